This is an optimization exercise on Yosys and OpenROAD, whose aim is small area, a short achievable clock period and few clock cycles per item, not a production implementation.
At most, simulation tests tie the RTL to the original design; equivalence was not proved.
The runs stand in the order in which they began. Some may have run side by side, so a run need not build on the results above it, and the first need not be the original design.
Not every run is shown, and edits may drop behaviour that the tests do not exercise.
For runs 2, 4 to 8, 11, 12, 15, 16, 19 and 27, only the layout was checked, not whether the RTL still works.
The flow treats the clock pin as an ideal source, which a real chip does not have.
Power and IR drop assume default switching activity.

### run.sh
#!/bin/bash
# synth_recipe.tcl (not shown) runs the flow's synth.tcl, then flattens the netlist and writes it again
# the make line also repeats each setting of config.mk as NAME=value (left out here)
make -C /OpenROAD-flow-scripts/flow DESIGN_CONFIG=/design/flow/config.mk WORK_HOME=/design/flow/orfs CLKGATE_MAP_FILE= SYNTH_SCRIPT=/design/flow/synth_recipe.tcl finish
### design.v
module lpc_encoder
(
	input wire ACLK,
	input wire ARESET_N,
	input wire[15:0] TDATA,
	input wire TVALID,
	input wire TLAST,
	input wire TUSER,
	output wire TREADY,
	output wire OUT_VALID,
	output wire OUT_LAST,
	output wire OUT_USER,
	output wire [79:0] OUT_DATA,
	input wire OUT_READY
);
	reg [63:0] data_reg;
	reg [7:0]  pv_reg;
	reg [7:0]  ph_reg;
	reg        user_reg, last_reg;
	reg [1:0]  cnt_reg;
	reg        valid_reg;
	wire       acc   = TVALID & TREADY;
	wire [1:0] slot  = TUSER ? 2'd0 : cnt_reg;
	wire       first = (slot == 2'd0);
	wire [7:0] hi    = TDATA[15:8];
	wire [7:0] lo    = TDATA[7:0];
	always @(posedge ACLK or negedge ARESET_N) begin
		if (~ARESET_N) begin
			cnt_reg   <= 2'd0;
			valid_reg <= 1'b0;
		end else begin
			if (acc)
				cnt_reg <= slot + 2'd1;
			valid_reg <= (acc & (slot == 2'd3)) | (valid_reg & ~OUT_READY);
		end
	end
	always @(posedge ACLK) begin
		if (acc) begin
			case (slot)
				2'd0: begin data_reg[15:0]  <= {lo, hi}; pv_reg[1:0] <= {^lo, ^hi}; end
				2'd1: begin data_reg[31:16] <= {lo, hi}; pv_reg[3:2] <= {^lo, ^hi}; end
				2'd2: begin data_reg[47:32] <= {lo, hi}; pv_reg[5:4] <= {^lo, ^hi}; end
				2'd3: begin data_reg[63:48] <= {lo, hi}; pv_reg[7:6] <= {^lo, ^hi}; end
			endcase
			ph_reg   <= (first ? 8'd0 : ph_reg) ^ hi ^ lo;
			user_reg <= first ? TUSER : user_reg;
			last_reg <= (first ? 1'b0 : last_reg) | TLAST;
		end
	end
	assign TREADY    = ~valid_reg | OUT_READY;
	assign OUT_VALID = valid_reg;
	assign OUT_DATA  = {ph_reg, pv_reg, data_reg};
	assign OUT_USER  = user_reg;
	assign OUT_LAST  = last_reg;
endmodule
### constraint.sdc
create_clock -name core_clock -period 5.0 [get_ports {ACLK}]
set_input_delay 1.0000 -clock core_clock [delete_from_list [all_inputs] [get_ports {ACLK}]]
set_output_delay 1.0000 -clock core_clock [all_outputs]
set_load 0.01 [all_outputs]
### config.mk
export PLATFORM = sky130hd
export DESIGN_NAME = lpc_encoder
export DESIGN_NICKNAME = lpc_encoder
export VERILOG_FILES = /design/flow/design.v
export SDC_FILE = /design/flow/constraint.sdc
export NUM_CORES = 4
export LEC_CHECK = 0
export CAP_MARGIN = 20
export CORE_MARGIN = 2
export CORE_UTILIZATION = 40
export SLEW_MARGIN = 20
==> results of run 1 <==
==> per-stage QoR <==
step	cell area, um2	util (%)	std cells
after floorplan	2990	-	144
after global placement	4160	57.3	347
after detailed placement	4160	57.3	347
after CTS	4350	59.9	363
after global routing	4350	59.9	363
final	4350	59.9	363
==> cells by family (layout without fill, tap and decap cells) <==
| logic type | count (synthesis) | after routing | synth area share, % |
|---|---|---|---|
| compound gates | 2 | 2 | 0.587 |
| xor+xnor | 30 | 30 | 8.80 |
| fa+ha+maj | 3 | 3 | 1.26 |
| buf+inv | 4 | 124 | 0.628 |
| flops | 85 | 85 | 85.0 |
| mux | 2 | 2 | 0.754 |
| simple gates | 18 | 18 | 3.02 |
==> synthesized netlist by cell type (all sizes together) <==
library cell | count | share of area [%]
edfxtp | 82 | 82
xnor2 | 20 | 5.9
nand2 | 11 | 1.4
xor2 | 10 | 2.9
and3 | 3 | 0.63
dfrtp | 3 | 2.5
ha | 3 | 1.3
inv | 3 | 0.38
mux2 | 2 | 0.75
nor2b | 2 | 0.42
a21o | 1 | 0.25
buf | 1 | 0.25
nand2b | 1 | 0.46
nor2 | 1 | 0.13
o21ba | 1 | 0.34
==> cell type report <==
type | count | share of cell area, %
clock buffers | 9 | 2.85
repair buffers | 105 | 24.2
flip-flops and latches | 85 | 58.4
clock inverters | 7 | 1.50
inverters | 3 | 0.259
multi-input cells | 55 | 9.96
well taps | 99 | 2.85
==> power groups by stage <==
stage,logic [W],registers (W),clock network [W]
after floorplan,0.0000842,0.000926,0
after global placement,0.000258,0.000904,0
after detailed placement,0.000262,0.000904,0
after CTS,0.000263,0.000888,0.000473
after global routing,0.000277,0.000894,0.000503
final,0.000258,0.000887,0.000465
==> worst max-delay path, stage by stage <==
cell and delay [ns]:
clkdlybuf4s50_1 0.45, nand2b_4 0.14, clkdlybuf4s50_1 0.54
==> metal layers <==
metal	track usage, %	share of wire [%]	up-vias
li1	-	-	754
met1	20.5	43	775
met2	24.0	49	70
met3	3.42	5.4	11
met4	8.46	2.3	0
met5	0	0	-
==> path summary, 6_finish.rpt <==
path,startpoint,endpoint,slack (ns),depth (start not counted)
worst max register to register,cnt_reg[1],pv_reg[4],2.99,3
worst max-delay path,OUT_READY,TREADY,1.88,3
worst min-delay path,cnt_reg[0],cnt_reg[0],0.55,1
max in group asynchronous,ARESET_N,valid_reg,4.01,1
worst min register to register,cnt_reg[0],cnt_reg[0],0.55,1
min in group asynchronous,ARESET_N,cnt_reg[0],0.84,1
==> summary.md, run 1 <==
| Metric | Value |
|---|---|
| Outcome | complete, no violations |
| Post-CTS Resized | 0 |
| Fin worst setup slack | between 1.5 and 2 ns |
| 1st-iter DRT viols | 125 |
| H-tree Lvls | 3 |
| Clock Sinks | 85 |
| Sequential cell area | about 2500 um2 |
| Final #Nets | between 200 and 300 |
| Syn_nets | 169 |
| Max-slew violations | 0 |
| Syn_area_per_cell | 20.7 um2 |
| Worst-path clk slew | 0.08 ns |
| Clock root cell | clkbuf_8 |
| Max Cap Viol | 0 |
| Vias in the first global route | 1527 |
| DRT Wirelength | 6160 um |
| Area grow syn2layout | 45.5% |
| Worst setup EP type | primary output |
| Overflow after GRT | 0 |
| Critical path type | in -> out |
| Hold Violations, Final | 0 |
| Dpl ws | 1.84 ns |
| Final setup fails | 0 |
| Flop pwr share | 55.1% |
| Num CTS Buffers | 9 |
| Arr. time, crit path | roughly 2.1 ns |
| Combinational fraction of design power | about 16% |
| Post-route ant nets | 0 |
| Area occupied by multi-input gates | roughly 430 um2 |
| Routed via count | between 1500 and 2000 |
| Initial antenna violation count | 0 |
| #FFs+latches synth | 85 |
| Pleak | roughly 1.5 nW |
| Clock Tree Buf Depth | 2 |
| TritonCTS clock tree | yes |
| Max Fclk | about 0.32 GHz |
| Total Die Area | 8170 um2 |
| Mapped cell area | between 2000 and 3000 um2 |
| GP Congestion | 0.714 |
| Crit start category | primary input |
| Remaining DRCs | 0 |
| First-pass GRT wire length | 9280 um |
| Clk Latency, worst-skew pair | 0.35 ns |
| I/O pin total | 106 |
| RSZ-0062 raised after global routing | no |
| Psw | around 0.00038 W |
| N_diodes | 0 |
| Slew HR | 31.7% |
| Worst EP required | 4.00 ns |
| Core area | between 7000 and 8000 um2 |
| Switch share | 23.9% |
| Commonest cells after routing, fill and taps aside | 105 x clkdlybuf4s50_1, 82 x edfxtp_1, 20 x xnor2_1 |
| Mapped Cells | 144 |
| Commonest non-fill, non-tap cell in the layout | clkdlybuf4s50_1 |
| Setup Total Neg Slack | 0 ns |
| Largest net degree at the start of global routing | 20 |
| Hold-fix buffers at CTS | 0 |
| Worst hold slack | 0.548 ns |
| Min Tclk post-route | 3.12 ns |
| Filler instances | roughly 570 |
| Fin crit share | between 60% and 70% |
| Drt first pass iters | 4 |
| Layout cell share with drive strength beyond 1 | 7.20% |
| Pin slew with the least headroom to its limit | 1.02 ns |
| Worst Hold Class | reg -> reg |
| P per Cell Area | ~370 nW/um2 |
| Synth Warn # | 1 |
| Crit-path max FO | 6 |
| Internal | 0.00123 W |
| Post CTS Setup Buffer Count | 0 |
| Post-synthesis sequential area ratio | 85.0% |
| PortBufs | 105 |
| Count of cell types in the netlist | 15 |
| Row count | 31 |
| VDD IR max | 0.169 mV |
| Clock Power Share | 28.9% |
| Number of vias per cell | 4.44 |
| Fin Clk Skew | 0.0118 ns |
| Dpl hpwl | around 4300 um |
| Wire per inst | 17.0 um |
| Die Y | 90.4 um |
| Max FFs per register | 64 |
| Total power | 0.00161 W |
| Initial Util | 41.2% |
| Die W | 90.4 um |
| Gr usage total | between 10% and 20% |
Testbench counts, summed over its fixed seeds: cycles 12,808, items 3,200.
==> inputs of run 2 (changes only) <==
==> design.v (replaced) <==
module lpc_encoder
(
	input wire ACLK,
	input wire ARESET_N,
	input wire[15:0] TDATA,
	input wire TVALID,
	input wire TLAST,
	input wire TUSER,
	output wire TREADY,
	output wire OUT_VALID,
	output wire OUT_LAST,
	output wire OUT_USER,
	output wire [79:0] OUT_DATA,
	input wire OUT_READY
);
	reg[7:0] src_reg[7:0], src_nxt[7:0];
	reg[7:0] pv_reg, pv_nxt;
	reg[7:0] ph_reg, ph_nxt;
	reg[2:0] cnt_reg, cnt_nxt;
	reg[79:0] encoded_reg, encoded_nxt;
	reg ready_reg, ready_nxt;
	reg out_valid_reg, out_valid_nxt;
	reg[4:0] last_reg, last_nxt;
	reg[4:0] user_reg, user_nxt;
	reg [3:0] idx;
	always@(posedge ACLK or negedge ARESET_N)begin
		if(~ARESET_N)begin
			for(idx=0; idx<8; idx=idx+1)begin
				src_reg[idx]<=0;
			end
			pv_reg<=0;
			ph_reg<=0;
			cnt_reg<=0;
			encoded_reg<=0;
			ready_reg<=1;
			out_valid_reg<=0;
			last_reg<=0;
			user_reg<=0;
		end
		else begin
			for(idx=0; idx<8; idx=idx+1)begin
				src_reg[idx]<=src_nxt[idx];
			end
			pv_reg<=pv_nxt;
			ph_reg<=ph_nxt;
			cnt_reg<=cnt_nxt;
			encoded_reg<=encoded_nxt;
			ready_reg<=ready_nxt;
			out_valid_reg<=out_valid_nxt;
			last_reg<=last_nxt;
			user_reg<=user_nxt;
		end
	end
	always@(*)begin
		for(idx=0; idx<8; idx=idx+1)begin
			src_nxt[idx]=src_reg[idx];
		end
		pv_nxt=pv_reg;
		ph_nxt=ph_reg;
		cnt_nxt=cnt_reg;
		encoded_nxt=encoded_reg;
		ready_nxt=ready_reg;
		out_valid_nxt=out_valid_reg;
		last_nxt=last_reg;
		user_nxt=user_reg;
		if(TVALID&TREADY)begin
			if(TUSER)begin
				src_nxt[0]=TDATA[15:8];
				src_nxt[1]=TDATA[7:0];
				pv_nxt[0]=^TDATA[15:8];
				pv_nxt[1]=^TDATA[7:0];
				for(idx=0; idx<8; idx=idx+1)begin
				ph_nxt[idx]=TDATA[idx]^TDATA[idx+8];
				end
				cnt_nxt=1;	
				encoded_nxt=0;
				ready_nxt=1;
				out_valid_nxt=0;
				last_nxt[0]=TLAST;
				user_nxt[0]=TUSER;
			end
			else begin
				src_nxt[2*cnt_reg]=TDATA[15:8];
				src_nxt[2*cnt_reg+1]=TDATA[7:0];
				pv_nxt[2*cnt_reg]=^TDATA[15:8];
				pv_nxt[2*cnt_reg+1]=^TDATA[7:0];	
				last_nxt[cnt_reg]=TLAST;
				user_nxt[cnt_reg]=TUSER;
				for(idx=0; idx<8; idx=idx+1)begin
					ph_nxt[idx]=ph_reg[idx]^TDATA[idx]^TDATA[idx+8];
				end
				if(cnt_reg==3)begin
					ready_nxt=0;
					out_valid_nxt=0;
				end
				cnt_nxt=cnt_reg+1;				
			end
		end
		if(cnt_reg==4)begin
			out_valid_nxt=1;
			ready_nxt=0;
			encoded_nxt={ph_reg,pv_reg,src_reg[7],src_reg[6],src_reg[5],src_reg[4],src_reg[3],src_reg[2],src_reg[1],src_reg[0]};
		end
		if(OUT_VALID&OUT_READY)begin
			cnt_nxt=0;	
			ready_nxt=1;
			for(idx=0; idx<8; idx=idx+1)begin
				src_nxt[idx]=0;
			end
			pv_nxt=0;
			ph_nxt=0;
			encoded_nxt=0;
			out_valid_nxt=0;
			last_nxt=0;
			user_nxt=0;
		end
	end
assign TREADY=ready_reg;
assign OUT_VALID=out_valid_reg;
assign OUT_DATA=encoded_reg;
assign OUT_LAST=|last_reg;
assign OUT_USER=|user_reg;
endmodule
==> run 2 against run 1 <==
Against the previous run: total power grew to 3.8 times the previous value; routed wire length grew to 2.9 times the previous value; final area is 110% higher; register-to-register slack worse by 0.87 ns; still clean on timing, DRC and antenna; via count grew to 3.0 times the previous value; synthesized cell count grew to 4.0 times the previous value; largest cell class unchanged; utilization is 9.2 points lower; combinational power grew to 8.9 times the previous value.
==> summary.md, run 2 <==
| Metric | Value |
|---|---|
| Dpl hpwl | 12000 um |
| P per Cell Area | around 660 nW/um2 |
| Mapped Cells | 575 |
| Worst-path clk slew | 0.07 ns |
| Core Util, Final | 50.7% |
| GP Congestion | around 0.81 |
| Fin crit share | 60.8% |
| Post-CTS Resized | 0 |
| Max Cap Viol | 0 |
| Post-route ant nets | 0 |
| Worst setup EP type | register |
| Post CTS Setup Buffer Count | 0 |
| Commonest cells after routing, fill and taps aside | 174 x dfrtp_1, 104 x clkdlybuf4s50_1, 80 x a22o_1 |
| Crit-path max FO | 42 |
| Post-synth EDFFs | 0 |
| Syn_area_per_cell | 12.9 um2 |
| Syn_nets | 609 |
| Gr usage total | a little under a fifth |
| Worst hold slack | 0.484 ns |
| Initial antenna violation count | 0 |
| Die W | around 140 um |
| Overflow after GRT | 0 |
| Area grow syn2layout | 23.6% |
| Post-synthesis sequential area ratio | 59.0% |
| Clock Sinks | approximately 180 |
| Dpl ws | 1.52 ns |
| Initial Util | 41.0% |
| Worst-path cell chain | clkdlybuf4s50_1 > nand2_1 > and2_2 > buf_12 > a22o_1 |
| Largest stage delay, worst path | 0.78 ns |
| Remaining DRCs | 0 |
| Routed via count | 4864 |
| Clock root cell | clkbuf_16 |
| DRT Wirelength | around 18000 um |
| Worst Hold Class | reg -> reg |
| I/O pin total | 106 |
| Critical path type | in -> reg |
| PortBufs | between 100 and 150 |
| Hold-fix buffers at CTS | 0 |
| Wire per inst | 19.5 um |
| Max-slew violations | 0 |
| Min Tclk post-route | 3.04 ns |
| Crit-path leading delay family | simple AND/OR/NAND/NOR gates |
| Fin Clk Skew | 0.00818 ns |
| RSZ-0062 raised after global routing | no |
| Asr flop ratio synth | between 90% and 100% |
| Final #Nets | 697 |
| Clk Latency, worst-skew pair | 0.42 ns |
| Layout cell share with drive strength beyond 1 | about 15% |
| Slew HR | between 30% and 40% |
| Pleak | 4.07 nW |
| Largest net degree at the start of global routing | 97 |
| Commonest non-fill, non-tap cell in the layout | dfrtp_1 |
| Worst Path Buf+Inv | 2 |
| Yosys top cell area share | between 50% and 60% |
| 1st-iter DRT viols | between 300 and 400 |
| Drt first pass iters | 4 |
| TritonCTS clock tree | yes |
| Vias in the first global route | approximately 5200 |
| Clock Tree Buf Depth | 2 |
| Max FFs per register | 80 |
| #FFs+latches synth | 175 |
| Count of cell types in the netlist | 47 |
| First-pass GRT wire length | 28900 um |
| Total Die Area | 19700 um2 |
| N_diodes | 0 |
| Worst EP required | 5.36 ns |
| Top FF cell, synth | dfrtp_1 |
| H-tree Lvls | 4 |
| Synth cell count leaders | 174 x dfrtp_1, 80 x a22o_1, 56 x mux2_2, 30 x nor2_1, 26 x nand2_1 |
| Outcome | complete, no violations |
| Synth Warn # | 3 |
| Arr. time, crit path | 3.40 ns |
| Num CTS Buffers | 17 |
| Fin worst setup slack | 1.96 ns |
| Max Fclk | 0.329 GHz |
| Slowest CP cell | and2_2 |
| Hold Violations, Final | 0 |
| Area contributors post-synth | dfrtp_1 59%, a22o_1 9.4%, mux2_2 8.5%, mux2i_1 2.4%, ha_1 2.0% |
| Number of vias per cell | 5.38 |
| Final setup fails | 0 |
| Core area | 18100 um2 |
| Setup Total Neg Slack | 0 ns |
| Crit start category | primary input |
| Row count | 49 |
| Mapped cell area | 7420 um2 |
| VDD IR max | 0.323 mV |
| Cell with the most instances after synthesis | dfrtp_1 |
| Die Y | around 140 um |
| Synth area leader | dfrtp_1 |
| Pin slew with the least headroom to its limit | 0.919 ns |
[run 2: changes by cell type in the layout (fill, tap and decap cells not counted), moves of 10 or more]
cell / previous run / this run
clkbuf_16: 0 / 17
mux2i_1: 0 / 18
dfrtp_1: 3 / 174
nor2_1: 0 / 30
a22o_1: 0 / 80
a21oi_1: 0 / 14
o21ai_0: 0 / 16
nand2_1: 11 / 26
edfxtp_1: 82 / 0
and2_1: 0 / 10
mux2_2: 2 / 56
[run 2: routing by layer]
metal	track usage [%]	up-vias	wire (um)	share of wire, %
li1	-	2269	-	-
met1	26.4	2491	8460	48
met2	30.8	88	8460	48
met3	3.25	16	543	3.1
met4	5.42	0	198	1.1
met5	0	-	0	0
[run 2: stage by stage]
stage / power [W] / area, um2 / instances
6_report: 0.00609 / 9170 / 904
5_1_grt: 0.00647 / 9170 / 904
4_1_cts: 0.00613 / 9160 / 904
3_5_place_dp: 0.00480 / 8570 / 873
3_3_place_gp: 0.00474 / 8570 / 873
2_1_floorplan: 0.00381 / 7420 / 575
[run 2: report_power, final]
group          internal, W  total [W]  leakage (nW)  switching (W)
registers          0.00205    0.00249          2.28       0.000440
logic              0.00122    0.00229          1.50        0.00107
clock network     0.000745    0.00131         0.287       0.000565
[run 2: worst paths after layout]
check	slack, ns	cells past startpoint	endpoint	from
setup / recovery	1.96	5	encoded_reg[47]	OUT_READY
hold / removal	0.48	1	encoded_reg[54]	src_reg[6][6]
setup reg to reg	2.12	6	src_reg[0][1]	cnt_reg[0]
hold reg to reg	0.48	1	encoded_reg[54]	src_reg[6][6]
max in group asynchronous	3.37	2	encoded_reg[61]	ARESET_N
min in group asynchronous	0.66	1	encoded_reg[67]	ARESET_N
[run 2: cell families after synthesis]
family / after synthesis / share of synthesized area (%)
fa+ha+maj: 12 / 2.02
buf+inv: 50 / 3.91
flops: 175 / 59.0
mux: 74 / 10.9
compound gates: 142 / 14.7
simple gates: 100 / 6.76
xor+xnor: 22 / 2.60
[run 2: final cells by class]
class | count | area, um2
fill | 1573 | 8920
timing repair buffer | 110 | 1110
multi-input combinational | 350 | 2760
inverter | 9 | 33.8
clock inverter | 14 | 163
sequential | 175 | 4380
clock buffer | 17 | 425
tap | 229 | 287
==> inputs of run 3 (changes only) <==
==> design.v (replaced) <==
module lpc_encoder
(
	input wire ACLK,
	input wire ARESET_N,
	input wire[15:0] TDATA,
	input wire TVALID,
	input wire TLAST,
	input wire TUSER,
	output wire TREADY,
	output wire OUT_VALID,
	output wire OUT_LAST,
	output wire OUT_USER,
	output wire [79:0] OUT_DATA,
	input wire OUT_READY
);
	reg [63:0] data_reg;
	reg [7:0]  pv_reg;
	reg [7:0]  ph_reg;
	reg        user_reg, last_reg;
	reg [1:0]  cnt_reg;
	reg        valid_reg;
	wire       acc   = TVALID & TREADY;
	wire [1:0] slot  = TUSER ? 2'd0 : cnt_reg;
	wire       first = (slot == 2'd0);
	wire [7:0] hi    = TDATA[15:8];
	wire [7:0] lo    = TDATA[7:0];
	always @(posedge ACLK or negedge ARESET_N) begin
		if (~ARESET_N) begin
			cnt_reg   <= 2'd0;
			valid_reg <= 1'b0;
		end else begin
			if (acc)
				cnt_reg <= slot + 2'd1;
			valid_reg <= (acc & (slot == 2'd3)) | (valid_reg & ~OUT_READY);
		end
	end
	always @(posedge ACLK) begin
		if (acc) begin
			case (slot)
				2'd0: begin data_reg[15:0]  <= {lo, hi}; pv_reg[1:0] <= {^lo, ^hi}; end
				2'd1: begin data_reg[31:16] <= {lo, hi}; pv_reg[3:2] <= {^lo, ^hi}; end
				2'd2: begin data_reg[47:32] <= {lo, hi}; pv_reg[5:4] <= {^lo, ^hi}; end
				2'd3: begin data_reg[63:48] <= {lo, hi}; pv_reg[7:6] <= {^lo, ^hi}; end
			endcase
			ph_reg   <= (first ? 8'd0 : ph_reg) ^ hi ^ lo;
			user_reg <= first ? TUSER : user_reg;
			last_reg <= (first ? 1'b0 : last_reg) | TLAST;
		end
	end
	assign TREADY    = ~valid_reg | OUT_READY;
	assign OUT_VALID = valid_reg;
	assign OUT_DATA  = {ph_reg, pv_reg, data_reg};
	assign OUT_USER  = user_reg;
	assign OUT_LAST  = last_reg;
endmodule
--- a/config.mk
+++ b/config.mk
@@ -8,4 +8,5 @@
 export CAP_MARGIN = 20
 export CORE_MARGIN = 2
 export CORE_UTILIZATION = 40
+export SETUP_SLACK_MARGIN = 3.2
 export SLEW_MARGIN = 20
==> run 3 against run 2 <==
Against the previous run: combinational power decreased by 87%; global-route usage down 2.4 points; highest routed layer unchanged; final cell count down 58%; utilization rose by 8.3 points; setup slack better by 0.71 ns; total power shrank 72%; critical endpoint is now TREADY; routed wire length shrank 63%; clock-buffer cell count fell by 6; clock power shrank 61%; sequential cell count fell by 90; fmax grew 30%; non-clock buffer count is 14 higher.
==> summary.md, run 3 <==
| Metric | Value |
|---|---|
| Outcome | complete, no violations |
| Mapped Cells | 144 |
| Synth cell count leaders | 82 x edfxtp_1, 20 x xnor2_1, 11 x nand2_1, 10 x xor2_1 |
| Die W | ~90 um |
| Count of cell types in the netlist | 15 |
| Dpl cells | 347 |
| Wire per inst | between 15 and 20 um |
| Syn_area_per_cell | about 21 um2 |
| Post-synthesis sequential area ratio | 85.0% |
| Asr flop ratio synth | 3.53% |
| P per Cell Area | 392 nW/um2 |
| First-pass GRT wire length | between 10000 and 15000 um |
| GP Congestion | 0.722 |
| Number of vias per cell | around 4.4 |
| Commonest non-fill, non-tap cell in the layout | buf_2 |
| Area contributors post-synth | edfxtp_1 82%, xnor2_1 5.9%, xor2_1 2.9%, dfrtp_1 2.5%, nand2_1 1.4% |
| Overflow after GRT | 0 |
| Hold-fix buffers at CTS | 0 |
| Setup Total Neg Slack | 0 ns |
| PortBufs | 105 |
| Post-route ant nets | 0 |
| Total Die Area | 8170 um2 |
| Die Y | between 90 and 100 um |
| Max-slew violations | 0 |
| I/O pin total | 106 |
| Layout cell share with drive strength beyond 1 | between 50% and 60% |
| Synth Warn # | 1 |
| Post-synth EDFFs | between 80 and 90 |
| Vias in the first global route | 1720 |
| Max FFs per register | 64 |
| N_diodes | 0 |
| Largest net degree at the start of global routing | 14 |
| Clock root cell | clkbuf_8 |
| Mapped cell area | 2990 um2 |
| Routed via count | 1694 |
| DRT Wirelength | 6480 um |
| Final setup fails | 0 |
| Remaining DRCs | 0 |
| Worst setup EP type | primary output |
| Initial antenna violation count | 0 |
| Row count | 31 |
| Crit-path max FO | 2 |
| Gr usage total | 16.6% |
| Clock Tree Buf Depth | 2 |
| Final #Nets | 304 |
| Yosys top cell area share | ~82% |
| Num CTS Buffers | 9 |
| Worst Hold Class | reg -> reg |
| Fin crit share | 46.7% |
| TritonCTS clock tree | yes |
| Arr. time, crit path | 1.34 ns |
| #FFs+latches synth | 85 |
| Worst EP required | 4.00 ns |
| Max Fclk | roughly 0.43 GHz |
| Dpl hpwl | 4240 um |
| VDD IR max | 0.229 mV |
| Min Tclk post-route | 2.34 ns |
| Max Cap Viol | 0 |
| Layout Cells excl Fill | 382 |
| 1st-iter DRT viols | 49 |
| Clock Sinks | 85 |
| Core area | between 7000 and 8000 um2 |
| RSZ-0062 raised after global routing | yes |
| H-tree Lvls | 3 |
| Critical path type | in -> out |
| Commonest cells after routing, fill and taps aside | 88 x buf_2, 82 x edfxtp_1, 14 x xnor2_1 |
| Slew HR | 81.8% |
| Synth area leader | edfxtp_1 |
| Drt first pass iters | 5 |
| Pin slew with the least headroom to its limit | 0.274 ns |
| Cell with the most instances after synthesis | edfxtp_1 |
| Pleak | 1.68 nW |
| Top FF cell, synth | edfxtp_1 |
| Hold Violations, Final | 0 |
| Crit start category | primary input |
| Area grow syn2layout | 43.2% |
| Worst-path clk slew | 0.08 ns |
| Initial Util | 41.2% |
| Clk Latency, worst-skew pair | between 0.3 and 0.4 ns |
| Fin Clk Skew | 0.00854 ns |
| Syn_nets | ~170 |
run 3: cell count changes after synthesis, moves of 18 or more:
| cell | previous run | this run |
|---|---|---|
| mux2i_1 | 18 | 0 |
| dfrtp_1 | 174 | 3 |
| a22o_1 | 80 | 0 |
| edfxtp_1 | 0 | 82 |
| nor2_1 | 30 | 1 |
| mux2_2 | 56 | 2 |
run 3: kinds of logic (layout without fill, tap and decap cells):
| logic type | Yosys count | count (layout) | share of synthesized area [%] |
|---|---|---|---|
| AOI/OAI and AO/OA | 2 | 2 | 0.587 |
| xor gates and xnor gates | 30 | 30 | 8.80 |
| adders and majority gates | 3 | 3 | 1.26 |
| buffers and inverters | 4 | 143 | 0.628 |
| DFF | 85 | 85 | 85.0 |
| muxes | 2 | 2 | 0.754 |
| and+or+nand+nor | 18 | 18 | 3.02 |
run 3: final cells by class:
type | count | area [um2]
inverter | 3 | 15.0
clock buffer | 11 | 131
sequential | 85 | 2540
timing repair buffer | 124 | 851
clock inverter | 4 | 73.8
tap | 99 | 124
fill | 597 | 2980
multi-input combinational | 55 | 541
timing repair inverter | 1 | 5.00
run 3: routing by layer:
metal | vias up | wire [um] | part of all wire, % | track usage [%]
li1 | 793 | - | - | -
met1 | 836 | 3000 | 46 | 22.7
met2 | 55 | 3040 | 47 | 24.6
met3 | 10 | 317 | 4.9 | 4.42
met4 | 0 | 119 | 1.8 | 8.08
met5 | - | 0 | 0 | 0
run 3: worst paths after layout:
| check | from | end | slack (ns) | cells past startpoint |
|---|---|---|---|---|
| worst max register to register | cnt_reg[1] | pv_reg[3] | 3.60 | 5 |
| min in group asynchronous | ARESET_N | cnt_reg[1] | 0.83 | 1 |
| worst max-delay path | OUT_READY | TREADY | 2.66 | 3 |
| worst min register to register | cnt_reg[1] | cnt_reg[1] | 0.55 | 1 |
| max in group asynchronous | ARESET_N | cnt_reg[0] | 4.02 | 1 |
| worst min-delay path | cnt_reg[1] | cnt_reg[1] | 0.55 | 1 |
run 3: worst max-delay path, cell delays in order:
cell and delay (ns):
buf_6 0.09, nand2b_4 0.13, buf_6 0.12
run 3: repair_timing:
item,4_1_cts,5_1_grt
cloned,0,1
buffers inserted,17,2
hold endpoints to repair,0,0
pin swaps,11,5
setup endpoints to repair,185,122
gates resized for setup,397,34
run 3: power breakdown:
group	internal [W]	total [W]	switching [W]
Clock	0.000279	0.000505	0.000226
Sequential	0.000862	0.000882	0.0000201
Combinational	0.000141	0.000289	0.000148
Total	0.00128	0.00168	0.000394
run 3: stage by stage:
| step | cell area (um2) | hold slack, ns | total power, W | setup WS, ns | util (%) |
|---|---|---|---|---|---|
| after floorplan | 3000 | 0.495 | 0.00101 | 2.86 | - |
| after global placement | 4170 | 0.533 | 0.00116 | 1.88 | 57.4 |
| after detailed placement | 4170 | 0.524 | 0.00117 | 1.88 | 57.4 |
| after CTS | 4230 | 0.554 | 0.00167 | 2.67 | 58.3 |
| after global routing | 4280 | 0.577 | 0.00174 | 2.65 | 59.0 |
| final | 4280 | 0.554 | 0.00168 | 2.66 | 59.0 |
Testbench counts for the RTL of run 3, summed over its fixed seeds: cycles 12,808, items 3,200.
==> inputs of run 4 (changes only) <==
==> design.v (replaced) <==
module lpc_encoder
(
	input wire ACLK,
	input wire ARESET_N,
	input wire[15:0] TDATA,
	input wire TVALID,
	input wire TLAST,
	input wire TUSER,
	output wire TREADY,
	output wire OUT_VALID,
	output wire OUT_LAST,
	output wire OUT_USER,
	output wire [79:0] OUT_DATA,
	input wire OUT_READY
);
	reg [63:0] data_reg;
	reg [7:0]  pv_reg;
	reg [7:0]  ph_reg;
	reg        user_reg, last_reg;
	reg [1:0]  cnt_reg;
	reg        valid_reg;
	reg        full_reg;           
	reg [15:0] sk_data;
	reg        sk_user, sk_last;
	wire       acc   = TVALID & ~full_reg;
	wire       xfer  = valid_reg & OUT_READY;
	wire       park  = acc & valid_reg & ~OUT_READY;    
	wire       unpark = full_reg & OUT_READY;
	wire       wr    = (acc & ~park) | unpark;           
	wire [15:0] src  = full_reg ? sk_data : TDATA;
	wire       s_user = full_reg ? sk_user : TUSER;
	wire       s_last = full_reg ? sk_last : TLAST;
	wire [1:0] slot  = (s_user | full_reg) ? 2'd0 : cnt_reg;
	wire       first = (slot == 2'd0);
	wire [7:0] hi    = src[15:8];
	wire [7:0] lo    = src[7:0];
	always @(posedge ACLK or negedge ARESET_N) begin
		if (~ARESET_N) begin
			cnt_reg   <= 2'd0;
			valid_reg <= 1'b0;
			full_reg  <= 1'b0;
		end else begin
			if (wr)
				cnt_reg <= slot + 2'd1;
			valid_reg <= (wr & (slot == 2'd3)) | (valid_reg & ~OUT_READY);
			full_reg  <= park | (full_reg & ~OUT_READY);
		end
	end
	always @(posedge ACLK) begin
		if (~full_reg) begin
			sk_data <= TDATA;
			sk_user <= TUSER;
			sk_last <= TLAST;
		end
		if (wr) begin
			case (slot)
				2'd0: begin data_reg[15:0]  <= {lo, hi}; pv_reg[1:0] <= {^lo, ^hi}; end
				2'd1: begin data_reg[31:16] <= {lo, hi}; pv_reg[3:2] <= {^lo, ^hi}; end
				2'd2: begin data_reg[47:32] <= {lo, hi}; pv_reg[5:4] <= {^lo, ^hi}; end
				2'd3: begin data_reg[63:48] <= {lo, hi}; pv_reg[7:6] <= {^lo, ^hi}; end
			endcase
			ph_reg   <= (first ? 8'd0 : ph_reg) ^ hi ^ lo;
			user_reg <= first ? s_user : user_reg;
			last_reg <= (first ? 1'b0 : last_reg) | s_last;
		end
	end
	assign TREADY    = ~full_reg;
	assign OUT_VALID = valid_reg;
	assign OUT_DATA  = {ph_reg, pv_reg, data_reg};
	assign OUT_USER  = user_reg;
	assign OUT_LAST  = last_reg;
endmodule
==> run 4 against run 3 <==
Against the previous run: still clean; register-to-register slack worse by 0.60 ns; first-iteration DRC count grew 130%; clock-buffer cell count decreased by 2; final area increased by 20%; worst hold slack lost 0.070 ns; fmax increased by 14%; synthesized cell count is 43% higher; critical endpoint unchanged; largest power group unchanged.
==> summary.md, run 4 <==
| Metric | Value |
|---|---|
| Dpl hpwl | between 5000 and 6000 um |
| Core area | roughly 9200 um2 |
| Met1 Use GR | a little under a quarter |
| Synth cell count leaders | 82 x edfxtp_1, 30 x xnor2_1, 18 x dfxtp_1, 12 x inv_1, 9 x mux2_2 |
| Max-slew violations | 0 |
| Initial antenna violation count | 0 |
| Busiest grt layer | met2 |
| Slowest CP cell | dfrtp_4 |
| Final #Nets | ~370 |
| GR Util met3 | roughly 4.3% |
| P per Cell Area | approximately 420 nW/um2 |
| Hold Violations, Final | 0 |
| Min Tclk post-route | just over 2 ns |
| GP Congestion | 0.708 |
| Count of cell types in the netlist | 22 |
| Top FF cell, synth | edfxtp_1 |
| Total Die Area | slightly above 10000 um2 |
| Commonest cells after routing, fill and taps aside | 82 x edfxtp_1, 81 x buf_2, 26 x xnor2_1 |
| Worst Hold Class | reg -> reg |
| Gr usage total | between 10% and 20% |
| Outcome | complete, no violations |
| Vias in the first global route | 2251 |
| Syn_area_per_cell | 18.4 um2 |
| Synth area leader | edfxtp_1 |
| Hold-fix buffers at CTS | 0 |
| Crit-path leading delay family | flip-flops |
| Clk Latency, worst-skew pair | 0.36 ns |
| Post-route ant nets | 0 |
| Largest stage delay, worst path | 0.53 ns |
| PortBufs | approximately 110 |
| H-tree Lvls | 3 |
| Worst setup EP type | primary output |
| Worst-path cell chain | clkinv_4 > buf_6 |
| Worst-path clk slew | 0.10 ns |
| Asr flop ratio synth | between 3 and 4% |
| N_diodes | 0 |
| Final setup fails | 0 |
| Cell area after placement | about 5000 um2 |
| Wire per inst | around 19 um |
| Slew HR | 79.7% |
| Setup slack, reg-to-reg | 3.00 ns |
| Pleak | between 2 and 2.5 nW |
| Drt first pass iters | 4 |
| Mapped Cells | 206 |
| Remaining DRCs | 0 |
| Yosys top cell area share | about two thirds |
| Clock Tree Buf Depth | 2 |
| Crit-path max FO | 2 |
| Clock Sinks | 104 |
| Layout cell share with drive strength beyond 1 | ~47% |
| Area contributors post-synth | edfxtp_1 65%, dfxtp_1 9.5%, xnor2_1 6.9%, mux2i_4 3.0%, mux2_2 2.7% |
| Die W | 101 um |
| Arr. time, crit path | ~1.1 ns |
| Number of vias per cell | 4.75 |
| I/O pin total | ~110 |
| Met2 usage | 27.7% |
| Setup Total Neg Slack | 0 ns |
| Synth Warn # | 1 |
| Routed via count | around 2200 |
| Pin slew with the least headroom to its limit | 0.305 ns |
| Syn_nets | roughly 230 |
| Die Y | 101 um |
| Critical path type | reg -> out |
| Fin crit share | just over 40% |
| TritonCTS clock tree | yes |
| Clock root cell | clkbuf_8 |
| VDD IR max | about 0.18 mV |
| #FFs+latches synth | 104 |
| Crit start category | register |
| Max Fclk | just under 0.5 GHz |
| Row count | 35 |
| Worst EP required | 4.00 ns |
| Largest net degree at the start of global routing | 19 |
| Post-synth EDFFs | 82 |
| Mapped cell area | 3790 um2 |
| RSZ-0062 raised after global routing | yes |
| Area grow syn2layout | 36.0% |
| Post-synthesis sequential area ratio | between 70 and 80% |
| Finished Cell Area | 5150 um2 |
| Fin Clk Skew | 0.0120 ns |
| Num CTS Buffers | 9 |
| Initial Util | 41.2% |
| Max Cap Viol | 0 |
| Commonest non-fill, non-tap cell in the layout | edfxtp_1 |
| DRT Wirelength | 8540 um |
| First-pass GRT wire length | 12800 um |
| Max FFs per register | 64 |
| 1st-iter DRT viols | roughly 110 |
| Overflow after GRT | 0 |
| Worst Path Buf+Inv | 2 |
| Cell with the most instances after synthesis | edfxtp_1 |
-- run 4: through the flow --
stage / cells / total power (W) / util, % / setup slack, ns / hold WS [ns]
after floorplan: 206 / 0.00140 / - / 3.04 / 0.441
after global placement: 418 / 0.00162 / 54.5 / 2.10 / 0.453
after detailed placement: 418 / 0.00163 / 54.5 / 2.08 / 0.463
after CTS: 459 / 0.00216 / 55.5 / 2.94 / 0.486
after global routing: 461 / 0.00226 / 56.0 / 2.92 / 0.515
final: 461 / 0.00217 / 56.0 / 2.95 / 0.484
-- run 4: final timing paths --
path / from / endpoint / depth (start not counted)
min in group asynchronous: ARESET_N / full_reg / 1
hold reg to reg: sk_user / sk_user / 1
setup / recovery: full_reg / TREADY / 2
max in group asynchronous: ARESET_N / full_reg / 1
hold / removal: sk_user / sk_user / 1
setup reg to reg: full_reg / ph_reg[2] / 5
-- run 4: cells by family after synthesis --
group / after synthesis / share of synthesized area, %
adders and majority gates: 4 / 1.32
buffers and inverters: 17 / 2.38
muxes: 22 / 7.80
DFF: 104 / 77.2
AOI/OAI and AO/OA: 6 / 1.02
xor gates and xnor gates: 34 / 7.87
and+or+nand+nor: 19 / 2.41
-- run 4: what timing repair did --
action / CTS / global route
pin swaps: 19 / 0
buffers inserted: 20 / 2
cloned: 5 / 0
gates resized for setup: 379 / 7
endpoints found under the setup margin: 190 / 168
-- run 4: area by class of cell --
class                   count  area [um2]
inverters                  13        56.3
repair buffers            127         863
well taps                 111         139
fillers                   783        4050
clock inverters             7        77.6
multi-input cells          90         963
flip-flops and latches    104        2930
clock buffers               9         124
-- run 4: per-layer routing --
metal / share of wire [%] / up-vias
li1: - / 1013
met5: 0 / -
met3: 6.3 / 10
met2: 48 / 86
met4: 1.4 / 0
met1: 44 / 1080
-- run 4: power breakdown --
part | switching, W | internal, W
Combinational | 0.000263 | 0.000240
Sequential | 0.0000479 | 0.00108
Clock | 0.000294 | 0.000237
==> inputs of run 5 (changes only) <==
--- a/design.v
+++ b/design.v
@@ -19,18 +19,18 @@
 	reg        user_reg, last_reg;
 	reg [1:0]  cnt_reg;
 	reg        valid_reg;
-	reg        full_reg;           
+	reg        ready_reg;          
 	reg [15:0] sk_data;
 	reg        sk_user, sk_last;
-	wire       acc   = TVALID & ~full_reg;
+	wire       acc   = TVALID & ready_reg;
 	wire       xfer  = valid_reg & OUT_READY;
 	wire       park  = acc & valid_reg & ~OUT_READY;    
-	wire       unpark = full_reg & OUT_READY;
+	wire       unpark = ~ready_reg & OUT_READY;
 	wire       wr    = (acc & ~park) | unpark;           
-	wire [15:0] src  = full_reg ? sk_data : TDATA;
-	wire       s_user = full_reg ? sk_user : TUSER;
-	wire       s_last = full_reg ? sk_last : TLAST;
-	wire [1:0] slot  = (s_user | full_reg) ? 2'd0 : cnt_reg;
+	wire [15:0] src  = ready_reg ? TDATA : sk_data;
+	wire       s_user = ready_reg ? TUSER : sk_user;
+	wire       s_last = ready_reg ? TLAST : sk_last;
+	wire [1:0] slot  = (s_user | ~ready_reg) ? 2'd0 : cnt_reg;
 	wire       first = (slot == 2'd0);
 	wire [7:0] hi    = src[15:8];
 	wire [7:0] lo    = src[7:0];
@@ -38,16 +38,16 @@
 		if (~ARESET_N) begin
 			cnt_reg   <= 2'd0;
 			valid_reg <= 1'b0;
-			full_reg  <= 1'b0;
+			ready_reg <= 1'b1;
 		end else begin
 			if (wr)
 				cnt_reg <= slot + 2'd1;
 			valid_reg <= (wr & (slot == 2'd3)) | (valid_reg & ~OUT_READY);
-			full_reg  <= park | (full_reg & ~OUT_READY);
+			ready_reg <= ~park & (ready_reg | OUT_READY);
 		end
 	end
 	always @(posedge ACLK) begin
-		if (~full_reg) begin
+		if (ready_reg) begin
 			sk_data <= TDATA;
 			sk_user <= TUSER;
 			sk_last <= TLAST;
@@ -64,7 +64,7 @@
 			last_reg <= (first ? 1'b0 : last_reg) | s_last;
 		end
 	end
-	assign TREADY    = ~full_reg;
+	assign TREADY    = ready_reg;
 	assign OUT_VALID = valid_reg;
 	assign OUT_DATA  = {ph_reg, pv_reg, data_reg};
 	assign OUT_USER  = user_reg;
==> flow/run.sh (new file) <==
#!/bin/bash
set -euo pipefail
export BUFFER_PORTS_ARGS="-buffer_cell sky130_fd_sc_hd__buf_1"
bash standard.sh > standard_flow.log 2>&1
==> standard.sh (new file) <==
#!/bin/bash
# synth_recipe.tcl (not shown) runs the flow's synth.tcl, then flattens the netlist and writes it again
# the make line also repeats each setting of config.mk as NAME=value (left out here)
make -C /OpenROAD-flow-scripts/flow DESIGN_CONFIG=/design/flow/config.mk WORK_HOME=/design/flow/orfs CLKGATE_MAP_FILE= SYNTH_SCRIPT=/design/flow/synth_recipe.tcl "${@:-finish}"
removed: run.sh
==> run 5 against run 4 <==
Against the previous run: final area increased by 14%; setup slack worse by 0.072 ns; critical endpoint is now ph_reg[5]; clock power is 1% higher; combinational power is 44% higher; largest power group unchanged; sequential cell count stayed put; critical path type is now reg -> reg.
==> summary.md, run 5 <==
| Metric | Value |
|---|---|
| Outcome | complete, no violations |
| Initial antenna violation count | 0 |
| 1st-iter DRT viols | just over 80 |
| Number of vias per cell | 4.78 |
| Layout cell share with drive strength beyond 1 | 57.5% |
| Final #Nets | 414 |
| Slew HR | between 70 and 80% |
| Clock Sinks | 104 |
| Syn_nets | ~230 |
| N_diodes | 0 |
| Worst setup EP type | register |
| Post-synth EDFFs | 82 |
| Reg2reg path depth | 9 |
| Min Tclk post-route | 2.12 ns |
| Count of cell types in the netlist | 22 |
| Synth cell count leaders | 82 x edfxtp_1, 30 x xnor2_1, 18 x dfxtp_1, 12 x inv_1 |
| Crit path top cell by count | buf_6 |
| Max FFs per register | 64 |
| Post-synthesis sequential area ratio | between 70 and 80% |
| Worst-path clk slew | 0.09 ns |
| Mapped cell area | 3760 um2 |
| Vias in the first global route | roughly 2300 |
| Area contributors post-synth | edfxtp_1 66%, dfxtp_1 9.6%, xnor2_1 7.0%, mux2_2 3.0%, mux2i_1 2.7% |
| Dpl hpwl | 4750 um |
| H-tree Lvls | 3 |
| Setup Total Neg Slack | 0 ns |
| RSZ-0062 raised after global routing | yes |
| Commonest non-fill, non-tap cell in the layout | edfxtp_1 |
| Dpl cells | between 400 and 500 |
| Cell with the most instances after synthesis | edfxtp_1 |
| Clk Latency, worst-skew pair | 0.36 ns |
| Largest stage delay, worst path | 0.65 ns |
| Top FF cell, synth | edfxtp_1 |
| Worst Hold Class | in -> async |
| Crit-path max FO | 8 |
| Overflow after GRT | 0 |
| Hold Violations, Final | 0 |
| Setup slack, reg-to-reg | 2.88 ns |
| Arr. time, crit path | 2.23 ns |
| Crit start category | register |
| Total Die Area | about 10000 um2 |
| Synth area leader | edfxtp_1 |
| Total power | 0.00240 W |
| Crit. Startpoint | ready_reg |
| Worst-path cell chain | buf_6 > buf_6 > nor2b_4 > nand2_4 > buf_6 > ha_4 > nor2b_2 > xnor2_1 > xnor2_1 |
| Pin slew with the least headroom to its limit | 0.314 ns |
| Fin Clk Skew | 0.00781 ns |
| Fin crit share | 42.4% |
| Max-slew violations | 0 |
| Routed via count | 2408 |
| Initial Util | between 40 and 50% |
| First-pass GRT wire length | approximately 13000 um |
| GP Congestion | 0.728 |
| Filler instances | 660 |
| TritonCTS clock tree | yes |
| Mapped Cells | 205 |
| Row count | 35 |
| Layout Cells excl Fill | 504 |
| Fin worst setup slack | 2.88 ns |
| Die Y | 101 um |
| Pleak | between 2 and 2.5 nW |
| Reg2reg start | ready_reg |
| Final setup fails | 0 |
| Die W | just over 100 um |
| Worst EP required | 5.11 ns |
| Commonest cells after routing, fill and taps aside | 82 x edfxtp_1, 66 x clkbuf_2, 34 x buf_1 |
| Asr flop ratio synth | 3.85% |
| Largest net degree at the start of global routing | 18 |
| Syn_area_per_cell | 18.3 um2 |
| Remaining DRCs | 0 |
| Max Fclk | 0.472 GHz |
| Max Cap Viol | 0 |
| Dpl ws | between 2 and 2.5 ns |
| Area grow syn2layout | 56.3% |
| #FFs+latches synth | approximately 100 |
| PortBufs | 105 |
| Yosys top cell area share | 65.5% |
| Wire per inst | 18.9 um |
| VDD IR max | 0.199 mV |
| Synth Warn # | 1 |
| Slowest CP cell | dfstp_4 |
| Clock root cell | clkbuf_8 |
| Setup crit end | ph_reg[5] |
| Num CTS Buffers | 9 |
| I/O pin total | 106 |
| Core area | about 9200 um2 |
| Gr usage total | a little under a fifth |
| Post-route ant nets | 0 |
| DRT Wirelength | 9520 um |
| P per Cell Area | 408 nW/um2 |
| R2r endpoint | ph_reg[5] |
| Critical path type | reg -> reg |
| Clock Tree Buf Depth | 2 |
| Drt first pass iters | 4 |
==> run 5: kinds of logic (layout without fill, tap and decap cells) <==
logic type | count (synthesis) | after routing | synth area share, %
compound gates | 6 | 6 | 1.10
xor+xnor | 34 | 34 | 7.93
fa+ha+maj | 4 | 4 | 1.33
buf+inv | 15 | 200 | 2.10
flops | 104 | 104 | 77.8
mux | 22 | 22 | 6.86
simple gates | 20 | 23 | 2.86
==> run 5: cell type report <==
type / count / area [um2] / area share [%]
Inverter: 12 / 62.6 / 1.07
Sequential cell: 104 / 2930 / 49.9
Multi-Input combinational cell: 89 / 1190 / 20.3
Timing Repair Buffer: 172 / 1340 / 22.8
Clock buffer: 11 / 151 / 2.58
Tap cell: 111 / 139 / 2.37
Clock inverter: 5 / 61.3 / 1.04
==> run 5: worst max-delay path, delay by kind of cell (launching register included) <==
kind | cells | cell delay (ns)
adders and majority gates | 1 | 0.23
and+or+nand+nor | 3 | 0.42
xor gates and xnor gates | 2 | 0.25
DFF | 1 | 0.65
buffers and inverters | 3 | 0.33
==> run 5: report_power, final <==
| group | internal [W] | switching, W |
|---|---|---|
| logic | 0.000380 | 0.000343 |
| registers | 0.00108 | 0.0000517 |
| clock network | 0.000262 | 0.000277 |
==> run 5: how the worst min path moves through the flow <==
stage,startpoint,to,slack [ns]
final,ARESET_N,valid_reg,0.46
after global routing,ARESET_N,valid_reg,0.46
after CTS,ARESET_N,valid_reg,0.44
after detailed placement,sk_last,sk_last,0.47
after global placement,sk_user,sk_user,0.45
after floorplan,sk_user,sk_user,0.45
==> run 5: repair_timing <==
| action | in CTS | in global routing |
|---|---|---|
| resized for setup | 70 | 112 |
| endpoints found under the setup margin | 244 | 196 |
| buffers inserted | 46 | 16 |
| hold buffers | 0 | 0 |
| pin swaps | 12 | 12 |
| gates cloned | 8 | 0 |
==> run 5: metal layers <==
layer  GRT usage (%)  share of wire, %
met4            8.21               2.8
met5               0                 0
met1            23.8                40
met2            29.3                52
met3            3.40               4.8
==> run 5: stage by stage <==
stage | utilization (%) | instance area, um2 | hold WS [ns]
after global placement | 46.9 | 4310 | 0.454
after floorplan | - | 3820 | 0.447
after detailed placement | 46.9 | 4310 | 0.466
final | 63.9 | 5870 | 0.457
after CTS | 58.9 | 5420 | 0.437
after global routing | 63.9 | 5870 | 0.457
==> inputs of run 6 (changes only) <==
--- a/config.mk
+++ b/config.mk
@@ -8,5 +8,5 @@
 export CAP_MARGIN = 20
 export CORE_MARGIN = 2
 export CORE_UTILIZATION = 40
-export SETUP_SLACK_MARGIN = 3.2
+export SETUP_SLACK_MARGIN = 3.4
 export SLEW_MARGIN = 20
==> run 6 against run 5 <==
Against the previous run: still clean on timing, DRC and antenna; sequential power about the same; worst hold slack worse by 0.012 ns; global-route usage is 1.7 points lower; first-iteration DRC count down 3.6%; area after synthesis did not move; final cell count shrank 1.4%; setup slack got worse by 0.033 ns; clock skew grew 0.0064 ns.
==> summary.md, run 6 <==
| Metric | Value |
|---|---|
| Syn_nets | between 200 and 250 |
| Max Fclk | 0.465 GHz |
| Cell with the most instances after synthesis | edfxtp_1 |
| Core area | roughly 9200 um2 |
| VDD IR max | 0.189 mV |
| Synth cell count leaders | 82 x edfxtp_1, 30 x xnor2_1, 18 x dfxtp_1, 12 x inv_1 |
| Pleak | 2.37 nW |
| Fin worst setup slack | 2.85 ns |
| Commonest non-fill, non-tap cell in the layout | edfxtp_1 |
| Critical path type | reg -> reg |
| Crit-path max FO | 6 |
| Pin slew with the least headroom to its limit | around 0.37 ns |
| Setup Total Neg Slack | 0 ns |
| Max Cap Viol | 0 |
| Worst EP required | 5.08 ns |
| Largest stage delay, worst path | 0.66 ns |
| Fin Clk Skew | 0.0142 ns |
| Row count | 35 |
| H-tree Lvls | 3 |
| Mapped Cells | 205 |
| I/O pin total | 106 |
| Slew HR | 74.9% |
| GP Congestion | about 0.74 |
| Die Y | 101 um |
| Layout cell share with drive strength beyond 1 | 53.9% |
| Slowest CP cell | dfstp_4 |
| Psw | 0.000657 W |
| Top FF cell, synth | edfxtp_1 |
| Switch share | approximately 28% |
| Worst setup EP type | register |
| Syn_area_per_cell | 18.3 um2 |
| Mapped cell area | 3760 um2 |
| Wire per inst | ~18 um |
| Arr. time, crit path | 2.23 ns |
| Worst-path cell chain | buf_8 > buf_12 > mux2i_4 > xnor2_1 > xnor2_1 > xnor2_2 |
| Dpl cells | 418 |
| Post-synth EDFFs | 82 |
| Max layer used | met4 |
| Total power | 0.00235 W |
| DRT Wirelength | around 8800 um |
| Clock Sinks | 104 |
| Asr flop ratio synth | 3.85% |
| Outcome | complete, no violations |
| Number of vias per cell | between 4 and 5 |
| Drt first pass iters | 4 |
| Final #Nets | 407 |
| PortBufs | between 100 and 150 |
| Routed via count | 2304 |
| WL met2 | 4460 um |
| Gr usage total | between 10% and 20% |
| Vias in the first global route | 2204 |
| Overflow after GRT | 0 |
| P per Cell Area | 406 nW/um2 |
| Clk Latency, worst-skew pair | 0.36 ns |
| Flop pwr share | 48.3% |
| Post-route ant nets | 0 |
| Die W | slightly above 100 um |
| Cell area after placement | 4310 um2 |
| Finished Cell Area | 5790 um2 |
| Crit start category | register |
| 1st-iter DRT viols | 80 |
| Max FFs per register | 64 |
| Final setup fails | 0 |
| Area contributors post-synth | edfxtp_1 66%, dfxtp_1 9.6%, xnor2_1 7.0%, mux2_2 3.0%, mux2i_1 2.7% |
| RSZ-0062 raised after global routing | yes |
| Total Die Area | 10200 um2 |
| Remaining DRCs | 0 |
| Worst Hold Class | in -> async |
| Synth Warn # | 1 |
| Initial antenna violation count | 0 |
| Layout Cells excl Fill | between 400 and 500 |
| Count of cell types in the netlist | 22 |
| Met3 wire length | ~340 um |
| Worst-path clk slew | approximately 0.1 ns |
| Synth area leader | edfxtp_1 |
| Max-slew violations | 0 |
| Area grow syn2layout | 54.2% |
| N_diodes | 0 |
| Crit path top cell by count | xnor2_1 |
| Hold-fix buffers at CTS | 0 |
| Clock root cell | clkbuf_8 |
| Wire length on met1 | 3710 um |
| Dpl hpwl | 4680 um |
| Clock Power Share | 22.0% |
| Min Tclk post-route | 2.15 ns |
| First-pass GRT wire length | 12000 um |
| #FFs+latches synth | 104 |
| TritonCTS clock tree | yes |
| Combinational fraction of design power | 29.7% |
| Fin crit share | 43.0% |
| Initial Util | 40.9% |
| Hold Violations, Final | 0 |
| Num CTS Buffers | 9 |
| Dpl ws | 2.41 ns |
| Commonest cells after routing, fill and taps aside | 82 x edfxtp_1, 71 x clkbuf_2, 32 x buf_1 |
| Yosys top cell area share | about two thirds |
| Clock Tree Buf Depth | 2 |
| Internal | 0.00169 W |
| Largest net degree at the start of global routing | 18 |
| Post-synthesis sequential area ratio | a little under 80% |
[run 6: cell counts after synthesis]
No cell type changed its count.
[run 6: cells by family (layout without fill, tap and decap cells)]
kind of cell | Yosys count | in the layout | share of synthesized area (%)
flops | 104 | 104 | 77.8
xor+xnor | 34 | 34 | 7.93
mux | 22 | 22 | 6.86
simple gates | 20 | 20 | 2.86
buf+inv | 15 | 196 | 2.10
compound gates | 6 | 6 | 1.10
fa+ha+maj | 4 | 4 | 1.33
[run 6: power groups by stage]
stage               Sequential [W]  Clock, W  Combinational (W)
floorplan                  0.00118         0           0.000210
global placement           0.00115         0           0.000351
detailed placement         0.00115         0           0.000359
CTS                        0.00113  0.000520           0.000565
global route               0.00114  0.000561           0.000742
finish                     0.00113  0.000517           0.000699
[run 6: repair_timing]
item | CTS | global route
pin swaps | 13 | 13
endpoints found under the setup margin | 268 | 257
cloned | 5 | 1
buffers inserted | 40 | 17
gates resized for setup | 53 | 120
[run 6: cell type report]
type	count	area [um2]
fill	662	3400
sequential	104	2930
multi-input combinational	86	1080
tap	111	139
timing repair buffer	168	1390
inverter	12	67.6
clock inverter	6	67.6
clock buffer	10	128
[run 6: layer usage]
metal | vias to the layer above | global-route usage (%)
met4 | 0 | 7.07
met2 | 75 | 27.4
li1 | 1074 | -
met5 | - | 0
met1 | 1138 | 21.5
met3 | 17 | 2.15
[run 6: final timing paths]
check	start	slack, ns	depth (start not counted)	to
max	ready_reg	2.85	6	pv_reg[0]
min	ARESET_N	0.45	1	valid_reg
max reg2reg	ready_reg	2.85	6	pv_reg[0]
min reg2reg	sk_user	0.48	1	sk_user
max in group asynchronous	ARESET_N	4.31	1	ready_reg
min in group core_clock	sk_user	0.48	1	sk_user
[run 6: worst max-delay path, delay by kind of cell, from the launching register on]
kind | cells | cell delay [ns]
xor gates and xnor gates | 3 | 0.62
buffers and inverters | 2 | 0.32
DFF | 1 | 0.66
muxes | 1 | 0.25
[run 6: through the flow]
stage | utilization (%) | hold slack, ns
2_1_floorplan | - | 0.447
5_1_grt | 63.0 | 0.445
3_5_place_dp | 46.9 | 0.463
6_report | 63.0 | 0.446
4_1_cts | 57.9 | 0.442
3_3_place_gp | 46.9 | 0.453
==> inputs of run 7 (changes only) <==
==> design.v (replaced) <==
module lpc_encoder
(
	input wire ACLK,
	input wire ARESET_N,
	input wire[15:0] TDATA,
	input wire TVALID,
	input wire TLAST,
	input wire TUSER,
	output wire TREADY,
	output wire OUT_VALID,
	output wire OUT_LAST,
	output wire OUT_USER,
	output wire [79:0] OUT_DATA,
	input wire OUT_READY
);
	reg [63:0] data_reg;
	reg [7:0]  pv_reg;
	reg [7:0]  ph_reg;
	reg        user_reg, last_reg;
	reg [3:0]  slot_reg;           
	reg        valid_reg;
	reg        full_reg;           
	reg        ready_reg;          
	reg [15:0] sk_data;
	reg        sk_user, sk_last;
	wire       busy   = valid_reg & ~OUT_READY;            
	wire       take   = TVALID & ready_reg;
	wire       park   = take & busy;
	wire       wr     = (take & ~busy) | (full_reg & OUT_READY);
	wire [15:0] src   = full_reg ? sk_data : TDATA;
	wire       s_user = full_reg ? sk_user : TUSER;
	wire       s_last = full_reg ? sk_last : TLAST;
	wire       first  = full_reg | TUSER | slot_reg[0];
	wire       en0    = wr & first;
	wire       en1    = wr & ~first & slot_reg[1];
	wire       en2    = wr & ~first & slot_reg[2];
	wire       en3    = wr & ~first & slot_reg[3];
	wire [7:0] hi     = src[15:8];
	wire [7:0] lo     = src[7:0];
	always @(posedge ACLK or negedge ARESET_N) begin
		if (~ARESET_N) begin
			slot_reg  <= 4'b0001;
			valid_reg <= 1'b0;
			full_reg  <= 1'b0;
			ready_reg <= 1'b1;
		end else begin
			if (wr)
				slot_reg <= {en2, en1, en0, en3};
			valid_reg <= en3 | busy;
			full_reg  <= park | (full_reg & ~OUT_READY);
			ready_reg <= ~park & (ready_reg | OUT_READY);
		end
	end
	always @(posedge ACLK) begin
		if (ready_reg) begin
			sk_data <= TDATA;
			sk_user <= TUSER;
			sk_last <= TLAST;
		end
		if (en0) begin data_reg[15:0]  <= {lo, hi}; pv_reg[1:0] <= {^lo, ^hi}; user_reg <= s_user; end
		if (en1) begin data_reg[31:16] <= {lo, hi}; pv_reg[3:2] <= {^lo, ^hi}; end
		if (en2) begin data_reg[47:32] <= {lo, hi}; pv_reg[5:4] <= {^lo, ^hi}; end
		if (en3) begin data_reg[63:48] <= {lo, hi}; pv_reg[7:6] <= {^lo, ^hi}; end
		if (wr) begin
			ph_reg   <= (first ? 8'd0 : ph_reg) ^ hi ^ lo;
			last_reg <= (first ? 1'b0 : last_reg) | s_last;
		end
	end
	assign TREADY    = ready_reg;
	assign OUT_VALID = valid_reg;
	assign OUT_DATA  = {ph_reg, pv_reg, data_reg};
	assign OUT_USER  = user_reg;
	assign OUT_LAST  = last_reg;
endmodule
==> run.sh (new file) <==
#!/bin/bash
# synth_recipe.tcl (not shown) runs the flow's synth.tcl, then flattens the netlist and writes it again
# the make line also repeats each setting of config.mk as NAME=value (left out here)
make -C /OpenROAD-flow-scripts/flow DESIGN_CONFIG=/design/flow/config.mk WORK_HOME=/design/flow/orfs CLKGATE_MAP_FILE= SYNTH_SCRIPT=/design/flow/synth_recipe.tcl finish
--- a/config.mk
+++ b/config.mk
@@ -8,5 +8,5 @@
 export CAP_MARGIN = 20
 export CORE_MARGIN = 2
 export CORE_UTILIZATION = 40
-export SETUP_SLACK_MARGIN = 3.4
+export SETUP_SLACK_MARGIN = 3.2
 export SLEW_MARGIN = 20
removed: flow/run.sh
removed: standard.sh
==> run 7 against run 6 <==
Against the previous run: combinational power down 43%; total power down 16%; global-route usage rose by 0.81 points; sequential cell count is 3 higher; critical endpoint is now TREADY; area after synthesis increased by 7.3%; clock skew is 0.0031 ns higher; non-clock buffer count decreased by 8; routed wire length grew 5.1%; via count is 1.3% higher; synthesized cell count down 2.4%; still clean on timing, DRC and antenna.
==> summary.md, run 7 <==
| Metric | Value |
|---|---|
| Outcome | complete, no violations |
| Core Util, Final | ~60% |
| Slowest CP cell | dfstp_4 |
| Overflow after GRT | 0 |
| Number of vias per cell | 4.61 |
| Fin worst setup slack | 2.89 ns |
| Commonest cells after routing, fill and taps aside | 100 x edfxtp_1, 89 x buf_2, 34 x buf_4 |
| Syn_nets | 222 |
| Clock root cell | clkbuf_8 |
| Core area | approximately 9800 um2 |
| Setup Total Neg Slack | 0 ns |
| Max FFs per register | 64 |
| First-pass GRT wire length | between 10000 and 15000 um |
| Synth area leader | edfxtp_1 |
| Clock Tree Buf Depth | 2 |
| Commonest non-fill, non-tap cell in the layout | edfxtp_1 |
| Crit-path max FO | 2 |
| N_diodes | 0 |
| Cell area after placement | 5310 um2 |
| Final setup fails | 0 |
| RSZ-0062 raised after global routing | yes |
| P per Cell Area | 344 nW/um2 |
| Dpl ws | 1.95 ns |
| VDD IR max | 0.170 mV |
| H-tree Lvls | 3 |
| Critical path type | reg -> out |
| Largest stage delay, worst path | 0.65 ns |
| Worst EP required | 4.00 ns |
| Crit-path leading delay family | flip-flops |
| Gr usage total | 17.2% |
| Worst Hold Class | reg -> reg |
| Worst-path cell chain | buf_6 |
| Cell with the most instances after synthesis | edfxtp_1 |
| Max Fclk | 0.475 GHz |
| Asr flop ratio synth | 6.54% |
| Crit. Startpoint | ready_reg |
| PortBufs | 105 |
| Pin slew with the least headroom to its limit | around 0.37 ns |
| Max Cap Viol | 0 |
| Min Tclk post-route | 2.11 ns |
| Synth cell count leaders | 100 x edfxtp_1, 18 x xnor2_1, 10 x inv_1, 10 x nand2_1, 9 x mux2_2 |
| Total Die Area | 10900 um2 |
| Hold-fix buffers at CTS | 0 |
| Count of cell types in the netlist | 28 |
| Drt first pass iters | 4 |
| Wire per inst | about 18 um |
| Routed via count | 2334 |
| I/O pin total | 106 |
| Sequential cell area | 3190 um2 |
| 1st-iter DRT viols | a little over 100 |
| TritonCTS clock tree | yes |
| Remaining DRCs | 0 |
| Die Y | 104 um |
| Hold_sp | slot_reg[1] |
| Area grow syn2layout | 42.7% |
| Layout cell share with drive strength beyond 1 | 55.5% |
| Fin crit share | 42.1% |
| Filler instances | 785 |
| Area occupied by multi-input gates | 960 um2 |
| Syn_area_per_cell | 20.2 um2 |
| Dpl hpwl | 5380 um |
| Max-slew violations | 0 |
| Max layer used | met4 |
| Mapped cell area | ~4000 um2 |
| Met3 wire length | 530 um |
| GP Congestion | around 0.7 |
| Largest net degree at the start of global routing | 19 |
| Clock Sinks | 107 |
| Arr. time, crit path | between 1 and 1.5 ns |
| Top FF cell, synth | edfxtp_1 |
| DRT Wirelength | 9200 um |
| Worst-path clk slew | roughly 0.10 ns |
| Slew HR | about 75% |
| Finished Cell Area | around 5800 um2 |
| Row count | 36 |
| Initial Util | 41.2% |
| Mapped Cells | 200 |
| Worst setup EP type | primary output |
| Initial antenna violation count | 0 |
| Fin Clk Skew | 0.0173 ns |
| Wire length on met1 | 3730 um |
| Pleak | approximately 2.3 nW |
| Reg2reg start | ready_reg |
| Post-synth EDFFs | 100 |
| Clk Latency, worst-skew pair | 0.36 ns |
| Post-route ant nets | 0 |
| Vias in the first global route | 2430 |
| Num CTS Buffers | 9 |
| Crit start category | register |
| #FFs+latches synth | 107 |
| Post-synthesis sequential area ratio | between 70 and 80% |
| Area contributors post-synth | edfxtp_1 74%, xnor2_1 3.9%, dfrtp_1 3.1%, mux2i_4 2.8%, mux2_2 2.5% |
| Final #Nets | 390 |
| Worst Path Buf+Inv | 1 |
| Die W | 104 um |
| WL met2 | 4780 um |
| Total power | 0.00198 W |
| Yosys top cell area share | 74.5% |
| Hold Violations, Final | 0 |
| Synth Warn # | 1 |
-- run 7: cell count changes in the layout (fill, tap and decap cells not counted), moves of 5 or more --
cell      previous run  this run
buf_2                1        89
buf_6               25         5
clkbuf_2            71         8
xnor2_1             21        10
edfxtp_1            82       100
buf_4               15        34
buf_1               32         0
dfxtp_1             18         0
nand2_1              1         9
mux2_4              10         5
-- run 7: layout make-up --
cell class                 count  share of cell area [%]
sequential                   107                    55.4
timing repair buffer         160                    21.2
multi-input combinational     79                    16.7
tap                          133                    2.89
clock buffer                  11                    2.28
inverter                      10                   0.718
clock inverter                 5                   0.631
timing repair inverter         1                   0.130
-- run 7: path summary, 6_finish.rpt --
kind                                      to  slack (ns)  cells after the start
min in group asynchronous          valid_reg        0.91                      1
worst min-delay path             slot_reg[2]        0.56                      1
worst min register to register   slot_reg[2]        0.56                      1
max in group asynchronous        slot_reg[0]        3.77                      1
worst max register to register  data_reg[26]        2.95                      9
worst max-delay path                  TREADY        2.89                      1
-- run 7: routing by layer --
metal / global-route usage (%) / up-vias
met5: 0 / -
met4: 5.31 / 0
met3: 4.32 / 11
met2: 29.5 / 77
met1: 21.4 / 1160
li1: - / 1086
-- run 7: stage by stage --
step,hold WS (ns),std cells
final,0.557,506
after global routing,0.587,506
after CTS,0.553,495
after detailed placement,0.525,434
after global placement,0.509,434
after floorplan,0.486,200
-- run 7: power by group --
group	switching (W)	internal (W)
registers	0.0000351	0.00108
logic	0.000189	0.000209
clock network	0.000280	0.000184
total	0.000504	0.00148
-- run 7: kinds of logic (layout without fill, tap and decap cells) --
logic type	count (synthesis)	after routing	synth area share (%)
compound gates	9	9	1.89
flops	107	107	78.9
xor+xnor	30	30	7.88
simple gates	19	19	2.27
buf+inv	14	187	2.02
mux	21	21	7.05
-- run 7: what timing repair did --
action,4_1_cts,5_1_grt
gates cloned,3,0
buffers inserted,42,11
pin swaps,19,16
resized for setup,412,16
endpoints found under the setup margin,244,175
==> inputs of run 8 (changes only) <==
==> flow/run.sh (new file) <==
#!/bin/bash
set -euo pipefail
export BUFFER_PORTS_ARGS="-buffer_cell sky130_fd_sc_hd__buf_1"
bash standard.sh > standard_flow.log 2>&1
==> standard.sh (new file) <==
#!/bin/bash
# synth_recipe.tcl (not shown) runs the flow's synth.tcl, then flattens the netlist and writes it again
# the make line also repeats each setting of config.mk as NAME=value (left out here)
make -C /OpenROAD-flow-scripts/flow DESIGN_CONFIG=/design/flow/config.mk WORK_HOME=/design/flow/orfs CLKGATE_MAP_FILE= SYNTH_SCRIPT=/design/flow/synth_recipe.tcl "${@:-finish}"
removed: run.sh
==> run 8 against run 7 <==
Against the previous run: die area unchanged; critical endpoint unchanged; clock skew is 0.0077 ns lower; area after synthesis did not move; total power is 1.5% lower; routed wire length is 8.8% lower; setup slack better by 0.0021 ns; combinational power shrank 11%; worst hold slack got worse by 0.032 ns; largest cell class unchanged; clock power up 3%; clock-buffer cell count decreased by 2.
==> summary.md, run 8 <==
| Metric | Value |
|---|---|
| Worst setup EP type | primary output |
| Fin Clk Skew | 0.00959 ns |
| Core area | slightly below 10000 um2 |
| Initial Util | 41.2% |
| Total Die Area | 10900 um2 |
| #FFs+latches synth | 107 |
| Post-synthesis sequential area ratio | 78.9% |
| Reg2reg start | ready_reg |
| Worst-path clk slew | 0.10 ns |
| Final setup fails | 0 |
| Worst-path cell chain | buf_6 |
| Commonest non-fill, non-tap cell in the layout | edfxtp_1 |
| Pleak | 2.12 nW |
| Outcome | complete, no violations |
| Post-route ant nets | 0 |
| Dpl hpwl | 5140 um |
| Fin crit share | 42.1% |
| P per Cell Area | 353 nW/um2 |
| Setup slack, reg-to-reg | 3.00 ns |
| Area grow syn2layout | 36.9% |
| Critical path type | reg -> out |
| Num CTS Buffers | 9 |
| Largest stage delay, worst path | between 0.6 and 0.7 ns |
| Remaining DRCs | 0 |
| Gr usage total | 15.8% |
| Routed via count | 2258 |
| Clk Latency, worst-skew pair | 0.37 ns |
| Synth Warn # | 1 |
| Min Tclk post-route | 2.11 ns |
| Wire per inst | between 15 and 20 um |
| R2r endpoint | data_reg[47] |
| Hold Violations, Final | 0 |
| Slowest CP cell | dfstp_4 |
| Crit-path max FO | 2 |
| Initial antenna violation count | 0 |
| RSZ-0062 raised after global routing | yes |
| Crit start category | register |
| Number of vias per cell | ~4.6 |
| Dpl cells | approximately 430 |
| Worst Hold Class | in -> async |
| N_diodes | 0 |
| Max-slew violations | 0 |
| Post-synth EDFFs | 100 |
| Clock Sinks | 107 |
| Die W | 104 um |
| Commonest cells after routing, fill and taps aside | 100 x edfxtp_1, 77 x clkbuf_2, 24 x buf_1 |
| Layout Cells excl Fill | 493 |
| 1st-iter DRT viols | 62 |
| Worst EP required | ~4 ns |
| Count of cell types in the netlist | 28 |
| Yosys top cell area share | between 70% and 80% |
| TritonCTS clock tree | yes |
| Mapped Cells | 200 |
| Final #Nets | roughly 380 |
| Clock Tree Buf Depth | 2 |
| Syn_nets | about 220 |
| Crit-path leading delay family | flip-flops |
| Max Fclk | 0.475 GHz |
| Overflow after GRT | 0 |
| Synth cell count leaders | 100 x edfxtp_1, 18 x xnor2_1, 10 x inv_1, 10 x nand2_1, 9 x mux2_2 |
| Area contributors post-synth | edfxtp_1 74%, xnor2_1 3.9%, dfrtp_1 3.1%, mux2i_4 2.8%, mux2_2 2.5% |
| Top FF cell, synth | edfxtp_1 |
| DRT Wirelength | 8390 um |
| Max Cap Viol | 0 |
| Hold-fix buffers at CTS | 0 |
| Syn_area_per_cell | 20.2 um2 |
| Largest net degree at the start of global routing | 20 |
| I/O pin total | 106 |
| GP Congestion | between 0.7 and 0.8 |
| Drt first pass iters | 4 |
| Max FFs per register | 64 |
| Pin slew with the least headroom to its limit | 0.411 ns |
| Vias in the first global route | between 2000 and 2500 |
| Cell with the most instances after synthesis | edfxtp_1 |
| Row count | 36 |
| Arr. time, crit path | 1.11 ns |
| Slew HR | between 70% and 80% |
| Asr flop ratio synth | approximately 6.5% |
| Synth area leader | edfxtp_1 |
| Die Y | 104 um |
| PortBufs | 105 |
| Reg2reg path depth | 8 |
| H-tree Lvls | 3 |
| Mapped cell area | about 4000 um2 |
| VDD IR max | 0.143 mV |
| Worst Path Buf+Inv | 1 |
| Layout cell share with drive strength beyond 1 | 47.5% |
| Setup Total Neg Slack | 0 ns |
| First-pass GRT wire length | 12700 um |
| Clock root cell | clkbuf_8 |
run 8: metal layers:
metal  part of all wire [%]  vias to the layer above  track usage [%]
met2                     52                       68             27.1
li1                       -                     1051                -
met3                    4.3                       14             3.57
met5                      0                        -                0
met4                    1.8                        0             6.27
met1                     42                     1125             19.3
run 8: how the worst max path moves through the flow:
stage | startpoint | to | slack [ns] | cells past startpoint
floorplan | OUT_READY | data_reg[16] | 2.79 | 4
global placement | TUSER | pv_reg[6] | 2.38 | 4
detailed placement | OUT_READY | data_reg[32] | 2.30 | 5
CTS | ready_reg | TREADY | 2.87 | 1
global route | ready_reg | TREADY | 2.86 | 1
finish | ready_reg | TREADY | 2.89 | 1
run 8: timing repair:
action | CTS | global route
cloned | 3 | 0
resized for setup | 18 | 83
pin swaps | 7 | 8
setup endpoints to repair | 232 | 158
setup buffers | 31 | 9
hold endpoints to repair | 0 | 0
run 8: logic make-up (layout without fill, tap and decap cells):
| family | after synthesis | after routing | share of synthesized area (%) |
|---|---|---|---|
| buffers and inverters | 14 | 174 | 2.02 |
| flip-flops | 107 | 107 | 78.9 |
| AO/OA/AOI/OAI | 9 | 9 | 1.89 |
| AND/OR/NAND/NOR | 19 | 19 | 2.27 |
| multiplexers | 21 | 21 | 7.05 |
| XOR/XNOR | 30 | 30 | 7.88 |
run 8: layout make-up:
cell class	count	area, um2
clock buffers	9	124
clock inverters	7	52.6
fillers	800	4260
inverters	10	41.3
multi-input cells	79	900
flip-flops and latches	107	3190
well taps	133	166
repair buffers	147	1040
repair inverters	1	7.51
run 8: metrics by stage:
step	area [um2]	power (W)	utilization (%)	hold WS, ns	setup slack, ns
2_1_floorplan	4150	0.00130	-	0.486	2.79
3_3_place_gp	4660	0.00138	47.6	0.522	2.38
3_5_place_dp	4660	0.00139	47.6	0.516	2.30
4_1_cts	5320	0.00193	54.4	0.518	2.87
5_1_grt	5520	0.00203	56.5	0.552	2.86
6_report	5520	0.00195	56.5	0.524	2.89
run 8: power by group:
group / internal, W / switching [W]
Sequential: 0.00108 / 0.0000364
Clock: 0.000185 / 0.000293
Combinational: 0.000178 / 0.000174
==> inputs of run 9 (changes only) <==
==> design.v (replaced) <==
module lpc_encoder
(
	input wire ACLK,
	input wire ARESET_N,
	input wire[15:0] TDATA,
	input wire TVALID,
	input wire TLAST,
	input wire TUSER,
	output wire TREADY,
	output wire OUT_VALID,
	output wire OUT_LAST,
	output wire OUT_USER,
	output wire [79:0] OUT_DATA,
	input wire OUT_READY
);
	reg [63:0] data_reg;
	reg [7:0]  pv_reg;
	reg [7:0]  ph_reg;
	reg        user_reg, last_reg;
	reg [1:0]  cnt_reg;
	reg        valid_reg;
	wire       acc   = TVALID & TREADY;
	wire [1:0] slot  = TUSER ? 2'd0 : cnt_reg;
	wire       first = (slot == 2'd0);
	wire [7:0] hi    = TDATA[15:8];
	wire [7:0] lo    = TDATA[7:0];
	always @(posedge ACLK or negedge ARESET_N) begin
		if (~ARESET_N) begin
			cnt_reg   <= 2'd0;
			valid_reg <= 1'b0;
		end else begin
			if (acc)
				cnt_reg <= slot + 2'd1;
			valid_reg <= (acc & (slot == 2'd3)) | (valid_reg & ~OUT_READY);
		end
	end
	always @(posedge ACLK) begin
		if (acc) begin
			case (slot)
				2'd0: begin data_reg[15:0]  <= {lo, hi}; pv_reg[1:0] <= {^lo, ^hi}; end
				2'd1: begin data_reg[31:16] <= {lo, hi}; pv_reg[3:2] <= {^lo, ^hi}; end
				2'd2: begin data_reg[47:32] <= {lo, hi}; pv_reg[5:4] <= {^lo, ^hi}; end
				2'd3: begin data_reg[63:48] <= {lo, hi}; pv_reg[7:6] <= {^lo, ^hi}; end
			endcase
			ph_reg   <= (first ? 8'd0 : ph_reg) ^ hi ^ lo;
			user_reg <= first ? TUSER : user_reg;
			last_reg <= (first ? 1'b0 : last_reg) | TLAST;
		end
	end
	assign TREADY    = ~valid_reg | OUT_READY;
	assign OUT_VALID = valid_reg;
	assign OUT_DATA  = {ph_reg, pv_reg, data_reg};
	assign OUT_USER  = user_reg;
	assign OUT_LAST  = last_reg;
endmodule
--- a/config.mk
+++ b/config.mk
@@ -7,6 +7,6 @@
 export LEC_CHECK = 0
 export CAP_MARGIN = 20
 export CORE_MARGIN = 2
-export CORE_UTILIZATION = 40
-export SETUP_SLACK_MARGIN = 3.2
+export CORE_UTILIZATION = 60
+export SETUP_SLACK_MARGIN = 2.7
 export SLEW_MARGIN = 20
==> run 9 against run 8 <==
Against the previous run: routed wire length is 35% lower; still clean; non-clock buffer count is 41 lower; setup slack got worse by 0.25 ns; largest cell class unchanged; total power decreased by 23%; largest power group unchanged.
==> summary.md, run 9 <==
| Metric | Value |
|---|---|
| Filler instances | 301 |
| PortBufs | 105 |
| Pin slew with the least headroom to its limit | between 0.5 and 0.6 ns |
| Worst Hold Class | in -> async |
| Slew HR | 60.2% |
| Number of vias per cell | around 4.9 |
| Cell area after placement | 3460 um2 |
| Reg2reg path depth | 3 |
| Crit start category | primary input |
| #FFs+latches synth | 85 |
| Drt first pass iters | 4 |
| Area grow syn2layout | 22.6% |
| Finished Cell Area | 3660 um2 |
| Clock Tree Buf Depth | 2 |
| Fin crit share | about 47% |
| Mapped Cells | 144 |
| Core area | between 4000 and 5000 um2 |
| Total Die Area | approximately 5600 um2 |
| Final #Nets | 285 |
| Yosys top cell area share | around 82% |
| Gr usage total | 20.3% |
| Vias in the first global route | 1538 |
| DRT Wirelength | 5460 um |
| Worst EP required | 4.00 ns |
| Area contributors post-synth | edfxtp_1 82%, xnor2_1 5.9%, xor2_1 2.9%, dfrtp_1 2.5%, nand2_1 1.4% |
| Routed via count | 1623 |
| Worst setup EP type | primary output |
| TritonCTS clock tree | yes |
| GP Congestion | 0.775 |
| Row count | 25 |
| Synth Warn # | 1 |
| Num CTS Buffers | 9 |
| Post-synthesis sequential area ratio | 85.0% |
| Fin Clk Skew | 0.00333 ns |
| Mapped cell area | about 3000 um2 |
| Wire per inst | 16.5 um |
| Reg2reg start | cnt_reg[1] |
| Post-route ant nets | 0 |
| Count of cell types in the netlist | 15 |
| Hold Violations, Final | 0 |
| H-tree Lvls | 3 |
| N_diodes | 0 |
| Overflow after GRT | 0 |
| Worst-path clk slew | 0.07 ns |
| R2r endpoint | data_reg[48] |
| Final setup fails | 0 |
| Commonest non-fill, non-tap cell in the layout | buf_1 |
| Dpl hpwl | 3750 um |
| Layout cell share with drive strength beyond 1 | under 10% |
| Crit-path max FO | 4 |
| Max-slew violations | 0 |
| Max FFs per register | 64 |
| Min Tclk post-route | about 2.4 ns |
| Initial antenna violation count | 0 |
| Setup Total Neg Slack | 0 ns |
| Clock root cell | clkbuf_8 |
| Initial Util | between 60 and 70% |
| First-pass GRT wire length | 7730 um |
| Pleak | 1.21 nW |
| Syn_area_per_cell | ~21 um2 |
| Arr. time, crit path | 1.35 ns |
| Total power | 0.00151 W |
| Commonest cells after routing, fill and taps aside | 104 x buf_1, 82 x edfxtp_1, 20 x xnor2_1 |
| Critical path type | in -> out |
| Max Fclk | between 0.4 and 0.5 GHz |
| 1st-iter DRT viols | roughly 130 |
| VDD IR max | 0.239 mV |
| Cell with the most instances after synthesis | edfxtp_1 |
| RSZ-0062 raised after global routing | yes |
| Clk Latency, worst-skew pair | 0.33 ns |
| Remaining DRCs | 0 |
| Clock Sinks | 85 |
| Synth area leader | edfxtp_1 |
| Hold-fix buffers at CTS | 0 |
| Worst hold slack | 0.454 ns |
| Outcome | complete, no violations |
| Max Cap Viol | 0 |
| Largest net degree at the start of global routing | 20 |
| Top FF cell, synth | edfxtp_1 |
| Syn_nets | 169 |
| Die W | 74.6 um |
| I/O pin total | 106 |
| Die Y | 74.6 um |
| Post-synth EDFFs | 82 |
| Asr flop ratio synth | under 10% |
| Setup slack, reg-to-reg | 3.33 ns |
| P per Cell Area | 412 nW/um2 |
| Synth cell count leaders | 82 x edfxtp_1, 20 x xnor2_1, 11 x nand2_1, 10 x xor2_1 |
run 9: worst max-delay path: stages:
cell,delay (ns)
buf_1,0.08
nand2b_4,0.15
buf_6,0.12
run 9: cell families after synthesis:
family          Yosys count  synth area share [%]
flops                    85                  85.0
fa+ha+maj                 3                  1.26
compound gates            2                 0.587
mux                       2                 0.754
xor+xnor                 30                  8.80
simple gates             18                  3.02
buf+inv                   4                 0.628
run 9: how the worst max path moves through the flow:
stage	startpoint	to	slack (ns)	depth (start not counted)
floorplan	TUSER	data_reg[48]	2.75	3
global placement	TUSER	data_reg[41]	2.37	4
detailed placement	TUSER	data_reg[56]	2.28	4
CTS	OUT_READY	TREADY	2.65	3
global route	OUT_READY	TREADY	2.65	3
finish	OUT_READY	TREADY	2.65	3
run 9: layer usage:
layer / part of all wire (%) / GRT usage [%] / up-vias
met4: 1.3 / 10.7 / 0
met1: 42 / 27.4 / 783
met2: 50 / 31.5 / 75
li1: - / - / 759
met5: 0 / 0 / -
met3: 6.3 / 4.34 / 6
run 9: repair_timing:
action,CTS,global route
gates cloned,0,0
setup buffers,0,1
resized for setup,6,0
endpoints found under the setup margin,74,1
run 9: metrics by stage:
stage          setup slack, ns  cells  utilization, %
3_5_place_dp              2.28    315            72.8
5_1_grt                   2.65    331            77.0
3_3_place_gp              2.37    315            72.8
4_1_cts                   2.65    330            76.9
6_report                  2.65    331            77.0
2_1_floorplan             2.75    144               -
run 9: layout make-up:
| class | instances | area [um2] | area share, % |
|---|---|---|---|
| clock buffer | 9 | 124 | 3.38 |
| timing repair buffer | 106 | 409 | 11.2 |
| tap | 67 | 83.8 | 2.29 |
| multi-input combinational | 55 | 442 | 12.1 |
| inverter | 3 | 11.3 | 0.307 |
| clock inverter | 6 | 55.1 | 1.50 |
| sequential | 85 | 2540 | 69.3 |
run 9: report_power, final:
group          total, W  switching, W  internal [W]
registers      0.000888     0.0000239      0.000864
clock network  0.000435      0.000212      0.000223
logic          0.000187      0.000123     0.0000635
total           0.00151      0.000359       0.00115
Testbench counts for the RTL of run 9, summed over its fixed seeds: cycles 12,808, items 3,200.
==> inputs of run 10 (changes only) <==
--- a/config.mk
+++ b/config.mk
@@ -8,5 +8,5 @@
 export CAP_MARGIN = 20
 export CORE_MARGIN = 2
 export CORE_UTILIZATION = 60
-export SETUP_SLACK_MARGIN = 2.7
+export SETUP_SLACK_MARGIN = 2.9
 export SLEW_MARGIN = 20
==> run 10 against run 9 <==
Against the previous run: first-iteration DRC count is 14% lower; die area did not move; total power fell by 1.8%; via count increased by 2.7%; critical path type unchanged; largest cell class unchanged.
==> summary.md, run 10 <==
| Metric | Value |
|---|---|
| Syn_area_per_cell | 20.7 um2 |
| #FFs+latches synth | 85 |
| Worst EP required | 4.00 ns |
| Hold Violations, Final | 0 |
| P per Cell Area | 403 nW/um2 |
| Dpl ws | 2.55 ns |
| Synth cell count leaders | 82 x edfxtp_1, 20 x xnor2_1, 11 x nand2_1, 10 x xor2_1 |
| Internal | between 0.001 and 0.0015 W |
| Crit start category | primary input |
| 1st-iter DRT viols | 111 |
| Final setup fails | 0 |
| Routed via count | 1667 |
| Mapped cell area | 2990 um2 |
| Max-slew violations | 0 |
| Asr flop ratio synth | 3.53% |
| Wire per inst | around 17 um |
| Crit-path max FO | 2 |
| GP Congestion | 0.741 |
| DRT Wirelength | 5540 um |
| R2r endpoint | data_reg[37] |
| First-pass GRT wire length | 8050 um |
| Min Tclk post-route | 2.33 ns |
| VDD IR max | 0.252 mV |
| I/O pin total | 106 |
| Fin crit share | 46.5% |
| Worst setup EP type | primary output |
| Clock root cell | clkbuf_8 |
| Max FFs per register | 64 |
| Fin Clk Skew | 0.00720 ns |
| Die W | 74.6 um |
| Count of cell types in the netlist | 15 |
| Post-synth EDFFs | 82 |
| Synth area leader | edfxtp_1 |
| Post-route ant nets | 0 |
| Synth Warn # | 1 |
| Psw | roughly 0.00037 W |
| Area contributors post-synth | edfxtp_1 82%, xnor2_1 5.9%, xor2_1 2.9%, dfrtp_1 2.5%, nand2_1 1.4% |
| Clk Latency, worst-skew pair | 0.33 ns |
| Mapped Cells | roughly 140 |
| Die Y | about 75 um |
| Outcome | complete, no violations |
| Area grow syn2layout | 23.0% |
| Syn_nets | 169 |
| Final #Nets | 286 |
| Commonest non-fill, non-tap cell in the layout | buf_1 |
| Worst Hold Class | in -> async |
| Gr usage total | 20.6% |
| Worst-path clk slew | 0.08 ns |
| Setup Total Neg Slack | 0 ns |
| Clock Power Share | 27.1% |
| Combinational fraction of design power | between 10% and 20% |
| RSZ-0062 raised after global routing | yes |
| Max Fclk | 0.430 GHz |
| Top FF cell, synth | edfxtp_1 |
| Reg2reg start | cnt_reg[1] |
| Cell with the most instances after synthesis | edfxtp_1 |
| Setup slack, reg-to-reg | 3.43 ns |
| Drt first pass iters | 4 |
| Arr. time, crit path | 1.33 ns |
| N_diodes | 0 |
| Largest net degree at the start of global routing | 20 |
| Core area | 4750 um2 |
| Initial Util | 62.8% |
| Overflow after GRT | 0 |
| Commonest cells after routing, fill and taps aside | 104 x buf_1, 82 x edfxtp_1, 20 x xnor2_1 |
| Layout cell share with drive strength beyond 1 | 9.02% |
| Vias in the first global route | 1601 |
| Clock Sinks | 85 |
| Switch share | 25.0% |
| Slew HR | 75.5% |
| Initial antenna violation count | 0 |
| Clock Tree Buf Depth | 2 |
| Number of vias per cell | 5.01 |
| Num CTS Buffers | 9 |
| Post-synthesis sequential area ratio | 85.0% |
| Flop pwr share | between 50 and 60% |
| Dpl hpwl | 3700 um |
| Yosys top cell area share | 82.4% |
| Critical path type | in -> out |
| PortBufs | 105 |
| TritonCTS clock tree | yes |
| Pin slew with the least headroom to its limit | 0.367 ns |
| Fin worst setup slack | 2.67 ns |
| Total Die Area | 5560 um2 |
| Max Cap Viol | 0 |
| Remaining DRCs | 0 |
| Row count | 25 |
| Pleak | 1.20 nW |
| Reg2reg path depth | 3 |
| H-tree Lvls | 3 |
-- run 10: cell types whose count changed in the layout (fill, tap and decap cells not counted), sizes merged --
cell | previous run | this run
buf | 106 | 107
bufinv | 1 | 0
clkbuf | 9 | 12
clkinv | 4 | 2
clkinvlp | 1 | 2
-- run 10: how the worst max path moves through the flow --
| stage | slack [ns] | from | end |
|---|---|---|---|
| 6_report | 2.67 | OUT_READY | TREADY |
| 5_1_grt | 2.67 | OUT_READY | TREADY |
| 4_1_cts | 2.68 | OUT_READY | TREADY |
| 3_5_place_dp | 2.55 | TUSER | data_reg[40] |
| 3_3_place_gp | 2.65 | OUT_READY | TREADY |
| 2_1_floorplan | 2.86 | OUT_READY | TREADY |
-- run 10: layout make-up --
| cell class | instances | area [um2] |
|---|---|---|
| Clock inverter | 4 | 25.0 |
| Multi-Input combinational cell | 55 | 453 |
| Sequential cell | 85 | 2540 |
| Inverter | 3 | 11.3 |
| Timing Repair Buffer | 107 | 429 |
| Tap cell | 67 | 83.8 |
| Fill cell | 315 | 1080 |
| Clock buffer | 12 | 135 |
-- run 10: cell families (layout without fill, tap and decap cells) --
logic type / count (synthesis) / after routing / share of synthesized area [%]
adders and majority gates: 3 / 3 / 1.26
AOI/OAI and AO/OA: 2 / 2 / 0.587
muxes: 2 / 2 / 0.754
xor gates and xnor gates: 30 / 30 / 8.80
and+or+nand+nor: 18 / 18 / 3.02
DFF: 85 / 85 / 85.0
buffers and inverters: 4 / 126 / 0.628
-- run 10: through the flow --
step / hold slack [ns] / instance area, um2 / std cells / power, W / util (%)
after detailed placement: 0.520 / 3470 / 315 / 0.00109 / 72.9
after floorplan: 0.495 / 3000 / 144 / 0.00101 / -
after CTS: 0.443 / 3640 / 332 / 0.00148 / 76.6
after global placement: 0.517 / 3470 / 315 / 0.00108 / 72.9
after global routing: 0.451 / 3670 / 333 / 0.00154 / 77.3
final: 0.450 / 3670 / 333 / 0.00148 / 77.3
-- run 10: repair_timing --
item / 4_1_cts / 5_1_grt
endpoints found under the setup margin: 1 / 74
hold buffers: 0 / 0
pin swaps: 0 / 1
resized for setup: 2 / 3
buffers inserted: 1 / 1
-- run 10: critical path, stage by stage --
cell	delay, ns
buf_1	0.07
nand2b_4	0.14
buf_6	0.12
-- run 10: power groups by stage --
stage	combinational (W)	clock (W)	sequential, W
after global placement	0.000180	0	0.000899
after floorplan	0.0000865	0	0.000925
after global routing	0.000215	0.000430	0.000890
final	0.000196	0.000402	0.000885
after detailed placement	0.000191	0	0.000901
after CTS	0.000193	0.000405	0.000886
-- run 10: routing by layer --
layer	vias up	part of all wire [%]	wire (um)	global-route usage [%]
met2	70	50	2760	32.5
met1	828	42	2350	27.1
met4	0	1.4	80	9.72
met5	-	0	0	0
li1	758	-	-	-
met3	11	6.3	350	5.15
==> inputs of run 11 (changes only) <==
==> design.v (replaced) <==
module lpc_encoder
(
	input wire ACLK,
	input wire ARESET_N,
	input wire[15:0] TDATA,
	input wire TVALID,
	input wire TLAST,
	input wire TUSER,
	output wire TREADY,
	output wire OUT_VALID,
	output wire OUT_LAST,
	output wire OUT_USER,
	output wire [79:0] OUT_DATA,
	input wire OUT_READY
);
	reg [63:0] data_reg;
	reg [7:0]  pv_reg;
	reg [7:0]  ph_reg;
	reg        user_reg, last_reg;
	reg [1:0]  cnt_reg;            
	reg        valid_reg;
	wire       acc   = TVALID & TREADY;
	wire       first = TUSER | (cnt_reg == 2'd0);
	wire       done  = ~TUSER & (cnt_reg == 2'd3);
	wire [7:0] hi    = TDATA[15:8];
	wire [7:0] lo    = TDATA[7:0];
	always @(posedge ACLK or negedge ARESET_N) begin
		if (~ARESET_N) begin
			cnt_reg   <= 2'd0;
			valid_reg <= 1'b0;
		end else begin
			if (acc)
				cnt_reg <= first ? 2'd1 : cnt_reg + 2'd1;
			valid_reg <= (acc & done) | (valid_reg & ~OUT_READY);
		end
	end
	always @(posedge ACLK) begin
		if (acc) begin
			data_reg <= {lo, hi, data_reg[63:16]};
			pv_reg   <= {^lo, ^hi, pv_reg[7:2]};
			ph_reg   <= (first ? 8'd0 : ph_reg) ^ hi ^ lo;
			user_reg <= first ? TUSER : user_reg;
			last_reg <= (first ? 1'b0 : last_reg) | TLAST;
		end
	end
	assign TREADY    = ~valid_reg | OUT_READY;
	assign OUT_VALID = valid_reg;
	assign OUT_DATA  = {ph_reg, pv_reg, data_reg};
	assign OUT_USER  = user_reg;
	assign OUT_LAST  = last_reg;
endmodule
--- a/config.mk
+++ b/config.mk
@@ -7,6 +7,6 @@
 export LEC_CHECK = 0
 export CAP_MARGIN = 20
 export CORE_MARGIN = 2
-export CORE_UTILIZATION = 60
+export CORE_UTILIZATION = 75
 export SETUP_SLACK_MARGIN = 2.9
 export SLEW_MARGIN = 20
==> run 11 against run 10 <==
Against the previous run: the flow now stops in 3_5_place_dp; synthesized cell count down 2.8%; area after synthesis down 1.8%.
==> summary.md, run 11 <==
| Metric | Value |
|---|---|
| Outcome | aborted with a tool error |
| Fail Step | 3_5_place_dp |
| First error in the log | [ERROR DPL-0033] detailed placement checks failed during check placement. |
| PortBufs | approximately 110 |
| Row count | 22 |
| Mapped cell area | 2930 um2 |
| I/O pin total | 106 |
| Area contributors post-synth | edfxtp_1 84%, xnor2_1 6.0%, xor2_1 3.0%, dfrtp_1 2.6%, nand2_1 1.3% |
| Mapped Cells | 140 |
| Syn_area_per_cell | 20.9 um2 |
| GP Congestion | 0.726 |
| Synth Warn # | 1 |
| Synth area leader | edfxtp_1 |
| Syn_nets | ~160 |
| Cell with the most instances after synthesis | edfxtp_1 |
| Synth cell count leaders | 82 x edfxtp_1, 20 x xnor2_1, 10 x nand2_1, 10 x xor2_1 |
| Dpl hpwl | 5390 um |
| Count of cell types in the netlist | 14 |
| Asr flop ratio synth | 3.53% |
| Initial Util | just under 80% |
| Post-synthesis sequential area ratio | between 80 and 90% |
| #FFs+latches synth | between 80 and 90 |
| Yosys top cell area share | a little over four fifths |
| Die Y | 66.5 um |
| Top FF cell, synth | edfxtp_1 |
| Post-synth EDFFs | between 80 and 90 |
| Die W | 66.5 um |
-- run 11: cell count changes after synthesis --
| cell | delta |
|---|---|
| nand2b_1 | +1 |
| o21ai_0 | +2 |
| nand2_1 | -1 |
| o21ba_2 | -1 |
| mux2_2 | -2 |
| ha_1 | -1 |
| nor2b_1 | -2 |
| and3_1 | -3 |
| a21boi_0 | +1 |
| nand4_1 | +2 |
| nand2b_4 | -1 |
| nor2_1 | +1 |
-- run 11: metrics by stage --
step              power, W  cells  instance area (um2)  hold slack (ns)
floorplan          0.00104    140                 2950            0.499
global placement   0.00110    293                 3410            0.428
-- run 11: power by group through the flow --
stage	registers, W	logic [W]	clock network, W
2_1_floorplan	0.000958	0.0000778	0
3_3_place_gp	0.000921	0.000178	0
-- run 11: how the worst max path moves through the flow --
stage / from / to / slack, ns / cells after the start
3_3_place_gp: OUT_READY / data_reg[51] / 2.11 / 5
2_1_floorplan: OUT_READY / data_reg[0] / 2.19 / 3
-- run 11: cells by family after synthesis --
kind of cell             Yosys count  synth area share [%]
flip-flops                        85                  86.5
XOR/XNOR                          30                  8.96
AND/OR/NAND/NOR                   15                  2.18
AO/OA/AOI/OAI                      4                 0.853
buffers and inverters              4                 0.640
adder cells (fa/ha/maj)            2                 0.853
==> inputs of run 12 (changes only) <==
--- a/config.mk
+++ b/config.mk
@@ -7,6 +7,6 @@
 export LEC_CHECK = 0
 export CAP_MARGIN = 20
 export CORE_MARGIN = 2
-export CORE_UTILIZATION = 75
+export CORE_UTILIZATION = 60
 export SETUP_SLACK_MARGIN = 2.9
 export SLEW_MARGIN = 20
==> run 12 against run 11 <==
Against the previous run: the run now finishes clean; synthesized cell count unchanged; area after synthesis unchanged.
==> summary.md, run 12 <==
| Metric | Value |
|---|---|
| Hold-fix buffers at CTS | 0 |
| Die Y | ~74 um |
| Core area | 4720 um2 |
| Cell with the most instances after synthesis | edfxtp_1 |
| Clock Tree Buf Depth | 2 |
| RSZ-0062 raised after global routing | yes |
| N_diodes | 0 |
| Largest net degree at the start of global routing | 35 |
| Setup Total Neg Slack | 0 ns |
| Total power | 0.00157 W |
| Pin slew with the least headroom to its limit | about 0.80 ns |
| Row count | 25 |
| Fin crit share | about 47% |
| Area grow syn2layout | 25.6% |
| Mapped cell area | around 2900 um2 |
| Fin Clk Skew | 0.0128 ns |
| Area occupied by multi-input gates | 392 um2 |
| Synth Warn # | 1 |
| Switch share | around a quarter |
| Remaining DRCs | 0 |
| Clock Sinks | 85 |
| Setup slack, reg-to-reg | 3.17 ns |
| Worst-path cell chain | buf_1 > nand2b_4 > buf_6 |
| #FFs+latches synth | 85 |
| Clk Latency, worst-skew pair | 0.34 ns |
| Overflow after GRT | 0 |
| Reg2reg start | cnt_reg[0] |
| Max Cap Viol | 0 |
| Gr usage total | 18.6% |
| Min Tclk post-route | between 2 and 2.5 ns |
| Mapped Cells | 140 |
| Number of vias per cell | 4.88 |
| Synth area leader | edfxtp_1 |
| Psw | 0.000390 W |
| Wire per inst | 15.2 um |
| Max Fclk | roughly 0.43 GHz |
| P per Cell Area | 425 nW/um2 |
| DRT Wirelength | 5080 um |
| First-pass GRT wire length | 7220 um |
| Vias in the first global route | 1466 |
| Crit start category | primary input |
| Critical path type | in -> out |
| TritonCTS clock tree | yes |
| Post-synthesis sequential area ratio | roughly 87% |
| Worst EP required | approximately 4.0 ns |
| Worst-path clk slew | 0.09 ns |
| Total Die Area | between 5000 and 6000 um2 |
| Asr flop ratio synth | under 10% |
| Clock Power Share | 29.3% |
| Count of cell types in the netlist | 14 |
| Num CTS Buffers | 9 |
| Internal | ~0.0012 W |
| CP Depth | 3 |
| I/O pin total | between 100 and 150 |
| Largest stage delay, worst path | roughly 0.14 ns |
| Commonest cells after routing, fill and taps aside | 104 x buf_1, 82 x edfxtp_1, 20 x xnor2_1 |
| VDD IR max | 0.238 mV |
| Clock root cell | clkbuf_8 |
| Yosys top cell area share | between 80% and 90% |
| Post-route ant nets | 0 |
| Hold Violations, Final | 0 |
| Pleak | 1.24 nW |
| PortBufs | between 100 and 150 |
| Sequential cell area | 2540 um2 |
| Worst Hold Class | in -> async |
| Synth cell count leaders | 82 x edfxtp_1, 20 x xnor2_1, 10 x nand2_1, 10 x xor2_1 |
| Slew HR | 46.7% |
| Fin worst setup slack | between 2 and 3 ns |
| Worst Path Buf+Inv | 2 |
| Initial antenna violation count | 0 |
| Post-synth EDFFs | 82 |
| Final #Nets | 287 |
| Slowest CP cell | nand2b_4 |
| 1st-iter DRT viols | 93 |
| Drt first pass iters | 4 |
| Outcome | complete, no violations |
| Worst setup EP type | primary output |
| Area contributors post-synth | edfxtp_1 84%, xnor2_1 6.0%, xor2_1 3.0%, dfrtp_1 2.6%, nand2_1 1.3% |
| Dpl ws | 2.04 ns |
| Die W | roughly 74 um |
| Layout cell share with drive strength beyond 1 | 10.1% |
| Top FF cell, synth | edfxtp_1 |
| GP Congestion | 0.713 |
| Final setup fails | 0 |
| Combinational fraction of design power | 12.5% |
| Filler instances | 277 |
| Max-slew violations | 0 |
| Max FFs per register | 64 |
| Crit-path max FO | 2 |
| Syn_area_per_cell | 20.9 um2 |
| Syn_nets | 164 |
| R2r endpoint | ph_reg[5] |
| Arr. time, crit path | 1.33 ns |
| Flop pwr share | 58.2% |
| Routed via count | 1634 |
| Initial Util | 62.1% |
| Crit-path leading delay family | buffers and inverters |
| Commonest non-fill, non-tap cell in the layout | buf_1 |
| H-tree Lvls | 3 |
| Dpl hpwl | about 3500 um |
| Reg2reg path depth | 5 |
-- run 12: cell counts after synthesis --
No cell type changed its count.
-- run 12: power groups by stage --
stage               Sequential, W  Combinational, W  Clock (W)
finish                   0.000911          0.000196   0.000459
global route             0.000921          0.000215   0.000487
CTS                      0.000912          0.000194   0.000463
detailed placement       0.000927          0.000190          0
global placement         0.000922          0.000179          0
floorplan                0.000958         0.0000778          0
-- run 12: layout make-up --
cell class	count	share of cell area, %
clock buffers	10	3.47
clock inverters	6	1.73
repair inverters	2	0.340
flip-flops and latches	85	68.9
repair buffers	111	12.2
well taps	67	2.28
inverters	3	0.408
multi-input cells	51	10.6
-- run 12: through the flow --
step / utilization (%) / std cells / area [um2] / hold WS (ns)
2_1_floorplan: - / 140 / 2950 / 0.499
3_3_place_gp: 72.6 / 312 / 3430 / 0.426
3_5_place_dp: 72.6 / 312 / 3430 / 0.430
4_1_cts: 77.2 / 330 / 3650 / 0.446
5_1_grt: 78.0 / 335 / 3680 / 0.440
6_report: 78.0 / 335 / 3680 / 0.450
-- run 12: metal layers --
metal	wire length (um)	global-route usage, %	part of all wire [%]	vias to the layer above
met2	2540	30.1	50	85
met4	97	10.9	1.9	0
met5	0	0	0	-
li1	-	-	-	762
met3	347	4.66	6.8	8
met1	2090	23.1	41	779
-- run 12: how the worst max path moves through the flow --
stage | start | end | slack [ns]
final | OUT_READY | TREADY | 2.67
after global routing | OUT_READY | TREADY | 2.66
after CTS | OUT_READY | TREADY | 2.67
after detailed placement | OUT_READY | data_reg[60] | 2.04
after global placement | OUT_READY | data_reg[57] | 2.16
after floorplan | OUT_READY | data_reg[0] | 2.19
-- run 12: timing repair --
| item | 4_1_cts | 5_1_grt |
|---|---|---|
| resized for setup | 4 | 0 |
| gates cloned | 1 | 1 |
| buffers inserted | 1 | 4 |
| setup endpoints to repair | 83 | 36 |
| pin swaps | 0 | 0 |
-- run 12: logic make-up (layout without fill, tap and decap cells) --
group           after synthesis  count (layout)  synth area share [%]
buf+inv                       4             132                 0.640
simple gates                 15              15                  2.18
flops                        85              85                  86.5
xor+xnor                     30              30                  8.96
fa+ha+maj                     2               2                 0.853
compound gates                4               4                 0.853
==> inputs of run 13 (changes only) <==
--- a/design.v
+++ b/design.v
@@ -17,11 +17,11 @@
 	reg [7:0]  pv_reg;
 	reg [7:0]  ph_reg;
 	reg        user_reg, last_reg;
-	reg [1:0]  cnt_reg;            
+	reg [1:0]  cnt_reg;
 	reg        valid_reg;
 	wire       acc   = TVALID & TREADY;
-	wire       first = TUSER | (cnt_reg == 2'd0);
-	wire       done  = ~TUSER & (cnt_reg == 2'd3);
+	wire [1:0] slot  = TUSER ? 2'd0 : cnt_reg;
+	wire       first = (slot == 2'd0);
 	wire [7:0] hi    = TDATA[15:8];
 	wire [7:0] lo    = TDATA[7:0];
 	always @(posedge ACLK or negedge ARESET_N) begin
@@ -30,14 +30,18 @@
 			valid_reg <= 1'b0;
 		end else begin
 			if (acc)
-				cnt_reg <= first ? 2'd1 : cnt_reg + 2'd1;
-			valid_reg <= (acc & done) | (valid_reg & ~OUT_READY);
+				cnt_reg <= slot + 2'd1;
+			valid_reg <= (acc & (slot == 2'd3)) | (valid_reg & ~OUT_READY);
 		end
 	end
 	always @(posedge ACLK) begin
 		if (acc) begin
-			data_reg <= {lo, hi, data_reg[63:16]};
-			pv_reg   <= {^lo, ^hi, pv_reg[7:2]};
+			case (slot)
+				2'd0: begin data_reg[15:0]  <= {lo, hi}; pv_reg[1:0] <= {^lo, ^hi}; end
+				2'd1: begin data_reg[31:16] <= {lo, hi}; pv_reg[3:2] <= {^lo, ^hi}; end
+				2'd2: begin data_reg[47:32] <= {lo, hi}; pv_reg[5:4] <= {^lo, ^hi}; end
+				2'd3: begin data_reg[63:48] <= {lo, hi}; pv_reg[7:6] <= {^lo, ^hi}; end
+			endcase
 			ph_reg   <= (first ? 8'd0 : ph_reg) ^ hi ^ lo;
 			user_reg <= first ? TUSER : user_reg;
 			last_reg <= (first ? 1'b0 : last_reg) | TLAST;
--- a/config.mk
+++ b/config.mk
@@ -7,6 +7,9 @@
 export LEC_CHECK = 0
 export CAP_MARGIN = 20
 export CORE_MARGIN = 2
-export CORE_UTILIZATION = 60
+export CORE_UTILIZATION = 65
+export CTS_BUF_LIST = sky130_fd_sc_hd__clkbuf_16
+export CTS_CLUSTER_DIAMETER = 200
+export CTS_CLUSTER_SIZE = 50
 export SETUP_SLACK_MARGIN = 2.9
 export SLEW_MARGIN = 20
==> run 13 against run 12 <==
Against the previous run: still clean; highest routed layer unchanged; largest power group unchanged; worst hold slack gained 0.034 ns; sequential power shrank 2.6%; clock skew shrank 0.0077 ns; setup slack lost 0.0038 ns; final area grew 1.8%; global-route usage grew 5.5 points; combinational power is essentially flat.
==> summary.md, run 13 <==
| Metric | Value |
|---|---|
| Outcome | complete, no violations |
| Mapped Cells | between 100 and 150 |
| Wire length on met1 | 2260 um |
| Die Y | 71.8 um |
| Area contributors post-synth | edfxtp_1 82%, xnor2_1 5.9%, xor2_1 2.9%, dfrtp_1 2.5%, nand2_1 1.4% |
| N_diodes | 0 |
| Max Fclk | 0.429 GHz |
| Count of cell types in the netlist | 15 |
| Yosys top cell area share | 82.4% |
| Clock root cell | clkbuf_16 |
| H-tree Lvls | 3 |
| Largest stage delay, worst path | between 0.1 and 0.15 ns |
| Worst Path Buf+Inv | 2 |
| Clock Tree Buf Depth | 2 |
| Routed via count | ~1700 |
| Worst EP required | ~4.0 ns |
| 1st-iter DRT viols | between 80 and 90 |
| Syn_nets | 169 |
| Max Cap Viol | 0 |
| Die W | 71.8 um |
| RSZ-0062 raised after global routing | yes |
| Wire per inst | 18.8 um |
| P per Cell Area | 441 nW/um2 |
| VDD IR max | between 0.2 and 0.3 mV |
| Arr. time, crit path | 1.33 ns |
| I/O pin total | around 110 |
| Commonest non-fill, non-tap cell in the layout | buf_1 |
| Remaining DRCs | 0 |
| Worst setup EP type | primary output |
| Clock Sinks | 85 |
| Reg2reg path depth | 3 |
| Max FFs per register | 64 |
| Number of vias per cell | 5.26 |
| Synth Warn # | 1 |
| Initial antenna violation count | 0 |
| Initial Util | between 60% and 70% |
| Crit-path leading delay family | buffers and inverters |
| Worst-path clk slew | 0.05 ns |
| Core Util, Final | 85.5% |
| Core area | approximately 4400 um2 |
| Post-synthesis sequential area ratio | 85.0% |
| Hold Violations, Final | 0 |
| Worst-path cell chain | buf_1 > nand2b_4 > buf_6 |
| Max-slew violations | 0 |
| Clk Latency, worst-skew pair | 0.32 ns |
| TritonCTS clock tree | yes |
| Gr usage total | between 20% and 30% |
| First-pass GRT wire length | 8980 um |
| Slowest CP cell | nand2b_4 |
| Post-synth EDFFs | 82 |
| Area grow syn2layout | 25.6% |
| WL met2 | 3350 um |
| Synth area leader | edfxtp_1 |
| Final setup fails | 0 |
| Pin slew with the least headroom to its limit | 0.396 ns |
| Reg2reg start | cnt_reg[0] |
| Post-route ant nets | 0 |
| Asr flop ratio synth | 3.53% |
| DRT Wirelength | about 6000 um |
| Max layer used | met4 |
| Final #Nets | ~290 |
| Row count | 24 |
| Setup Total Neg Slack | 0 ns |
| Fin crit share | around 47% |
| Total Die Area | 5150 um2 |
| Commonest cells after routing, fill and taps aside | 104 x buf_1, 82 x edfxtp_1, 20 x xnor2_1 |
| Dpl ws | 2.59 ns |
| Syn_area_per_cell | 20.7 um2 |
| Fin worst setup slack | 2.67 ns |
| Crit start category | primary input |
| Synth cell count leaders | 82 x edfxtp_1, 20 x xnor2_1, 11 x nand2_1, 10 x xor2_1 |
| Cell with the most instances after synthesis | edfxtp_1 |
| Pleak | 1.27 nW |
| Worst Hold Class | in -> async |
| Fin Clk Skew | approximately 0.0051 ns |
| Vias in the first global route | 1747 |
| Critical path type | in -> out |
| Met3 wire length | ~340 um |
| GP Congestion | 0.708 |
| Crit-path max FO | 2 |
| Overflow after GRT | 0 |
| Min Tclk post-route | 2.33 ns |
| Num CTS Buffers | 9 |
| Top FF cell, synth | edfxtp_1 |
| Setup slack, reg-to-reg | 3.49 ns |
| #FFs+latches synth | 85 |
| Drt first pass iters | 4 |
| PortBufs | 105 |
| Total power | ~0.0017 W |
| Dpl hpwl | 3960 um |
| R2r endpoint | data_reg[17] |
| Largest net degree at the start of global routing | 20 |
| Layout cell share with drive strength beyond 1 | roughly 8.3% |
| Slew HR | 73.6% |
| Mapped cell area | roughly 3000 um2 |
run 13: stage by stage:
step / area, um2 / std cells / hold slack (ns)
6_report: 3750 / 318 / 0.484
5_1_grt: 3750 / 318 / 0.489
4_1_cts: 3720 / 317 / 0.481
3_5_place_dp: 3450 / 300 / 0.528
3_3_place_gp: 3450 / 300 / 0.513
2_1_floorplan: 3000 / 144 / 0.495
run 13: repair_timing:
action,4_1_cts,5_1_grt
setup buffers,1,1
gates resized for setup,2,3
pin swaps,0,1
endpoints found under the setup margin,1,70
hold buffers,0,0
run 13: layout make-up:
cell class,count,area (um2)
clock buffer,9,225
clock inverter,7,28.8
fill,216,634
inverter,3,11.3
multi-input combinational,55,453
sequential,85,2540
tap,52,65.1
timing repair buffer,107,429
run 13: worst max path at each step:
stage,start,endpoint,cells after the start
after floorplan,OUT_READY,TREADY,1
after global placement,OUT_READY,TREADY,3
after detailed placement,TUSER,pv_reg[5],4
after CTS,OUT_READY,TREADY,3
after global routing,OUT_READY,TREADY,3
final,OUT_READY,TREADY,3
run 13: per-layer routing:
layer / vias up / GRT usage (%)
li1: 764 / -
met1: 838 / 27.9
met2: 70 / 45.1
met5: - / 0
met4: 0 / 4.82
met3: 2 / 6.89
run 13: worst reg2reg max path, stage by stage (launching register included):
cell	delay (ns)
dfrtp_1	0.36
nor2b_1	0.25
ha_1	0.20
and3_4	0.37
run 13: cell families after synthesis:
group           synth area share, %
compound gates                0.587
xor+xnor                       8.80
fa+ha+maj                      1.26
buf+inv                       0.628
flops                          85.0
mux                           0.754
simple gates                   3.02
run 13: power by group:
group | internal, W | switching, W
clock network | 0.000325 | 0.000241
registers | 0.000864 | 0.0000230
logic | 0.0000696 | 0.000129
Testbench counts for the RTL of run 13, summed over its fixed seeds: cycles 12,808, items 3,200.
==> inputs of run 14 (changes only) <==
--- a/config.mk
+++ b/config.mk
@@ -8,8 +8,7 @@
 export CAP_MARGIN = 20
 export CORE_MARGIN = 2
 export CORE_UTILIZATION = 65
-export CTS_BUF_LIST = sky130_fd_sc_hd__clkbuf_16
-export CTS_CLUSTER_DIAMETER = 200
-export CTS_CLUSTER_SIZE = 50
+export CTS_CLUSTER_DIAMETER = 100
+export CTS_CLUSTER_SIZE = 30
 export SETUP_SLACK_MARGIN = 2.9
 export SLEW_MARGIN = 20
==> run 14 against run 13 <==
Against the previous run: clock-buffer cell count up 5; total power down 9.2%; combinational power fell by 4%; register-to-register slack got worse by 0.14 ns; first-iteration DRC count increased by 88%; worst hold slack got worse by 0.018 ns; routed wire length fell by 3.7%; sequential share of layout area up 2.0 points; area after synthesis is the same; setup slack got worse by 0.0033 ns; clock skew is 0.0015 ns higher; final cell count shrank 0.31%.
==> summary.md, run 14 <==
| Metric | Value |
|---|---|
| Crit-path leading delay family | buffers and inverters |
| Crit-path max FO | 2 |
| Count of cell types in the netlist | 15 |
| Simple-gate area share of the yosys netlist | 3.02% |
| Initial antenna violation count | 0 |
| Critical path type | in -> out |
| Worst Hold Class | in -> async |
| Pin slew with the least headroom to its limit | 0.593 ns |
| Commonest non-fill, non-tap cell in the layout | buf_1 |
| Combinational fraction of design power | between 10% and 20% |
| Mapped cell area | 2990 um2 |
| Syn_area_per_cell | approximately 21 um2 |
| Fin worst setup slack | 2.66 ns |
| Psw | 0.000365 W |
| TritonCTS clock tree | yes |
| Number of vias per cell | 5.20 |
| PortBufs | 105 |
| Cell with the most instances after synthesis | edfxtp_1 |
| Worst Path Buf+Inv | 2 |
| First-pass GRT wire length | 8620 um |
| Largest stage delay, worst path | between 0.1 and 0.15 ns |
| H-tree Lvls | 3 |
| Max Cap Viol | 0 |
| Max FFs per register | 64 |
| Cell area after placement | 3450 um2 |
| Arr. time, crit path | 1.34 ns |
| Row count | 24 |
| Die W | 71.8 um |
| Post-route ant nets | 0 |
| Internal | 0.00114 W |
| Clock Tree Buf Depth | 2 |
| Num CTS Buffers | 9 |
| Remaining DRCs | 0 |
| Outcome | complete, no violations |
| Post-Synth XOR/XNOR Area | 8.80% |
| Crit start category | primary input |
| Initial Util | 68.1% |
| Flop pwr share | 59.0% |
| Vias in the first global route | between 1500 and 2000 |
| Clk Latency, worst-skew pair | 0.34 ns |
| Adder-cell share of the synthesized area | 1.26% |
| Overflow after GRT | 0 |
| Commonest cells after routing, fill and taps aside | 104 x buf_1, 82 x edfxtp_1, 20 x xnor2_1 |
| Post-synthesis mux area share | less than 1% |
| Largest net degree at the start of global routing | 20 |
| Slowest CP cell | nand2b_4 |
| Worst-path cell chain | buf_1 > nand2b_4 > buf_6 |
| 1st-iter DRT viols | around 150 |
| Max Fclk | around 0.43 GHz |
| Total Die Area | about 5000 um2 |
| Core area | 4380 um2 |
| I/O pin total | 106 |
| P per Cell Area | 412 nW/um2 |
| Max-slew violations | 0 |
| Fin Clk Skew | ~0.0066 ns |
| Post-synth EDFFs | 82 |
| Largest family of logic cells by synthesized area | XOR/XNOR gates |
| Worst EP required | 4.00 ns |
| RSZ-0062 raised after global routing | yes |
| Setup Total Neg Slack | 0 ns |
| VDD IR max | 0.266 mV |
| Hold Violations, Final | 0 |
| Top FF cell, synth | edfxtp_1 |
| Clock Sinks | 85 |
| Total power | 0.00150 W |
| DRT Wirelength | 5740 um |
| Post-synthesis sequential area ratio | a little over four fifths |
| Area grow syn2layout | 22.0% |
| #FFs+latches synth | 85 |
| Syn_nets | 169 |
| Mapped Cells | 144 |
| Pleak | between 1 and 1.5 nW |
| Synth cell count leaders | 82 x edfxtp_1, 20 x xnor2_1, 11 x nand2_1, 10 x xor2_1 |
| Final #Nets | 285 |
| Routed via count | about 1600 |
| Clock Power Share | 28.2% |
| N_diodes | 0 |
| Final setup fails | 0 |
| Layout cell share with drive strength beyond 1 | 8.68% |
| Min Tclk post-route | 2.34 ns |
| Drt first pass iters | 4 |
| Finished Cell Area | 3640 um2 |
| Worst setup EP type | primary output |
| Worst-path clk slew | about 0.070 ns |
| Dpl ws | 2.59 ns |
| Compound-Gate Fraction of Synth Area | less than 1% |
| Gr usage total | 23.3% |
| Switch share | 24.3% |
| Die Y | approximately 72 um |
| Synth area leader | edfxtp_1 |
| Yosys top cell area share | about 82% |
| Slew HR | 60.4% |
| Clock root cell | clkbuf_8 |
| Synth Warn # | 1 |
| Dpl hpwl | 3960 um |
| Fin crit share | between 40% and 50% |
| Area contributors post-synth | edfxtp_1 82%, xnor2_1 5.9%, xor2_1 2.9%, dfrtp_1 2.5%, nand2_1 1.4% |
| Asr flop ratio synth | 3.53% |
| Wire per inst | 18.1 um |
| GP Congestion | slightly above 0.7 |
-- run 14: cell counts after synthesis --
No cell type changed its count.
-- run 14: cells by family (layout without fill, tap and decap cells) --
family / count (synthesis) / count (layout)
AO/OA/AOI/OAI: 2 / 2
XOR/XNOR: 30 / 30
adder cells (fa/ha/maj): 3 / 3
buffers and inverters: 4 / 125
flip-flops: 85 / 85
multiplexers: 2 / 2
AND/OR/NAND/NOR: 18 / 18
-- run 14: final cells by class --
class                           count  area [um2]
Clock inverter                      2        10.0
Tap cell                           52        65.1
Timing Repair Buffer              106         409
Clock buffer                       14         163
Inverter                            3        11.3
Sequential cell                    85        2540
Fill cell                         233         739
Multi-Input combinational cell     55         449
-- run 14: routing by layer --
layer	global-route usage (%)	vias up	share of wire [%]
met5	0	-	0
met4	7.55	0	0.91
met3	6.47	7	6.1
met2	42.6	74	55
met1	26.5	806	38
li1	-	761	-
-- run 14: what timing repair did --
action / CTS / global route
setup endpoints to repair: 1 / 22
gates resized for setup: 2 / 2
hold buffers: 0 / 0
buffers inserted: 1 / 0
pin swaps: 0 / 0
-- run 14: metrics by stage --
step / std cells / util, % / hold WS (ns)
6_report: 317 / 83.1 / 0.466
5_1_grt: 317 / 83.1 / 0.464
4_1_cts: 317 / 83.0 / 0.458
3_5_place_dp: 300 / 78.7 / 0.528
3_3_place_gp: 300 / 78.7 / 0.513
2_1_floorplan: 144 / - / 0.495
-- run 14: worst reg2reg max path, cell delays in order (launching register included) --
cell,delay (ns)
dfrtp_1,0.42
nand2b_4,0.09
buf_4,0.13
nand2_1,0.15
nor2_4,0.51
-- run 14: final timing paths --
kind                            startpoint           end  slack (ns)  cells after the start
worst max-delay path             OUT_READY        TREADY        2.66                      3
worst min-delay path              ARESET_N    cnt_reg[1]        0.47                      1
worst max register to register   valid_reg  data_reg[12]        3.35                      4
worst min register to register  cnt_reg[1]    cnt_reg[1]        0.54                      1
max in group asynchronous         ARESET_N     valid_reg        4.37                      1
min in group core_clock         cnt_reg[1]    cnt_reg[1]        0.54                      1
-- run 14: power by group through the flow --
stage / clock network (W) / registers (W) / logic, W
3_5_place_dp: 0 / 0.000901 / 0.000192
5_1_grt: 0.000455 / 0.000890 / 0.000211
6_report: 0.000423 / 0.000885 / 0.000192
4_1_cts: 0.000427 / 0.000886 / 0.000194
3_3_place_gp: 0 / 0.000898 / 0.000180
2_1_floorplan: 0 / 0.000925 / 0.0000865
==> inputs of run 15 (changes only) <==
==> design.v (replaced) <==
module lpc_encoder
(
	input wire ACLK,
	input wire ARESET_N,
	input wire[15:0] TDATA,
	input wire TVALID,
	input wire TLAST,
	input wire TUSER,
	output wire TREADY,
	output wire OUT_VALID,
	output wire OUT_LAST,
	output wire OUT_USER,
	output wire [79:0] OUT_DATA,
	input wire OUT_READY
);
	reg [63:0] data_reg;
	reg [7:0]  pv_reg;
	reg [7:0]  ph_reg;
	reg        user_reg, last_reg;
	reg [3:0]  slot_reg;           
	reg        valid_reg;
	reg        full_reg;           
	reg        ready_reg;          
	reg [15:0] sk_data;
	reg        sk_user, sk_last;
	wire       busy   = valid_reg & ~OUT_READY;            
	wire       take   = TVALID & ready_reg;
	wire       park   = take & busy;
	wire       full_nxt = park | (full_reg & ~OUT_READY);
	wire       wr     = (take & ~busy) | (full_reg & OUT_READY);
	wire [15:0] src   = full_reg ? sk_data : TDATA;
	wire       s_user = full_reg ? sk_user : TUSER;
	wire       s_last = full_reg ? sk_last : TLAST;
	wire       first  = full_reg | TUSER | slot_reg[0];
	wire       en0    = wr & first;
	wire       en1    = wr & ~first & slot_reg[1];
	wire       en2    = wr & ~first & slot_reg[2];
	wire       en3    = wr & ~first & slot_reg[3];
	wire [7:0] hi     = src[15:8];
	wire [7:0] lo     = src[7:0];
	wire [15:0] beat  = {lo, hi};
	wire [1:0] bpar   = {^lo, ^hi};
	wire [7:0] ph_new = (first ? 8'd0 : ph_reg) ^ hi ^ lo;
	wire       l_new  = (first ? 1'b0 : last_reg) | s_last;
	always @(posedge ACLK or negedge ARESET_N) begin
		if (~ARESET_N) begin
			slot_reg  <= 4'b0001;
			valid_reg <= 1'b0;
			full_reg  <= 1'b0;
			ready_reg <= 1'b0;
		end else begin
			if (wr)
				slot_reg <= {en2, en1, en0, en3};
			valid_reg <= en3 | busy;
			full_reg  <= full_nxt;
			ready_reg <= ~full_nxt;
		end
	end
	always @(posedge ACLK) begin
		if (~full_reg) begin
			sk_data <= TDATA;
			sk_user <= TUSER;
			sk_last <= TLAST;
		end
		data_reg[15:0]  <= data_reg[15:0]  ^ ({16{en0}} & (beat ^ data_reg[15:0]));
		data_reg[31:16] <= data_reg[31:16] ^ ({16{en1}} & (beat ^ data_reg[31:16]));
		data_reg[47:32] <= data_reg[47:32] ^ ({16{en2}} & (beat ^ data_reg[47:32]));
		data_reg[63:48] <= data_reg[63:48] ^ ({16{en3}} & (beat ^ data_reg[63:48]));
		pv_reg[1:0] <= pv_reg[1:0] ^ ({2{en0}} & (bpar ^ pv_reg[1:0]));
		pv_reg[3:2] <= pv_reg[3:2] ^ ({2{en1}} & (bpar ^ pv_reg[3:2]));
		pv_reg[5:4] <= pv_reg[5:4] ^ ({2{en2}} & (bpar ^ pv_reg[5:4]));
		pv_reg[7:6] <= pv_reg[7:6] ^ ({2{en3}} & (bpar ^ pv_reg[7:6]));
		user_reg <= user_reg ^ (en0 & (s_user ^ user_reg));
		ph_reg   <= ph_reg ^ ({8{wr}} & (ph_new ^ ph_reg));
		last_reg <= last_reg ^ (wr & (l_new ^ last_reg));
	end
	assign TREADY    = ready_reg;
	assign OUT_VALID = valid_reg;
	assign OUT_DATA  = {ph_reg, pv_reg, data_reg};
	assign OUT_USER  = user_reg;
	assign OUT_LAST  = last_reg;
endmodule
--- a/config.mk
+++ b/config.mk
@@ -7,8 +7,6 @@
 export LEC_CHECK = 0
 export CAP_MARGIN = 20
 export CORE_MARGIN = 2
-export CORE_UTILIZATION = 65
-export CTS_CLUSTER_DIAMETER = 100
-export CTS_CLUSTER_SIZE = 30
-export SETUP_SLACK_MARGIN = 2.9
+export CORE_UTILIZATION = 60
+export SETUP_SLACK_MARGIN = 3.3
 export SLEW_MARGIN = 20
==> run 15 against run 14 <==
Against the previous run: register-to-register slack worse by 0.15 ns; sequential power increased by about 30%; worst hold slack gained 0.031 ns; synthesized cell count up 40%; die area up 39%; routed wire length increased by 85%; via count grew 55%; critical endpoint is now OUT_DATA[77]; critical path depth fell by 2; largest cell class unchanged; sequential share of layout area down 15 points; clock-buffer cell count shrank 5.
==> summary.md, run 15 <==
| Metric | Value |
|---|---|
| Outcome | complete, no violations |
| Pin slew with the least headroom to its limit | ~0.43 ns |
| Setup Total Neg Slack | 0 ns |
| Row count | 29 |
| #FFs+latches synth | 107 |
| Max-slew violations | 0 |
| Asr flop ratio synth | under 10% |
| First-pass GRT wire length | approximately 13000 um |
| Post-synthesis sequential area ratio | 77.0% |
| Synth area leader | edfxtp_1 |
| Hold Violations, Final | 0 |
| Worst setup EP type | primary output |
| Synth Warn # | 1 |
| Largest stage delay, worst path | 0.45 ns |
| Initial Util | 61.7% |
| Critical path type | reg -> out |
| Slew HR | 71.2% |
| Hold-fix buffers at CTS | 0 |
| Overflow after GRT | 0 |
| Slowest CP cell | edfxtp_1 |
| Clock root cell | clkbuf_8 |
| Wire per inst | 22.7 um |
| Worst EP required | 4.00 ns |
| I/O pin total | 106 |
| Cell area after placement | 4410 um2 |
| Gr usage total | 25.8% |
| Fin crit share | 39.5% |
| Die W | 84.6 um |
| Crit-path max FO | 2 |
| Reg2reg start | full_reg |
| Clock Tree Buf Depth | 2 |
| Layout cell share with drive strength beyond 1 | between 50% and 60% |
| Syn_nets | 223 |
| Syn_area_per_cell | between 15 and 20 um2 |
| Crit-path leading delay family | flip-flops |
| Post-synth EDFFs | 82 |
| Count of cell types in the netlist | 24 |
| 1st-iter DRT viols | 210 |
| Worst Hold Class | reg -> reg |
| Total Die Area | 7150 um2 |
| Dpl hpwl | 4500 um |
| Mapped Cells | 201 |
| Worst Path Buf+Inv | 1 |
| Top FF cell, synth | edfxtp_1 |
| Core area | ~6300 um2 |
| Num CTS Buffers | 9 |
| Crit start category | register |
| Max Cap Viol | 0 |
| Final setup fails | 0 |
| Commonest cells after routing, fill and taps aside | 82 x edfxtp_1, 68 x clkbuf_2, 36 x buf_4 |
| Worst-path cell chain | clkbuf_2 |
| P per Cell Area | 399 nW/um2 |
| Arr. time, crit path | between 0.9 and 1 ns |
| Commonest non-fill, non-tap cell in the layout | edfxtp_1 |
| Remaining DRCs | 0 |
| Clk Latency, worst-skew pair | 0.37 ns |
| Worst-path clk slew | 0.11 ns |
| Initial antenna violation count | 0 |
| Drt first pass iters | 4 |
| Min Tclk post-route | around 2 ns |
| Vias in the first global route | 2383 |
| Finished Cell Area | between 5000 and 6000 um2 |
| Post-route ant nets | 0 |
| H-tree Lvls | 3 |
| DRT Wirelength | between 10000 and 15000 um |
| PortBufs | 105 |
| Filler instances | 252 |
| TritonCTS clock tree | yes |
| Final #Nets | just over 400 |
| Mapped cell area | between 3000 and 4000 um2 |
| Max Fclk | 0.506 GHz |
| Area contributors post-synth | edfxtp_1 63%, dfxtp_1 9.3%, mux2i_4 4.6%, xnor2_1 4.0%, dfrtp_1 3.9% |
| Clock Sinks | 107 |
| Fin Clk Skew | ~0.013 ns |
| Number of vias per cell | 5.48 |
| Yosys top cell area share | ~63% |
| Cell with the most instances after synthesis | edfxtp_1 |
| Hold_sp | sk_user |
| Die Y | 84.6 um |
| Largest net degree at the start of global routing | 19 |
| N_diodes | 0 |
| GP Congestion | between 0.6 and 0.7 |
| Pleak | 2.29 nW |
| Routed via count | 2554 |
| Synth cell count leaders | 82 x edfxtp_1, 18 x dfxtp_1, 18 x xnor2_1, 11 x inv_1, 10 x mux2_2 |
| RSZ-0062 raised after global routing | yes |
| Area grow syn2layout | 42.0% |
| VDD IR max | 0.278 mV |
run 15: cell types whose count changed after synthesis, moves of 3 or more:
cell,change
a21o_1,+5
mux2i_4,+8
inv_1,+8
dfrtp_1,+3
mux2_2,+8
mux2i_1,+4
ha_1,-3
dfxtp_1,+18
xnor3_1,+4
run 15: cells by family (layout without fill, tap and decap cells):
| group | after synthesis | in the layout | share of synthesized area, % |
|---|---|---|---|
| DFF | 107 | 107 | 77.0 |
| xor gates and xnor gates | 30 | 30 | 8.16 |
| muxes | 22 | 22 | 8.55 |
| and+or+nand+nor | 17 | 26 | 2.22 |
| buffers and inverters | 16 | 195 | 2.38 |
| AOI/OAI and AO/OA | 9 | 9 | 1.67 |
run 15: per-layer routing:
layer / GRT usage, % / vias to the layer above / routed length [um]
li1: - / 1107 / -
met2: 43.1 / 149 / 5440
met5: 0 / - / 0
met1: 33.4 / 1268 / 4030
met4: 9.09 / 0 / 371
met3: 6.49 / 30 / 757
run 15: power breakdown:
part           total, W  internal, W  leakage (nW)  switching [W]
Clock          0.000488     0.000184        0.0860       0.000304
Sequential      0.00115      0.00109         0.997      0.0000573
Combinational  0.000563     0.000279          1.20       0.000284
Total           0.00220      0.00156          2.29       0.000645
run 15: timing repair:
item	in CTS	in global routing
setup endpoints to repair	255	176
hold endpoints to repair	0	0
cloned	11	1
gates resized for setup	37	92
pin swaps	15	12
setup buffers	37	22
run 15: layout make-up:
cell class / count / area [um2] / share of cell area, %
repair buffers: 166 / 1120 / 20.2
flip-flops and latches: 107 / 3000 / 54.3
clock inverters: 7 / 51.3 / 0.928
multi-input cells: 87 / 1070 / 19.4
clock buffers: 9 / 124 / 2.24
inverters: 12 / 50.0 / 0.905
repair inverters: 1 / 11.3 / 0.204
well taps: 77 / 96.3 / 1.74
run 15: final timing paths:
path	end	slack, ns	cells past startpoint
max	OUT_DATA[77]	3.02	1
min	sk_user	0.50	1
max reg2reg	register	3.20	5
min reg2reg	sk_user	0.50	1
max in group asynchronous	full_reg	4.14	1
min in group asynchronous	slot_reg[3]	0.53	1
run 15: stage by stage:
step	hold WS, ns	cells	power, W	setup slack, ns	util, %
6_report	0.497	466	0.00220	3.02	87.6
3_3_place_gp	0.462	379	0.00147	2.47	69.9
5_1_grt	0.524	466	0.00226	3.00	87.6
3_5_place_dp	0.468	379	0.00148	2.45	69.9
2_1_floorplan	0.446	201	0.00137	2.99	-
4_1_cts	0.495	443	0.00208	3.05	81.4
==> inputs of run 16 (changes only) <==
--- a/config.mk
+++ b/config.mk
@@ -8,5 +8,5 @@
 export CAP_MARGIN = 20
 export CORE_MARGIN = 2
 export CORE_UTILIZATION = 60
-export SETUP_SLACK_MARGIN = 3.3
+export SETUP_SLACK_MARGIN = 3.1
 export SLEW_MARGIN = 20
==> run 16 against run 15 <==
Against the previous run: global-route usage shrank 4.7 points; final area down 13%; worst hold slack got worse by 0.018 ns; register-to-register slack improved by 0.04 ns; sequential power barely moved; total power decreased by 11%; via count decreased by 17%; routed wire length decreased by 31%; clock skew shrank 0.00067 ns; combinational power shrank 34%; largest power group unchanged; highest routed layer unchanged.
==> summary.md, run 16 <==
| Metric | Value |
|---|---|
| Crit-path leading delay family | flip-flops |
| Clk Latency, worst-skew pair | 0.35 ns |
| Worst-path cell chain | clkbuf_2 |
| Finished Cell Area | roughly 4800 um2 |
| RSZ-0062 raised after global routing | yes |
| Routed via count | 2127 |
| Max Cap Viol | 0 |
| Synth cell count leaders | 82 x edfxtp_1, 18 x dfxtp_1, 18 x xnor2_1, 11 x inv_1, 10 x mux2_2 |
| Core area | approximately 6300 um2 |
| Vias in the first global route | approximately 2100 |
| Drt first pass iters | 4 |
| VDD IR max | 0.303 mV |
| Crit-path max FO | 2 |
| Fin Clk Skew | around 0.012 ns |
| Synth Warn # | 1 |
| Wire per inst | 17.6 um |
| Count of cell types in the netlist | 24 |
| Hold Violations, Final | 0 |
| Top FF cell, synth | edfxtp_1 |
| Row count | 29 |
| Hold_sp | sk_user |
| N_diodes | 0 |
| Post-synthesis sequential area ratio | between 70% and 80% |
| Asr flop ratio synth | under 10% |
| Dpl cells | 379 |
| Clock Sinks | 107 |
| #FFs+latches synth | 107 |
| H-tree Lvls | 3 |
| Post-synth EDFFs | 82 |
| Worst Hold Class | reg -> reg |
| Max Fclk | 0.522 GHz |
| P per Cell Area | 410 nW/um2 |
| Number of vias per cell | between 5 and 6 |
| Pleak | 1.78 nW |
| Syn_nets | around 220 |
| Slew HR | 75.2% |
| Arr. time, crit path | ~0.91 ns |
| Synth area leader | edfxtp_1 |
| Adder-cell share of the synthesized area | 0% |
| Area grow syn2layout | 23.2% |
| 1st-iter DRT viols | slightly below 80 |
| First-pass GRT wire length | 11100 um |
| Clock root cell | clkbuf_8 |
| Dpl ws | roughly 2.5 ns |
| Fin worst setup slack | between 3 and 4 ns |
| Dpl hpwl | ~4400 um |
| Pin slew with the least headroom to its limit | around 0.37 ns |
| Initial Util | about three fifths |
| Post-synthesis mux area share | between 8 and 9% |
| Compound-Gate Fraction of Synth Area | 1.67% |
| Mapped cell area | 3890 um2 |
| Worst setup EP type | primary output |
| Final setup fails | 0 |
| Syn_area_per_cell | 19.4 um2 |
| Gr usage total | about a fifth |
| Outcome | complete, no violations |
| Die W | 84.6 um |
| Post-route ant nets | 0 |
| Die Y | 84.6 um |
| Setup slack, reg-to-reg | 3.24 ns |
| Initial antenna violation count | 0 |
| PortBufs | 105 |
| Reg2reg start | full_reg |
| Min Tclk post-route | around 1.9 ns |
| Yosys top cell area share | 63.2% |
| Largest net degree at the start of global routing | 18 |
| Num CTS Buffers | 9 |
| Largest stage delay, worst path | 0.42 ns |
| Layout cell share with drive strength beyond 1 | between 20 and 30% |
| Cell with the most instances after synthesis | edfxtp_1 |
| GP Congestion | 0.711 |
| Total power | 0.00196 W |
| Worst EP required | 4.00 ns |
| Largest family of logic cells by synthesized area | multiplexers |
| DRT Wirelength | 7310 um |
| Post-Synth XOR/XNOR Area | 8.16% |
| I/O pin total | 106 |
| Final #Nets | 355 |
| Setup Total Neg Slack | 0 ns |
| Crit start category | register |
| TritonCTS clock tree | yes |
| Cell area after placement | approximately 4400 um2 |
| Total Die Area | 7150 um2 |
| Fin crit share | 38.3% |
| Reg2reg path depth | 4 |
| Remaining DRCs | 0 |
| Area contributors post-synth | edfxtp_1 63%, dfxtp_1 9.3%, mux2i_4 4.6%, xnor2_1 4.0%, dfrtp_1 3.9% |
| Mapped Cells | 201 |
| Worst Path Buf+Inv | 1 |
| Clock Tree Buf Depth | 2 |
| Commonest cells after routing, fill and taps aside | 82 x edfxtp_1, 74 x buf_1, 27 x clkbuf_2 |
| Layout Cells excl Fill | slightly above 400 |
| Commonest non-fill, non-tap cell in the layout | edfxtp_1 |
| Worst Hold Path Cells | 1 |
| Hold-fix buffers at CTS | 0 |
| Worst hold endpoint | sk_user |
| Slowest CP cell | edfxtp_1 |
| Overflow after GRT | 0 |
| Max-slew violations | 0 |
| Simple-gate area share of the yosys netlist | 2.22% |
| Worst-path clk slew | 0.09 ns |
| Critical path type | reg -> out |
==> run 16: layer usage <==
layer / global-route usage (%) / up-vias / part of all wire [%]
met2: 32.4 / 81 / 48
met4: 7.22 / 0 / 1.3
li1: - / 996 / -
met1: 29.7 / 1040 / 45
met5: 0 / - / 0
met3: 5.80 / 10 / 6.3
==> run 16: area by class of cell <==
cell class | count | area [um2]
clock buffers | 10 | 128
clock inverters | 6 | 42.5
fillers | 391 | 1520
inverters | 12 | 47.5
multi-input cells | 81 | 871
flip-flops and latches | 107 | 3000
well taps | 77 | 96.3
repair buffers | 122 | 608
==> run 16: repair_timing <==
item | CTS | global route
gates cloned | 3 | 0
pin swaps | 6 | 2
endpoints found under the setup margin | 104 | 95
gates resized for setup | 8 | 28
setup buffers | 13 | 4
==> run 16: how the worst max path moves through the flow <==
stage	startpoint	to	slack (ns)	cells after the start
floorplan	TVALID	valid_reg	2.99	5
global placement	TUSER	register	2.58	3
detailed placement	TUSER	register	2.52	3
CTS	register	OUT_DATA[74]	3.07	1
global route	TVALID	register	3.05	5
finish	register	OUT_DATA[72]	3.09	1
==> run 16: where the power goes <==
group	leakage (nW)	switching (W)	internal, W
registers	0.997	0.0000438	0.00109
clock network	0.0822	0.000273	0.000181
logic	0.704	0.000206	0.000166
total	1.78	0.000523	0.00144
==> run 16: cells by family (layout without fill, tap and decap cells) <==
group / Yosys count / in the layout
buffers and inverters: 16 / 150
AND/OR/NAND/NOR: 17 / 20
AO/OA/AOI/OAI: 9 / 9
flip-flops: 107 / 107
multiplexers: 22 / 22
XOR/XNOR: 30 / 30
==> run 16: per-stage QoR <==
stage	utilization (%)	hold WS [ns]
CTS	74.9	0.480
detailed placement	69.3	0.459
finish	76.0	0.479
floorplan	-	0.446
global placement	69.3	0.452
global route	76.0	0.504
==> inputs of run 17 (changes only) <==
==> design.v (replaced) <==
module lpc_encoder
(
	input wire ACLK,
	input wire ARESET_N,
	input wire[15:0] TDATA,
	input wire TVALID,
	input wire TLAST,
	input wire TUSER,
	output wire TREADY,
	output wire OUT_VALID,
	output wire OUT_LAST,
	output wire OUT_USER,
	output wire [79:0] OUT_DATA,
	input wire OUT_READY
);
	reg [63:0] data_reg;
	reg [7:0]  pv_reg;
	reg [7:0]  ph_reg;
	reg        user_reg, last_reg;
	reg [1:0]  cnt_reg;
	reg        valid_reg;
	wire       acc   = TVALID & TREADY;
	wire [1:0] slot  = TUSER ? 2'd0 : cnt_reg;
	wire       first = (slot == 2'd0);
	wire [7:0] hi    = TDATA[15:8];
	wire [7:0] lo    = TDATA[7:0];
	always @(posedge ACLK or negedge ARESET_N) begin
		if (~ARESET_N) begin
			cnt_reg   <= 2'd0;
			valid_reg <= 1'b0;
		end else begin
			if (acc)
				cnt_reg <= slot + 2'd1;
			valid_reg <= (acc & (slot == 2'd3)) | (valid_reg & ~OUT_READY);
		end
	end
	always @(posedge ACLK) begin
		if (acc) begin
			case (slot)
				2'd0: begin data_reg[15:0]  <= {lo, hi}; pv_reg[1:0] <= {^lo, ^hi}; end
				2'd1: begin data_reg[31:16] <= {lo, hi}; pv_reg[3:2] <= {^lo, ^hi}; end
				2'd2: begin data_reg[47:32] <= {lo, hi}; pv_reg[5:4] <= {^lo, ^hi}; end
				2'd3: begin data_reg[63:48] <= {lo, hi}; pv_reg[7:6] <= {^lo, ^hi}; end
			endcase
			ph_reg   <= (first ? 8'd0 : ph_reg) ^ hi ^ lo;
			user_reg <= first ? TUSER : user_reg;
			last_reg <= (first ? 1'b0 : last_reg) | TLAST;
		end
	end
	assign TREADY    = ~valid_reg | OUT_READY;
	assign OUT_VALID = valid_reg;
	assign OUT_DATA  = {ph_reg, pv_reg, data_reg};
	assign OUT_USER  = user_reg;
	assign OUT_LAST  = last_reg;
endmodule
==> flow/run.sh (replaced) <==
#!/bin/bash
set -euo pipefail
export BUFFER_PORTS_ARGS="-buffer_cell sky130_fd_sc_hd__buf_1"
export CTS_ARGS="-sink_clustering_enable -repair_clock_nets -dont_use_dummy_load -sink_clustering_size 30 -sink_clustering_max_diameter 120"
bash standard.sh > standard_flow.log 2>&1
--- a/config.mk
+++ b/config.mk
@@ -7,6 +7,6 @@
 export LEC_CHECK = 0
 export CAP_MARGIN = 20
 export CORE_MARGIN = 2
-export CORE_UTILIZATION = 60
-export SETUP_SLACK_MARGIN = 3.1
+export CORE_UTILIZATION = 65
+export SETUP_SLACK_MARGIN = 2.9
 export SLEW_MARGIN = 20
==> run 17 against run 16 <==
Against the previous run: die area decreased by 28%; critical endpoint is now TREADY; first-iteration DRC count increased by 85%; clock-buffer cell count decreased by 1; clock power decreased by 21%; sequential share of layout area increased by 7.3 points; still clean on timing, DRC and antenna; non-clock buffer count decreased by 14; setup slack got worse by 0.42 ns; critical path depth increased by 2; combinational power decreased by 47%.
==> summary.md, run 17 <==
| Metric | Value |
|---|---|
| #FFs+latches synth | 85 |
| Reg2reg start | cnt_reg[1] |
| Total Die Area | 5150 um2 |
| Commonest non-fill, non-tap cell in the layout | buf_1 |
| Min Tclk post-route | 2.33 ns |
| Asr flop ratio synth | 3.53% |
| Reg2reg path depth | 3 |
| Setup slack, reg-to-reg | 3.48 ns |
| Hold-fix buffers at CTS | 0 |
| Crit. Startpoint | OUT_READY |
| Max Cap Viol | 0 |
| Die W | approximately 72 um |
| Core area | approximately 4400 um2 |
| Largest net degree at the start of global routing | 20 |
| Hold Violations, Final | 0 |
| Gr usage total | 23.1% |
| 1st-iter DRT viols | 146 |
| Max Fclk | 0.428 GHz |
| Fin Clk Skew | 0.0115 ns |
| Area grow syn2layout | 21.4% |
| RSZ-0062 raised after global routing | yes |
| WL met2 | a little over 3000 um |
| Top FF cell, synth | edfxtp_1 |
| Critical path type | in -> out |
| Clock root cell | clkbuf_8 |
| Worst-path clk slew | 0.07 ns |
| Slowest CP cell | nand2b_4 |
| Fin crit share | between 40% and 50% |
| Initial Util | 68.1% |
| Layout Cells excl Fill | 312 |
| P per Cell Area | between 300 and 400 nW/um2 |
| Routed via count | ~1700 |
| Syn_area_per_cell | 20.7 um2 |
| Setup crit end | TREADY |
| Max layer used | met4 |
| VDD IR max | 0.263 mV |
| Mapped Cells | 144 |
| Outcome | complete, no violations |
| Dpl cells | 300 |
| Crit-path max FO | 2 |
| Pleak | approximately 1.2 nW |
| Layout cell share with drive strength beyond 1 | 8.08% |
| Synth Warn # | 1 |
| Final setup fails | 0 |
| Worst setup EP type | primary output |
| Clock Tree Buf Depth | 2 |
| Clock Sinks | 85 |
| Largest stage delay, worst path | 0.14 ns |
| DRT Wirelength | about 5700 um |
| PortBufs | 105 |
| GP Congestion | 0.708 |
| Worst EP required | roughly 4 ns |
| I/O pin total | 106 |
| Met3 wire length | 424 um |
| Drt first pass iters | 4 |
| Crit start category | primary input |
| Slew HR | 73.9% |
| R2r endpoint | pv_reg[4] |
| Clk Latency, worst-skew pair | 0.33 ns |
| Commonest cells after routing, fill and taps aside | 104 x buf_1, 82 x edfxtp_1, 20 x xnor2_1 |
| Num CTS Buffers | 9 |
| N_diodes | 0 |
| Area contributors post-synth | edfxtp_1 82%, xnor2_1 5.9%, xor2_1 2.9%, dfrtp_1 2.5%, nand2_1 1.4% |
| Setup Total Neg Slack | 0 ns |
| Filler instances | 239 |
| H-tree Lvls | 3 |
| Wire per inst | 18.3 um |
| Post-synthesis sequential area ratio | 85.0% |
| Mapped cell area | around 3000 um2 |
| Post-route ant nets | 0 |
| Yosys top cell area share | 82.4% |
| Initial antenna violation count | 0 |
| Max-slew violations | 0 |
| Die Y | just over 70 um |
| Arr. time, crit path | 1.33 ns |
| Synth area leader | edfxtp_1 |
| Final #Nets | 287 |
| Syn_nets | approximately 170 |
| Wire length on met1 | around 2100 um |
| Count of cell types in the netlist | 15 |
| Dpl hpwl | 3960 um |
| Remaining DRCs | 0 |
| Max FFs per register | 64 |
| Post-synth EDFFs | 82 |
| Worst Hold Class | in -> async |
| Synth cell count leaders | 82 x edfxtp_1, 20 x xnor2_1, 11 x nand2_1, 10 x xor2_1 |
| Overflow after GRT | 0 |
| Worst-path cell chain | buf_1 > nand2b_4 > buf_6 |
| Row count | 24 |
| Cell with the most instances after synthesis | edfxtp_1 |
| Pin slew with the least headroom to its limit | 0.391 ns |
| Vias in the first global route | 1739 |
| TritonCTS clock tree | yes |
| Number of vias per cell | 5.35 |
| First-pass GRT wire length | around 8600 um |
## run 17: cell count changes in the layout (fill, tap and decap cells not counted), moves of 5 or more
cell / delta
clkbuf_2: -27
buf_4: -11
a21o_1: -5
dfxtp_1: -18
buf_1: +30
inv_1: -8
mux2i_4: -8
mux2_2: -8
## run 17: final cells by class
type	count	area, um2	area share [%]
clock buffers	9	124	3.41
inverters	3	11.3	0.310
multi-input cells	55	453	12.5
flip-flops and latches	85	2540	70.0
well taps	52	65.1	1.79
repair buffers	108	437	12.0
## run 17: cells by family after synthesis
family	Yosys count	share of synthesized area, %
xor+xnor	30	8.80
buf+inv	4	0.628
flops	85	85.0
compound gates	2	0.587
mux	2	0.754
fa+ha+maj	3	1.26
simple gates	18	3.02
## run 17: timing repair
item | CTS | global route
gates cloned | 0 | 0
gates resized for setup | 2 | 3
pin swaps | 0 | 1
setup endpoints to repair | 1 | 46
setup buffers | 1 | 2
## run 17: per-stage QoR
step / total power (W) / setup slack, ns / hold slack [ns] / utilization (%) / instance area [um2]
6_report: 0.00144 / 2.67 / 0.463 / 82.7 / 3630
2_1_floorplan: 0.00101 / 2.86 / 0.495 / - / 3000
3_3_place_gp: 0.00108 / 2.65 / 0.513 / 78.7 / 3450
4_1_cts: 0.00144 / 2.67 / 0.460 / 81.8 / 3590
3_5_place_dp: 0.00109 / 2.59 / 0.528 / 78.7 / 3450
5_1_grt: 0.00149 / 2.65 / 0.470 / 82.7 / 3630
## run 17: worst min-delay path by stage
| stage | to | slack (ns) | depth (start not counted) |
|---|---|---|---|
| finish | cnt_reg[0] | 0.46 | 1 |
| global route | cnt_reg[0] | 0.47 | 1 |
| CTS | cnt_reg[0] | 0.46 | 1 |
| detailed placement | cnt_reg[0] | 0.53 | 1 |
| global placement | cnt_reg[1] | 0.51 | 1 |
| floorplan | cnt_reg[0] | 0.50 | 1 |
## run 17: layer usage
metal | GRT usage, % | vias up
li1 | - | 759
met1 | 26.4 | 819
met2 | 42.6 | 82
met4 | 8.81 | 0
met3 | 4.78 | 8
met5 | 0 | -
## run 17: critical path: cells and delay by family
kind	cells	cell delay, ns
buf+inv	2	0.20
simple gates	1	0.14
## run 17: report_power, final
| group | leakage [nW] | internal, W | switching [W] |
|---|---|---|---|
| Sequential | 0.795 | 0.000863 | 0.0000218 |
| Combinational | 0.338 | 0.0000708 | 0.000128 |
| Clock | 0.0647 | 0.000161 | 0.000200 |
| Total | 1.20 | 0.00110 | 0.000349 |
Testbench counts for the RTL of run 17, summed over its fixed seeds: cycles 12,808, items 3,200.
==> inputs of run 18 (changes only) <==
==> flow/run.sh (replaced) <==
#!/bin/bash
set -euo pipefail
export BUFFER_PORTS_ARGS="-buffer_cell sky130_fd_sc_hd__buf_1"
bash standard.sh > standard_flow.log 2>&1
--- a/config.mk
+++ b/config.mk
@@ -7,6 +7,6 @@
 export LEC_CHECK = 0
 export CAP_MARGIN = 20
 export CORE_MARGIN = 2
-export CORE_UTILIZATION = 65
+export CORE_UTILIZATION = 70
 export SETUP_SLACK_MARGIN = 2.9
 export SLEW_MARGIN = 20
==> run 18 against run 17 <==
Against the previous run: register-to-register slack got worse by 0.21 ns; worst hold slack got worse by 0.027 ns; highest routed layer unchanged; sequential cell count did not move; routed wire length rose by 21%; final cell count rose by 0.32%; largest power group unchanged.
==> summary.md, run 18 <==
| Metric | Value |
|---|---|
| Outcome | complete, no violations |
| Fin crit share | 46.8% |
| Die Y | approximately 69 um |
| Routed via count | 1789 |
| Largest net degree at the start of global routing | 20 |
| Hold-fix buffers at CTS | 0 |
| P per Cell Area | 425 nW/um2 |
| N_diodes | 0 |
| Total power | 0.00155 W |
| Syn_area_per_cell | roughly 21 um2 |
| GP Congestion | between 0.7 and 0.8 |
| Remaining DRCs | 0 |
| Syn_nets | 169 |
| Gr usage total | 31.2% |
| Mapped cell area | 2990 um2 |
| First-pass GRT wire length | 10600 um |
| I/O pin total | 106 |
| Clock Tree Buf Depth | 2 |
| Slew HR | 58.3% |
| Mapped Cells | about 140 |
| Overflow after GRT | 0 |
| Synth Warn # | 1 |
| Max-slew violations | 0 |
| Cell with the most instances after synthesis | edfxtp_1 |
| Pin slew with the least headroom to its limit | approximately 0.62 ns |
| Final setup fails | 0 |
| Clock Sinks | 85 |
| #FFs+latches synth | 85 |
| Top FF cell, synth | edfxtp_1 |
| Post-synth EDFFs | 82 |
| Initial Util | between 70% and 80% |
| Crit-path max FO | 2 |
| VDD IR max | 0.328 mV |
| Commonest non-fill, non-tap cell in the layout | buf_1 |
| Clk Latency, worst-skew pair | ~0.35 ns |
| Post-route ant nets | 0 |
| Synth area leader | edfxtp_1 |
| Crit start category | primary input |
| Worst Hold Class | in -> async |
| 1st-iter DRT viols | between 200 and 250 |
| GR Util met3 | 10.2% |
| Area grow syn2layout | 22.2% |
| Vias in the first global route | 1796 |
| DRT Wirelength | 6910 um |
| H-tree Lvls | 3 |
| Arr. time, crit path | 1.34 ns |
| Reg2reg path depth | 4 |
| Fin Clk Skew | 0.00692 ns |
| Drt first pass iters | 4 |
| Max Cap Viol | 0 |
| Number of vias per cell | 5.72 |
| Asr flop ratio synth | 3.53% |
| Post-synthesis sequential area ratio | 85.0% |
| Max FFs per register | 64 |
| Core Util, Final | 90.0% |
| PortBufs | 105 |
| Critical path type | in -> out |
| Layout cell share with drive strength beyond 1 | 8.37% |
| Met2 usage | 53.1% |
| RSZ-0062 raised after global routing | yes |
| Synth cell count leaders | 82 x edfxtp_1, 20 x xnor2_1, 11 x nand2_1, 10 x xor2_1 |
| Clock root cell | clkbuf_8 |
| Num CTS Buffers | 9 |
| Worst-path clk slew | 0.08 ns |
| Layout Cells excl Fill | 313 |
| Wire per inst | 22.1 um |
| TritonCTS clock tree | yes |
| Commonest cells after routing, fill and taps aside | 103 x buf_1, 82 x edfxtp_1, 20 x xnor2_1 |
| Setup Total Neg Slack | 0 ns |
| Total Die Area | 4810 um2 |
| Yosys top cell area share | 82.4% |
| Final #Nets | 285 |
| Row count | 23 |
| Die W | 69.3 um |
| Count of cell types in the netlist | 15 |
| Dpl hpwl | 4010 um |
| Busiest grt layer | met2 |
| Dpl cells | ~300 |
| Worst setup EP type | primary output |
| Initial antenna violation count | 0 |
| Worst EP required | ~4.0 ns |
| Area contributors post-synth | edfxtp_1 82%, xnor2_1 5.9%, xor2_1 2.9%, dfrtp_1 2.5%, nand2_1 1.4% |
| Min Tclk post-route | 2.34 ns |
| Pleak | 1.21 nW |
| Hold Violations, Final | 0 |
| Met1 Use GR | between 30% and 40% |
| Core area | 4060 um2 |
| Max Fclk | roughly 0.43 GHz |
run 18: worst paths after layout:
path                                 start           to  slack (ns)
worst min register to register  cnt_reg[1]   cnt_reg[1]        0.56
min in group core_clock         cnt_reg[1]   cnt_reg[1]        0.56
worst max-delay path             OUT_READY       TREADY        2.66
worst min-delay path              ARESET_N   cnt_reg[1]        0.44
max in group asynchronous         ARESET_N    valid_reg        4.41
worst max register to register   valid_reg  data_reg[5]        3.27
run 18: cell families after synthesis:
| logic type | after synthesis | synth area share [%] |
|---|---|---|
| buffers and inverters | 4 | 0.628 |
| DFF | 85 | 85.0 |
| and+or+nand+nor | 18 | 3.02 |
| AOI/OAI and AO/OA | 2 | 0.587 |
| muxes | 2 | 0.754 |
| xor gates and xnor gates | 30 | 8.80 |
| adders and majority gates | 3 | 1.26 |
run 18: timing repair:
action                                 CTS  global route
endpoints found under the hold margin    0             0
setup endpoints to repair               37            38
setup buffers                            1             0
resized for setup                        4             3
run 18: final cells by class:
| cell class | instances | area [um2] |
|---|---|---|
| fillers | 139 | 407 |
| clock buffers | 11 | 131 |
| multi-input cells | 55 | 453 |
| flip-flops and latches | 85 | 2540 |
| repair buffers | 106 | 417 |
| clock inverters | 3 | 38.8 |
| inverters | 3 | 11.3 |
| well taps | 50 | 62.6 |
run 18: layer usage:
metal	vias to the layer above	routed length [um]
met2	140	3630
met5	-	0
li1	755	-
met4	0	284
met3	30	607
met1	864	2390
run 18: where the power goes:
group | switching [W] | internal, W | total [W] | leakage (nW)
sequential | 0.0000265 | 0.000863 | 0.000890 | 0.795
clock | 0.000234 | 0.000224 | 0.000458 | 0.0867
combinational | 0.000138 | 0.0000664 | 0.000204 | 0.329
run 18: per-stage QoR:
step / hold WS, ns / setup WS [ns] / area [um2]
floorplan: 0.495 / 2.86 / 3000
global placement: 0.510 / 2.65 / 3450
detailed placement: 0.528 / 2.52 / 3450
CTS: 0.454 / 2.66 / 3640
global route: 0.435 / 2.65 / 3650
finish: 0.436 / 2.66 / 3650
run 18: critical path, stage by stage:
cell and delay [ns]:
buf_6 0.09, nand2b_4 0.13, buf_6 0.12
==> inputs of run 19 (changes only) <==
==> design.v: back to that of run 15 <==
==> flow/run.sh (replaced) <==
#!/bin/bash
set -euo pipefail
export BUFFER_PORTS_ARGS="-buffer_cell sky130_fd_sc_hd__buf_1"
export CTS_ARGS="-sink_clustering_enable -repair_clock_nets -dont_use_dummy_load -sink_clustering_size 60 -sink_clustering_max_diameter 300 -root_buf sky130_fd_sc_hd__clkbuf_16 -buf_list sky130_fd_sc_hd__clkbuf_16"
bash standard.sh > standard_flow.log 2>&1
--- a/config.mk
+++ b/config.mk
@@ -7,6 +7,6 @@
 export LEC_CHECK = 0
 export CAP_MARGIN = 20
 export CORE_MARGIN = 2
-export CORE_UTILIZATION = 70
-export SETUP_SLACK_MARGIN = 2.9
+export CORE_UTILIZATION = 60
+export SETUP_SLACK_MARGIN = 3.1
 export SLEW_MARGIN = 20
==> run 19 against run 18 <==
Against the previous run: still clean; setup slack improved by 0.44 ns; routed wire length rose by 12%; sequential share of layout area fell by 7.8 points; sequential power is 29% higher; final area increased by 33%; total power grew 35%; sequential cell count grew 22; global-route usage decreased by 9.5 points; critical path depth is 2 lower.
==> summary.md, run 19 <==
| Metric | Value |
|---|---|
| Outcome | complete, no violations |
| PortBufs | 105 |
| Flop pwr share | 54.8% |
| Die Y | 84.6 um |
| Reg2reg path depth | 6 |
| Max Fclk | 0.526 GHz |
| Remaining DRCs | 0 |
| Crit-path leading delay family | flip-flops |
| Clock Tree Buf Depth | 2 |
| Max Cap Viol | 0 |
| Worst-path clk slew | ~0.050 ns |
| Die W | 84.6 um |
| Layout Cells excl Fill | 412 |
| Setup Total Neg Slack | 0 ns |
| Internal | 0.00157 W |
| Worst Path Buf+Inv | 1 |
| Final setup fails | 0 |
| Number of vias per cell | 5.24 |
| Post-synthesis sequential area ratio | 77.0% |
| Combinational fraction of design power | 17.6% |
| Clock root cell | clkbuf_16 |
| Gr usage total | 21.6% |
| Largest stage delay, worst path | 0.42 ns |
| Routed via count | 2159 |
| Clock Power Share | 27.6% |
| First-pass GRT wire length | between 10000 and 15000 um |
| Worst hold slack | 0.471 ns |
| Worst Hold Path Cells | 1 |
| Slew HR | roughly 75% |
| Num CTS Buffers | 9 |
| Mapped cell area | 3890 um2 |
| Pleak | 1.76 nW |
| Switch share | between 20 and 25% |
| Clock Sinks | 107 |
| Initial Util | 61.7% |
| Worst EP required | 4.00 ns |
| Core area | 6310 um2 |
| Largest net degree at the start of global routing | 26 |
| Top FF cell, synth | edfxtp_1 |
| Worst-path cell chain | buf_1 |
| Commonest cells after routing, fill and taps aside | 97 x buf_1, 82 x edfxtp_1, 18 x xnor2_1, 18 x dfxtp_1 |
| Crit-path max FO | 2 |
| Hold-fix buffers at CTS | 0 |
| Drt first pass iters | 4 |
| Fin crit share | 38.0% |
| VDD IR max | 0.249 mV |
| Dpl hpwl | 4420 um |
| Layout cell share with drive strength beyond 1 | 20.9% |
| Filler instances | 379 |
| Min Tclk post-route | about 1.9 ns |
| Area contributors post-synth | edfxtp_1 63%, dfxtp_1 9.3%, mux2i_4 4.6%, xnor2_1 4.0%, dfrtp_1 3.9% |
| Post-synth EDFFs | 82 |
| Mapped Cells | 201 |
| Initial antenna violation count | 0 |
| Crit start category | register |
| Final #Nets | 359 |
| Asr flop ratio synth | 6.54% |
| 1st-iter DRT viols | 90 |
| Wire per inst | 18.8 um |
| Synth cell count leaders | 82 x edfxtp_1, 18 x dfxtp_1, 18 x xnor2_1, 11 x inv_1, 10 x mux2_2 |
| Synth area leader | edfxtp_1 |
| Psw | 0.000520 W |
| Overflow after GRT | 0 |
| Total power | 0.00209 W |
| Synth Warn # | 1 |
| CP Depth | 1 |
| DRT Wirelength | 7740 um |
| TritonCTS clock tree | yes |
| Max-slew violations | 0 |
| Arr. time, crit path | 0.90 ns |
| RSZ-0062 raised after global routing | yes |
| Syn_area_per_cell | 19.4 um2 |
| Slowest CP cell | edfxtp_1 |
| Total Die Area | between 7000 and 8000 um2 |
| Critical path type | reg -> out |
| Syn_nets | 223 |
| Dpl cells | 379 |
| Post-route ant nets | 0 |
| Pin slew with the least headroom to its limit | 0.374 ns |
| Fin Clk Skew | 0.0128 ns |
| Worst setup EP type | primary output |
| Count of cell types in the netlist | 24 |
| #FFs+latches synth | 107 |
| Commonest non-fill, non-tap cell in the layout | buf_1 |
| H-tree Lvls | 3 |
| Vias in the first global route | about 2100 |
| Worst Hold Class | reg -> reg |
| Cell with the most instances after synthesis | edfxtp_1 |
| N_diodes | 0 |
| Hold Violations, Final | 0 |
| Setup slack, reg-to-reg | 3.28 ns |
| P per Cell Area | 430 nW/um2 |
| Yosys top cell area share | between 60% and 70% |
| Area grow syn2layout | 24.9% |
| Clk Latency, worst-skew pair | 0.34 ns |
| I/O pin total | 106 |
| GP Congestion | 0.711 |
| Row count | 29 |
run 19: cell count changes after synthesis, moves of 3 or more:
cell / delta
a21o_1: +5
ha_1: -3
mux2_2: +8
mux2i_1: +4
dfxtp_1: +18
xnor3_1: +4
dfrtp_1: +3
inv_1: +8
mux2i_4: +8
run 19: final cells by class:
class                   count  area [um2]  share of cell area (%)
clock buffers               9         225                    4.63
inverters                  12        50.0                    1.03
multi-input cells          87         931                    19.1
flip-flops and latches    107        3000                    61.7
well taps                  77        96.3                    1.98
repair buffers            120         558                    11.5
run 19: per-stage QoR:
step	worst slack (ns)	util [%]	area, um2
detailed placement	2.52	69.3	4380
CTS	3.08	75.4	4760
global route	3.08	77.0	4860
floorplan	2.99	-	3930
finish	3.10	77.0	4860
global placement	2.58	69.3	4380
run 19: repair_timing:
item | 4_1_cts | 5_1_grt
endpoints found under the setup margin | 93 | 78
resized for setup | 4 | 13
cloned | 8 | 1
pin swaps | 8 | 2
setup buffers | 8 | 7
run 19: layer usage:
metal  part of all wire, %  track usage, %  up-vias
li1                      -               -     1013
met1                    43            30.7     1039
met2                    49            33.0       94
met3                   7.2            5.41       13
met4                   1.6            8.23        0
met5                     0               0        -
run 19: power by group through the flow:
stage | Combinational, W | Sequential (W) | Clock, W
floorplan | 0.000171 | 0.00119 | 0
global placement | 0.000292 | 0.00116 | 0
detailed placement | 0.000300 | 0.00116 | 0
CTS | 0.000341 | 0.00115 | 0.000579
global route | 0.000397 | 0.00115 | 0.000613
finish | 0.000368 | 0.00115 | 0.000576
run 19: cells by family after synthesis:
kind of cell,share of synthesized area [%]
DFF,77.0
and+or+nand+nor,2.22
xor gates and xnor gates,8.16
buffers and inverters,2.38
AOI/OAI and AO/OA,1.67
muxes,8.55
run 19: final timing paths:
check / from / to
worst min register to register: sk_user / sk_user
worst max register to register: full_reg / slot_reg[3]
worst max-delay path: register / OUT_DATA[72]
max in group asynchronous: ARESET_N / slot_reg[0]
worst min-delay path: sk_user / sk_user
min in group asynchronous: ARESET_N / slot_reg[3]
==> inputs of run 20 (changes only) <==
==> design.v (replaced) <==
module lpc_encoder
(
	input wire ACLK,
	input wire ARESET_N,
	input wire[15:0] TDATA,
	input wire TVALID,
	input wire TLAST,
	input wire TUSER,
	output wire TREADY,
	output wire OUT_VALID,
	output wire OUT_LAST,
	output wire OUT_USER,
	output wire [79:0] OUT_DATA,
	input wire OUT_READY
);
	reg [63:0] data_reg;
	reg [7:0]  pv_reg;
	reg [7:0]  ph_reg;
	reg        user_reg, last_reg;
	reg [1:0]  cnt_reg;
	reg        valid_reg;
	wire       acc   = TVALID & OUT_READY;
	wire [1:0] slot  = TUSER ? 2'd0 : cnt_reg;
	wire       first = (slot == 2'd0);
	wire [7:0] hi    = TDATA[15:8];
	wire [7:0] lo    = TDATA[7:0];
	always @(posedge ACLK or negedge ARESET_N) begin
		if (~ARESET_N) begin
			cnt_reg   <= 2'd0;
			valid_reg <= 1'b0;
		end else begin
			if (acc)
				cnt_reg <= slot + 2'd1;
			valid_reg <= (acc & (slot == 2'd3)) | (valid_reg & ~OUT_READY);
		end
	end
	always @(posedge ACLK) begin
		if (acc) begin
			case (slot)
				2'd0: begin data_reg[15:0]  <= {lo, hi}; pv_reg[1:0] <= {^lo, ^hi}; end
				2'd1: begin data_reg[31:16] <= {lo, hi}; pv_reg[3:2] <= {^lo, ^hi}; end
				2'd2: begin data_reg[47:32] <= {lo, hi}; pv_reg[5:4] <= {^lo, ^hi}; end
				2'd3: begin data_reg[63:48] <= {lo, hi}; pv_reg[7:6] <= {^lo, ^hi}; end
			endcase
			ph_reg   <= (first ? 8'd0 : ph_reg) ^ hi ^ lo;
			user_reg <= first ? TUSER : user_reg;
			last_reg <= (first ? 1'b0 : last_reg) | TLAST;
		end
	end
	assign TREADY    = OUT_READY;
	assign OUT_VALID = valid_reg;
	assign OUT_DATA  = {ph_reg, pv_reg, data_reg};
	assign OUT_USER  = user_reg;
	assign OUT_LAST  = last_reg;
endmodule
==> flow/run.sh (replaced) <==
#!/bin/bash
set -euo pipefail
export BUFFER_PORTS_ARGS="-buffer_cell sky130_fd_sc_hd__buf_1"
export CTS_ARGS="-sink_clustering_enable -repair_clock_nets -dont_use_dummy_load -sink_clustering_size 30 -sink_clustering_max_diameter 120"
bash standard.sh > standard_flow.log 2>&1
--- a/config.mk
+++ b/config.mk
@@ -7,6 +7,6 @@
 export LEC_CHECK = 0
 export CAP_MARGIN = 20
 export CORE_MARGIN = 2
-export CORE_UTILIZATION = 60
-export SETUP_SLACK_MARGIN = 3.1
+export CORE_UTILIZATION = 65
+export SETUP_SLACK_MARGIN = 3.0
 export SLEW_MARGIN = 20
==> run 20 against run 19 <==
Against the previous run: still clean; setup slack worse by 0.31 ns; sequential cell count down 22; total power is 36% lower; die area is 28% lower; first-iteration DRC count grew 28%; clock-buffer cell count stayed put; utilization is 6.0 points higher; final area is 25% lower; register-to-register slack better by 0.17 ns; sequential power is 27% lower; clock power decreased by 38%.
==> summary.md, run 20 <==
| Metric | Value |
|---|---|
| Worst-path cell chain | buf_8 > buf_6 |
| Worst EP required | about 4.0 ns |
| Total Die Area | slightly above 5000 um2 |
| Worst-path clk slew | 0.06 ns |
| Max-slew violations | 0 |
| Fin crit share | 44.1% |
| Largest family of logic cells by synthesized area | XOR/XNOR gates |
| Worst Hold Class | in -> async |
| Finished Cell Area | 3640 um2 |
| GP Congestion | 0.727 |
| Vias in the first global route | 1731 |
| Top FF cell, synth | edfxtp_1 |
| VDD IR max | approximately 0.24 mV |
| RSZ-0062 raised after global routing | yes |
| 1st-iter DRT viols | 115 |
| Asr flop ratio synth | 3.53% |
| Clk Latency, worst-skew pair | 0.34 ns |
| Die W | 71.7 um |
| Largest stage delay, worst path | 0.11 ns |
| Mapped Cells | 145 |
| Crit start category | primary input |
| Final setup fails | 0 |
| Final #Nets | 287 |
| Remaining DRCs | 0 |
| Arr. time, crit path | ~1.2 ns |
| Critical path type | in -> out |
| Min Tclk post-route | around 2.2 ns |
| Initial Util | 68.0% |
| Slowest CP cell | buf_6 |
| N_diodes | 0 |
| Area grow syn2layout | 22.0% |
| Dpl cells | 300 |
| Core area | 4380 um2 |
| Pin slew with the least headroom to its limit | 0.583 ns |
| Commonest cells after routing, fill and taps aside | 103 x buf_1, 82 x edfxtp_1, 20 x xnor2_1 |
| Largest net degree at the start of global routing | 20 |
| Worst hold slack | 0.461 ns |
| Dpl hpwl | 3720 um |
| Fin Clk Skew | 0.0133 ns |
| Total power | 0.00133 W |
| Crit-path leading delay family | buffers and inverters |
| Clock Sinks | 85 |
| Post-Synth XOR/XNOR Area | 8.81% |
| Routed via count | approximately 1600 |
| #FFs+latches synth | 85 |
| Layout Cells excl Fill | 312 |
| Synth cell count leaders | 82 x edfxtp_1, 20 x xnor2_1, 10 x nand2_1, 10 x xor2_1, 4 x inv_1 |
| First-pass GRT wire length | roughly 8600 um |
| P per Cell Area | between 300 and 400 nW/um2 |
| Synth Warn # | 1 |
| H-tree Lvls | 3 |
| Outcome | complete, no violations |
| Max Cap Viol | 0 |
| Wire per inst | 17.6 um |
| Syn_nets | 170 |
| Compound-Gate Fraction of Synth Area | slightly above 1% |
| Max Fclk | 0.453 GHz |
| Reg2reg path depth | 2 |
| I/O pin total | ~110 |
| Count of cell types in the netlist | 15 |
| Mapped cell area | 2980 um2 |
| Layout cell share with drive strength beyond 1 | 7.69% |
| Row count | 24 |
| Cell area after placement | 3450 um2 |
| Post-route ant nets | 0 |
| Drt first pass iters | 4 |
| Pleak | between 1 and 1.5 nW |
| Num CTS Buffers | 9 |
| Filler instances | 236 |
| Max FFs per register | 64 |
| Initial antenna violation count | 0 |
| Post-synthesis sequential area ratio | about 85% |
| Die Y | between 70 and 80 um |
| Yosys top cell area share | between 80 and 90% |
| Area contributors post-synth | edfxtp_1 83%, xnor2_1 5.9%, xor2_1 2.9%, dfrtp_1 2.5%, ha_1 1.3% |
| Number of vias per cell | 5.23 |
| Worst setup EP type | primary output |
| Hold Violations, Final | 0 |
| DRT Wirelength | 5500 um |
| PortBufs | 105 |
| Gr usage total | 23.2% |
| Cell with the most instances after synthesis | edfxtp_1 |
| CP Depth | 2 |
| Post-synth EDFFs | 82 |
| Syn_area_per_cell | 20.6 um2 |
| TritonCTS clock tree | yes |
| Slew HR | 61.1% |
| Commonest non-fill, non-tap cell in the layout | buf_1 |
| Simple-gate area share of the yosys netlist | 2.43% |
| Clock Tree Buf Depth | 2 |
| Crit-path max FO | 2 |
| Post-synthesis mux area share | 0.378% |
| Clock root cell | clkbuf_8 |
| Overflow after GRT | 0 |
| Adder-cell share of the synthesized area | 1.26% |
| Synth area leader | edfxtp_1 |
| Worst Path Buf+Inv | 2 |
| Setup Total Neg Slack | 0 ns |
## run 20: cell types whose count changed in the layout (fill, tap and decap cells not counted), moves of 4 or more
cell / change
buf_1: +6
clkbuf_8: +9
a21o_1: -4
mux2i_4: -8
clkbuf_16: -9
mux2_2: -9
clkbuf_2: -8
mux2i_1: -4
and3_4: -7
buf_4: -10
inv_1: -7
dfxtp_1: -18
xnor3_1: -4
## run 20: what timing repair did
item,4_1_cts,5_1_grt
hold buffers,0,0
pin swaps,0,3
buffers inserted,1,2
setup endpoints to repair,1,39
gates resized for setup,6,0
## run 20: metrics by stage
step,setup slack [ns],util [%]
2_1_floorplan,2.90,-
3_3_place_gp,2.65,78.7
3_5_place_dp,2.61,78.7
4_1_cts,2.80,82.1
5_1_grt,2.79,83.0
6_report,2.79,83.0
## run 20: final timing paths
| kind | startpoint | end | slack (ns) |
|---|---|---|---|
| setup / recovery | OUT_READY | TREADY | 2.79 |
| hold / removal | ARESET_N | valid_reg | 0.46 |
| min in group core_clock | valid_reg | valid_reg | 0.48 |
| hold reg to reg | valid_reg | valid_reg | 0.48 |
| setup reg to reg | cnt_reg[0] | data_reg[13] | 3.45 |
| max in group asynchronous | ARESET_N | cnt_reg[0] | 4.39 |
## run 20: routing by layer
metal,vias up,track usage [%],wire (um)
met4,0,11.5,106
met5,-,0,0
met3,14,5.91,462
li1,755,-,-
met2,85,38.9,2770
met1,778,28.1,2160
## run 20: cells by family after synthesis
logic type / Yosys count
XOR/XNOR: 30
flip-flops: 85
AO/OA/AOI/OAI: 4
AND/OR/NAND/NOR: 16
buffers and inverters: 6
adder cells (fa/ha/maj): 3
multiplexers: 1
## run 20: final cells by class
cell class	instances	area (um2)	share of cell area, %
timing repair buffer	108	460	12.7
tap	52	65.1	1.79
sequential	85	2540	69.7
multi-input combinational	54	437	12.0
inverter	4	15.0	0.413
clock buffer	9	124	3.40
## run 20: where the power goes
part,internal [W],switching (W),leakage [nW]
combinational,0.0000520,0.0000865,0.348
clock,0.000161,0.000196,0.0647
sequential,0.000827,0.0000118,0.786
Testbench counts for the RTL of run 20, summed over its fixed seeds: cycles 12,808, items 3,200.
==> inputs of run 21 (changes only) <==
--- a/config.mk
+++ b/config.mk
@@ -8,5 +8,5 @@
 export CAP_MARGIN = 20
 export CORE_MARGIN = 2
 export CORE_UTILIZATION = 65
-export SETUP_SLACK_MARGIN = 3.0
+export SETUP_SLACK_MARGIN = 3.15
 export SLEW_MARGIN = 20
==> run 21 against run 20 <==
Against the previous run: the run now fails in 5_1_grt; area after synthesis did not move; synthesized cell count is the same.
==> summary.md, run 21 <==
| Metric | Value |
|---|---|
| Clock Sinks | 85 |
| Area contributors post-synth | edfxtp_1 83%, xnor2_1 5.9%, xor2_1 2.9%, dfrtp_1 2.5%, ha_1 1.3% |
| Worst EP kind | primary output |
| Mapped cell area | 2980 um2 |
| Largest net degree at the start of global routing | 20 |
| Post-synthesis sequential area ratio | 85.1% |
| GP Congestion | 0.704 |
| I/O pin total | 106 |
| Post-synthesis mux area share | 0.378% |
| Mapped Cells | 145 |
| Largest family of logic cells by synthesized area | XOR/XNOR gates |
| Post-Synth XOR/XNOR Area | under 10% |
| Die W | 71.7 um |
| Count of cell types in the netlist | 15 |
| Dpl hpwl | 3590 um |
| Yosys top cell area share | 82.6% |
| First error in the log | [ERROR DPL-0033] detailed placement checks failed during check placement. |
| Synth area leader | edfxtp_1 |
| GRT repair_timing worst endpoint | TREADY |
| Syn_nets | 170 |
| Compound-Gate Fraction of Synth Area | around 1.0% |
| Top FF cell, synth | edfxtp_1 |
| PortBufs | 105 |
| Clock root cell | clkbuf_8 |
| H-tree Lvls | 3 |
| Simple-gate area share of the yosys netlist | 2.43% |
| Hold-fix buffers at CTS | 0 |
| Clock Tree Buf Depth | 2 |
| Initial antenna violation count | 0 |
| Cell with the most instances after synthesis | edfxtp_1 |
| Outcome | aborted with a tool error |
| Row count | 24 |
| Syn_area_per_cell | 20.6 um2 |
| Die Y | 71.7 um |
| Synth cell count leaders | 82 x edfxtp_1, 20 x xnor2_1, 10 x nand2_1, 10 x xor2_1, 4 x inv_1 |
| Num CTS Buffers | 9 |
| Initial Util | 68.0% |
| Asr flop ratio synth | 3.53% |
| Adder-cell share of the synthesized area | 1.26% |
| Fail Step | 5_1_grt |
| Synth Warn # | 1 |
| Post-synth EDFFs | 82 |
| #FFs+latches synth | 85 |
## run 21: worst min-delay path by stage
stage | cells after the start | to | slack [ns]
3_3_place_gp | 1 | valid_reg | 0.46
3_5_place_dp | 1 | valid_reg | 0.47
4_1_cts | 1 | valid_reg | 0.46
2_1_floorplan | 2 | cnt_reg[0] | 0.49
## run 21: per-stage QoR
stage               total power (W)  area, um2  setup WS (ns)  utilization [%]  cells
detailed placement         0.000993       3470           2.63             79.1    300
global placement           0.000985       3470           2.65             79.1    300
floorplan                  0.000943       3030           2.90                -    145
CTS                         0.00135       3730           2.80             85.2    319
## run 21: kinds of logic after synthesis
| kind of cell | after synthesis |
|---|---|
| and+or+nand+nor | 16 |
| muxes | 1 |
| buffers and inverters | 6 |
| AOI/OAI and AO/OA | 4 |
| DFF | 85 |
| xor gates and xnor gates | 30 |
| adders and majority gates | 3 |
## run 21: power by group through the flow
stage               registers, W  clock network [W]  logic [W]
floorplan               0.000866                  0  0.0000764
global placement        0.000854                  0   0.000131
CTS                     0.000840           0.000360   0.000154
detailed placement      0.000855                  0   0.000138
## run 21: what timing repair did
action / CTS
pin swaps: 1
cloned: 1
buffers inserted: 9
gates resized for setup: 13
endpoints found under the setup margin: 126
==> inputs of run 22 (changes only) <==
--- a/config.mk
+++ b/config.mk
@@ -8,5 +8,5 @@
 export CAP_MARGIN = 20
 export CORE_MARGIN = 2
 export CORE_UTILIZATION = 65
-export SETUP_SLACK_MARGIN = 3.15
+export SETUP_SLACK_MARGIN = 2.9
 export SLEW_MARGIN = 20
==> run 22 against run 21 <==
Against the previous run: now clean on timing, DRC and antenna; area after synthesis did not move; synthesized cell count did not move.
==> summary.md, run 22 <==
| Metric | Value |
|---|---|
| Synth area leader | edfxtp_1 |
| PortBufs | 105 |
| Area contributors post-synth | edfxtp_1 83%, xnor2_1 5.9%, xor2_1 2.9%, dfrtp_1 2.5%, ha_1 1.3% |
| Total Die Area | 5150 um2 |
| Overflow after GRT | 0 |
| I/O pin total | approximately 110 |
| Outcome | complete, no violations |
| Pleak | 1.18 nW |
| Top FF cell, synth | edfxtp_1 |
| Post-route ant nets | 0 |
| Reg2reg path depth | 2 |
| Max Fclk | 0.454 GHz |
| Layout cell share with drive strength beyond 1 | 6.98% |
| Clk Latency, worst-skew pair | about 0.34 ns |
| TritonCTS clock tree | yes |
| P per Cell Area | 372 nW/um2 |
| Arr. time, crit path | 1.20 ns |
| Post-Synth XOR/XNOR Area | 8.81% |
| GP Congestion | 0.693 |
| Wire per inst | about 18 um |
| Hold Violations, Final | 0 |
| Crit start category | primary input |
| Post-synth EDFFs | 82 |
| Area grow syn2layout | 20.7% |
| Worst Path Buf+Inv | 2 |
| Die Y | 71.7 um |
| Setup Total Neg Slack | 0 ns |
| Slew HR | a little under three fifths |
| Final #Nets | 285 |
| Critical path type | in -> out |
| DRT Wirelength | 5560 um |
| Adder-cell share of the synthesized area | 1.26% |
| Clock Sinks | 85 |
| Simple-gate area share of the yosys netlist | 2.43% |
| Worst setup EP type | primary output |
| Hold-fix buffers at CTS | 0 |
| 1st-iter DRT viols | 111 |
| Die W | 71.7 um |
| VDD IR max | 0.245 mV |
| Dpl hpwl | ~3800 um |
| Max FFs per register | 64 |
| Initial antenna violation count | 0 |
| Slowest CP cell | buf_6 |
| Asr flop ratio synth | under 10% |
| Max Cap Viol | 0 |
| Number of vias per cell | 5.29 |
| Mapped cell area | 2980 um2 |
| Core area | ~4400 um2 |
| Largest family of logic cells by synthesized area | XOR/XNOR gates |
| Post-synthesis mux area share | less than 1% |
| N_diodes | 0 |
| Pin slew with the least headroom to its limit | about 0.65 ns |
| Dpl ws | between 2 and 3 ns |
| Mapped Cells | between 100 and 150 |
| Worst-path clk slew | 0.07 ns |
| RSZ-0062 raised after global routing | yes |
| R2r endpoint | data_reg[13] |
| Cell with the most instances after synthesis | edfxtp_1 |
| Worst Hold Class | in -> async |
| Syn_nets | 170 |
| Post-synthesis sequential area ratio | 85.1% |
| #FFs+latches synth | 85 |
| Synth cell count leaders | 82 x edfxtp_1, 20 x xnor2_1, 10 x nand2_1, 10 x xor2_1, 4 x inv_1 |
| Routed via count | 1641 |
| Num CTS Buffers | 9 |
| Gr usage total | between 20% and 30% |
| Largest stage delay, worst path | 0.11 ns |
| Met1 Use GR | a little over a quarter |
| Setup slack, reg-to-reg | 3.34 ns |
| Min Tclk post-route | ~2.2 ns |
| Filler instances | approximately 240 |
| Fin crit share | 44.1% |
| Yosys top cell area share | between 80% and 90% |
| Clock Tree Buf Depth | 2 |
| Reg2reg start | cnt_reg[0] |
| Remaining DRCs | 0 |
| Initial Util | approximately two thirds |
| First-pass GRT wire length | 8480 um |
| Largest net degree at the start of global routing | 20 |
| Synth Warn # | 1 |
| Final setup fails | 0 |
| Fin worst setup slack | 2.80 ns |
| Met2 usage | 40.0% |
| Worst-path cell chain | buf_8 > buf_6 |
| Busiest grt layer | met2 |
| Count of cell types in the netlist | 15 |
| Syn_area_per_cell | between 20 and 25 um2 |
| Row count | 24 |
| H-tree Lvls | 3 |
| Vias in the first global route | between 1500 and 2000 |
| Commonest cells after routing, fill and taps aside | 103 x buf_1, 82 x edfxtp_1, 20 x xnor2_1 |
| GR Util met3 | ~4.8% |
| Worst EP required | 4.00 ns |
| Clock root cell | clkbuf_8 |
| Compound-Gate Fraction of Synth Area | 1.01% |
| Max-slew violations | 0 |
| Drt first pass iters | 4 |
| Commonest non-fill, non-tap cell in the layout | buf_1 |
| Crit-path leading delay family | buffers and inverters |
| Fin Clk Skew | 0.0115 ns |
| Crit-path max FO | 2 |
==> run 22: cell counts after synthesis <==
No cell type changed its count.
==> run 22: final cells by class <==
cell class | count | area, um2 | share of cell area (%)
flip-flops and latches | 85 | 2540 | 70.5
multi-input cells | 54 | 437 | 12.1
repair buffers | 106 | 420 | 11.7
clock buffers | 9 | 124 | 3.44
well taps | 52 | 65.1 | 1.81
inverters | 4 | 15.0 | 0.417
==> run 22: worst max-delay path by stage <==
stage	from	to	slack, ns	cells past startpoint
6_report	OUT_READY	TREADY	2.80	2
5_1_grt	OUT_READY	TREADY	2.79	2
4_1_cts	OUT_READY	TREADY	2.80	2
3_5_place_dp	TUSER	data_reg[53]	2.52	4
3_3_place_gp	TUSER	pv_reg[7]	2.67	4
2_1_floorplan	OUT_READY	TREADY	2.90	1
==> run 22: per-stage QoR <==
stage / hold slack [ns] / utilization [%] / instance area, um2 / instances / total power [W]
after floorplan: 0.465 / - / 3000 / 145 / 0.000935
after global placement: 0.465 / 78.4 / 3440 / 300 / 0.000976
after detailed placement: 0.473 / 78.4 / 3440 / 300 / 0.000988
after CTS: 0.459 / 81.9 / 3590 / 310 / 0.00134
after global routing: 0.466 / 82.1 / 3600 / 310 / 0.00138
final: 0.467 / 82.1 / 3600 / 310 / 0.00134
==> run 22: what timing repair did <==
action / CTS / global route
endpoints found under the setup margin: 19 / 37
resized for setup: 7 / 2
setup buffers: 1 / 0
cloned: 0 / 0
==> run 22: cell families (layout without fill, tap and decap cells) <==
logic type | Yosys count | count (layout)
adder cells (fa/ha/maj) | 3 | 3
AND/OR/NAND/NOR | 16 | 16
buffers and inverters | 6 | 119
flip-flops | 85 | 85
XOR/XNOR | 30 | 30
AO/OA/AOI/OAI | 4 | 4
multiplexers | 1 | 1
==> run 22: layer usage <==
layer	up-vias	share of wire [%]	wire length, um
met5	-	0	0
met4	0	1.3	74
met3	8	6.5	359
met2	75	54	3000
met1	806	38	2120
li1	752	-	-
==> run 22: report_power, final <==
group	leakage, nW	internal (W)	total [W]	switching [W]
registers	0.786	0.000827	0.000839	0.0000122
clock network	0.0647	0.000161	0.000362	0.000201
logic	0.332	0.0000493	0.000136	0.0000871
==> inputs of run 23 (changes only) <==
--- a/config.mk
+++ b/config.mk
@@ -8,5 +8,5 @@
 export CAP_MARGIN = 20
 export CORE_MARGIN = 2
 export CORE_UTILIZATION = 65
-export SETUP_SLACK_MARGIN = 2.9
+export SETUP_SLACK_MARGIN = 2.8
 export SLEW_MARGIN = 20
==> run 23 against run 22 <==
Against the previous run: clock skew up 0.0050 ns; still clean on timing, DRC and antenna; total power down 0.30%; final area down 0.10%; critical path depth unchanged; global-route usage up 0.49 points; non-clock buffer count unchanged; routed wire length up 1.3%; worst hold slack worse by 0.013 ns.
==> summary.md, run 23 <==
| Metric | Value |
|---|---|
| Fin crit share | 44.1% |
| Clock Tree Buf Depth | 2 |
| Dpl cells | 300 |
| Cell with the most instances after synthesis | edfxtp_1 |
| H-tree Lvls | 3 |
| #FFs+latches synth | 85 |
| PortBufs | 105 |
| Post-route ant nets | 0 |
| Layout Cells excl Fill | a little over 300 |
| Overflow after GRT | 0 |
| Setup slack, reg-to-reg | between 3 and 4 ns |
| Filler instances | between 200 and 300 |
| Final #Nets | 285 |
| Top FF cell, synth | edfxtp_1 |
| Total power | around 0.0013 W |
| Core area | 4380 um2 |
| Synth cell count leaders | 82 x edfxtp_1, 20 x xnor2_1, 10 x nand2_1, 10 x xor2_1, 4 x inv_1 |
| Pin slew with the least headroom to its limit | between 0.6 and 0.7 ns |
| Max Cap Viol | 0 |
| Wire per inst | 18.1 um |
| Initial Util | 68.0% |
| Crit start category | primary input |
| Commonest non-fill, non-tap cell in the layout | buf_1 |
| Post-synth EDFFs | 82 |
| Layout cell share with drive strength beyond 1 | roughly 7% |
| Clock Sinks | 85 |
| Slowest CP cell | buf_6 |
| GP Congestion | between 0.7 and 0.8 |
| VDD IR max | 0.258 mV |
| Synth Warn # | 1 |
| Synth area leader | edfxtp_1 |
| 1st-iter DRT viols | 145 |
| RSZ-0062 raised after global routing | yes |
| Dpl hpwl | between 3000 and 4000 um |
| Syn_area_per_cell | 20.6 um2 |
| Drt first pass iters | 4 |
| Gr usage total | between 20% and 30% |
| Routed via count | 1659 |
| Count of cell types in the netlist | 15 |
| Yosys top cell area share | 82.6% |
| Worst-path cell chain | buf_8 > buf_6 |
| Slew HR | 55.7% |
| Mapped Cells | 145 |
| R2r endpoint | pv_reg[4] |
| Die W | 71.7 um |
| Worst Path Buf+Inv | 2 |
| Commonest cells after routing, fill and taps aside | 103 x buf_1, 82 x edfxtp_1, 20 x xnor2_1 |
| Min Tclk post-route | 2.20 ns |
| Arr. time, crit path | 1.20 ns |
| Core Util, Final | 82.0% |
| Max FFs per register | 64 |
| Num CTS Buffers | 9 |
| Remaining DRCs | 0 |
| Syn_nets | 170 |
| Max Fclk | 0.454 GHz |
| Crit-path max FO | 2 |
| Hold-fix buffers at CTS | 0 |
| Final setup fails | 0 |
| Clk Latency, worst-skew pair | 0.34 ns |
| Largest net degree at the start of global routing | 20 |
| Area grow syn2layout | 20.6% |
| DRT Wirelength | 5630 um |
| Setup Total Neg Slack | 0 ns |
| Worst EP required | 4.00 ns |
| Asr flop ratio synth | under 10% |
| Worst-path clk slew | 0.08 ns |
| Worst Hold Class | in -> async |
| Max-slew violations | 0 |
| Hold Violations, Final | 0 |
| Vias in the first global route | 1717 |
| Crit-path leading delay family | buffers and inverters |
| Fin Clk Skew | 0.0165 ns |
| Number of vias per cell | 5.35 |
| Sequential cell area | 2540 um2 |
| Total Die Area | roughly 5000 um2 |
| Initial antenna violation count | 0 |
| Row count | 24 |
| Area occupied by multi-input gates | 433 um2 |
| Post-synthesis sequential area ratio | 85.1% |
| Area contributors post-synth | edfxtp_1 83%, xnor2_1 5.9%, xor2_1 2.9%, dfrtp_1 2.5%, ha_1 1.3% |
| TritonCTS clock tree | yes |
| First-pass GRT wire length | 8580 um |
| P per Cell Area | 371 nW/um2 |
| Fin worst setup slack | roughly 2.8 ns |
| N_diodes | 0 |
| Clock root cell | clkbuf_8 |
| Largest stage delay, worst path | 0.11 ns |
| Reg2reg start | cnt_reg[1] |
| Reg2reg path depth | 3 |
| Worst setup EP type | primary output |
| Die Y | 71.7 um |
| Outcome | complete, no violations |
| Pleak | ~1.2 nW |
| Critical path type | in -> out |
| I/O pin total | between 100 and 150 |
| Mapped cell area | just under 3000 um2 |
| Dpl ws | 2.52 ns |
[run 23: cells by family after synthesis]
| kind of cell | share of synthesized area (%) |
|---|---|
| buf+inv | 1.01 |
| compound gates | 1.01 |
| simple gates | 2.43 |
| xor+xnor | 8.81 |
| flops | 85.1 |
| fa+ha+maj | 1.26 |
| mux | 0.378 |
[run 23: worst max path at each step]
stage	startpoint	endpoint	cells after the start
after floorplan	OUT_READY	TREADY	1
after global placement	TUSER	pv_reg[6]	4
after detailed placement	TUSER	data_reg[29]	4
after CTS	OUT_READY	TREADY	2
after global routing	OUT_READY	TREADY	2
final	OUT_READY	TREADY	2
[run 23: repair_timing]
action	4_1_cts	5_1_grt
buffers inserted	1	0
pin swaps	0	0
gates resized for setup	6	2
endpoints found under the setup margin	1	37
[run 23: stage by stage]
step	cell area [um2]	hold WS, ns
final	3590	0.454
after global routing	3590	0.458
after CTS	3590	0.452
after detailed placement	3440	0.469
after global placement	3440	0.465
after floorplan	2990	0.465
[run 23: area by class of cell]
type,count,share of cell area (%)
Clock buffer,9,3.45
Inverter,4,0.418
Multi-Input combinational cell,54,12.0
Sequential cell,85,70.6
Tap cell,52,1.81
Timing Repair Buffer,106,11.7
[run 23: report_power, final]
| group | switching, W | internal [W] |
|---|---|---|
| logic | 0.0000852 | 0.0000489 |
| registers | 0.0000117 | 0.000827 |
| clock network | 0.000200 | 0.000161 |
| total | 0.000297 | 0.00104 |
[run 23: routing by layer]
metal  vias up  wire length, um  global-route usage (%)
met5         -                0                       0
met4         0              106                    11.5
met3        13              384                    5.06
met2        80             2840                    38.6
met1       814             2290                    29.8
li1        752                -                       -
==> inputs of run 24 (changes only) <==
==> flow/run.sh (replaced) <==
#!/bin/bash
set -euo pipefail
export BUFFER_PORTS_ARGS="-buffer_cell sky130_fd_sc_hd__buf_1"
export CTS_ARGS="-sink_clustering_enable -repair_clock_nets -dont_use_dummy_load -sink_clustering_size 45 -sink_clustering_max_diameter 200 -buf_list {sky130_fd_sc_hd__clkbuf_4 sky130_fd_sc_hd__clkbuf_8}"
bash standard.sh > standard_flow.log 2>&1
==> run 24 against run 23 <==
Against the previous run: still clean; fmax did not move; clock skew did not move; total power did not move; combinational power barely moved; global-route usage did not move; clock power barely moved; critical path depth did not move; final cell count did not move; final area did not move; non-clock buffer count did not move; synthesized cell count did not move; critical path type unchanged; critical endpoint unchanged; largest cell class unchanged.
==> summary.md, run 24 <==
| Metric | Value |
|---|---|
| Max Fclk | 0.454 GHz |
| Pin slew with the least headroom to its limit | between 0.6 and 0.7 ns |
| Layout cell share with drive strength beyond 1 | between 6 and 7% |
| Crit-path leading delay family | buffers and inverters |
| DRT Wirelength | 5630 um |
| Wire per inst | about 18 um |
| Clock Sinks | 85 |
| Critical path type | in -> out |
| N_diodes | 0 |
| Remaining DRCs | 0 |
| Fin Clk Skew | 0.0165 ns |
| Post-route ant nets | 0 |
| Simple-gate area share of the yosys netlist | 2.43% |
| Clk Latency, worst-skew pair | 0.34 ns |
| 1st-iter DRT viols | around 150 |
| Worst-path clk slew | 0.08 ns |
| Max-slew violations | 0 |
| Core Util, Final | 82.0% |
| Worst Path Buf+Inv | 2 |
| RSZ-0062 raised after global routing | yes |
| Hold Violations, Final | 0 |
| Mapped Cells | 145 |
| Clock Tree Buf Depth | 2 |
| GP Congestion | 0.729 |
| Num CTS Buffers | 9 |
| Area grow syn2layout | 20.6% |
| Fin crit share | 44.1% |
| GR Util met3 | 5.06% |
| Post-synthesis mux area share | 0.378% |
| First-pass GRT wire length | 8580 um |
| Total power | 0.00133 W |
| Top FF cell, synth | edfxtp_1 |
| Synth area leader | edfxtp_1 |
| Worst EP required | 4.00 ns |
| Die W | 71.7 um |
| Synth Warn # | 1 |
| Setup Total Neg Slack | 0 ns |
| Drt first pass iters | 4 |
| VDD IR max | 0.258 mV |
| Busiest grt layer | met2 |
| Area contributors post-synth | edfxtp_1 83%, xnor2_1 5.9%, xor2_1 2.9%, dfrtp_1 2.5%, ha_1 1.3% |
| Worst setup EP type | primary output |
| Gr usage total | 23.4% |
| Final #Nets | 285 |
| Adder-cell share of the synthesized area | 1.26% |
| Synth cell count leaders | 82 x edfxtp_1, 20 x xnor2_1, 10 x nand2_1, 10 x xor2_1, 4 x inv_1 |
| Routed via count | 1659 |
| Max Cap Viol | 0 |
| Overflow after GRT | 0 |
| Worst-path cell chain | buf_8 > buf_6 |
| Vias in the first global route | 1717 |
| Largest stage delay, worst path | 0.11 ns |
| Core area | 4380 um2 |
| Number of vias per cell | 5.35 |
| Count of cell types in the netlist | 15 |
| P per Cell Area | ~370 nW/um2 |
| Commonest non-fill, non-tap cell in the layout | buf_1 |
| Yosys top cell area share | a little over 80% |
| Compound-Gate Fraction of Synth Area | 1.01% |
| Met1 Use GR | just under 30% |
| Initial Util | 68.0% |
| Syn_area_per_cell | 20.6 um2 |
| Max FFs per register | 64 |
| TritonCTS clock tree | yes |
| Clock root cell | clkbuf_8 |
| Crit start category | primary input |
| Min Tclk post-route | between 2 and 2.5 ns |
| Largest family of logic cells by synthesized area | XOR/XNOR gates |
| Slowest CP cell | buf_6 |
| Post-synthesis sequential area ratio | roughly 85% |
| Cell with the most instances after synthesis | edfxtp_1 |
| I/O pin total | 106 |
| Hold-fix buffers at CTS | 0 |
| Post-Synth XOR/XNOR Area | under 10% |
| Initial antenna violation count | 0 |
| H-tree Lvls | 3 |
| Asr flop ratio synth | between 3 and 4% |
| Commonest cells after routing, fill and taps aside | 103 x buf_1, 82 x edfxtp_1, 20 x xnor2_1 |
| Final setup fails | 0 |
| Met2 usage | 38.6% |
| Die Y | 71.7 um |
| PortBufs | 105 |
| Dpl hpwl | 3750 um |
| Pleak | 1.18 nW |
| Syn_nets | 170 |
| Worst Hold Class | in -> async |
| Outcome | complete, no violations |
| Crit-path max FO | 2 |
| Slew HR | a little under three fifths |
| Row count | 24 |
| Largest net degree at the start of global routing | 20 |
| Arr. time, crit path | around 1.2 ns |
| Post-synth EDFFs | 82 |
| Mapped cell area | 2980 um2 |
| #FFs+latches synth | 85 |
| Total Die Area | 5150 um2 |
run 24: cell counts after synthesis:
Identical to the previous run, type by type.
run 24: repair_timing:
action	in CTS	in global routing
pin swaps	0	0
resized for setup	6	2
buffers inserted	1	0
endpoints found under the setup margin	1	37
run 24: through the flow:
| stage | setup slack [ns] | hold slack, ns | cells | instance area, um2 |
|---|---|---|---|---|
| final | 2.80 | 0.454 | 310 | 3590 |
| after global routing | 2.79 | 0.458 | 310 | 3590 |
| after CTS | 2.80 | 0.452 | 310 | 3590 |
| after detailed placement | 2.52 | 0.469 | 300 | 3440 |
| after global placement | 2.65 | 0.465 | 300 | 3440 |
| after floorplan | 2.88 | 0.465 | 145 | 2990 |
run 24: per-layer routing:
layer,share of wire [%],vias up
met1,41,814
met4,1.9,0
met3,6.8,13
met5,0,-
met2,50,80
li1,-,752
run 24: final timing paths:
path / depth (start not counted) / from / slack (ns) / to
setup reg to reg: 3 / cnt_reg[1] / 3.31 / pv_reg[4]
hold reg to reg: 1 / valid_reg / 0.51 / valid_reg
hold / removal: 1 / ARESET_N / 0.45 / cnt_reg[0]
max in group asynchronous: 1 / ARESET_N / 4.36 / valid_reg
min in group core_clock: 1 / valid_reg / 0.51 / valid_reg
setup / recovery: 2 / OUT_READY / 2.80 / TREADY
run 24: cell type report:
cell class	instances	area (um2)
tap	52	65.1
clock buffer	9	124
timing repair buffer	106	420
inverter	4	15.0
fill	253	790
sequential	85	2540
multi-input combinational	54	433
run 24: kinds of logic after synthesis:
kind of cell	after synthesis
xor+xnor	30
buf+inv	6
mux	1
flops	85
fa+ha+maj	3
simple gates	16
compound gates	4
run 24: power breakdown:
group	total, W	switching, W	leakage (nW)	internal [W]
clock	0.000361	0.000200	0.0647	0.000161
combinational	0.000134	0.0000852	0.334	0.0000489
sequential	0.000839	0.0000117	0.786	0.000827
total	0.00133	0.000297	1.18	0.00104
==> inputs of run 25 (changes only) <==
==> flow/run.sh (replaced) <==
#!/bin/bash
set -euo pipefail
export BUFFER_PORTS_ARGS="-buffer_cell sky130_fd_sc_hd__buf_1"
export CTS_ARGS="-sink_clustering_enable -repair_clock_nets -dont_use_dummy_load -root_buf sky130_fd_sc_hd__clkbuf_8 -buf_list sky130_fd_sc_hd__clkbuf_4"
bash standard.sh > standard_flow.log 2>&1
==> run 25 against run 24 <==
Against the previous run: still clean; synthesized cell count unchanged; global-route usage unchanged; setup slack unchanged; utilization unchanged; routed wire length unchanged; area after synthesis unchanged; fmax unchanged; die area unchanged; non-clock buffer count unchanged; total power unchanged; critical path depth unchanged.
==> summary.md, run 25 <==
| Metric | Value |
|---|---|
| Synth area leader | edfxtp_1 |
| Syn_area_per_cell | 20.6 um2 |
| Largest stage delay, worst path | 0.11 ns |
| Commonest cells after routing, fill and taps aside | 103 x buf_1, 82 x edfxtp_1, 20 x xnor2_1 |
| Reg2reg start | cnt_reg[1] |
| N_diodes | 0 |
| Asr flop ratio synth | 3.53% |
| Vias in the first global route | between 1500 and 2000 |
| Outcome | complete, no violations |
| PortBufs | 105 |
| Post-route ant nets | 0 |
| Hold Violations, Final | 0 |
| Max Fclk | 0.454 GHz |
| Slowest CP cell | buf_6 |
| Num CTS Buffers | 9 |
| Filler instances | around 250 |
| Worst-path clk slew | about 0.080 ns |
| TritonCTS clock tree | yes |
| Post-synthesis sequential area ratio | 85.1% |
| DRT Wirelength | 5630 um |
| 1st-iter DRT viols | 145 |
| Crit-path leading delay family | buffers and inverters |
| Routed via count | 1659 |
| Min Tclk post-route | 2.20 ns |
| Pleak | 1.18 nW |
| Final #Nets | 285 |
| Crit start category | primary input |
| Worst EP required | approximately 4 ns |
| Clock Sinks | between 80 and 90 |
| Worst-path cell chain | buf_8 > buf_6 |
| Yosys top cell area share | 82.6% |
| Mapped cell area | 2980 um2 |
| P per Cell Area | 371 nW/um2 |
| Die W | 71.7 um |
| Gr usage total | 23.4% |
| Max FFs per register | 64 |
| Row count | 24 |
| Setup Total Neg Slack | 0 ns |
| Clock Tree Buf Depth | 2 |
| Syn_nets | 170 |
| Fin crit share | 44.1% |
| R2r endpoint | pv_reg[4] |
| Post-synth EDFFs | between 80 and 90 |
| Cell with the most instances after synthesis | edfxtp_1 |
| Max-slew violations | 0 |
| Drt first pass iters | 4 |
| Reg2reg path depth | 3 |
| Mapped Cells | 145 |
| Setup slack, reg-to-reg | 3.31 ns |
| Clk Latency, worst-skew pair | 0.34 ns |
| Worst Hold Class | in -> async |
| Critical path type | in -> out |
| Dpl hpwl | 3750 um |
| Slew HR | between 50 and 60% |
| Remaining DRCs | 0 |
| Layout cell share with drive strength beyond 1 | 6.98% |
| H-tree Lvls | 3 |
| VDD IR max | 0.258 mV |
| Synth Warn # | 1 |
| RSZ-0062 raised after global routing | yes |
| Pin slew with the least headroom to its limit | 0.663 ns |
| Final setup fails | 0 |
| Initial antenna violation count | 0 |
| Area grow syn2layout | 20.6% |
| Number of vias per cell | between 5 and 6 |
| Arr. time, crit path | 1.20 ns |
| Clock root cell | clkbuf_8 |
| Count of cell types in the netlist | 15 |
| Overflow after GRT | 0 |
| Largest net degree at the start of global routing | 20 |
| #FFs+latches synth | 85 |
| Initial Util | 68.0% |
| Fin Clk Skew | around 0.016 ns |
| Worst setup EP type | primary output |
| Crit-path max FO | 2 |
| Wire per inst | 18.1 um |
| Total power | 0.00133 W |
| Core area | roughly 4400 um2 |
| Total Die Area | 5150 um2 |
| First-pass GRT wire length | 8580 um |
| GP Congestion | 0.729 |
| Die Y | 71.7 um |
| Max Cap Viol | 0 |
| Synth cell count leaders | 82 x edfxtp_1, 20 x xnor2_1, 10 x nand2_1, 10 x xor2_1, 4 x inv_1 |
| I/O pin total | 106 |
| Hold-fix buffers at CTS | 0 |
| Area contributors post-synth | edfxtp_1 83%, xnor2_1 5.9%, xor2_1 2.9%, dfrtp_1 2.5%, ha_1 1.3% |
| Top FF cell, synth | edfxtp_1 |
| Worst Path Buf+Inv | 2 |
| Commonest non-fill, non-tap cell in the layout | buf_1 |
==> run 25: worst max path at each step <==
stage | startpoint | to | cells past startpoint
2_1_floorplan | OUT_READY | TREADY | 1
6_report | OUT_READY | TREADY | 2
4_1_cts | OUT_READY | TREADY | 2
3_5_place_dp | TUSER | data_reg[29] | 4
3_3_place_gp | TUSER | pv_reg[6] | 4
5_1_grt | OUT_READY | TREADY | 2
==> run 25: cell type report <==
| cell class | count | area [um2] | share of cell area, % |
|---|---|---|---|
| inverter | 4 | 15.0 | 0.418 |
| tap | 52 | 65.1 | 1.81 |
| timing repair buffer | 106 | 420 | 11.7 |
| multi-input combinational | 54 | 433 | 12.0 |
| sequential | 85 | 2540 | 70.6 |
| clock buffer | 9 | 124 | 3.45 |
==> run 25: through the flow <==
step                hold WS [ns]  setup WS (ns)  utilization [%]  instances  instance area, um2
floorplan                  0.465           2.88                -        145                2990
global placement           0.465           2.65             78.4        300                3440
detailed placement         0.469           2.52             78.4        300                3440
CTS                        0.452           2.80             81.8        310                3590
global route               0.458           2.79             82.0        310                3590
finish                     0.454           2.80             82.0        310                3590
==> run 25: timing repair <==
action / in CTS / in global routing
endpoints found under the hold margin: 0 / 0
gates cloned: 0 / 0
setup endpoints to repair: 1 / 37
gates resized for setup: 6 / 2
buffers inserted: 1 / 0
==> run 25: logic make-up after synthesis <==
kind of cell               share of synthesized area (%)
xor gates and xnor gates                            8.81
buffers and inverters                               1.01
DFF                                                 85.1
adders and majority gates                           1.26
muxes                                              0.378
and+or+nand+nor                                     2.43
AOI/OAI and AO/OA                                   1.01
==> run 25: routing by layer <==
layer  routed length (um)  GRT usage [%]
met1                 2290           29.8
met2                 2840           38.6
met3                  384           5.06
met4                  106           11.5
met5                    0              0
==> run 25: where the power goes <==
part / internal [W] / switching [W]
clock network: 0.000161 / 0.000200
logic: 0.0000489 / 0.0000852
registers: 0.000827 / 0.0000117
==> inputs of run 26 (changes only) <==
==> flow/run.sh (replaced) <==
#!/bin/bash
set -euo pipefail
export BUFFER_PORTS_ARGS="-buffer_cell sky130_fd_sc_hd__buf_1"
export CTS_ARGS="-sink_clustering_enable -repair_clock_nets -dont_use_dummy_load -buf_list sky130_fd_sc_hd__clkbuf_4"
export POST_CTS_TCL="$PWD/flow/post_cts.tcl"
bash standard.sh > standard_flow.log 2>&1
==> flow/post_cts.tcl (new file) <==
# Upsize the leaf clock buffers that drive many clock pins, so that the clock
# slew at every flip-flop stays low with the small clock buffers.
set block [ord::get_db_block]
foreach inst [$block getInsts] {
  if {[[$inst getMaster] getName] ne "sky130_fd_sc_hd__clkbuf_4"} { continue }
  set sinks 0
  foreach it [$inst getITerms] {
    if {[$it isOutputSignal] && [$it getNet] ne "NULL"} {
      set sinks [expr {[llength [[$it getNet] getITerms]] - 1}]
    }
  }
  if {$sinks >= 12} {
    puts "post_cts: [$inst getName] drives $sinks pins, upsized"
    replace_cell [$inst getName] sky130_fd_sc_hd__clkbuf_8
  }
}
detailed_placement
check_placement -verbose
==> run 26 against run 25 <==
Against the previous run: combinational power is essentially flat; area after synthesis unchanged; global-route usage is 0.27 points higher; clock skew is 0.010 ns higher; routed wire length is 0.60% lower; highest routed layer unchanged; final cell count unchanged; critical endpoint unchanged.
==> summary.md, run 26 <==
| Metric | Value |
|---|---|
| Outcome | complete, no violations |
| Slew HR | ~56% |
| Met3 wire length | 433 um |
| Overflow after GRT | 0 |
| P per Cell Area | between 300 and 400 nW/um2 |
| Gr usage total | 23.6% |
| Fin crit share | 44.1% |
| Worst-path clk slew | 0.10 ns |
| Arr. time, crit path | about 1.2 ns |
| Initial antenna violation count | 0 |
| Area occupied by multi-input gates | 425 um2 |
| Drt first pass iters | 4 |
| Wire per inst | 18.0 um |
| Filler instances | 263 |
| #FFs+latches synth | 85 |
| N_diodes | 0 |
| Vias in the first global route | 1700 |
| First-pass GRT wire length | 8610 um |
| Clock Sinks | 85 |
| Area contributors post-synth | edfxtp_1 83%, xnor2_1 5.9%, xor2_1 2.9%, dfrtp_1 2.5%, ha_1 1.3% |
| Worst Path Buf+Inv | 2 |
| Count of cell types in the netlist | 15 |
| Pleak | ~1.2 nW |
| GP Congestion | 0.729 |
| Post-synthesis sequential area ratio | 85.1% |
| Clk Latency, worst-skew pair | between 0.4 and 0.5 ns |
| Mapped cell area | 2980 um2 |
| Worst setup EP type | primary output |
| TritonCTS clock tree | yes |
| Core area | 4380 um2 |
| Sequential cell area | around 2500 um2 |
| Min Tclk post-route | 2.20 ns |
| Crit-path leading delay family | buffers and inverters |
| Critical path type | in -> out |
| Pin slew with the least headroom to its limit | 0.655 ns |
| Total Die Area | 5150 um2 |
| Wire length on met1 | 2220 um |
| Crit start category | primary input |
| Final setup fails | 0 |
| Slowest CP cell | buf_6 |
| Max layer used | met4 |
| VDD IR max | 0.263 mV |
| Worst-path cell chain | buf_8 > buf_6 |
| Area grow syn2layout | 18.8% |
| DRT Wirelength | 5590 um |
| Remaining DRCs | 0 |
| Largest net degree at the start of global routing | 20 |
| Worst Hold Class | in -> async |
| I/O pin total | 106 |
| Syn_area_per_cell | 20.6 um2 |
| 1st-iter DRT viols | 155 |
| Die W | 71.7 um |
| Top FF cell, synth | edfxtp_1 |
| Synth area leader | edfxtp_1 |
| Routed via count | 1662 |
| Layout cell share with drive strength beyond 1 | 6.98% |
| Setup Total Neg Slack | 0 ns |
| WL met2 | 2810 um |
| PortBufs | 105 |
| Initial Util | 68.0% |
| Max-slew violations | 0 |
| Die Y | 71.7 um |
| Final #Nets | 285 |
| Worst EP required | 4.00 ns |
| Max FFs per register | between 60 and 70 |
| Syn_nets | 170 |
| Commonest cells after routing, fill and taps aside | 103 x buf_1, 82 x edfxtp_1, 20 x xnor2_1 |
| Total power | 0.00126 W |
| Yosys top cell area share | 82.6% |
| Mapped Cells | 145 |
| Fin Clk Skew | 0.0267 ns |
| Post-route ant nets | 0 |
| Commonest non-fill, non-tap cell in the layout | buf_1 |
| Crit-path max FO | 2 |
| Row count | 24 |
| Synth Warn # | 1 |
| Max Fclk | roughly 0.45 GHz |
| Largest stage delay, worst path | 0.11 ns |
| Post-synth EDFFs | 82 |
| RSZ-0062 raised after global routing | yes |
| Hold Violations, Final | 0 |
| Cell with the most instances after synthesis | edfxtp_1 |
| Max Cap Viol | 0 |
| Number of vias per cell | 5.36 |
| Synth cell count leaders | 82 x edfxtp_1, 20 x xnor2_1, 10 x nand2_1, 10 x xor2_1, 4 x inv_1 |
| Asr flop ratio synth | 3.53% |
| Dpl hpwl | 3750 um |
## run 26: cell count changes in the layout (fill, tap and decap cells not counted)
| cell | delta |
|---|---|
| clkbuf_4 | +7 |
| clkbuf_8 | -7 |
| and3_4 | -2 |
| and3_2 | +2 |
## run 26: routing by layer
metal,vias to the layer above,GRT usage [%]
met1,815,29.8
li1,755,-
met5,-,0
met3,12,6.61
met2,80,38.3
met4,0,11.5
## run 26: final timing paths
check / end / startpoint / slack, ns / cells past startpoint
hold / removal: cnt_reg[1] / ARESET_N / 0.39 / 1
setup reg to reg: data_reg[39] / cnt_reg[1] / 3.26 / 3
setup / recovery: TREADY / OUT_READY / 2.80 / 2
hold reg to reg: valid_reg / valid_reg / 0.51 / 1
min in group core_clock: valid_reg / valid_reg / 0.51 / 1
max in group asynchronous: cnt_reg[0] / ARESET_N / 4.42 / 1
## run 26: kinds of logic (layout without fill, tap and decap cells)
family,after synthesis,after routing,synth area share (%)
xor+xnor,30,30,8.81
flops,85,85,85.1
compound gates,4,4,1.01
mux,1,1,0.378
fa+ha+maj,3,3,1.26
buf+inv,6,119,1.01
simple gates,16,16,2.43
## run 26: power by group
group / internal (W) / switching [W] / leakage [nW]
sequential: 0.000826 / 0.0000118 / 0.786
combinational: 0.0000486 / 0.0000851 / 0.336
clock: 0.000101 / 0.000190 / 0.0466
total: 0.000976 / 0.000286 / 1.17
## run 26: metrics by stage
step                instance area [um2]  utilization (%)  instances  hold WS [ns]  setup WS, ns
finish                             3540             80.8        310         0.389          2.80
floorplan                          2990                -        145         0.465          2.88
global route                       3540             80.8        310         0.367          2.79
detailed placement                 3440             78.4        300         0.469          2.52
global placement                   3440             78.4        300         0.465          2.65
## run 26: layout make-up
class | instances | share of cell area [%]
Clock buffer | 9 | 2.26
Timing Repair Buffer | 106 | 11.9
Inverter | 4 | 0.424
Tap cell | 52 | 1.84
Sequential cell | 85 | 71.6
Multi-Input combinational cell | 54 | 12.0
==> inputs of run 27 (changes only) <==
==> design.v (replaced) <==
module lpc_encoder
(
	input wire ACLK,
	input wire ARESET_N,
	input wire[15:0] TDATA,
	input wire TVALID,
	input wire TLAST,
	input wire TUSER,
	output wire TREADY,
	output wire OUT_VALID,
	output wire OUT_LAST,
	output wire OUT_USER,
	output wire [79:0] OUT_DATA,
	input wire OUT_READY
);
	reg [63:0] data_reg;
	reg [7:0]  pv_reg;
	reg [7:0]  ph_reg;
	reg        user_reg, last_reg;
	reg [3:1]  next_reg;           
	reg        valid_reg;
	wire       acc   = TVALID & OUT_READY;
	wire       first = TUSER | ~(|next_reg);
	wire       en0   = acc & first;
	wire [3:1] en    = {3{acc & ~TUSER}} & next_reg;
	wire [7:0] hi    = TDATA[15:8];
	wire [7:0] lo    = TDATA[7:0];
	always @(posedge ACLK or negedge ARESET_N) begin
		if (~ARESET_N) begin
			next_reg  <= 3'b000;
			valid_reg <= 1'b0;
		end else begin
			if (acc)
				next_reg <= {en[2], en[1], en0};
			valid_reg <= en[3] | (valid_reg & ~OUT_READY);
		end
	end
	always @(posedge ACLK) begin
		if (en0)   begin data_reg[15:0]  <= {lo, hi}; pv_reg[1:0] <= {^lo, ^hi}; end
		if (en[1]) begin data_reg[31:16] <= {lo, hi}; pv_reg[3:2] <= {^lo, ^hi}; end
		if (en[2]) begin data_reg[47:32] <= {lo, hi}; pv_reg[5:4] <= {^lo, ^hi}; end
		if (en[3]) begin data_reg[63:48] <= {lo, hi}; pv_reg[7:6] <= {^lo, ^hi}; end
		if (acc) begin
			ph_reg   <= (first ? 8'd0 : ph_reg) ^ hi ^ lo;
			last_reg <= (first ? 1'b0 : last_reg) | TLAST;
		end
		if (en0)
			user_reg <= TUSER;
	end
	assign TREADY    = OUT_READY;
	assign OUT_VALID = valid_reg;
	assign OUT_DATA  = {ph_reg, pv_reg, data_reg};
	assign OUT_USER  = user_reg;
	assign OUT_LAST  = last_reg;
endmodule
==> run 27 against run 26 <==
Against the previous run: utilization shrank 0.27 points; die area is 0.71% higher; global-route usage down 1.8 points; combinational power down 8%; clock skew increased by 0.00082 ns; synthesized cell count is 2.1% lower; final area increased by 0.35%; first-iteration DRC count grew 3.9%; non-clock buffer count decreased by 1; total power about the same.
==> summary.md, run 27 <==
| Metric | Value |
|---|---|
| Asr flop ratio synth | 4.65% |
| Pin slew with the least headroom to its limit | 0.570 ns |
| I/O pin total | 106 |
| Area grow syn2layout | 18.4% |
| Row count | 24 |
| GP Congestion | 0.773 |
| Fin Clk Skew | 0.0275 ns |
| N_diodes | 0 |
| Sequential cell area | 2560 um2 |
| GR Util met3 | 5.28% |
| Mapped Cells | roughly 140 |
| Die Y | 72.0 um |
| Syn_area_per_cell | 21.2 um2 |
| Max Fclk | 0.450 GHz |
| Area occupied by multi-input gates | 432 um2 |
| Synth area leader | edfxtp_1 |
| Count of cell types in the netlist | 18 |
| Area contributors post-synth | edfxtp_1 82%, xnor2_1 8.2%, dfrtp_1 3.3%, nor3b_1 2.0%, a22o_2 0.67% |
| Final #Nets | 278 |
| Filler instances | 245 |
| Worst-path clk slew | 0.09 ns |
| Worst Path Buf+Inv | 2 |
| Core area | 4410 um2 |
| Fin crit share | 44.5% |
| Dpl ws | 2.30 ns |
| Remaining DRCs | 0 |
| #FFs+latches synth | 86 |
| Commonest cells after routing, fill and taps aside | 103 x buf_1, 82 x edfxtp_1, 28 x xnor2_1 |
| First-pass GRT wire length | about 8100 um |
| Reg2reg start | next_reg[2] |
| Final setup fails | 0 |
| Largest net degree at the start of global routing | 20 |
| Synth cell count leaders | 82 x edfxtp_1, 28 x xnor2_1, 8 x nor3b_1, 4 x dfrtp_1 |
| VDD IR max | approximately 0.24 mV |
| Post-synth EDFFs | ~80 |
| Cell with the most instances after synthesis | edfxtp_1 |
| PortBufs | 105 |
| 1st-iter DRT viols | 161 |
| Overflow after GRT | 0 |
| Drt first pass iters | 4 |
| Post-synthesis sequential area ratio | 85.3% |
| Initial antenna violation count | 0 |
| Clock Sinks | between 80 and 90 |
| Initial Util | 68.1% |
| Commonest non-fill, non-tap cell in the layout | buf_1 |
| Setup Total Neg Slack | 0 ns |
| Post-route ant nets | 0 |
| Number of vias per cell | 5.38 |
| Crit-path leading delay family | buffers and inverters |
| Gr usage total | 21.8% |
| Crit start category | primary input |
| Mapped cell area | 3000 um2 |
| Synth Warn # | 1 |
| Met2 usage | 36.0% |
| Crit-path max FO | 3 |
| Finished Cell Area | around 3600 um2 |
| Worst-path cell chain | clkbuf_2 > buf_6 |
| Worst EP required | 4.00 ns |
| Largest stage delay, worst path | 0.12 ns |
| Top FF cell, synth | edfxtp_1 |
| Slew HR | slightly above 60% |
| Total power | approximately 0.0013 W |
| Die W | 72.0 um |
| Wire per inst | approximately 18 um |
| Dpl hpwl | 3760 um |
| Arr. time, crit path | ~1.2 ns |
| Routed via count | about 1600 |
| Critical path type | in -> out |
| Busiest grt layer | met2 |
| Outcome | complete, no violations |
| Min Tclk post-route | 2.22 ns |
| Crit. Startpoint | OUT_READY |
| Cell area after placement | 3460 um2 |
| Fin worst setup slack | 2.78 ns |
| Syn_nets | 164 |
| Worst Hold Class | in -> async |
| Met1 Use GR | approximately 28% |
| TritonCTS clock tree | yes |
| Hold Violations, Final | 0 |
| Total Die Area | 5180 um2 |
| Slowest CP cell | buf_6 |
| DRT Wirelength | 5410 um |
| Pleak | 1.12 nW |
| Yosys top cell area share | 82.0% |
| Worst hold slack | approximately 0.41 ns |
| Layout cell share with drive strength beyond 1 | 7.48% |
| Clk Latency, worst-skew pair | 0.41 ns |
| P per Cell Area | 355 nW/um2 |
| Max Cap Viol | 0 |
| Worst setup EP type | primary output |
| RSZ-0062 raised after global routing | yes |
| Max-slew violations | 0 |
| Max FFs per register | 64 |
| Vias in the first global route | 1662 |
-- run 27: area by class of cell --
type	instances	area share [%]
Clock buffer	9	2.43
Inverter	2	0.211
Multi-Input combinational cell	52	12.1
Sequential cell	86	72.1
Tap cell	52	1.83
Timing Repair Buffer	105	11.3
-- run 27: layer usage --
metal,up-vias,routed length (um)
li1,752,-
met1,803,2210
met2,79,2730
met3,12,359
met4,0,109
met5,-,0
-- run 27: stage by stage --
stage	instances	utilization, %
after floorplan	142	-
after global placement	297	78.3
after detailed placement	297	78.3
after global routing	306	80.6
final	306	80.6
-- run 27: power by group --
part | switching, W | total [W] | internal, W
sequential | 0.0000134 | 0.000843 | 0.000829
clock | 0.000187 | 0.000296 | 0.000109
combinational | 0.0000769 | 0.000123 | 0.0000459
-- run 27: cells by family (layout without fill, tap and decap cells) --
| logic type | Yosys count | in the layout | share of synthesized area (%) |
|---|---|---|---|
| compound gates | 5 | 5 | 1.37 |
| buf+inv | 4 | 116 | 0.666 |
| flops | 86 | 86 | 85.3 |
| simple gates | 17 | 17 | 3.92 |
| xor+xnor | 30 | 30 | 8.75 |
-- run 27: worst paths after layout --
| check | depth (start not counted) | slack, ns | endpoint |
|---|---|---|---|
| setup / recovery | 2 | 2.78 | TREADY |
| hold / removal | 1 | 0.41 | next_reg[2] |
| setup reg to reg | 3 | 3.16 | data_reg[6] |
| hold reg to reg | 1 | 0.52 | valid_reg |
| max in group asynchronous | 1 | 4.39 | next_reg[3] |
| min in group core_clock | 1 | 0.52 | valid_reg |
==> inputs of run 28 (changes only) <==
==> design.v (replaced) <==
module lpc_encoder
(
	input wire ACLK,
	input wire ARESET_N,
	input wire[15:0] TDATA,
	input wire TVALID,
	input wire TLAST,
	input wire TUSER,
	output wire TREADY,
	output wire OUT_VALID,
	output wire OUT_LAST,
	output wire OUT_USER,
	output wire [79:0] OUT_DATA,
	input wire OUT_READY
);
	reg [63:0] data_reg;
	reg [7:0]  pv_reg;
	reg [7:0]  ph_reg;
	reg        user_reg, last_reg;
	reg [1:0]  cnt_reg;            
	reg        valid_reg;
	wire       acc   = TVALID & OUT_READY;
	wire       first = TUSER | (cnt_reg == 2'd0);
	wire       done  = ~TUSER & (cnt_reg == 2'd3);
	wire [7:0] hi    = TDATA[15:8];
	wire [7:0] lo    = TDATA[7:0];
	always @(posedge ACLK or negedge ARESET_N) begin
		if (~ARESET_N) begin
			cnt_reg   <= 2'd0;
			valid_reg <= 1'b0;
		end else begin
			if (acc)
				cnt_reg <= first ? 2'd1 : cnt_reg + 2'd1;
			valid_reg <= (acc & done) | (valid_reg & ~OUT_READY);
		end
	end
	always @(posedge ACLK) begin
		if (acc) begin
			data_reg <= {lo, hi, data_reg[63:16]};
			pv_reg   <= {^lo, ^hi, pv_reg[7:2]};
			ph_reg   <= (first ? 8'd0 : ph_reg) ^ hi ^ lo;
			user_reg <= first ? TUSER : user_reg;
			last_reg <= (first ? 1'b0 : last_reg) | TLAST;
		end
	end
	assign TREADY    = OUT_READY;
	assign OUT_VALID = valid_reg;
	assign OUT_DATA  = {ph_reg, pv_reg, data_reg};
	assign OUT_USER  = user_reg;
	assign OUT_LAST  = last_reg;
endmodule
--- a/config.mk
+++ b/config.mk
@@ -7,6 +7,6 @@
 export LEC_CHECK = 0
 export CAP_MARGIN = 20
 export CORE_MARGIN = 2
-export CORE_UTILIZATION = 65
+export CORE_UTILIZATION = 70
 export SETUP_SLACK_MARGIN = 2.8
 export SLEW_MARGIN = 20
==> run 28 against run 27 <==
Against the previous run: clock power is 1% higher; global-route usage increased by 3.1 points; synthesized cell count down 1.4%; largest power group unchanged; combinational power increased by 7%.
==> summary.md, run 28 <==
| Metric | Value |
|---|---|
| GP Congestion | 0.722 |
| Die W | 68.8 um |
| Drt first pass iters | 4 |
| Post-route ant nets | 0 |
| Dpl cells | 295 |
| Largest net degree at the start of global routing | 33 |
| Max FFs per register | 64 |
| Routed via count | 1626 |
| Count of cell types in the netlist | 16 |
| GR Util met3 | 4.71% |
| Worst setup EP type | primary output |
| Syn_nets | 164 |
| Core area | between 4000 and 5000 um2 |
| Max Cap Viol | 0 |
| #FFs+latches synth | 85 |
| Crit-path leading delay family | buffers and inverters |
| Mapped cell area | 2940 um2 |
| Dpl ws | just over 2 ns |
| Post-synthesis mux area share | 0% |
| Initial antenna violation count | 0 |
| Hold Violations, Final | 0 |
| TritonCTS clock tree | yes |
| DRT Wirelength | 5480 um |
| Worst-path cell chain | buf_12 > buf_6 |
| Setup slack, reg-to-reg | approximately 3.4 ns |
| Met2 usage | 43.3% |
| Max-slew violations | 0 |
| Synth cell count leaders | 82 x edfxtp_1, 20 x xnor2_1, 10 x xor2_1, 9 x nand2_1, 4 x inv_1 |
| Layout cell share with drive strength beyond 1 | 6.64% |
| Setup Total Neg Slack | 0 ns |
| Largest stage delay, worst path | approximately 0.11 ns |
| Slew HR | around two thirds |
| Top FF cell, synth | edfxtp_1 |
| Area contributors post-synth | edfxtp_1 84%, xnor2_1 6.0%, xor2_1 3.0%, dfrtp_1 2.6%, nand2_1 1.2% |
| PortBufs | 105 |
| 1st-iter DRT viols | 157 |
| Area occupied by multi-input gates | 393 um2 |
| Crit-path max FO | 4 |
| Commonest non-fill, non-tap cell in the layout | buf_1 |
| Final setup fails | 0 |
| Crit start category | primary input |
| Synth Warn # | 1 |
| Filler instances | 158 |
| First-pass GRT wire length | 7770 um |
| Die Y | 68.8 um |
| Post-synth EDFFs | 82 |
| Sequential cell area | 2540 um2 |
| Commonest cells after routing, fill and taps aside | 103 x buf_1, 82 x edfxtp_1, 20 x xnor2_1 |
| Largest family of logic cells by synthesized area | XOR/XNOR gates |
| Wire per inst | between 15 and 20 um |
| Simple-gate area share of the yosys netlist | 1.96% |
| Synth area leader | edfxtp_1 |
| Post-Synth XOR/XNOR Area | 8.95% |
| Fin crit share | 44.5% |
| Cell with the most instances after synthesis | edfxtp_1 |
| Pin slew with the least headroom to its limit | 0.528 ns |
| R2r endpoint | ph_reg[0] |
| Overflow after GRT | 0 |
| Min Tclk post-route | 2.22 ns |
| Clk Latency, worst-skew pair | 0.40 ns |
| Final #Nets | between 200 and 300 |
| Asr flop ratio synth | ~3.5% |
| Row count | 23 |
| Mapped Cells | 140 |
| Pleak | 1.16 nW |
| P per Cell Area | 361 nW/um2 |
| Worst EP required | 4.00 ns |
| Fin worst setup slack | 2.78 ns |
| Adder-cell share of the synthesized area | less than 1% |
| Gr usage total | 24.9% |
| RSZ-0062 raised after global routing | yes |
| Busiest grt layer | met2 |
| Cell area after placement | 3410 um2 |
| Worst-path clk slew | 0.11 ns |
| Clock Sinks | 85 |
| Remaining DRCs | 0 |
| Arr. time, crit path | 1.22 ns |
| Post-synthesis sequential area ratio | 86.4% |
| Number of vias per cell | around 5.3 |
| Combinational fraction of design power | between 10% and 20% |
| Critical path type | in -> out |
| Slowest CP cell | buf_12 |
| Fin Clk Skew | 0.0340 ns |
| Internal | 0.000987 W |
| Finished Cell Area | 3540 um2 |
| Layout Cells excl Fill | 306 |
| VDD IR max | ~0.26 mV |
| Core Util, Final | 87.9% |
| Area grow syn2layout | 20.6% |
| Max Fclk | 0.450 GHz |
| Met1 Use GR | 29.0% |
| N_diodes | 0 |
| Psw | 0.000292 W |
| Reg2reg path depth | 5 |
| Syn_area_per_cell | 21.0 um2 |
| Reg2reg start | cnt_reg[0] |
| Compound-Gate Fraction of Synth Area | 1.07% |
| Outcome | complete, no violations |
| Switch share | between 20% and 30% |
| Vias in the first global route | 1551 |
| Total Die Area | 4730 um2 |
| Worst Path Buf+Inv | 2 |
| Initial Util | 72.9% |
| Flop pwr share | 66.2% |
| Worst Hold Class | in -> async |
| Dpl hpwl | 3870 um |
| Yosys top cell area share | 83.9% |
| I/O pin total | 106 |
| Clock Power Share | about a quarter |
-- run 28: cell families (layout without fill, tap and decap cells) --
kind of cell    Yosys count  count (layout)
buf+inv                   5             121
xor+xnor                 30              30
simple gates             13              13
flops                    85              85
fa+ha+maj                 2               2
compound gates            5               5
-- run 28: area by class of cell --
| class | count | area share [%] |
|---|---|---|
| tap | 50 | 1.77 |
| clock buffer | 9 | 2.44 |
| multi-input combinational | 50 | 11.1 |
| timing repair buffer | 107 | 12.3 |
| inverter | 4 | 0.530 |
| sequential | 85 | 71.6 |
| timing repair inverter | 1 | 0.212 |
-- run 28: worst max-delay path by stage --
stage / start / slack (ns) / end / depth (start not counted)
global placement: OUT_READY / 2.13 / data_reg[2] / 4
detailed placement: OUT_READY / 2.06 / data_reg[7] / 4
finish: OUT_READY / 2.78 / TREADY / 2
floorplan: TVALID / 2.38 / data_reg[0] / 2
global route: OUT_READY / 2.77 / TREADY / 2
-- run 28: per-layer routing --
layer | up-vias | wire [um]
met5 | - | 0
met4 | 0 | 146
met3 | 12 | 406
met2 | 97 | 3000
met1 | 771 | 1920
li1 | 746 | -
-- run 28: power groups by stage --
| stage | logic, W | registers, W | clock network (W) |
|---|---|---|---|
| after floorplan | 0.0000615 | 0.000875 | 0 |
| after global placement | 0.000119 | 0.000858 | 0 |
| after detailed placement | 0.000129 | 0.000863 | 0 |
| after global routing | 0.000145 | 0.000850 | 0.000330 |
| final | 0.000132 | 0.000846 | 0.000300 |
-- run 28: through the flow --
| stage | hold slack [ns] | power, W |
|---|---|---|
| 3_5_place_dp | 0.430 | 0.000991 |
| 3_3_place_gp | 0.429 | 0.000978 |
| 5_1_grt | 0.371 | 0.00133 |
| 2_1_floorplan | 0.468 | 0.000936 |
| 6_report | 0.385 | 0.00128 |
Testbench counts for the RTL of run 28, summed over its fixed seeds: cycles 12,808, items 3,200.
==> inputs of run 29 (changes only) <==
--- a/design.v
+++ b/design.v
@@ -17,11 +17,11 @@
 	reg [7:0]  pv_reg;
 	reg [7:0]  ph_reg;
 	reg        user_reg, last_reg;
-	reg [1:0]  cnt_reg;            
+	reg [1:0]  cnt_reg;
 	reg        valid_reg;
 	wire       acc   = TVALID & OUT_READY;
-	wire       first = TUSER | (cnt_reg == 2'd0);
-	wire       done  = ~TUSER & (cnt_reg == 2'd3);
+	wire [1:0] slot  = TUSER ? 2'd0 : cnt_reg;
+	wire       first = (slot == 2'd0);
 	wire [7:0] hi    = TDATA[15:8];
 	wire [7:0] lo    = TDATA[7:0];
 	always @(posedge ACLK or negedge ARESET_N) begin
@@ -30,14 +30,18 @@
 			valid_reg <= 1'b0;
 		end else begin
 			if (acc)
-				cnt_reg <= first ? 2'd1 : cnt_reg + 2'd1;
-			valid_reg <= (acc & done) | (valid_reg & ~OUT_READY);
+				cnt_reg <= slot + 2'd1;
+			valid_reg <= (acc & (slot == 2'd3)) | (valid_reg & ~OUT_READY);
 		end
 	end
 	always @(posedge ACLK) begin
 		if (acc) begin
-			data_reg <= {lo, hi, data_reg[63:16]};
-			pv_reg   <= {^lo, ^hi, pv_reg[7:2]};
+			case (slot)
+				2'd0: begin data_reg[15:0]  <= {lo, hi}; pv_reg[1:0] <= {^lo, ^hi}; end
+				2'd1: begin data_reg[31:16] <= {lo, hi}; pv_reg[3:2] <= {^lo, ^hi}; end
+				2'd2: begin data_reg[47:32] <= {lo, hi}; pv_reg[5:4] <= {^lo, ^hi}; end
+				2'd3: begin data_reg[63:48] <= {lo, hi}; pv_reg[7:6] <= {^lo, ^hi}; end
+			endcase
 			ph_reg   <= (first ? 8'd0 : ph_reg) ^ hi ^ lo;
 			user_reg <= first ? TUSER : user_reg;
 			last_reg <= (first ? 1'b0 : last_reg) | TLAST;
==> run 29 against run 28 <==
Against the previous run: clock-buffer cell count unchanged; final area up 0.35%; routed wire length up 4.8%; final cell count up 0.98%; sequential share of layout area down 0.25 points; register-to-register slack worse by 0.16 ns; area after synthesis up 1.5%; setup slack better by 0.016 ns; critical path type unchanged.
==> summary.md, run 29 <==
| Metric | Value |
|---|---|
| Outcome | complete, no violations |
| Synth cell count leaders | 82 x edfxtp_1, 20 x xnor2_1, 10 x nand2_1, 10 x xor2_1, 4 x inv_1 |
| Flop pwr share | 65.7% |
| Yosys top cell area share | 82.6% |
| Commonest cells after routing, fill and taps aside | 103 x buf_1, 82 x edfxtp_1, 20 x xnor2_1 |
| Largest net degree at the start of global routing | 20 |
| Worst Hold Class | in -> async |
| PortBufs | 105 |
| Number of vias per cell | about 5.5 |
| Cell with the most instances after synthesis | edfxtp_1 |
| Switch share | between 20% and 30% |
| Asr flop ratio synth | approximately 3.5% |
| Final #Nets | 286 |
| Worst-path clk slew | 0.09 ns |
| Remaining DRCs | 0 |
| Critical path type | in -> out |
| First-pass GRT wire length | 8980 um |
| Post-synth EDFFs | 82 |
| Wire per inst | 18.6 um |
| Crit. Startpoint | OUT_READY |
| Max-slew violations | 0 |
| Pleak | 1.18 nW |
| Final setup fails | 0 |
| GR Util met3 | 5.09% |
| Arr. time, crit path | 1.21 ns |
| Worst EP required | 4.00 ns |
| Total power | 0.00128 W |
| Layout cell share with drive strength beyond 1 | 7.34% |
| Count of cell types in the netlist | 15 |
| Core area | between 4000 and 5000 um2 |
| Post-route ant nets | 0 |
| #FFs+latches synth | 85 |
| Area contributors post-synth | edfxtp_1 83%, xnor2_1 5.9%, xor2_1 2.9%, dfrtp_1 2.5%, ha_1 1.3% |
| Drt first pass iters | 5 |
| Area grow syn2layout | 19.2% |
| RSZ-0062 raised after global routing | yes |
| I/O pin total | 106 |
| Commonest non-fill, non-tap cell in the layout | buf_1 |
| Vias in the first global route | 1711 |
| DRT Wirelength | 5740 um |
| Psw | 0.000293 W |
| GP Congestion | 0.788 |
| Initial Util | approximately three quarters |
| Dpl ws | 2.55 ns |
| Syn_area_per_cell | 20.6 um2 |
| Clock Power Share | 23.8% |
| Filler instances | 189 |
| Finished Cell Area | 3550 um2 |
| Slew HR | around three fifths |
| Reg2reg start | cnt_reg[1] |
| Worst setup EP type | primary output |
| Die W | 69.3 um |
| Worst-path cell chain | buf_8 > buf_6 |
| P per Cell Area | about 360 nW/um2 |
| Overflow after GRT | 0 |
| Setup Total Neg Slack | 0 ns |
| Mapped Cells | 145 |
| N_diodes | 0 |
| Post-synthesis sequential area ratio | 85.1% |
| 1st-iter DRT viols | between 200 and 250 |
| Mapped cell area | 2980 um2 |
| Die Y | 69.3 um |
| Internal | roughly 0.00098 W |
| Crit start category | primary input |
| Worst hold slack | ~0.38 ns |
| TritonCTS clock tree | yes |
| Fin worst setup slack | 2.79 ns |
| Initial antenna violation count | 0 |
| VDD IR max | 0.244 mV |
| Min Tclk post-route | 2.21 ns |
| Synth area leader | edfxtp_1 |
| Pin slew with the least headroom to its limit | 0.602 ns |
| Max Cap Viol | 0 |
| Clk Latency, worst-skew pair | 0.40 ns |
| Max Fclk | 0.453 GHz |
| Worst Path Buf+Inv | 2 |
| Fin crit share | roughly 44% |
| Syn_nets | 170 |
| Busiest grt layer | met2 |
| Cell area after placement | about 3400 um2 |
| Max FFs per register | 64 |
| Row count | 23 |
| Clock Sinks | 85 |
| Synth Warn # | 1 |
| Combinational fraction of design power | between 10% and 20% |
| Crit-path leading delay family | buffers and inverters |
| Gr usage total | 25.6% |
| Crit-path max FO | 2 |
| Hold Violations, Final | 0 |
| Fin Clk Skew | between 0.015 and 0.02 ns |
| Largest stage delay, worst path | 0.11 ns |
| Slowest CP cell | buf_6 |
| Met2 usage | between 40% and 50% |
| Met1 Use GR | 30.2% |
| Total Die Area | 4800 um2 |
| Dpl hpwl | between 3000 and 4000 um |
| Top FF cell, synth | edfxtp_1 |
| Routed via count | 1700 |
[run 29: power groups by stage]
stage / clock network (W) / registers [W] / logic [W]
finish: 0.000304 / 0.000840 / 0.000134
global route: 0.000331 / 0.000842 / 0.000147
detailed placement: 0 / 0.000855 / 0.000132
global placement: 0 / 0.000853 / 0.000123
floorplan: 0 / 0.000865 / 0.0000694
[run 29: metal layers]
layer / part of all wire [%] / wire length (um) / vias up
li1: - / - / 753
met1: 36 / 2090 / 842
met2: 54 / 3130 / 99
met3: 7.7 / 441 / 6
met4: 1.4 / 82 / 0
met5: 0 / 0 / -
[run 29: metrics by stage]
stage	utilization (%)	std cells
6_report	87.6	309
5_1_grt	87.6	309
3_5_place_dp	84.6	298
3_3_place_gp	84.6	298
2_1_floorplan	-	145
[run 29: kinds of logic (layout without fill, tap and decap cells)]
logic type | count (synthesis) | after routing | synth area share, %
AOI/OAI and AO/OA | 4 | 4 | 1.01
xor gates and xnor gates | 30 | 30 | 8.81
adders and majority gates | 3 | 3 | 1.26
buffers and inverters | 6 | 120 | 1.01
DFF | 85 | 85 | 85.1
muxes | 1 | 1 | 0.378
and+or+nand+nor | 16 | 16 | 2.43
[run 29: final cells by class]
| class | count | area (um2) | share of cell area [%] |
|---|---|---|---|
| flip-flops and latches | 85 | 2540 | 71.4 |
| repair buffers | 107 | 428 | 12.0 |
| multi-input cells | 54 | 425 | 12.0 |
| clock buffers | 9 | 86.3 | 2.43 |
| well taps | 50 | 62.6 | 1.76 |
| inverters | 4 | 15.0 | 0.422 |
[run 29: final timing paths]
kind	endpoint	slack, ns	cells after the start
hold / removal	cnt_reg[0]	0.38	1
setup reg to reg	pv_reg[5]	3.27	3
min in group core_clock	valid_reg	0.53	1
max in group asynchronous	cnt_reg[1]	4.47	1
hold reg to reg	valid_reg	0.53	1
setup / recovery	TREADY	2.79	2
Testbench counts for the RTL of run 29, summed over its fixed seeds: cycles 12,808, items 3,200.
==> inputs of run 30 (changes only) <==
==> design.v (replaced) <==
module lpc_encoder
(
	input wire ACLK,
	input wire ARESET_N,
	input wire[15:0] TDATA,
	input wire TVALID,
	input wire TLAST,
	input wire TUSER,
	output wire TREADY,
	output wire OUT_VALID,
	output wire OUT_LAST,
	output wire OUT_USER,
	output wire [79:0] OUT_DATA,
	input wire OUT_READY
);
	reg [63:0] data_reg;
	reg [7:0]  pv_reg;
	reg [7:0]  ph_reg;
	reg        user_reg, last_reg;
	reg [1:0]  cnt_reg;            
	reg        valid_reg;
	wire       acc   = TVALID & OUT_READY;
	wire       first = TUSER | (cnt_reg == 2'd0);
	wire       done  = ~TUSER & (cnt_reg == 2'd3);
	wire [7:0] hi    = TDATA[15:8];
	wire [7:0] lo    = TDATA[7:0];
	always @(posedge ACLK or negedge ARESET_N) begin
		if (~ARESET_N) begin
			cnt_reg   <= 2'd0;
			valid_reg <= 1'b0;
		end else begin
			if (acc)
				cnt_reg <= first ? 2'd1 : cnt_reg + 2'd1;
			valid_reg <= (acc & done) | (valid_reg & ~OUT_READY);
		end
	end
	always @(posedge ACLK) begin
		if (acc) begin
			data_reg <= {lo, hi, data_reg[63:16]};
			pv_reg   <= {^lo, ^hi, pv_reg[7:2]};
			ph_reg   <= (first ? 8'd0 : ph_reg) ^ hi ^ lo;
			user_reg <= first ? TUSER : user_reg;
			last_reg <= (first ? 1'b0 : last_reg) | TLAST;
		end
	end
	assign TREADY    = OUT_READY;
	assign OUT_VALID = valid_reg;
	assign OUT_DATA  = {ph_reg, pv_reg, data_reg};
	assign OUT_USER  = user_reg;
	assign OUT_LAST  = last_reg;
endmodule
--- a/config.mk
+++ b/config.mk
@@ -7,6 +7,6 @@
 export LEC_CHECK = 0
 export CAP_MARGIN = 20
 export CORE_MARGIN = 2
-export CORE_UTILIZATION = 70
+export CORE_UTILIZATION = 65
 export SETUP_SLACK_MARGIN = 2.8
 export SLEW_MARGIN = 20
==> run 30 against run 29 <==
Against the previous run: routed wire length down 16%; largest cell class unchanged; clock skew is 0.019 ns higher; first-iteration DRC count down 72%; register-to-register slack better by 0.17 ns; still clean on timing, DRC and antenna; utilization shrank 6.5 points; critical path type unchanged.
==> summary.md, run 30 <==
| Metric | Value |
|---|---|
| Outcome | complete, no violations |
| Initial antenna violation count | 0 |
| Yosys top cell area share | 83.9% |
| Commonest cells after routing, fill and taps aside | 103 x buf_1, 82 x edfxtp_1, 20 x xnor2_1 |
| Filler instances | around 230 |
| Max Cap Viol | 0 |
| Synth Warn # | 1 |
| Core area | 4350 um2 |
| Crit start category | primary input |
| Post-synthesis sequential area ratio | 86.4% |
| Worst-path clk slew | 0.11 ns |
| VDD IR max | 0.204 mV |
| Hold Violations, Final | 0 |
| Clk Latency, worst-skew pair | 0.39 ns |
| RSZ-0062 raised after global routing | yes |
| Final #Nets | between 200 and 300 |
| Die W | around 70 um |
| 1st-iter DRT viols | 65 |
| Cell with the most instances after synthesis | edfxtp_1 |
| Largest net degree at the start of global routing | 82 |
| Synth cell count leaders | 82 x edfxtp_1, 20 x xnor2_1, 10 x xor2_1, 9 x nand2_1, 4 x inv_1 |
| Post-route ant nets | 0 |
| Setup Total Neg Slack | 0 ns |
| Worst Path Buf+Inv | 2 |
| Syn_nets | 164 |
| Gr usage total | 19.4% |
| Total Die Area | 5070 um2 |
| Mapped Cells | 140 |
| Area grow syn2layout | 20.2% |
| GP Congestion | 0.742 |
| Initial Util | 67.4% |
| Final setup fails | 0 |
| Slowest CP cell | buf_6 |
| Pin slew with the least headroom to its limit | 0.699 ns |
| Fin Clk Skew | about 0.035 ns |
| Arr. time, crit path | 1.21 ns |
| DRT Wirelength | 4800 um |
| Worst setup EP type | primary output |
| TritonCTS clock tree | yes |
| Min Tclk post-route | 2.21 ns |
| Overflow after GRT | 0 |
| Slew HR | ~53% |
| Worst-path cell chain | buf_12 > buf_6 |
| Worst hold slack | 0.392 ns |
| #FFs+latches synth | 85 |
| Max FFs per register | 64 |
| Layout cell share with drive strength beyond 1 | around 6.3% |
| Top FF cell, synth | edfxtp_1 |
| Die Y | 71.2 um |
| Mapped cell area | between 2000 and 3000 um2 |
| Post-synth EDFFs | 82 |
| Synth area leader | edfxtp_1 |
| Crit-path max FO | 2 |
| Area contributors post-synth | edfxtp_1 84%, xnor2_1 6.0%, xor2_1 3.0%, dfrtp_1 2.6%, nand2_1 1.2% |
| First-pass GRT wire length | 7320 um |
| Largest stage delay, worst path | around 0.11 ns |
| Crit-path leading delay family | buffers and inverters |
| Vias in the first global route | 1491 |
| Pleak | ~1.2 nW |
| P per Cell Area | 356 nW/um2 |
| Area occupied by multi-input gates | 393 um2 |
| Clock Sinks | 85 |
| Wire per inst | 15.6 um |
| Commonest non-fill, non-tap cell in the layout | buf_1 |
| Fin crit share | 44.2% |
| Dpl hpwl | 3430 um |
| Asr flop ratio synth | roughly 3.5% |
| Row count | 24 |
| Remaining DRCs | 0 |
| Count of cell types in the netlist | 16 |
| Max Fclk | around 0.45 GHz |
| Drt first pass iters | 4 |
| Worst Hold Class | in -> async |
| Number of vias per cell | between 5 and 6 |
| Worst EP required | 4.00 ns |
| Max-slew violations | 0 |
| I/O pin total | about 110 |
| Routed via count | 1589 |
| Sequential cell area | 2540 um2 |
| Syn_area_per_cell | 21.0 um2 |
| N_diodes | 0 |
| PortBufs | 105 |
| Critical path type | in -> out |
==> run 30: cell families (layout without fill, tap and decap cells) <==
| family | Yosys count | count (layout) | share of synthesized area [%] |
|---|---|---|---|
| fa+ha+maj | 2 | 2 | 0.852 |
| buf+inv | 5 | 120 | 0.767 |
| flops | 85 | 85 | 86.4 |
| simple gates | 13 | 13 | 1.96 |
| xor+xnor | 30 | 30 | 8.95 |
| compound gates | 5 | 5 | 1.07 |
==> run 30: path summary, 6_finish.rpt <==
| kind | from | to | slack [ns] | cells after the start |
|---|---|---|---|---|
| max in group asynchronous | ARESET_N | cnt_reg[0] | 4.43 | 1 |
| hold reg to reg | data_reg[27] | data_reg[11] | 0.42 | 0 |
| setup / recovery | OUT_READY | TREADY | 2.79 | 2 |
| setup reg to reg | cnt_reg[0] | ph_reg[6] | 3.44 | 5 |
| hold / removal | ARESET_N | valid_reg | 0.39 | 1 |
| min in group core_clock | data_reg[27] | data_reg[11] | 0.42 | 0 |
==> run 30: per-layer routing <==
metal	global-route usage [%]	routed length [um]	vias up	part of all wire, %
li1	-	-	746	-
met4	9.22	68	0	1.4
met5	0	0	-	0
met2	33.4	2530	80	53
met1	23.5	1860	754	39
met3	4.36	338	9	7.0
==> run 30: area by class of cell <==
cell class,instances,share of cell area [%]
repair buffers,107,12.4
clock buffers,9,2.27
flip-flops and latches,85,71.9
inverters,4,0.532
multi-input cells,50,11.1
well taps,52,1.84
==> run 30: worst reg2reg max path, cell delays in order, from the launching register on <==
cell and delay, ns:
dfrtp_1 0.42, inv_1 0.06, ha_1 0.21, nor2_2 0.33
nand2_1 0.14, xnor2_1 0.14
==> run 30: through the flow <==
stage / total power [W] / util, % / setup WS, ns / area, um2 / instances
final: 0.00126 / 81.1 / 2.79 / 3530 / 307
after global routing: 0.00130 / 81.1 / 2.79 / 3530 / 307
after detailed placement: 0.000988 / 78.4 / 2.40 / 3420 / 297
after global placement: 0.000978 / 78.4 / 2.49 / 3420 / 297
after floorplan: 0.000936 / - / 2.38 / 2960 / 140
==> run 30: where the power goes <==
part / internal, W / leakage, nW / total, W / switching (W)
Sequential: 0.000827 / 0.806 / 0.000846 / 0.0000191
Clock: 0.000101 / 0.0466 / 0.000282 / 0.000181
Combinational: 0.0000498 / 0.301 / 0.000127 / 0.0000774
Testbench counts for the RTL of run 30, summed over its fixed seeds: cycles 12,808, items 3,200.

static timing again, ports no longer ideal:
The flow's constraints put no driver on any port. The routed layouts listed below were extracted and timed again, unchanged, in two steps.
Step 1 sets driving cells, clkbuf_16 on the clock port and buf_2 on the other inputs (assumed; they add their load-dependent delay and slew).
Step 2 moves the port delays by t, midway between the first and last clock arrival at a register: inputs arrive t later, outputs are due t later. That takes back most of the time a late clock gives input paths.
Three values: no drivers, after step 1, after step 2; two values: the first two.
run | t, ns | setup WS [ns] | worst setup path at the end
run 1 | 0.376 | 1.879 / 1.853 / 1.853 | input to output
run 2 | 0.460 | 1.958 / 1.975 / 1.516 | input to register
run 3 | 0.370 | 2.664 / 2.633 / 2.633 | input to output
run 4 | 0.383 | 2.954 / 2.923 / 2.675 | input to register
run 5 | 0.388 | 2.882 / 2.866 / 2.559 | input to register
run 6 | 0.378 | 2.849 / 2.849 / 2.624 | input to register
run 7 | 0.383 | 2.893 / 2.862 / 2.627 | input to register
run 8 | 0.392 | 2.895 / 2.866 / 2.656 | input to register
run 9 | 0.357 | 2.645 / 2.623 / 2.581 | input to register
run 10 | 0.359 | 2.674 / 2.650 / 2.650 | input to output
run 12 | 0.363 | 2.671 / 2.653 / 2.640 | input to register
run 13 | 0.348 | 2.667 / 2.641 / 2.641 | input to output
run 14 | 0.359 | 2.664 / 2.638 / 2.606 | input to register
run 15 | 0.392 | 3.023 / 2.990 / 2.710 | input to register
run 16 | 0.373 | 3.085 / 3.055 / 2.752 | input to register
run 17 | 0.357 | 2.666 / 2.640 / 2.640 | input to output
run 18 | 0.382 | 2.658 / 2.616 / 2.561 | input to register
run 19 | 0.362 | 3.099 / 3.067 / 2.804 | input to register
run 20 | 0.361 | 2.793 / 2.744 / 2.701 | input to register
run 22 | 0.361 | 2.797 / 2.758 / 2.622 | input to register
run 23 | 0.357 | 2.797 / 2.755 / 2.564 | input to register
run 24 | 0.357 | 2.797 / 2.755 / 2.564 | input to register
run 25 | 0.357 | 2.797 / 2.755 / 2.564 | input to register
run 26 | 0.419 | 2.797 / 2.755 / 2.534 | input to register
run 27 | 0.418 | 2.777 / 2.755 / 2.423 | input to register
run 28 | 0.409 | 2.777 / 2.727 / 2.544 | input to register
run 29 | 0.420 | 2.793 / 2.753 / 2.556 | input to register
run 30 | 0.395 | 2.792 / 2.745 / 2.605 | input to register
After both steps every run listed still meets setup and hold. For run 2, which loses most, drivers alone change the setup slack by +0.017 ns; drivers and shift together by -0.442 ns.
